From an optimization exercise on the open Yosys and OpenROAD flow, aimed at small area and a short achievable clock period; shortcuts taken in it are not production practice. At most, simulation tests tie the RTL to the original design; equivalence was not proved. Order is by start time. A run may have started before the one above it ended, and the first run may already hold edits. Not every run is shown, and edits may drop behaviour that the tests do not exercise. Only the layout flow was run in runs 2, 3, 5, 15 and 16; the RTL was not checked for function there. Power is estimated from default activity; no workload was simulated.

File: config.mk
export PLATFORM = sky130hd
export DESIGN_NAME = naive_dot
export DESIGN_NICKNAME = naive_dot
export VERILOG_FILES = /design/flow/design.v
export SDC_FILE = /design/flow/constraint.sdc
export NUM_CORES = 4
export LEC_CHECK = 0
export CAP_MARGIN = 20
export CORE_MARGIN = 2
export CORE_UTILIZATION = 40
export SETUP_SLACK_MARGIN = 0.05
export SLEW_MARGIN = 20
File: constraint.sdc
create_clock -name core_clock -period 4.5 [get_ports {clk}]
set_input_delay 0.9000 -clock core_clock [delete_from_list [all_inputs] [get_ports {clk}]]
set_output_delay 0.9000 -clock core_clock [all_outputs]
set_load 0.01 [all_outputs]
File: design.v
`timescale 1ns / 1ps
module naive_dot #(
    parameter N = 128,
    parameter WEIGHT_WIDTH = 4,
    parameter ACT_WIDTH = 4
)(
    input                        clk,
    input                        rst,
    input                        start,
    input [N*WEIGHT_WIDTH-1 : 0] i_weights_flat, 
    input [N*ACT_WIDTH-1 : 0]    i_acts_flat,
    output reg                   done,
    output reg [15:0]            result
);
    wire signed [WEIGHT_WIDTH-1:0] w_wire [0:N-1];
    wire signed [ACT_WIDTH-1:0]    a_wire [0:N-1];
    wire signed [7:0]             mul_wire [0:N-1];
    genvar i;
    generate
        for (i=0; i<N; i=i+1) begin : GEN_INPUT_MUL
            assign w_wire[i] = i_weights_flat[i*WEIGHT_WIDTH +: WEIGHT_WIDTH];
            assign a_wire[i] = i_acts_flat[i*ACT_WIDTH +: ACT_WIDTH];
            assign mul_wire[i] = $signed(w_wire[i]) * $signed(a_wire[i]);
        end
    endgenerate
    reg signed [8:0]  pipe1 [0:63];   
    reg signed [10:0] pipe2 [0:15];   
    reg signed [12:0] pipe3 [0:3];    
    reg signed [14:0] pipe4;          
    reg [3:0] valid_pipe;   
    integer k;
    always @(posedge clk) begin
        if (rst) begin
            for (k=0; k<64; k=k+1) pipe1[k] <= 0;
            for (k=0; k<16; k=k+1) pipe2[k] <= 0;
            for (k=0; k<4; k=k+1)  pipe3[k] <= 0;
            pipe4 <= 0;
            valid_pipe <= 4'b0000;
            done <= 0;
            result <= 0;
        end else begin
            for (k=0; k<64; k=k+1) begin
                pipe1[k] <= mul_wire[2*k] + mul_wire[2*k+1];
            end
            valid_pipe[0] <= start;   
            for (k=0; k<16; k=k+1) begin
                pipe2[k] <= (pipe1[4*k] + pipe1[4*k+1]) + (pipe1[4*k+2] + pipe1[4*k+3]);
            end
            valid_pipe[1] <= valid_pipe[0];   
            for (k=0; k<4; k=k+1) begin
                pipe3[k] <= (pipe2[4*k] + pipe2[4*k+1]) + (pipe2[4*k+2] + pipe2[4*k+3]);
            end
            valid_pipe[2] <= valid_pipe[1];
            pipe4 <= ((pipe3[0] + pipe3[1]) + (pipe3[2] + pipe3[3]));
            valid_pipe[3] <= valid_pipe[2];
            if (valid_pipe[3]) begin   
                done <= 1'b1;
                result <= {pipe4[14], pipe4};   
            end else begin
                done <= 1'b0;
            end
        end
    end
endmodule
File: run.sh
#!/bin/bash
# synth_recipe.tcl (not shown) runs the flow's synth.tcl, then flattens the netlist and writes it again
# the make line also repeats each setting of config.mk as NAME=value (left out here)
make -C /OpenROAD-flow-scripts/flow DESIGN_CONFIG=/design/flow/config.mk WORK_HOME=/design/flow/orfs CLKGATE_MAP_FILE= SYNTH_SCRIPT=/design/flow/synth_recipe.tcl finish
==> summary.md, run 1 <==
| Metric | Value |
|---|---|
| Hold Fails Final Rpt | 0 |
| Vias | 103000 |
| Post-DP HPWL | between 300000 and 400000 µm |
| RD Place Congestion | between 0.8 and 0.9 |
| Clock Tree Buf Depth | 3 |
| Most numerous cell on the critical path | fa_1 |
| Drt first pass iters | 5 |
| # nets final | about 22000 |
| Endpoint class of the critical path | register |
| Slew headroom | between 30% and 40% |
| Psw | about 53 mW |
| Synth-to-Final Area Change | 24.7% |
| Die H | approximately 590 µm |
| Tot GR Track Use | between 20% and 30% |
| R2R setup slack | between 1000 and 1500 ps |
| Core area | ~340000 µm² |
| I/O pin cnt | between 1000 and 1500 |
| Share of layout cells above drive strength 1 | 13.9% |
| Worst Tran Pin Value | ~920 ps |
| Sequential-to-total area share from yosys stat | between 10% and 20% |
| Post-synth ARST share | 0% |
| Worst r2r src | pipe2[13][1]$_SDFF_PP0_ |
| Clock root buffer master | clkbuf_16 |
| Worst Path Buf+Inv | 6 |
| #FFs+latches synth | between 800 and 900 |
| Setup crit start kind | primary input |
| Slew Viols, Final | 0 |
| Sw Ratio | 46.8% |
| Skew final | between 40 and 50 ps |
| Clk pin slew, worst setup/hold paths | 60 ps |
| Grt ovf | 0 |
| Starting DRC count in detailed routing | ~4500 |
| Unrepaired setup endpoints after global routing | true |
| Fillers | between 30000 and 40000 |
| Die W | ~590 µm |
| Critical Path Max Stage Delay | 580 ps |
| # hold bufs at CTS | 0 |
| Hold_ws | ~440 ps |
| Leak Pwr | 84.7 nW |
| CTS tree | done |
| Vias in the first global route | between 100k and 150k |
| Starting Density | between 40% and 50% |
| FMAX | roughly 0.23 GHz |
| Cell area power density | between 600 and 700 nW/µm² |
| Top_reg_cell synth | dfxtp_1 |
| H-tree Lvls | 3 |
| Status | complete, no violations |
| Required time of the worst setup path | 5110 ps |
| Clock latency on the worst-skew pair | 740 ps |
| Period minus WS final | 4400 ps |
| P_int | approximately 60 mW |
| Gate power share | ~80% |
| Final setup vio count | 0 |
| Ordered list of cells on the worst path | clkdlybuf4s50_1, buf_4, nand2_1, fa_1, inv_1, fa_1, fa_1, inv_1, fa_1, inv_1, ha_1, a21o_1, o211ai_1, and3_1, nor3_1, buf_4 |
| CP endpoint | pipe1[39][8]$_SDFF_PP0_ |
| WL final | 359000 µm |
| Max Cap Viol | 0 |
| CP Max Fanout | 3 |
| Clock Sinks | between 800 and 900 |
| Synth Instances | between 10000 and 15000 |
| IO buf count | around 1000 |
| Critical path class | primary input to register |
| Share of power burned in registers | about an eighth |
| Vias per cell | 4.69 |
| Largest net degree at the start of global routing | between 150 and 200 |
| HP Class | register to register |
| Crit. Startpoint | i_weights_flat[314] |
| Synth warnings | 4 |
| # rows | around 220 |
| Overall power | around 110 mW |
| Delay-heaviest family, CP | adder cells |
| Cell Area, Synth | 138000 µm² |
| Hold depth | 1 |
| Total negative slack | 0 ps |
| Slowest cell on the critical path | fa_1 |
| Synth cell types | between 50 and 60 |
| Syn Area/Cell | approximately 9.5 µm² |
| DRC errors left | 0 |
| Depth of the worst register-to-register path | 10 |
| DIE AREA | approximately 350000 µm² |
| First-pass GRT wire length | around 600000 µm |
| CP Depth | 16 |
| CTS Buf Count | ~100 |
| Crit path DAT | 5010 ps |
| Post-synth EDFFs | 0 |
| Initial antenna violation count | between 50 and 60 |
| Routed length per instance | approximately 16 µm |
| Crit share post-route | a little over nine tenths |
| IR drop worst, VDD | 0.418 mV |
| FF-to-FF End | pipe3[3][9]$_SDFF_PP0_ |
| Clk pwr share | under 10% |
| Routed Antenna Nets | 0 |
==> power groups by stage <==
stage / Sequential [mW] / Clock (mW) / Combinational (mW)
final: 13.8 / 8.79 / 91.0
after global routing: 14.1 / 9.34 / 104
after CTS: 13.9 / 9.08 / 91.9
after detailed placement: 14.0 / 0 / 90.8
after global placement: 14.1 / 0 / 90.0
after floorplan: 12.5 / 0 / 61.3
==> cells by family after synthesis <==
logic type                 after synthesis  share of synthesized area, %
buffers and inverters                 3147                          8.66
and+or+nand+nor                       3985                          15.6
xor gates and xnor gates               728                          4.63
DFF                                    839                          12.2
muxes                                  181                          1.46
adders and majority gates             4094                          50.4
AOI/OAI and AO/OA                     1497                          7.09
==> cell usage in the layout, fill, tap and decap left out, drive strengths merged, types with 17 or more instances in the layout <==
| cell | count |
|---|---|
| a211o | 17 |
| a211oi | 100 |
| a21boi | 59 |
| a21o | 114 |
| a21oi | 435 |
| a31oi | 27 |
| and2 | 1132 |
| and3 | 69 |
| buf | 1895 |
| clkbuf | 131 |
| clkdlybuf4s50 | 1007 |
| clkinv | 30 |
| dfxtp | 839 |
| diode | 39 |
| dlymetal6s2s | 35 |
| fa | 2408 |
| ha | 1686 |
| inv | 3017 |
| mux2 | 158 |
| mux2i | 23 |
| nand2 | 681 |
| nand2b | 256 |
| nand3 | 60 |
| nand4 | 36 |
| nand4b | 47 |
| nor2 | 761 |
| nor2b | 357 |
| nor3 | 280 |
| nor3b | 104 |
| nor4b | 25 |
| nor4bb | 27 |
| o211ai | 255 |
| o21a | 96 |
| o21ai | 242 |
| o31a | 68 |
| o41ai | 17 |
| or2 | 72 |
| or4b | 28 |
| xnor2 | 484 |
| xor2 | 244 |
==> metrics by stage <==
step | worst slack [ps] | area, µm² | utilization [%] | cells
floorplan | -15.2 | 138000 | - | 14500
global placement | -708 | 168000 | 48.9 | 21800
detailed placement | -708 | 168000 | 48.9 | 21800
CTS | 131 | 171000 | 49.9 | 22000
global route | 20.5 | 172000 | 50.1 | 22000
finish | 97.7 | 172000 | 50.1 | 22100
==> sequential cells by signal, summed over array words and instances, names as in the netlist <==
name,count
done,1
pipe3,52
result,15
pipe4,15
valid_pipe,4
pipe1,576
pipe2,176
==> worst reg2reg max path: stages, from the launching register on <==
cell,delay (ps)
dfxtp_1,510
fa_1,530
fa_1,470
ha_1,230
inv_1,80
fa_1,180
nor2b_1,70
o31a_1,270
o21a_1,210
o41ai_1,360
mux2_2,430
==> layout make-up <==
cell class,instances,area (µm²),share of cell area [%]
Multi-Input combinational cell,10500,109000,63.7
Timing Repair Buffer,2937,24900,14.5
Sequential cell,839,16800,9.79
Inverter,3008,11300,6.58
Tap cell,4557,5700,3.32
Clock buffer,131,2850,1.66
Clock inverter,56,681,0.397
Antenna cell,39,97.6,0.0569
==> worst min-delay path by stage <==
stage / from / end / slack [ps]
after floorplan: valid_pipe[0]$_SDFF_PP0_ / valid_pipe[1]$_SDFF_PP0_ / 410
after global placement: valid_pipe[2]$_SDFF_PP0_ / valid_pipe[3]$_SDFF_PP0_ / 420
after detailed placement: valid_pipe[0]$_SDFF_PP0_ / valid_pipe[1]$_SDFF_PP0_ / 430
after CTS: valid_pipe[2]$_SDFF_PP0_ / valid_pipe[3]$_SDFF_PP0_ / 440
after global routing: valid_pipe[0]$_SDFF_PP0_ / valid_pipe[1]$_SDFF_PP0_ / 450
final: valid_pipe[0]$_SDFF_PP0_ / valid_pipe[1]$_SDFF_PP0_ / 440
==> Yosys cell counts (all sizes together), types with 97 or more instances <==
cell    count  area [µm²]
a21oi     435        2190
inv      3008       11300
a211oi    100         751
and2     1132        7080
o211ai    255        1910
nand2     681        2560
xor2      244        2140
nor3      280        1400
nor2      761        2860
dfxtp     839       16800
fa       2408       48200
buf        97         473
ha       1686       21100
xnor2     484        4240
o21ai     242        1210
nand2b    256        1600
nor3b     104         781
mux2      158        1780
a21o      114         856
nor2b     357        2230
==> routing by layer <==
metal,wire (µm),track usage [%]
met5,181,0
met4,9390,5.22
met3,14800,2.77
met2,170000,35.4
met1,164000,28.6
==> timing repair <==
item | in CTS | in global routing
resized for setup | 0 | 111
buffers inserted | 0 | 2
endpoints found under the setup margin | 0 | 61
hold endpoints to repair | 0 | 0
--- run 2: outline of the changes from run 1 ---
design.v: 64 -> 11819 lines; modules unchanged: 0
  naive_dot: edited, 63 -> 11814 lines, shown in part
  fa: new, 4 lines
==> module naive_dot as of run 2, first 150 of 11814 lines <==
module naive_dot #(
    parameter N = 128,
    parameter WEIGHT_WIDTH = 4,
    parameter ACT_WIDTH = 4
)(
    input                        clk,
    input                        rst,
    input                        start,
    input [N*WEIGHT_WIDTH-1 : 0] i_weights_flat,
    input [N*ACT_WIDTH-1 : 0]    i_acts_flat,
    output reg                   done,
    output reg [15:0]            result
);
wire p1;
wire p2;
wire p3;
wire p4;
wire p5;
wire p6;
wire p7;
wire p8;
wire p9;
wire p10;
wire p11;
wire p12;
wire p13;
wire p14;
wire p15;
wire p16;
wire p17;
wire p18;
wire p19;
wire p20;
wire p21;
wire p22;
wire p23;
wire p24;
wire p25;
wire p26;
wire p27;
wire p28;
wire p29;
wire p30;
wire p31;
wire p32;
wire p33;
wire p34;
wire p35;
wire p36;
wire p37;
wire p38;
wire p39;
wire p40;
wire p41;
wire p42;
wire p43;
wire p44;
wire p45;
wire p46;
wire p47;
wire p48;
wire p49;
wire p50;
wire p51;
wire p52;
wire p53;
wire p54;
wire p55;
wire p56;
wire p57;
wire p58;
wire p59;
wire p60;
wire p61;
wire p62;
wire p63;
wire p64;
wire p65;
wire p66;
wire p67;
wire p68;
wire p69;
wire p70;
wire p71;
wire p72;
wire p73;
wire p74;
wire p75;
wire p76;
wire p77;
wire p78;
wire p79;
wire p80;
wire p81;
wire p82;
wire p83;
wire p84;
wire p85;
wire p86;
wire p87;
wire p88;
wire p89;
wire p90;
wire p91;
wire p92;
wire p93;
wire p94;
wire p95;
wire p96;
wire p97;
wire p98;
wire p99;
wire p100;
wire p101;
wire p102;
wire p103;
wire p104;
wire p105;
wire p106;
wire p107;
wire p108;
wire p109;
wire p110;
wire p111;
wire p112;
wire p113;
wire p114;
wire p115;
wire p116;
wire p117;
wire p118;
wire p119;
wire p120;
wire p121;
wire p122;
wire p123;
wire p124;
wire p125;
wire p126;
wire p127;
wire p128;
wire p129;
wire p130;
wire p131;
wire p132;
wire p133;
wire p134;
wire p135;
wire p136;
wire p137;
==> module fa as of run 2 <==
module fa(input a, input b, input ci, output s, output co);
    assign s = a ^ b ^ ci;
    assign co = (a & b) | (ci & (a ^ b));
endmodule
--- a/config.mk
+++ b/config.mk
@@ -9,4 +9,6 @@
 export CORE_MARGIN = 2
-export CORE_UTILIZATION = 40
+export CORE_UTILIZATION = 55
 export SETUP_SLACK_MARGIN = 0.05
 export SLEW_MARGIN = 20
+export SYNTH_HIERARCHICAL = 1
+export SYNTH_MINIMUM_KEEP_SIZE = 0
==> run 2 against run 1 <==
Against the previous run: sequential cell count is 19 lower; first-iteration DRC count is 11% higher; synthesized cell count is 66% lower; combinational power is 52% lower; routed wire length is 24% lower; synthesized area is 50% lower; setup slack better by 1100 ps; final area is 51% lower; global-route usage is 24 points higher.
==> summary.md, run 2 <==
| Metric | Value |
|---|---|
| Status | complete, no violations |
| Clock Sinks | between 800 and 900 |
| Core area | about 120000 µm² |
| FMAX | ~0.30 GHz |
| Crit path DAT | approximately 3800 ps |
| Clk pin slew, worst setup/hold paths | about 60 ps |
| Post-synth ARST share | 0% |
| Slowest cell on the critical path | clkdlybuf4s50_1 |
| IO buf count | 1043 |
| # rows | about 130 |
| Post-CTS sizing | 0 |
| HP Class | register to register |
| Most common cell after layout, fill and taps aside | fa_1 |
| Delay-heaviest family, CP | adder cells |
| Synth area leader | fa_1 |
| Unrepaired setup endpoints after global routing | false |
| Total negative slack | 0 ps |
| Setup WS post-layout | between 1000 and 1500 ps |
| R2R setup slack | about 1500 ps |
| Vias | approximately 45000 |
| Endpoint class of the critical path | register |
| Post-DP HPWL | approximately 250000 µm |
| Cell Area, Synth | between 60000 and 70000 µm² |
| Largest net degree at the start of global routing | 16 |
| Starting DRC count in detailed routing | 4929 |
| Synth-to-Final Area Change | 22.4% |
| Critical Path Max Stage Delay | ~900 ps |
| Worst r2r src | r1_c4548$_DFF_P_ |
| # hold bufs at CTS | 0 |
| Syn Area/Cell | 13.8 µm² |
| Top post-synthesis cells by count | fa_1 (2029), and2_1 (1281), dfxtp_1 (820), nand2_1 (771), xnor2_1 (10) |
| CTS tree | done |
| Grt ovf | 0 |
| Final setup vio count | 0 |
| Leak Pwr | around 33 nW |
| Vias per cell | 5.78 |
| Post-synth EDFFs | 0 |
| Hold Fails Final Rpt | 0 |
| Worst Hold End | r3_r2_s4949$_DFF_P_ |
| First-pass GRT wire length | around 380000 µm |
| Skew final | 22.1 ps |
| Worst Path Buf+Inv | 1 |
| Required time of the worst setup path | between 5000 and 6000 ps |
| Sequential-to-total area share from yosys stat | between 20% and 30% |
| Synth top area cells | fa_1 (59%), dfxtp_1 (24%), and2_1 (12%), nand2_1 (4.2%), ha_1 (0.13%) |
| Worst Hold Launch | r2_s4949$_DFF_P_ |
| Drt first pass iters | 5 |
| Biggest regs | result (16), vld (4) |
| Tot GR Track Use | between 40 and 50% |
| Setup crit start kind | primary input |
| Top_reg_cell synth | dfxtp_1 |
| Vias in the first global route | approximately 52000 |
| CP Max Fanout | 4 |
| Depth of the worst register-to-register path | 4 |
| Routed Antenna Nets | 0 |
| Critical path class | primary input to register |
| Most frequent cells in the layout | fa_1 (2029), and2_1 (1281), clkdlybuf4s50_1 (1043), dfxtp_1 (820), nand2_1 (771) |
| RD Place Congestion | approximately 1.1 |
| Ordered list of cells on the worst path | clkdlybuf4s50_1, nand2_1, fa_1, fa_1, fa_1 |
| Routed length per instance | between 30 and 40 µm |
| Initial antenna violation count | 15 |
| Die W | about 360 µm |
| Clock root buffer master | clkbuf_16 |
| Worst Tran Pin Value | about 750 ps |
| Crit share post-route | around 73% |
| Post-DP Area | between 80000 and 90000 µm² |
| Top reg by flops | result |
| I/O pin cnt | ~1000 |
| Post-CTS setup buffers | 0 |
| Post-synth top area share | approximately 59% |
| Most numerous cell on the critical path | fa_1 |
| WL final | 274000 µm |
| Slew Viols, Final | 0 |
| IR drop worst, VDD | about 0.88 mV |
| Clock Tree Buf Depth | 3 |
| FF-to-FF End | r2_s5667$_DFF_P_ |
| Synth cell types | 22 |
| Most frequent cell after synthesis | fa_1 |
| Period minus WS final | roughly 3300 ps |
| Die H | around 360 µm |
| Hold depth | 0 |
| Synth Instances | a little under 5000 |
| Clock latency on the worst-skew pair | ~660 ps |
| Finished layout cell area | 83700 µm² |
| # nets final | slightly above 9000 |
| Starting Density | around 55% |
| Max reg flops | 16 |
| #FFs+latches synth | around 800 |
| Cell area power density | around 800 nW/µm² |
| DIE AREA | approximately 130000 µm² |
| Slew headroom | 49.9% |
| Max Cap Viol | 0 |
| H-tree Lvls | 3 |
| DRC errors left | 0 |
| Synth warnings | 7 |
| CTS Buf Count | between 80 and 90 |
| Share of layout cells above drive strength 1 | 2.51% |
| Placement Setup Slack | ~630 ps |
==> run 2: cell count changes after synthesis, sizes merged, moves of 280 or more <==
cell	change
ha	-1679
nor3	-280
fa	-379
inv	-3004
nor2	-761
nor2b	-352
a21oi	-434
xnor2	-474
==> run 2: cell families (layout without fill, tap and decap cells) <==
| family | after synthesis | after routing | share of synthesized area, % |
|---|---|---|---|
| XOR/XNOR | 12 | 12 | 0.154 |
| AO/OA/AOI/OAI | 7 | 7 | 0.156 |
| adder cells (fa/ha/maj) | 2036 | 2036 | 59.5 |
| AND/OR/NAND/NOR | 2066 | 2066 | 16.1 |
| buffers and inverters | 4 | 1201 | 0.0220 |
| other | 0 | 3 | 0 |
| flip-flops | 820 | 820 | 24.0 |
==> run 2: where the power goes <==
group          switching (mW)  internal (mW)  leakage (nW)
Clock                    3.21           3.99          1.38
Sequential               2.96           11.8          6.89
Combinational            24.5           19.3          24.9
==> run 2: modules after synthesis, one instance, submodules excluded <==
module	cells inside	copies in the design
fa	1	2029
naive_dot	2916	1
==> run 2: stage by stage <==
stage | power (mW) | utilization [%] | std cells | hold slack (ps)
2_1_floorplan | 36.3 | - | 4945 | 310
3_3_place_gp | 55.6 | 65.5 | 7625 | 312
3_5_place_dp | 56.8 | 65.5 | 7625 | 312
4_1_cts | 64.4 | 67.8 | 7779 | 305
5_1_grt | 69.2 | 67.8 | 7780 | 323
6_report | 65.7 | 67.8 | 7782 | 321
==> run 2: how the worst max path moves through the flow <==
stage / cells after the start / slack, ps / endpoint / from
floorplan: 4 / 1840 / r1_s3553$_DFF_P_ / i_weights_flat[270]
global placement: 5 / 700 / r1_s4153$_DFF_P_ / i_acts_flat[1]
detailed placement: 5 / 630 / r1_s3575$_DFF_P_ / i_acts_flat[3]
CTS: 5 / 1320 / r1_s3575$_DFF_P_ / i_acts_flat[3]
global route: 5 / 1270 / r1_s4153$_DFF_P_ / i_acts_flat[1]
finish: 5 / 1210 / r1_s4153$_DFF_P_ / i_acts_flat[1]
==> run 2: layout make-up <==
type	count	area (µm²)
inverter	4	15.0
tap	1637	2050
clock buffer	107	2310
multi-input combinational	4121	51900
clock inverter	47	508
timing repair buffer	1043	10400
antenna	3	7.51
sequential	820	16400
fill	9025	39800
==> run 2: routing by layer <==
| metal | global-route usage [%] | up-vias | routed length [µm] |
|---|---|---|---|
| met1 | 58.5 | 24000 | 99800 |
| met2 | 70.3 | 2951 | 129000 |
| li1 | - | 17300 | - |
| met3 | 10.8 | 723 | 28000 |
| met5 | 0 | - | 109 |
| met4 | 22.5 | 18 | 17400 |
## Run 3: large edit since run 2, in outline
design.v: 11819 -> 12769 lines; modules unchanged: 1
  naive_dot: edited, 11814 -> 12760 lines, shown in part
  ha: new, 4 lines
==> module naive_dot, changes in run 3, first 123 of 11858 lines <==
@@ -6121,245 +6121,590 @@
 wire c6108;
+wire s6109;
+wire c6110;
+wire s6111;
+wire c6112;
+wire s6113;
+wire c6114;
+wire s6115;
+wire c6116;
+wire s6117;
+wire c6118;
+wire s6119;
+wire c6120;
+wire s6121;
+wire c6122;
+wire s6123;
+wire c6124;
+wire s6125;
+wire c6126;
+wire s6127;
+wire c6128;
+wire s6129;
+wire c6130;
+wire s6131;
+wire c6132;
+wire s6133;
+wire c6134;
+wire s6135;
+wire c6136;
+wire s6137;
+wire s6138;
+reg r1_s2133;
+reg r1_s2135;
+reg r1_s2137;
+reg r1_s2139;
+reg r1_s2141;
+reg r1_s2143;
+reg r1_s2145;
+reg r1_s2147;
+reg r1_s2149;
+reg r1_s2151;
+reg r1_s2153;
+reg r1_s2155;
+reg r1_s2157;
 reg r1_s2159;
 reg r1_s2161;
-reg r1_s2163;
-reg r1_s2165;
-reg r1_s2167;
-reg r1_s2169;
-reg r1_s2423;
+reg r1_c2138;
+reg r1_c2140;
+reg r1_c2142;
+reg r1_c2144;
+reg r1_c2146;
+reg r1_c2148;
+reg r1_c2150;
+reg r1_c2152;
+reg r1_c2154;
+reg r1_c2156;
+reg r1_c2158;
+reg r1_c2160;
 reg r1_c2162;
-reg r1_c2164;
-reg r1_c2166;
-reg r1_c2168;
-reg r1_c2170;
-reg r1_s2425;
-reg r1_s2427;
-reg r1_s2429;
-reg r1_s2431;
-reg r1_s2433;
-reg r1_s2435;
-reg r1_s2437;
-reg r1_s2439;
-reg r1_s2441;
-reg r1_s2443;
-reg r1_s2445;
-reg r1_s2447;
-reg r1_s2449;
-reg r1_s2451;
-reg r1_s2453;
-reg r1_s2455;
-reg r1_s2457;
-reg r1_s2459;
-reg r1_s2461;
-reg r1_s2857;
-reg r1_s2859;
-reg r1_c2426;
-reg r1_c2428;
-reg r1_c2430;
-reg r1_c2432;
-reg r1_c2434;
-reg r1_c2436;
-reg r1_c2438;
-reg r1_c2440;
-reg r1_c2442;
-reg r1_c2444;
-reg r1_c2446;
-reg r1_c2448;
-reg r1_c2450;
-reg r1_c2452;
-reg r1_c2454;
-reg r1_c2456;
-reg r1_c2458;
-reg r1_c2460;
-reg r1_c2462;
-reg r1_s2861;
-reg r1_s2863;
-reg r1_s2865;
-reg r1_s2867;
-reg r1_s2869;
-reg r1_s2871;
-reg r1_s2873;
-reg r1_s2875;
-reg r1_s2877;
-reg r1_s2879;
-reg r1_s2881;
-reg r1_s2883;
-reg r1_s2885;
-reg r1_s2887;
==> module ha as of run 3 <==
module ha(input a, input b, output s, output co);
    assign s = a ^ b;
    assign co = a & b;
endmodule
removed: run.sh
==> flow/run.sh (new file) <==
#!/bin/bash
cp standard.sh standard_sh.txt
bash standard.sh BUFFER_PORTS_ARGS="-buffer_cell sky130_fd_sc_hd__buf_1" REMOVE_ABC_BUFFERS=1 finish > standard.log 2>&1
==> standard.sh (new file) <==
#!/bin/bash
# synth_recipe.tcl (not shown) runs the flow's synth.tcl, then flattens the netlist and writes it again
# the make line also repeats each setting of config.mk as NAME=value (left out here)
make -C /OpenROAD-flow-scripts/flow DESIGN_CONFIG=/design/flow/config.mk WORK_HOME=/design/flow/orfs CLKGATE_MAP_FILE= SYNTH_SCRIPT=/design/flow/synth_recipe.tcl "${@:-finish}"
--- a/config.mk
+++ b/config.mk
@@ -10,3 +10,3 @@
 export CORE_UTILIZATION = 55
-export SETUP_SLACK_MARGIN = 0.05
+export SETUP_SLACK_MARGIN = 2.3
 export SLEW_MARGIN = 20
==> run 3 against run 2 <==
Against the previous run: still clean on timing, DRC and antenna; sequential cell count grew 447; final area is 3.9% higher; largest cell class unchanged; setup slack improved by 1000 ps; final cell count increased by 9.2%; largest power group unchanged; count of clock-buffer cells in the layout up 79.
==> summary.md, run 3 <==
| Metric | Value |
|---|---|
| Fillers | 10900 |
| Post-DP Area | approximately 80000 µm² |
| Most frequent cell after synthesis | fa_1 |
| Finished layout cell area | 86900 µm² |
| CTS tree | done |
| HP Class | register to register |
| Max reg flops | 15 |
| H-tree Lvls | 4 |
| Multiplexer share of the synthesized area | 0% |
| Top_reg_cell synth | dfxtp_1 |
| Status | complete, no violations |
| # nets final | 9651 |
| Max Cap Viol | 0 |
| DRC errors left | 0 |
| Post-DP HPWL | 254000 µm |
| IO buf count | about 1000 |
| Top post-synthesis cells by count | fa_1 (2033), nand2_1 (1274), dfxtp_1 (1267), and2_1 (774), inv_1 (38) |
| Slowest cell on the critical path | fa_2 |
| Required time of the worst setup path | 5100 ps |
| Placement Setup Slack | 1430 ps |
| Grt ovf | 0 |
| Adder-Cell Fraction of Synth Area | between 50 and 60% |
| Most frequent cells in the layout | fa_1 (1926), nand2_1 (1274), dfxtp_1 (1239), buf_1 (1021), and2_1 (774) |
| Largest family of logic cells by synthesized area | adder cells |
| Synth area leader | fa_1 |
| Unrepaired setup endpoints after global routing | true |
| DIE AREA | about 140000 µm² |
| Clock root buffer master | clkbuf_16 |
| Initial antenna violation count | 37 |
| Clock latency on the worst-skew pair | roughly 760 ps |
| Biggest regs | result (15), vld (6) |
| Hold Fails Final Rpt | 0 |
| Die W | 376 µm |
| Endpoint class of the critical path | register |
| Cell area power density | between 700 and 800 nW/µm² |
| Synth warnings | 7 |
| # hold bufs at CTS | 0 |
| WL final | roughly 280000 µm |
| Skew final | approximately 28 ps |
| Starting DRC count in detailed routing | 4331 |
| Most numerous cell on the critical path | fa_2 |
| Die H | 376 µm |
| Synth cell types | 8 |
| CP Max Fanout | 1 |
| Post-synth top area share | around 54% |
| Share of layout cells above drive strength 1 | around 5.4% |
| Post-synth EDFFs | 0 |
| Post-CTS setup buffers | 0 |
| Setup crit start kind | register |
| CTS Buf Count | around 130 |
| Final setup vio count | 0 |
| Synth top area cells | fa_1 (54%), dfxtp_1 (33%), and2_1 (6.4%), nand2_1 (6.3%), inv_1 (0.19%) |
| Routed Antenna Nets | 0 |
| Synth Instances | 5405 |
| IR drop worst, VDD | 0.621 mV |
| Slew headroom | 69.3% |
| Most common cell after layout, fill and taps aside | fa_1 |
| Compound-cell area share of the yosys netlist | 0% |
| FMAX | about 0.44 GHz |
| Core area | approximately 140000 µm² |
| Top reg by flops | result |
| # rows | approximately 140 |
| Simple-gate share of the synthesized area | between 10% and 20% |
| Cell Area, Synth | around 76000 µm² |
| First-pass GRT wire length | approximately 390000 µm |
| Vias per cell | ~5.5 |
| Starting Density | around 55% |
| Vias | about 46000 |
| Clock Tree Buf Depth | 3 |
| Crit share post-route | a little over 50% |
| Sequential-to-total area share from yosys stat | 33.4% |
| Critical path class | register to register |
| Syn Area/Cell | roughly 14 µm² |
| Period minus WS final | 2290 ps |
| Ordered list of cells on the worst path | fa_2, fa_2, fa_1 |
| Critical Path Max Stage Delay | between 600 and 700 ps |
| Hold_ws | approximately 330 ps |
| Total negative slack | 0 ps |
| Xor and xnor fraction of the mapped netlist area | 0% |
| Slew Viols, Final | 0 |
| Vias in the first global route | ~53000 |
| Leak Pwr | about 33 nW |
| Worst Tran Pin Value | ~460 ps |
| RD Place Congestion | between 1 and 1.5 |
| Synth-to-Final Area Change | 14.3% |
| Tot GR Track Use | a little over 40% |
| Clock Sinks | approximately 1300 |
| Clk pin slew, worst setup/hold paths | about 60 ps |
| Setup WS post-layout | approximately 2200 ps |
| I/O pin cnt | between 1000 and 1500 |
| Crit path DAT | 2900 ps |
| Drt first pass iters | 6 |
| #FFs+latches synth | about 1300 |
| Largest net degree at the start of global routing | 17 |
| Routed length per instance | roughly 33 µm |
| Post-synth ARST share | 0% |
==> run 3: cell count changes after synthesis, sizes merged, moves of 3 or more <==
cell / previous run / this run
inv: 4 / 38
nand4: 3 / 0
nand2: 771 / 1274
ha: 7 / 11
xnor2: 10 / 0
fa: 2029 / 2033
and2: 1281 / 774
dfxtp: 820 / 1267
==> run 3: worst paths after layout <==
path | cells after the start | slack, ps | startpoint | endpoint
worst max-delay path | 3 | 2210 | r1_c4200$_DFF_P_ | r2_s5493$_DFF_P_
worst min-delay path | 0 | 330 | r5_s6105$_DFF_P_ | r6_r5_s6105$_DFF_P_
worst max register to register | 3 | 2210 | r1_c4200$_DFF_P_ | r2_s5493$_DFF_P_
worst min register to register | 0 | 330 | r5_s6105$_DFF_P_ | r6_r5_s6105$_DFF_P_
==> run 3: modules after synthesis, one instance, submodules excluded <==
module     flops+latches  cells  area (µm²)  times used
ha                     0      1        12.5           1
naive_dot           1267   3371       35300           1
fa                     0      1        20.0        2033
==> run 3: report_power, final <==
part / switching (mW) / internal (mW) / total [mW]
registers: 2.88 / 16.5 / 19.4
logic: 22.4 / 15.8 / 38.2
clock network: 4.70 / 6.41 / 11.1
total: 29.9 / 38.7 / 68.7
==> run 3: cells by family (layout without fill, tap and decap cells) <==
family,count (synthesis),after routing
flip-flops,1267,1267
adder cells (fa/ha/maj),2044,2044
other,0,27
buffers and inverters,39,1313
AND/OR/NAND/NOR,2055,2055
==> run 3: critical path: cells and delay by family, from the launching register on <==
kind	cells	cell delay, ps
adders and majority gates	3	1730
DFF	1	390
==> run 3: repair_timing <==
| item | 4_1_cts | 5_1_grt |
|---|---|---|
| pin swaps | 15 | 13 |
| gates cloned | 0 | 0 |
| endpoints found under the setup margin | 88 | 45 |
| resized for setup | 109 | 48 |
==> run 3: per-stage QoR <==
| step | power [mW] | util [%] | instances |
|---|---|---|---|
| after floorplan | 36.0 | - | 5404 |
| after global placement | 54.9 | 59.8 | 8241 |
| after detailed placement | 55.9 | 59.8 | 8241 |
| after CTS | 67.8 | 63.2 | 8473 |
| after global routing | 71.7 | 63.3 | 8497 |
| final | 68.7 | 63.3 | 8500 |
==> run 3: area by class of cell <==
class / instances / area [µm²] / area share, %
clock inverters: 46 / 571 / 0.656
diodes: 27 / 67.6 / 0.0777
well taps: 1794 / 2240 / 2.58
clock buffers: 186 / 3780 / 4.35
repair buffers: 1043 / 3940 / 4.54
flip-flops and latches: 1267 / 25400 / 29.2
inverters: 38 / 143 / 0.164
multi-input cells: 4099 / 50800 / 58.4
==> run 3: layer usage <==
layer	track usage [%]	share of wire, %
met5	0	0.032
met4	20.4	5.9
met3	8.88	8.6
met2	65.6	48
met1	54.1	38
--- run 4: outline of the changes from run 3 ---
design.v: 12769 -> 12355 lines; modules unchanged: 2
  naive_dot: edited, 12760 -> 12346 lines, shown in part
==> module naive_dot, changes in run 4, first 117 of 7365 lines <==
@@ -6166,29 +6166,2 @@
 reg r1_s2161;
-reg r1_c2138;
-reg r1_c2140;
-reg r1_c2142;
-reg r1_c2144;
-reg r1_c2146;
-reg r1_c2148;
-reg r1_c2150;
-reg r1_c2152;
-reg r1_c2154;
-reg r1_c2156;
-reg r1_c2158;
-reg r1_c2160;
-reg r1_c2162;
-reg r1_s2335;
-reg r1_s2337;
-reg r1_s2339;
-reg r1_s2341;
-reg r1_s2343;
-reg r1_s2345;
-reg r1_s2347;
-reg r1_s2349;
-reg r1_s2351;
-reg r1_s2353;
-reg r1_s2355;
-reg r1_s2357;
-reg r1_s2359;
-reg r1_s2361;
 reg r1_s2363;
@@ -6222,69 +6195,12 @@
 reg r1_s2419;
-reg r1_c2362;
-reg r1_c2364;
-reg r1_c2366;
-reg r1_c2368;
-reg r1_c2370;
-reg r1_c2372;
-reg r1_c2374;
-reg r1_c2376;
-reg r1_c2378;
-reg r1_c2380;
-reg r1_c2382;
-reg r1_c2384;
-reg r1_c2386;
-reg r1_c2388;
-reg r1_c2390;
-reg r1_c2392;
-reg r1_c2394;
-reg r1_c2396;
-reg r1_c2398;
-reg r1_c2400;
-reg r1_c2402;
-reg r1_c2404;
-reg r1_c2406;
-reg r1_c2408;
-reg r1_c2410;
-reg r1_c2412;
-reg r1_c2414;
-reg r1_c2416;
+reg r1_s2421;
+reg r1_s2423;
+reg r1_s2425;
+reg r1_s2427;
+reg r1_s2429;
+reg r1_s2431;
+reg r1_s2433;
+reg r1_s2435;
+reg r1_s2437;
 reg r1_c2418;
-reg r1_s2677;
-reg r1_s2679;
-reg r1_s2681;
-reg r1_s2683;
-reg r1_s2685;
-reg r1_s2687;
-reg r1_s2689;
-reg r1_s2691;
-reg r1_s2693;
-reg r1_s2695;
-reg r1_s2697;
-reg r1_s2699;
-reg r1_s2701;
-reg r1_s2703;
-reg r1_s2705;
-reg r1_s2707;
-reg r1_s2709;
-reg r1_s2711;
-reg r1_s2713;
-reg r1_s2715;
-reg r1_s2717;
-reg r1_s2719;
-reg r1_s2721;
-reg r1_s2723;
-reg r1_s2725;
-reg r1_s2727;
-reg r1_s2729;
-reg r1_s2731;
-reg r1_s2733;
-reg r1_s2735;
-reg r1_s2737;
-reg r1_s2739;
-reg r1_s2741;
-reg r1_s2743;
-reg r1_s2745;
-reg r1_s2747;
-reg r1_s2749;
-reg r1_s2751;
 reg r1_s2753;
@@ -6322,3 +6238,2 @@
 reg r1_s2817;
-reg r1_c2420;
 reg r1_s2819;
@@ -6328,117 +6243,40 @@
 reg r1_s2827;
-reg r1_c2734;
-reg r1_c2736;
==> run 4 against run 3 <==
Against the previous run: still clean on timing, DRC and antenna; final cell count fell by 3.7%; register-to-register slack improved by 40 ps; hold slack got worse by 5.1 ps.
==> summary.md, run 4 <==
| Metric | Value |
|---|---|
| Routed Antenna Nets | 0 |
| Synth top area cells | fa_1 (57%), dfxtp_1 (30%), and2_1 (6.7%), nand2_1 (6.7%), inv_1 (0.20%) |
| GR Layer Usage met3 | 9.00% |
| Clock Tree Buf Depth | 3 |
| Worst Hold Launch | r4_s6025$_DFF_P_ |
| DRC errors left | 0 |
| CP Max Fanout | 1 |
| I/O pin cnt | 1044 |
| Slew headroom | approximately two thirds |
| FMAX | between 0.4 and 0.5 GHz |
| Clock Sinks | between 1000 and 1500 |
| R2R setup slack | roughly 2200 ps |
| Synth-to-Final Area Change | 15.2% |
| Simple-gate share of the synthesized area | a little over an eighth |
| Post-synth EDFFs | 0 |
| Grt ovf | 0 |
| Clock latency on the worst-skew pair | about 740 ps |
| Drt first pass iters | 6 |
| Top_reg_cell synth | dfxtp_1 |
| # hold bufs at CTS | 0 |
| Vias | about 45000 |
| Depth of the worst register-to-register path | 3 |
| P_int | 35.7 mW |
| Clock root buffer master | clkbuf_16 |
| Required time of the worst setup path | about 5100 ps |
| Period minus WS final | ~2300 ps |
| Tot GR Track Use | 41.5% |
| First-pass GRT wire length | 372000 µm |
| Cell Area, Synth | just over 70000 µm² |
| Busiest grt layer | met2 |
| Hold_ws | around 320 ps |
| Total negative slack | 0 ps |
| Post-synth ARST share | 0% |
| IR drop worst, VDD | roughly 0.53 mV |
| Final setup vio count | 0 |
| Worst r2r src | r1_s2769$_DFF_P_ |
| Xor and xnor fraction of the mapped netlist area | 0% |
| Share of layout cells above drive strength 1 | between 10% and 20% |
| Syn Area/Cell | 13.8 µm² |
| Psw | between 20 and 30 mW |
| Crit path DAT | ~2800 ps |
| Core area | 130000 µm² |
| Max Cap Viol | 0 |
| Synth Instances | a little over 5000 |
| Biggest regs | result (15), vld (6) |
| Starting DRC count in detailed routing | between 4000 and 5000 |
| Gate power share | 58.1% |
| CTS tree | done |
| Share of power burned in registers | 27.5% |
| # nets final | 9419 |
| Slew Viols, Final | 0 |
| Post-DP HPWL | roughly 240000 µm |
| WL final | roughly 270000 µm |
| Skew final | 45.6 ps |
| Unrepaired setup endpoints after global routing | true |
| Critical path class | register to register |
| Adder-Cell Fraction of Synth Area | 56.8% |
| Hold depth | 0 |
| IO buf count | about 1000 |
| Initial antenna violation count | 20 |
| Sw Ratio | between 40% and 50% |
| Top reg by flops | result |
| Fillers | 10200 |
| Setup crit start kind | register |
| Cell area power density | between 700 and 800 nW/µm² |
| Endpoint class of the critical path | register |
| Die H | 366 µm |
| Synth cell types | 8 |
| Crit share post-route | between 50% and 60% |
| Leak Pwr | around 31 nW |
| Starting Density | a little under three fifths |
| Worst Tran Pin Value | 517 ps |
| Vias per cell | ~5.5 |
| Post-CTS setup buffers | 0 |
| Top post-synthesis cells by count | fa_1 (2033), nand2_1 (1274), dfxtp_1 (1060), and2_1 (774), inv_1 (38) |
| Vias in the first global route | between 50000 and 60000 |
| Synth warnings | 7 |
| Sequential-to-total area share from yosys stat | 29.5% |
| # rows | ~130 |
| Most common cell after layout, fill and taps aside | fa_1 |
| Die W | between 300 and 400 µm |
| CTS Buf Count | 106 |
| #FFs+latches synth | 1060 |
| Multiplexer share of the synthesized area | 0% |
| Hold Fails Final Rpt | 0 |
| Footprint of the multi-input gates | roughly 50000 µm² |
| Most frequent cells in the layout | fa_1 (1745), nand2_1 (1269), dfxtp_1 (1022), buf_1 (797), and2_1 (765) |
| Routed length per instance | around 33 µm |
| RD Place Congestion | between 1 and 1.5 |
| H-tree Lvls | 3 |
| Flip-flop and latch area | 21300 µm² |
| DIE AREA | 134000 µm² |
| FF-to-FF End | r2_s4921$_DFF_P_ |
| Worst Hold End | r5_r4_s6025$_DFF_P_ |
| Met2 Resource Use GR | about two thirds |
| Max reg flops | 15 |
| Largest family of logic cells by synthesized area | adder cells |
| Status | complete, no violations |
| Grt met1 use | a little under three fifths |
| Clk pin slew, worst setup/hold paths | ~60 ps |
| HP Class | register to register |
| Largest net degree at the start of global routing | 17 |
| Synth area leader | fa_1 |
| Post-synth top area share | between 50% and 60% |
| Compound-cell area share of the yosys netlist | 0% |
| Clk pwr share | between 10 and 15% |
| Most frequent cell after synthesis | fa_1 |
==> run 4: changes by cell type in the layout (fill, tap and decap cells not counted), moves of 14 or more <==
cell and change:
clkbuf_16 -29, diode_2 -15, dfxtp_1 -217, clkbuf_2 +193, buf_2 +31, clkbuf_1 -14
buf_1 -224, fa_1 -181, fa_2 +181
==> run 4: worst max-delay path by stage <==
stage                       start                to  cells after the start
2_1_floorplan      i_acts_flat[0]  r1_s3501$_DFF_P_                      4
3_3_place_gp     i_acts_flat[287]  r1_s4781$_DFF_P_                      5
3_5_place_dp     i_acts_flat[287]  r1_s4781$_DFF_P_                      5
4_1_cts          r1_s2769$_DFF_P_  r2_s4921$_DFF_P_                      3
5_1_grt        i_weights_flat[42]  r1_s3991$_DFF_P_                      5
6_report         r1_s2769$_DFF_P_  r2_s4921$_DFF_P_                      3
==> run 4: cells by family (layout without fill, tap and decap cells) <==
family                   after synthesis  count (layout)
adder cells (fa/ha/maj)             2044            2044
buffers and inverters                 39            1276
flip-flops                          1060            1060
other                                  0              12
AND/OR/NAND/NOR                     2055            2055
==> run 4: final cells by class <==
type,instances,area share [%]
Multi-Input combinational cell,4099,61.9
Clock buffer,141,3.59
Clock inverter,54,0.833
Sequential cell,1060,25.7
Antenna cell,12,0.0363
Inverter,38,0.172
Timing Repair Buffer,1043,5.10
Tap cell,1742,2.63
==> run 4: what timing repair did <==
action / 4_1_cts / 5_1_grt
hold endpoints to repair: 0 / 0
gates resized for setup: 227 / 361
setup endpoints to repair: 165 / 192
gates cloned: 0 / 0
pin swaps: 52 / 111
==> run 4: routing by layer <==
metal	vias up	wire, µm
met5	-	64
met4	10	14600
met3	551	24300
met2	2443	128000
met1	24100	101000
li1	18000	-
==> run 4: power by group through the flow <==
stage	sequential [mW]	clock (mW)	combinational, mW
after floorplan	16.6	0	17.7
after global placement	17.9	0	35.2
after detailed placement	17.9	0	35.8
after CTS	17.8	9.31	36.7
after global routing	18.2	9.67	40.1
final	17.9	9.29	37.7
==> run 4: per-stage QoR <==
stage | power [mW] | setup slack (ps) | utilization (%) | std cells | instance area [µm²]
after global routing | 67.9 | 2240 | 63.8 | 8184 | 82800
final | 64.8 | 2250 | 63.8 | 8189 | 82800
after CTS | 63.9 | 2270 | 63.3 | 8177 | 82100
after floorplan | 34.3 | 1890 | - | 5197 | 71900
after global placement | 53.1 | 1320 | 60.1 | 7982 | 78000
after detailed placement | 53.8 | 1340 | 60.1 | 7982 | 78000
==> run 4: modules after synthesis, one instance, submodules excluded <==
module / cell area [µm²] / times used
naive_dot: 31200 / 1
fa: 20.0 / 2033
ha: 12.5 / 1
==> run 4: worst max-delay path, cell delays in order, from the launching register on <==
cell     delay (ps)
dfxtp_1         320
fa_2            690
fa_2            570
fa_1            500
## Run 5: large edit since run 4, in outline
design.v: 12355 -> 12145 lines; modules unchanged: 2
  naive_dot: edited, 12346 -> 12136 lines, shown in part
==> module naive_dot, changes in run 5, first 118 of 7651 lines <==
@@ -6151,51 +6151,14 @@
 wire s6138;
-reg r1_s2133;
-reg r1_s2135;
-reg r1_s2137;
-reg r1_s2139;
-reg r1_s2141;
-reg r1_s2143;
-reg r1_s2145;
-reg r1_s2147;
-reg r1_s2149;
-reg r1_s2151;
-reg r1_s2153;
-reg r1_s2155;
-reg r1_s2157;
-reg r1_s2159;
-reg r1_s2161;
-reg r1_s2363;
-reg r1_s2365;
-reg r1_s2367;
-reg r1_s2369;
-reg r1_s2371;
-reg r1_s2373;
-reg r1_s2375;
-reg r1_s2377;
-reg r1_s2379;
-reg r1_s2381;
-reg r1_s2383;
-reg r1_s2385;
-reg r1_s2387;
-reg r1_s2389;
-reg r1_s2391;
-reg r1_s2393;
-reg r1_s2395;
-reg r1_s2397;
-reg r1_s2399;
-reg r1_s2401;
-reg r1_s2403;
-reg r1_s2405;
-reg r1_s2407;
-reg r1_s2409;
-reg r1_s2411;
-reg r1_s2413;
-reg r1_s2415;
-reg r1_s2417;
-reg r1_s2419;
-reg r1_s2421;
-reg r1_s2423;
-reg r1_s2425;
+reg r1_s2163;
+reg r1_s2165;
+reg r1_s2167;
+reg r1_s2169;
+reg r1_s2171;
 reg r1_s2427;
 reg r1_s2429;
+reg r1_c2164;
+reg r1_c2166;
+reg r1_c2168;
+reg r1_c2170;
+reg r1_c2172;
 reg r1_s2431;
@@ -6204,56 +6167,19 @@
 reg r1_s2437;
-reg r1_c2418;
-reg r1_s2753;
-reg r1_s2755;
-reg r1_s2757;
-reg r1_s2759;
-reg r1_s2761;
-reg r1_s2763;
-reg r1_s2765;
-reg r1_s2767;
-reg r1_s2769;
-reg r1_s2771;
-reg r1_s2773;
-reg r1_s2775;
-reg r1_s2777;
-reg r1_s2779;
-reg r1_s2781;
-reg r1_s2783;
-reg r1_s2785;
-reg r1_s2787;
-reg r1_s2789;
-reg r1_s2791;
-reg r1_s2793;
-reg r1_s2795;
-reg r1_s2797;
-reg r1_s2799;
-reg r1_s2801;
-reg r1_s2803;
-reg r1_s2805;
-reg r1_s2807;
-reg r1_s2809;
-reg r1_s2811;
-reg r1_s2813;
-reg r1_s2815;
-reg r1_s2817;
-reg r1_s2819;
-reg r1_s2821;
-reg r1_s2823;
-reg r1_s2825;
-reg r1_s2827;
-reg r1_s2829;
-reg r1_s2831;
-reg r1_s2833;
-reg r1_s2835;
-reg r1_c2420;
-reg r1_s2837;
-reg r1_c2422;
-reg r1_c2424;
-reg r1_c2426;
-reg r1_c2428;
-reg r1_s2839;
-reg r1_s2841;
-reg r1_s2843;
-reg r1_s2845;
+reg r1_s2439;
==> run 5 against run 4 <==
Against the previous run: via count shrank 0.88%; final area grew 0.96%; setup slack lost 67 ps; still clean.
==> summary.md, run 5 <==
| Metric | Value |
|---|---|
| Gate power share | a little under 60% |
| Share of layout cells above drive strength 1 | between 20% and 30% |
| Top reg by flops | result |
| H-tree Lvls | 3 |
| Max reg flops | 15 |
| Multiplexer share of the synthesized area | 0% |
| Share of power burned in registers | approximately 28% |
| Status | complete, no violations |
| IR drop worst, VDD | between 0.5 and 0.6 mV |
| CTS Buf Count | just under 100 |
| Overall power | 60.3 mW |
| Routed length per instance | 33.6 µm |
| Synth Instances | between 5000 and 6000 |
| Synth top area cells | fa_1 (58%), dfxtp_1 (27%), and2_1 (6.9%), nand2_1 (6.9%), inv_1 (0.20%) |
| Fillers | 9631 |
| Biggest regs | result (15), vld (6) |
| Cell Area, Synth | between 60000 and 70000 µm² |
| Critical path class | primary input to register |
| Vias | 44800 |
| First-pass GRT wire length | between 300000 and 400000 µm |
| CP Max Fanout | 4 |
| Starting Density | a little under three fifths |
| CTS tree | done |
| Vias in the first global route | slightly above 50000 |
| Adder-Cell Fraction of Synth Area | 58.5% |
| Largest net degree at the start of global routing | 15 |
| Clock Tree Buf Depth | 3 |
| Required time of the worst setup path | ~5000 ps |
| Leak Pwr | ~33 nW |
| Setup WS post-layout | about 2200 ps |
| Syn Area/Cell | roughly 14 µm² |
| Grt ovf | 0 |
| Worst Tran Pin Value | about 670 ps |
| Largest family of logic cells by synthesized area | adder cells |
| Die H | ~360 µm |
| Clk pin slew, worst setup/hold paths | 70 ps |
| FMAX | approximately 0.43 GHz |
| Clock root buffer master | clkbuf_16 |
| # nets final | just over 9000 |
| WL final | approximately 270000 µm |
| DRC errors left | 0 |
| Depth of the worst register-to-register path | 3 |
| Top post-synthesis cells by count | fa_1 (2033), nand2_1 (1274), dfxtp_1 (955), and2_1 (774), inv_1 (38) |
| Sequential-to-total area share from yosys stat | a little over a quarter |
| Compound-cell area share of the yosys netlist | 0% |
| Post-layout util | between 60% and 70% |
| RD Place Congestion | 1.05 |
| Setup crit start kind | primary input |
| Tot GR Track Use | approximately 43% |
| Worst r2r src | r1_c4908$_DFF_P_ |
| Starting DRC count in detailed routing | 4073 |
| DIE AREA | roughly 130000 µm² |
| Most frequent cells in the layout | fa_1 (1729), nand2_1 (1176), dfxtp_1 (938), and2_1 (449), buf_2 (364) |
| # rows | 130 |
| Synth-to-Final Area Change | 19.8% |
| Post-synth EDFFs | 0 |
| Slew headroom | roughly 55% |
| Crit. Startpoint | i_acts_flat[410] |
| Crit share post-route | about half |
| R2R setup slack | between 2000 and 2500 ps |
| Period minus WS final | 2320 ps |
| Total negative slack | 0 ps |
| Post-DP HPWL | roughly 240000 µm |
| Most common cell after layout, fill and taps aside | fa_1 |
| I/O pin cnt | approximately 1000 |
| Clk pwr share | between 10% and 20% |
| Simple-gate share of the synthesized area | about 14% |
| Skew final | 25.6 ps |
| Drt first pass iters | 7 |
| Initial antenna violation count | 13 |
| Sw Ratio | between 40% and 50% |
| Hold_ws | 314 ps |
| # hold bufs at CTS | 0 |
| Flip-flop and latch area | about 19000 µm² |
| Vias per cell | ~5.6 |
| Placement Setup Slack | 1300 ps |
| Endpoint class of the critical path | register |
| Core area | around 130000 µm² |
| Post-synth top area share | 58.3% |
| Max Cap Viol | 0 |
| Die W | 360 µm |
| Xor and xnor fraction of the mapped netlist area | 0% |
| IO buf count | ~1000 |
| Clock latency on the worst-skew pair | between 600 and 700 ps |
| Hold Fails Final Rpt | 0 |
| Top_reg_cell synth | dfxtp_1 |
| Synth cell types | 8 |
| Footprint of the multi-input gates | ~52000 µm² |
| FF-to-FF End | r2_s5775$_DFF_P_ |
| #FFs+latches synth | 955 |
| Post-synth ARST share | 0% |
| Synth warnings | 7 |
| CP endpoint | r1_s4607$_DFF_P_ |
| P_int | 33.5 mW |
| Clock Sinks | about 960 |
| Slew Viols, Final | 0 |
| Final setup vio count | 0 |
| HP Class | register to register |
| Most frequent cell after synthesis | fa_1 |
| Synth area leader | fa_1 |
| Crit path DAT | roughly 2900 ps |
| Routed Antenna Nets | 0 |
| Cell area power density | approximately 720 nW/µm² |
| Unrepaired setup endpoints after global routing | true |
| Psw | approximately 27 mW |
-- run 5: kinds of logic after synthesis --
kind of cell  Yosys count
simple gates         2055
fa+ha+maj            2044
flops                 955
buf+inv                39
-- run 5: timing repair --
item	4_1_cts	5_1_grt
setup buffers	0	2
resized for setup	989	1224
setup endpoints to repair	334	283
pin swaps	347	576
-- run 5: per-module statistics from Yosys, one instance, submodules excluded --
module / area [µm²] / copies in the design / flops+latches / cells inside
ha: 12.5 / 1 / 0 / 1
fa: 20.0 / 2033 / 0 / 1
naive_dot: 29100 / 1 / 955 / 3059
-- run 5: critical path, stage by stage --
cell,delay (ps)
buf_2,140
and2_4,170
fa_2,580
fa_2,480
fa_2,640
-- run 5: per-layer routing --
layer	wire (µm)	global-route usage, %	vias up	part of all wire, %
li1	-	-	17700	-
met1	101000	56.5	24000	38
met2	129000	68.9	2514	48
met3	23100	8.83	567	8.6
met4	14700	17.7	6	5.5
met5	35	0	-	0.013
-- run 5: metrics by stage --
step                      std cells  instance area, µm²
final                          7981               83600
after floorplan                5092               69800
after global routing           7978               83600
after CTS                      7972               81000
after detailed placement       7785               75700
after global placement         7785               75700
-- run 5: worst min-delay path by stage --
stage	start	end	slack, ps	cells after the start
finish	r5_r4_r3_r2_s4933$_DFF_P_	r6_r5_r4_r3_r2_s4933$_DFF_P_	310	0
global route	r4_c6110$_DFF_P_	r5_r4_c6110$_DFF_P_	320	0
CTS	r5_r4_r3_r2_s4933$_DFF_P_	r6_r5_r4_r3_r2_s4933$_DFF_P_	310	0
detailed placement	r5_s6113$_DFF_P_	r6_r5_s6113$_DFF_P_	310	0
global placement	r5_s6111$_DFF_P_	r6_r5_s6111$_DFF_P_	310	0
floorplan	r2_s4933$_DFF_P_	r3_r2_s4933$_DFF_P_	310	0
-- run 5: power by group through the flow --
stage               registers, mW  logic (mW)  clock network (mW)
finish                       16.6        35.0                8.70
CTS                          16.5        33.8                8.72
floorplan                    15.1        17.1                   0
global route                 16.8        37.3                9.03
detailed placement           16.6        32.9                   0
global placement             16.6        32.1                   0
-- run 5: cell type report --
class	instances	area share, %
Timing Repair Buffer	1045	7.62
Sequential cell	955	22.9
Inverter	38	0.171
Multi-Input combinational cell	4099	62.7
Clock buffer	142	3.54
Tap cell	1650	2.47
Antenna cell	7	0.0210
Clock inverter	45	0.612
==> inputs of run 6 (changes only) <==
==> design.v: back to that of run 4 <==
==> flow/run.sh (replaced) <==
#!/bin/bash
cp standard.sh standard_sh.txt
bash standard.sh BUFFER_PORTS_ARGS="-buffer_cell sky130_fd_sc_hd__buf_1" REMOVE_ABC_BUFFERS=1 RECOVER_POWER=100 finish > standard.log 2>&1
==> run 6 against run 5 <==
Against the previous run: count of clock-buffer cells in the layout fell by 1; die area increased by 3.0%; routed wire length about the same; largest cell class unchanged; largest power group unchanged.
==> summary.md, run 6 <==
| Metric | Value |
|---|---|
| Status | complete, no violations |
| IR drop worst, VDD | around 0.53 mV |
| Post-layout util | a little under two thirds |
| Finished layout cell area | slightly above 80000 µm² |
| Clock root buffer master | clkbuf_16 |
| Grt met1 use | between 50% and 60% |
| Synth-to-Final Area Change | 14.6% |
| Post-synth ARST share | 0% |
| Hold_ws | 321 ps |
| Top post-synthesis cells by count | fa_1 (2033), nand2_1 (1274), dfxtp_1 (1060), and2_1 (774), inv_1 (38) |
| Clock Sinks | roughly 1100 |
| Worst r2r src | r1_s2763$_DFF_P_ |
| Routed length per instance | approximately 33 µm |
| Setup crit start kind | register |
| # rows | 132 |
| Critical path class | register to register |
| Synth area leader | fa_1 |
| Met2 Resource Use GR | approximately 67% |
| Grt ovf | 0 |
| Setup WS post-layout | 2070 ps |
| Biggest regs | result (15), vld (6) |
| Synth warnings | 7 |
| RD Place Congestion | a little over 1 |
| FF-to-FF End | r2_s4921$_DFF_P_ |
| Cell area power density | a little under 800 nW/µm² |
| Starting DRC count in detailed routing | roughly 4200 |
| Cell Area, Synth | a little over 70000 µm² |
| Vias per cell | approximately 5.5 |
| Crit. Startpoint | r1_s2763$_DFF_P_ |
| Post-DP Area | around 80000 µm² |
| Top_reg_cell synth | dfxtp_1 |
| Largest net degree at the start of global routing | 17 |
| Post-synth EDFFs | 0 |
| HP Class | register to register |
| Leak Pwr | between 30 and 40 nW |
| Most frequent cell after synthesis | fa_1 |
| Die H | about 370 µm |
| Tot GR Track Use | 41.5% |
| Initial antenna violation count | 20 |
| Top reg by flops | result |
| Share of layout cells above drive strength 1 | about a tenth |
| CP endpoint | r2_s4921$_DFF_P_ |
| Syn Area/Cell | ~14 µm² |
| Die W | 366 µm |
| Vias | between 40000 and 50000 |
| Post-synth top area share | between 50 and 60% |
| Period minus WS final | approximately 2400 ps |
| Depth of the worst register-to-register path | 3 |
| CTS Buf Count | ~110 |
| IO buf count | 1043 |
| H-tree Lvls | 3 |
| Max reg flops | 15 |
| Skew final | between 40 and 50 ps |
| Vias in the first global route | ~50000 |
| Sequential-to-total area share from yosys stat | about 30% |
| Fillers | just over 10000 |
| First-pass GRT wire length | around 370000 µm |
| Crit path DAT | about 3000 ps |
| Total negative slack | 0 ps |
| Unrepaired setup endpoints after global routing | true |
| Required time of the worst setup path | a little over 5000 ps |
| WL final | about 270000 µm |
| Drt first pass iters | 5 |
| Synth top area cells | fa_1 (57%), dfxtp_1 (30%), and2_1 (6.7%), nand2_1 (6.7%), inv_1 (0.20%) |
| Crit share post-route | 54.0% |
| Synth cell types | 8 |
| #FFs+latches synth | about 1100 |
| Routed Antenna Nets | 0 |
| Post-DP HPWL | about 240000 µm |
| DIE AREA | 134000 µm² |
| Synth Instances | slightly above 5000 |
| Hold Fails Final Rpt | 0 |
| Core area | ~130000 µm² |
| Max Cap Viol | 0 |
| Endpoint class of the critical path | register |
| Most common cell after layout, fill and taps aside | fa_1 |
| # nets final | between 9000 and 10000 |
| GR Layer Usage met3 | a little under a tenth |
| CTS tree | done |
| Slew headroom | 60.7% |
| I/O pin cnt | 1044 |
| Starting Density | 55.4% |
| Final setup vio count | 0 |
| Busiest grt layer | met2 |
| Post-CTS setup buffers | 0 |
| CP Max Fanout | 1 |
| FMAX | 0.411 GHz |
| Clk pin slew, worst setup/hold paths | 70 ps |
| Slew Viols, Final | 0 |
| DRC errors left | 0 |
| Most frequent cells in the layout | fa_1 (1877), nand2_1 (1269), dfxtp_1 (1036), buf_1 (791), and2_1 (638) |
| Clock Tree Buf Depth | 3 |
| Placement Setup Slack | approximately 1300 ps |
| R2R setup slack | 2070 ps |
| Clock latency on the worst-skew pair | 740 ps |
| Worst Tran Pin Value | about 590 ps |
run 6: cell types whose count changed after synthesis:
cell | previous run | this run
dfxtp_1 | 955 | 1060
run 6: worst min path at each step:
stage          cells after the start                           end                       from  slack (ps)
2_1_floorplan                      0           r3_r2_s4797$_DFF_P_           r2_s4797$_DFF_P_         310
3_3_place_gp                       0           r5_r4_s6025$_DFF_P_           r4_s6025$_DFF_P_         310
3_5_place_dp                       0           r6_r5_s6107$_DFF_P_           r5_s6107$_DFF_P_         310
4_1_cts                            0           r5_r4_s6025$_DFF_P_           r4_s6025$_DFF_P_         320
5_1_grt                            0  r6_r5_r4_r3_r2_s4797$_DFF_P_  r5_r4_r3_r2_s4797$_DFF_P_         330
6_report                           0  r6_r5_r4_r3_r2_s4797$_DFF_P_  r5_r4_r3_r2_s4797$_DFF_P_         320
run 6: power breakdown:
group          total [mW]  leakage, nW  internal, mW  switching, mW
Sequential           17.8         8.91          14.7           3.17
Clock                9.29         1.78          5.23           4.06
Combinational        37.3         20.6          15.5           21.8
Total                64.4         31.3          35.4           29.0
run 6: per-layer routing:
metal,vias to the layer above,share of wire (%)
li1,18000,-
met1,24100,38
met2,2426,48
met3,552,9.0
met4,10,5.4
met5,-,0.024
run 6: through the flow:
step                      power, mW  std cells
after detailed placement       53.8       7982
after floorplan                34.3       5197
after global routing           67.5       8184
after CTS                      63.9       8177
final                          64.4       8189
after global placement         53.1       7982
run 6: final cells by class:
class	count	area (µm²)	share of cell area [%]
tap	1742	2180	2.65
clock inverter	54	689	0.837
clock buffer	141	2970	3.61
timing repair buffer	1043	4200	5.10
antenna	12	30.0	0.0364
sequential	1060	21300	25.8
inverter	38	143	0.173
multi-input combinational	4099	50900	61.8
run 6: repair_timing:
action	in CTS	in global routing
hold buffers	0	0
pin swaps	52	111
gates resized for setup	227	361
setup endpoints to repair	165	192
hold endpoints to repair	0	0
run 6: kinds of logic after synthesis:
logic type,Yosys count,synth area share (%)
adders and majority gates,2044,56.8
buffers and inverters,39,0.209
DFF,1060,29.5
and+or+nand+nor,2055,13.5
run 6: Yosys stat by module, one instance, submodules excluded:
module | cell area, µm² | flip-flops and latches
fa | 20.0 | 0
naive_dot | 31200 | 1060
ha | 12.5 | 0
run 6: worst max-delay path, stage by stage, from the launching register on:
cell     delay [ps]
dfxtp_1         330
fa_1            590
fa_1            830
fa_1            520
==> inputs of run 7 (changes only) <==
==> flow/run.sh (replaced) <==
#!/bin/bash
cp standard.sh standard_sh.txt
bash standard.sh BUFFER_PORTS_ARGS="-buffer_cell sky130_fd_sc_hd__buf_1" REMOVE_ABC_BUFFERS=1 finish > standard.log 2>&1
--- a/config.mk
+++ b/config.mk
@@ -10,2 +10,4 @@
 export CORE_UTILIZATION = 55
+export CTS_CLUSTER_DIAMETER = 50
+export CTS_CLUSTER_SIZE = 20
 export SETUP_SLACK_MARGIN = 2.3
==> run 7 against run 6 <==
Against the previous run: register-to-register slack improved by 200 ps; synthesized area stayed put; setup slack improved by 200 ps; count of clock-buffer cells in the layout fell by 33; sequential share of layout area is 0.12 points lower; hold slack improved by 9.6 ps; sequential cell count is the same; via count shrank 0.13%; non-clock buffer count stayed put; combinational power about the same; global-route usage fell by 0.16 points; sequential power is essentially flat.
==> summary.md, run 7 <==
| Metric | Value |
|---|---|
| Status | complete, no violations |
| Post-placement cell count | around 8000 |
| Vias | 45000 |
| Top_reg_cell synth | dfxtp_1 |
| Clk pwr share | 14.3% |
| Simple-gate share of the synthesized area | a little over an eighth |
| Hold Fails Final Rpt | 0 |
| Share of layout cells above drive strength 1 | 13.1% |
| Cell area power density | 780 nW/µm² |
| WL final | 267000 µm |
| Met3 WL post-DR | 22800 µm |
| Post-synth top area share | around 57% |
| Post-synth ARST share | 0% |
| Compound-cell area share of the yosys netlist | 0% |
| Max Used Layer | met5 |
| Most numerous cell on the critical path | fa_2 |
| Clock root buffer master | clkbuf_16 |
| #FFs+latches synth | ~1100 |
| Clk pin slew, worst setup/hold paths | approximately 80 ps |
| IO buf count | between 1000 and 1500 |
| Skew final | roughly 36 ps |
| CP Max Fanout | 4 |
| CTS tree | done |
| Synth-to-Final Area Change | 15.3% |
| Wire length on met2 | 128000 µm |
| Core area | approximately 130000 µm² |
| Routed Antenna Nets | 0 |
| DRC errors left | 0 |
| Synth top area cells | fa_1 (57%), dfxtp_1 (30%), and2_1 (6.7%), nand2_1 (6.7%), inv_1 (0.20%) |
| Drt first pass iters | 5 |
| Gate power share | about three fifths |
| Synth Instances | between 5000 and 6000 |
| Critical path class | primary input to register |
| Worst Path Buf+Inv | 1 |
| Overall power | about 65 mW |
| Die W | 366 µm |
| Worst Tran Pin Value | 553 ps |
| Post-layout util | between 60% and 70% |
| Most frequent cells in the layout | fa_1 (1720), nand2_1 (1269), dfxtp_1 (1021), buf_1 (761), and2_1 (747) |
| Total negative slack | 0 ps |
| HP Class | register to register |
| Slew headroom | between 60% and 70% |
| Die H | around 370 µm |
| DIE AREA | between 100000 and 150000 µm² |
| Top post-synthesis cells by count | fa_1 (2033), nand2_1 (1274), dfxtp_1 (1060), and2_1 (774), inv_1 (38) |
| M1 WL | between 100000 and 150000 µm |
| Synth area leader | fa_1 |
| Post-synth EDFFs | 0 |
| First-pass GRT wire length | roughly 370000 µm |
| Max reg flops | 15 |
| Critical Path Max Stage Delay | approximately 730 ps |
| Xor and xnor fraction of the mapped netlist area | 0% |
| Unrepaired setup endpoints after global routing | true |
| Vias in the first global route | 50500 |
| H-tree Lvls | 3 |
| Most frequent cell after synthesis | fa_1 |
| Clock Tree Buf Depth | 3 |
| CTS Buf Count | between 90 and 100 |
| IR drop worst, VDD | between 0.4 and 0.5 mV |
| Post-DP HPWL | ~240000 µm |
| Synth cell types | 8 |
| Routed length per instance | approximately 33 µm |
| # rows | 132 |
| Period minus WS final | 2230 ps |
| Ordered list of cells on the worst path | buf_1, nand2_1, fa_2, fa_2, fa_2 |
| Hold_ws | ~330 ps |
| Psw | around 30 mW |
| Clock latency on the worst-skew pair | 730 ps |
| Crit path DAT | roughly 2800 ps |
| P_int | 35.3 mW |
| Tot GR Track Use | approximately 41% |
| Initial antenna violation count | 24 |
| FMAX | roughly 0.45 GHz |
| Starting Density | 55.4% |
| Syn Area/Cell | between 10 and 15 µm² |
| Delay-heaviest family, CP | adder cells |
| Vias per cell | roughly 5.5 |
| Most common cell after layout, fill and taps aside | fa_1 |
| I/O pin cnt | between 1000 and 1500 |
| RD Place Congestion | 1.02 |
| Grt ovf | 0 |
| Clock Sinks | between 1000 and 1500 |
| Max Cap Viol | 0 |
| Synth warnings | 7 |
| Multiplexer share of the synthesized area | 0% |
| Required time of the worst setup path | 5080 ps |
| Adder-Cell Fraction of Synth Area | between 50% and 60% |
| Crit share post-route | around half |
| Share of power burned in registers | between 20% and 30% |
| Post-CTS setup buffers | 0 |
| Top reg by flops | result |
| Biggest regs | result (15), vld (6) |
| Largest net degree at the start of global routing | 21 |
| Layout Cells excl Fill | 8177 |
| Cell Area, Synth | 71900 µm² |
| Sw Ratio | between 40 and 50% |
| # nets final | approximately 9400 |
| Final setup vio count | 0 |
| Slew Viols, Final | 0 |
| Leak Pwr | ~31 nW |
| Starting DRC count in detailed routing | roughly 4400 |
| Sequential-to-total area share from yosys stat | between 20% and 30% |
| Largest family of logic cells by synthesized area | adder cells |
| Setup crit start kind | primary input |
| Endpoint class of the critical path | register |
| Slowest cell on the critical path | fa_2 |
==> run 7: power groups by stage <==
stage	Combinational (mW)	Sequential (mW)	Clock [mW]
2_1_floorplan	17.7	16.6	0
3_3_place_gp	35.2	17.9	0
3_5_place_dp	35.8	17.9	0
4_1_cts	36.6	17.8	9.26
5_1_grt	40.1	18.1	9.64
6_report	37.6	17.8	9.25
==> run 7: layer usage <==
layer / up-vias / track usage (%)
li1: 18000 / -
met1: 24100 / 55.1
met2: 2360 / 66.4
met3: 523 / 8.78
met4: 10 / 17.7
met5: - / 0
==> run 7: logic make-up after synthesis <==
| family | Yosys count |
|---|---|
| adders and majority gates | 2044 |
| buffers and inverters | 39 |
| DFF | 1060 |
| and+or+nand+nor | 2055 |
==> run 7: worst register-to-register path, delay by kind of cell (launching register included) <==
kind | cells | cell delay [ps]
adders and majority gates | 3 | 1770
DFF | 1 | 320
==> run 7: layout make-up <==
class	instances	area (µm²)
multi-input cells	4099	51400
fillers	10100	46800
flip-flops and latches	1060	21300
repair buffers	1043	4270
clock buffers	108	2560
well taps	1742	2180
clock inverters	72	1030
inverters	38	143
diodes	15	37.5
==> run 7: path summary, 6_finish.rpt <==
path                       start                   to  slack (ps)  cells after the start
min reg2reg     r5_s6107$_DFF_P_  r6_r5_s6107$_DFF_P_         330                      0
max reg2reg     r1_s2773$_DFF_P_     r2_s4921$_DFF_P_        2270                      3
max          i_weights_flat[367]     r1_s4763$_DFF_P_        2270                      5
min             r5_s6107$_DFF_P_  r6_r5_s6107$_DFF_P_         330                      0
==> run 7: metrics by stage <==
| stage | instance area [µm²] | worst slack (ps) |
|---|---|---|
| detailed placement | 78000 | 1340 |
| finish | 82900 | 2270 |
| CTS | 82000 | 2210 |
| global placement | 78000 | 1320 |
| global route | 82900 | 2270 |
| floorplan | 71900 | 1890 |
==> run 7: timing repair <==
item,CTS,global route
resized for setup,221,450
pin swaps,47,134
endpoints found under the setup margin,157,216
hold buffers,0,0
==> run 7: modules after synthesis, one instance, submodules excluded <==
module     flops+latches  cells inside  copies in the design  area (µm²)
fa                     0             1                  2033        20.0
naive_dot           1060          3164                     1       31200
ha                     0             1                     1        12.5
==> inputs of run 8 (changes only) <==
--- a/config.mk
+++ b/config.mk
@@ -10,5 +10,3 @@
 export CORE_UTILIZATION = 55
-export CTS_CLUSTER_DIAMETER = 50
-export CTS_CLUSTER_SIZE = 20
-export SETUP_SLACK_MARGIN = 2.3
+export SETUP_SLACK_MARGIN = 2.1
 export SLEW_MARGIN = 20
==> run 8 against run 7 <==
Against the previous run: still clean; setup slack got worse by 180 ps; critical path depth fell by 2; synthesized cell count did not move; first-iteration DRC count fell by 1.2%; sequential share of layout area rose by 0.30 points; clock power rose by 0.6%; sequential cell count did not move; final cell count rose by 0.23%; power fell by 0.84%; largest cell class unchanged; highest routed layer unchanged.
==> summary.md, run 8 <==
| Metric | Value |
|---|---|
| Cell area power density | ~780 nW/µm² |
| Biggest regs | result (15), vld (6) |
| Fillers | about 10000 |
| Share of layout cells above drive strength 1 | under 10% |
| Unrepaired setup endpoints after global routing | false |
| Clock root buffer master | clkbuf_16 |
| Ordered list of cells on the worst path | fa_1, fa_1, fa_1 |
| Critical path class | register to register |
| Vias per cell | 5.49 |
| DIE AREA | approximately 130000 µm² |
| H-tree Lvls | 3 |
| RD Place Congestion | slightly above 1 |
| Starting DRC count in detailed routing | ~4300 |
| Clk pin slew, worst setup/hold paths | 60 ps |
| IR drop worst, VDD | between 0.5 and 0.6 mV |
| Core area | about 130000 µm² |
| Skew final | 42.5 ps |
| Cell Area, Synth | between 70000 and 80000 µm² |
| Top reg by flops | result |
| Hold_ws | 322 ps |
| Most common cell after layout, fill and taps aside | fa_1 |
| Total negative slack | 0 ps |
| Post-synth ARST share | 0% |
| Finished layout cell area | roughly 80000 µm² |
| Sequential-to-total area share from yosys stat | between 20% and 30% |
| Post-DP Area | between 70000 and 80000 µm² |
| Endpoint class of the critical path | register |
| Vias in the first global route | just over 50000 |
| Setup crit start kind | register |
| Most frequent cells in the layout | fa_1 (2023), nand2_1 (1274), dfxtp_1 (1059), buf_1 (1043), and2_1 (774) |
| Synth-to-Final Area Change | 13.7% |
| I/O pin cnt | 1044 |
| Required time of the worst setup path | 5070 ps |
| Max Cap Viol | 0 |
| Crit share post-route | 53.7% |
| Leak Pwr | just over 30 nW |
| Routed Antenna Nets | 0 |
| Crit path DAT | around 3000 ps |
| Most numerous cell on the critical path | fa_1 |
| # nets final | about 9400 |
| Synth warnings | 7 |
| Top_reg_cell synth | dfxtp_1 |
| Synth cell types | 8 |
| First-pass GRT wire length | about 370000 µm |
| Vias | 45000 |
| Slew headroom | between 50% and 60% |
| Period minus WS final | 2420 ps |
| Max reg flops | 15 |
| IO buf count | 1043 |
| Footprint of the multi-input gates | around 51000 µm² |
| Tot GR Track Use | roughly two fifths |
| DRC errors left | 0 |
| Initial antenna violation count | 25 |
| Worst Path Buf+Inv | 0 |
| Status | complete, no violations |
| Hold Fails Final Rpt | 0 |
| FMAX | 0.414 GHz |
| Starting Density | a little under three fifths |
| Synth Instances | 5198 |
| Die W | between 300 and 400 µm |
| CTS tree | done |
| Synth top area cells | fa_1 (57%), dfxtp_1 (30%), and2_1 (6.7%), nand2_1 (6.7%), inv_1 (0.20%) |
| Largest net degree at the start of global routing | 17 |
| # rows | approximately 130 |
| Post-CTS setup buffers | 0 |
| Final setup vio count | 0 |
| Flip-flop and latch area | about 21000 µm² |
| Grt ovf | 0 |
| HP Class | register to register |
| Post-synth EDFFs | 0 |
| WL final | between 200000 and 300000 µm |
| Overall power | around 64 mW |
| Post-synth top area share | 56.6% |
| Drt first pass iters | 6 |
| Syn Area/Cell | ~14 µm² |
| Slowest cell on the critical path | fa_1 |
| #FFs+latches synth | roughly 1100 |
| Clock Tree Buf Depth | 3 |
| Top post-synthesis cells by count | fa_1 (2033), nand2_1 (1274), dfxtp_1 (1060), and2_1 (774), inv_1 (38) |
| CP Max Fanout | 1 |
| Slew Viols, Final | 0 |
| Clock Sinks | roughly 1100 |
| Most frequent cell after synthesis | fa_1 |
| Routed length per instance | approximately 33 µm |
| Delay-heaviest family, CP | adder cells |
| Clock latency on the worst-skew pair | about 740 ps |
| Worst Tran Pin Value | 660 ps |
| Post-DP HPWL | approximately 240000 µm |
| Critical Path Max Stage Delay | around 790 ps |
| CTS Buf Count | 106 |
| Die H | 366 µm |
| Synth area leader | fa_1 |
run 8: cell types whose count changed in the layout (fill, tap and decap cells not counted), sizes merged, moves of 4 or more:
cell	delta
clkbuf	-204
diode	+4
inv	-34
clkinvlp	+5
buf	+237
clkinv	+8
run 8: report_power, final:
part	leakage, nW	total, mW	switching, mW	internal, mW
clock	1.78	9.31	4.07	5.23
combinational	20.1	37.0	21.8	15.2
sequential	8.91	17.8	3.16	14.6
total	30.8	64.1	29.0	35.1
run 8: Yosys stat by module (local to each module, per instance):
| module | times used | cells inside |
|---|---|---|
| ha | 1 | 1 |
| fa | 2033 | 1 |
| naive_dot | 1 | 3164 |
run 8: per-stage QoR:
step	instances	utilization, %	setup slack [ps]
detailed placement	7982	60.1	1340
global route	8189	63.0	2100
finish	8196	63.0	2080
floorplan	5197	-	1890
CTS	8177	63.0	2110
global placement	7982	60.1	1320
run 8: cells by family (layout without fill, tap and decap cells):
| group | Yosys count | after routing | synth area share, % |
|---|---|---|---|
| AND/OR/NAND/NOR | 2055 | 2055 | 13.5 |
| other | 0 | 19 | 0 |
| adder cells (fa/ha/maj) | 2044 | 2044 | 56.8 |
| buffers and inverters | 39 | 1276 | 0.209 |
| flip-flops | 1060 | 1060 | 29.5 |
run 8: layout make-up:
type,instances,area share [%]
flip-flops and latches,1060,26.0
well taps,1742,2.67
diodes,19,0.0582
clock inverters,54,0.844
multi-input cells,4099,61.8
clock buffers,141,3.64
inverters,38,0.175
repair buffers,1043,4.79
run 8: path summary, 6_finish.rpt:
path | start | endpoint | cells after the start | slack, ps
max reg2reg | r1_s2769$_DFF_P_ | r2_s4921$_DFF_P_ | 3 | 2080
max | r1_s2769$_DFF_P_ | r2_s4921$_DFF_P_ | 3 | 2080
min reg2reg | r5_r4_r3_r2_s4797$_DFF_P_ | r6_r5_r4_r3_r2_s4797$_DFF_P_ | 0 | 320
min | r5_r4_r3_r2_s4797$_DFF_P_ | r6_r5_r4_r3_r2_s4797$_DFF_P_ | 0 | 320
run 8: metal layers:
layer,GRT usage [%],vias up,part of all wire [%]
met5,0,-,0.021
met4,17.4,8,5.0
met3,9.30,516,9.1
met2,66.9,2361,48
met1,54.8,24100,38
li1,-,18000,-
run 8: timing repair:
item / in CTS / in global routing
setup endpoints to repair: 5 / 6
gates resized for setup: 5 / 6
pin swaps: 0 / 0
hold buffers: 0 / 0
cloned: 0 / 0
hold endpoints to repair: 0 / 0
==> inputs of run 9 (changes only) <==
--- a/config.mk
+++ b/config.mk
@@ -9,4 +9,4 @@
 export CORE_MARGIN = 2
-export CORE_UTILIZATION = 55
-export SETUP_SLACK_MARGIN = 2.1
+export CORE_UTILIZATION = 45
+export SETUP_SLACK_MARGIN = 2.3
 export SLEW_MARGIN = 20
==> run 9 against run 8 <==
Against the previous run: still clean on timing, DRC and antenna; global-route usage down 4.6 points; sequential cell count stayed put; first-iteration DRC count is 9.1% lower; synthesized cell count is the same; die area up 22%; critical endpoint is now r1_s4763$_DFF_P_; highest routed layer unchanged.
==> summary.md, run 9 <==
| Metric | Value |
|---|---|
| RD Place Congestion | roughly 1.0 |
| Syn Area/Cell | approximately 14 µm² |
| Clock Sinks | 1060 |
| IR drop worst, VDD | 0.570 mV |
| Required time of the worst setup path | 5120 ps |
| Synth warnings | 7 |
| Critical path class | primary input to register |
| # nets final | between 9000 and 10000 |
| Final setup vio count | 0 |
| Die H | between 400 and 500 µm |
| CTS tree | done |
| Routed length per instance | 34.3 µm |
| Slew headroom | about 66% |
| Tot GR Track Use | between 30% and 40% |
| Finished layout cell area | ~84000 µm² |
| Worst Hold End | r6_r5_r4_r3_r2_s4797$_DFF_P_ |
| Fillers | 13900 |
| Post-synth top area share | a little under three fifths |
| Top reg by flops | result |
| Share of layout cells above drive strength 1 | between 10% and 20% |
| CTS Buf Count | 110 |
| Vias per cell | approximately 5.3 |
| Hold_ws | roughly 330 ps |
| Largest net degree at the start of global routing | 16 |
| Sequential-to-total area share from yosys stat | between 20% and 30% |
| Worst r2r src | r1_s4745$_DFF_P_ |
| Clock latency on the worst-skew pair | roughly 740 ps |
| Post-DP HPWL | 267000 µm |
| Setup WS post-layout | 2160 ps |
| Max Cap Viol | 0 |
| Endpoint class of the critical path | register |
| Post-DP Area | 78400 µm² |
| Placement Setup Slack | approximately 1300 ps |
| IO buf count | ~1000 |
| HP Class | register to register |
| Biggest regs | result (15), vld (6) |
| Period minus WS final | roughly 2300 ps |
| # hold bufs at CTS | 0 |
| FMAX | 0.427 GHz |
| #FFs+latches synth | around 1100 |
| Hold Fails Final Rpt | 0 |
| Synth Instances | slightly above 5000 |
| Unrepaired setup endpoints after global routing | true |
| R2R setup slack | around 2300 ps |
| CP Max Fanout | 4 |
| Drt first pass iters | 5 |
| Starting DRC count in detailed routing | 3915 |
| Clock Tree Buf Depth | 3 |
| Post-layout util | between 50 and 60% |
| Most frequent cell after synthesis | fa_1 |
| Synth-to-Final Area Change | 16.2% |
| Most frequent cells in the layout | fa_1 (1731), nand2_1 (1273), dfxtp_1 (1028), and2_1 (761), buf_1 (739) |
| Worst Hold Launch | r5_r4_r3_r2_s4797$_DFF_P_ |
| First-pass GRT wire length | 405000 µm |
| # rows | ~150 |
| Vias | approximately 45000 |
| Crit path DAT | 2960 ps |
| Skew final | between 30 and 40 ps |
| Grt ovf | 0 |
| Vias in the first global route | around 52000 |
| Routed Antenna Nets | 0 |
| Hold depth | 0 |
| Die W | between 400 and 500 µm |
| Synth cell types | 8 |
| DIE AREA | ~160000 µm² |
| Top_reg_cell synth | dfxtp_1 |
| Cell area power density | 791 nW/µm² |
| Clock root buffer master | clkbuf_16 |
| Cell Area, Synth | ~72000 µm² |
| Crit share post-route | about 52% |
| Core area | between 150000 and 200000 µm² |
| Starting Density | between 40% and 50% |
| Max reg flops | 15 |
| Total negative slack | 0 ps |
| Setup crit start kind | primary input |
| Post-CTS setup buffers | 0 |
| Synth area leader | fa_1 |
| Post-synth EDFFs | 0 |
| WL final | between 200000 and 300000 µm |
| H-tree Lvls | 3 |
| Post-synth ARST share | 0% |
| Most common cell after layout, fill and taps aside | fa_1 |
| Top post-synthesis cells by count | fa_1 (2033), nand2_1 (1274), dfxtp_1 (1060), and2_1 (774), inv_1 (38) |
| Clk pin slew, worst setup/hold paths | approximately 60 ps |
| Initial antenna violation count | 40 |
| DRC errors left | 0 |
| Slew Viols, Final | 0 |
| Leak Pwr | 31.6 nW |
| I/O pin cnt | between 1000 and 1500 |
| Synth top area cells | fa_1 (57%), dfxtp_1 (30%), and2_1 (6.7%), nand2_1 (6.7%), inv_1 (0.20%) |
| FF-to-FF End | r2_s5669$_DFF_P_ |
| Depth of the worst register-to-register path | 3 |
| Status | complete, no violations |
| Worst Tran Pin Value | between 500 and 600 ps |
run 9: cell count changes in the layout (fill, tap and decap cells not counted), moves of 6 or more:
| cell | previous run | this run |
|---|---|---|
| buf_1 | 1043 | 739 |
| fa_1 | 2023 | 1731 |
| fa_2 | 10 | 302 |
| clkbuf_2 | 0 | 230 |
| buf_2 | 0 | 74 |
| dfxtp_1 | 1059 | 1028 |
| dfxtp_2 | 1 | 31 |
| diode_2 | 19 | 33 |
| and2_1 | 774 | 761 |
| and2_4 | 0 | 13 |
| bufinv_16 | 9 | 15 |
run 9: cell type report:
class / count / area, µm² / share of cell area [%]
Antenna cell: 33 / 82.6 / 0.0988
Clock buffer: 142 / 3030 / 3.63
Clock inverter: 64 / 842 / 1.01
Inverter: 38 / 143 / 0.171
Multi-Input combinational cell: 4099 / 51300 / 61.4
Sequential cell: 1060 / 21300 / 25.5
Tap cell: 2072 / 2590 / 3.10
Timing Repair Buffer: 1043 / 4300 / 5.14
run 9: where the power goes:
| group | internal (mW) | total (mW) | switching (mW) |
|---|---|---|---|
| clock network | 5.68 | 9.83 | 4.15 |
| registers | 14.7 | 17.9 | 3.25 |
| logic | 16.0 | 38.3 | 22.3 |
run 9: worst max-delay path, cell delays in order:
cell	delay [ps]
buf_1	190
nand2_1	110
fa_1	510
fa_1	530
fa_2	710
run 9: per-module statistics from Yosys, one instance, submodules excluded:
module / flops+latches / cells inside / times used / cell area [µm²]
ha: 0 / 1 / 1 / 12.5
fa: 0 / 1 / 2033 / 20.0
naive_dot: 1060 / 3164 / 1 / 31200
run 9: timing repair:
| action | in CTS | in global routing |
|---|---|---|
| cloned | 0 | 0 |
| pin swaps | 32 | 76 |
| setup endpoints to repair | 173 | 221 |
| resized for setup | 243 | 410 |
run 9: layer usage:
metal	GRT usage, %	vias up	wire length [µm]	part of all wire [%]
li1	-	18100	-	-
met1	48.0	24200	113000	39
met2	60.7	2266	142000	49
met3	7.00	498	22100	7.5
met4	15.5	14	14900	5.1
met5	0	-	93	0.032
run 9: how the worst max path moves through the flow:
stage | slack [ps] | to | startpoint
2_1_floorplan | 1890 | r1_s3501$_DFF_P_ | i_acts_flat[0]
3_3_place_gp | 1310 | r1_s4763$_DFF_P_ | i_acts_flat[359]
3_5_place_dp | 1300 | r1_s4763$_DFF_P_ | i_acts_flat[359]
4_1_cts | 2130 | r1_s4763$_DFF_P_ | i_acts_flat[359]
5_1_grt | 2180 | r1_s4763$_DFF_P_ | i_acts_flat[359]
6_report | 2160 | r1_s4763$_DFF_P_ | i_acts_flat[455]
run 9: cells by family (layout without fill, tap and decap cells):
logic type    Yosys count  count (layout)  share of synthesized area, %
buf+inv                39            1287                         0.209
other cells             0              33                             0
fa+ha+maj            2044            2044                          56.8
flops                1060            1060                          29.5
simple gates         2055            2055                          13.5
run 9: stage by stage:
stage | power (mW) | std cells
3_3_place_gp | 54.1 | 8312
5_1_grt | 69.5 | 8547
4_1_cts | 65.4 | 8518
2_1_floorplan | 34.3 | 5197
3_5_place_dp | 54.7 | 8312
6_report | 66.1 | 8551
==> inputs of run 10 (changes only) <==
--- a/config.mk
+++ b/config.mk
@@ -9,4 +9,4 @@
 export CORE_MARGIN = 2
-export CORE_UTILIZATION = 45
-export SETUP_SLACK_MARGIN = 2.3
+export CORE_UTILIZATION = 55
+export SETUP_SLACK_MARGIN = 2.5
 export SLEW_MARGIN = 20
==> run 10 against run 9 <==
Against the previous run: still clean on timing, DRC and antenna; non-clock buffer count increased by 2; combinational power rose by 5%; global-route usage rose by 5.1 points; critical path depth down 2; highest routed layer unchanged.
==> summary.md, run 10 <==
| Metric | Value |
|---|---|
| Leak Pwr | between 30 and 40 nW |
| Synth-to-Final Area Change | 28.2% |
| Most frequent cells in the layout | fa_2 (1215), nand2_1 (954), dfxtp_1 (912), fa_1 (818), and2_4 (540) |
| FMAX | 0.444 GHz |
| Worst Tran Pin Value | between 500 and 600 ps |
| Synth area leader | fa_1 |
| Endpoint class of the critical path | register |
| Clock root buffer master | clkbuf_16 |
| Worst Path Buf+Inv | 0 |
| Post-DP HPWL | 243000 µm |
| Initial antenna violation count | 19 |
| Setup crit start kind | register |
| Critical Path Max Stage Delay | slightly above 700 ps |
| Vias in the first global route | between 50000 and 60000 |
| Most numerous cell on the critical path | fa_2 |
| Share of layout cells above drive strength 1 | 53.4% |
| Starting Density | between 50% and 60% |
| Post-layout util | between 70% and 80% |
| Largest net degree at the start of global routing | 17 |
| Post-synth EDFFs | 0 |
| IO buf count | approximately 1000 |
| Tot GR Track Use | 42.0% |
| Critical path class | register to register |
| Core area | between 100000 and 150000 µm² |
| IR drop worst, VDD | roughly 0.56 mV |
| Die W | approximately 370 µm |
| Status | complete, no violations |
| Ordered list of cells on the worst path | fa_2, fa_2, fa_2 |
| Overall power | a little under 70 mW |
| H-tree Lvls | 3 |
| WL final | between 200000 and 300000 µm |
| Starting DRC count in detailed routing | around 4200 |
| Most frequent cell after synthesis | fa_1 |
| Total negative slack | 0 ps |
| Hold Fails Final Rpt | 0 |
| Fillers | 8983 |
| Sequential-to-total area share from yosys stat | between 20 and 30% |
| Skew final | approximately 45 ps |
| CP Max Fanout | 1 |
| Top_reg_cell synth | dfxtp_1 |
| Slowest cell on the critical path | fa_2 |
| Post-synth ARST share | 0% |
| Hold_ws | 322 ps |
| Clock Sinks | approximately 1100 |
| DIE AREA | approximately 130000 µm² |
| Cell area power density | approximately 730 nW/µm² |
| #FFs+latches synth | around 1100 |
| Crit path DAT | about 2800 ps |
| I/O pin cnt | around 1000 |
| Die H | between 300 and 400 µm |
| Syn Area/Cell | between 10 and 15 µm² |
| Synth top area cells | fa_1 (57%), dfxtp_1 (30%), and2_1 (6.7%), nand2_1 (6.7%), inv_1 (0.20%) |
| # rows | 132 |
| Max Cap Viol | 0 |
| Period minus WS final | 2250 ps |
| CTS tree | done |
| Slew Viols, Final | 0 |
| RD Place Congestion | roughly 1 |
| Clk pin slew, worst setup/hold paths | ~60 ps |
| Biggest regs | result (15), vld (6) |
| Grt ovf | 0 |
| CTS Buf Count | 106 |
| Routed length per instance | 33.4 µm |
| Delay-heaviest family, CP | adder cells |
| Vias per cell | around 5.6 |
| Finished layout cell area | ~90000 µm² |
| DRC errors left | 0 |
| Cell Area, Synth | approximately 72000 µm² |
| Final setup vio count | 0 |
| Unrepaired setup endpoints after global routing | true |
| Synth cell types | 8 |
| Vias | roughly 46000 |
| Crit share post-route | between 50% and 60% |
| # nets final | between 9000 and 10000 |
| Max reg flops | 15 |
| Top reg by flops | result |
| Post-synth top area share | between 50 and 60% |
| Clock Tree Buf Depth | 3 |
| First-pass GRT wire length | ~380000 µm |
| Most common cell after layout, fill and taps aside | fa_2 |
| Post-DP Area | 78000 µm² |
| Required time of the worst setup path | 5080 ps |
| Routed Antenna Nets | 0 |
| Synth Instances | 5198 |
| HP Class | register to register |
| Synth warnings | 7 |
| Slew headroom | 64.2% |
| Top post-synthesis cells by count | fa_1 (2033), nand2_1 (1274), dfxtp_1 (1060), and2_1 (774), inv_1 (38) |
| Drt first pass iters | 7 |
| Clock latency on the worst-skew pair | ~730 ps |
## run 10: area by class of cell
class,count,area [µm²],area share [%]
antenna,16,40.0,0.0435
clock inverter,54,689,0.748
clock buffer,141,2970,3.23
tap,1742,2180,2.37
sequential,1060,21500,23.3
inverter,38,143,0.155
multi-input combinational,4099,56000,60.7
timing repair buffer,1045,8660,9.39
## run 10: worst paths after layout
| path | to | slack, ps | cells after the start | startpoint |
|---|---|---|---|---|
| worst min register to register | r6_r5_r4_r3_r2_s4797$_DFF_P_ | 320 | 0 | r5_r4_r3_r2_s4797$_DFF_P_ |
| worst min-delay path | r6_r5_r4_r3_r2_s4797$_DFF_P_ | 320 | 0 | r5_r4_r3_r2_s4797$_DFF_P_ |
| worst max register to register | r2_s4921$_DFF_P_ | 2250 | 3 | r1_s2769$_DFF_P_ |
| worst max-delay path | r2_s4921$_DFF_P_ | 2250 | 3 | r1_s2769$_DFF_P_ |
## run 10: kinds of logic after synthesis
| logic type | Yosys count | synth area share, % |
|---|---|---|
| flip-flops | 1060 | 29.5 |
| AND/OR/NAND/NOR | 2055 | 13.5 |
| buffers and inverters | 39 | 0.209 |
| adder cells (fa/ha/maj) | 2044 | 56.8 |
## run 10: modules after synthesis (local to each module, per instance)
module	area (µm²)	flops+latches	cells	times used
ha	12.5	0	1	1
naive_dot	31200	1060	3164	1
fa	20.0	0	1	2033
## run 10: per-stage QoR
stage | setup WS [ps] | instances
detailed placement | 1340 | 7982
floorplan | 1890 | 5197
finish | 2250 | 8195
global route | 2240 | 8189
CTS | 2280 | 8177
global placement | 1320 | 7982
## run 10: timing repair
action / 4_1_cts / 5_1_grt
endpoints found under the setup margin: 638 / 333
pin swaps: 989 / 824
gates resized for setup: 3251 / 1237
buffers inserted: 0 / 2
endpoints found under the hold margin: 0 / 0
hold buffers: 0 / 0
## run 10: routing by layer
metal  vias to the layer above  global-route usage (%)  part of all wire (%)  wire length, µm
met5                         -                       0                 0.023               64
met4                        10                    19.4                   6.1            16600
met3                       679                    9.03                   8.7            23700
met2                      2505                    67.8                    48           131000
met1                     24500                    55.0                    37           102000
li1                      18000                       -                     -                -
## run 10: power by group
group          switching (mW)  internal (mW)  total (mW)
registers                3.29           14.8        18.1
clock network            4.08           5.23        9.31
logic                    22.3           17.9        40.1
==> inputs of run 11 (changes only) <==
--- a/config.mk
+++ b/config.mk
@@ -10,3 +10,4 @@
 export CORE_UTILIZATION = 55
-export SETUP_SLACK_MARGIN = 2.5
+export PLACE_DENSITY = 0.75
+export SETUP_SLACK_MARGIN = 2.3
 export SLEW_MARGIN = 20
==> run 11 against run 10 <==
Against the previous run: clock skew fell by 3.4 ps; first-iteration DRC count rose by 17%; global-route usage rose by 1.6 points; power fell by 3.0%; synthesized area did not move; count of clock-buffer cells in the layout fell by 2; sequential share of layout area rose by 2.2 points; synthesized cell count did not move; register-to-register slack barely moved; utilization fell by 6.8 points; final cell count rose by 0.34%.
==> summary.md, run 11 <==
| Metric | Value |
|---|---|
| Initial antenna violation count | 64 |
| Hold depth | 0 |
| Psw | slightly below 30 mW |
| Post-layout util | roughly 64% |
| Sequential-to-total area share from yosys stat | about 30% |
| Required time of the worst setup path | 5030 ps |
| Leak Pwr | between 30 and 40 nW |
| Slew Viols, Final | 0 |
| Clk pin slew, worst setup/hold paths | 60 ps |
| Starting Density | between 50% and 60% |
| IO buf count | roughly 1000 |
| Synth-to-Final Area Change | 15.9% |
| Clock latency on the worst-skew pair | approximately 710 ps |
| Critical path class | primary input to register |
| Max reg flops | 15 |
| CTS tree | done |
| Endpoint class of the critical path | register |
| Worst Hold Launch | r4_s6025$_DFF_P_ |
| Drt first pass iters | 5 |
| Grt ovf | 0 |
| Post-CTS setup buffers | 0 |
| Post-synth ARST share | 0% |
| Sw Ratio | between 40% and 50% |
| Die W | 366 µm |
| Vias | roughly 47000 |
| Synth warnings | 7 |
| Fillers | 9983 |
| Worst Tran Pin Value | roughly 630 ps |
| Clk pwr share | between 10% and 20% |
| IR drop worst, VDD | 0.567 mV |
| Gate power share | between 50% and 60% |
| Synth cell types | 8 |
| Most frequent cell after synthesis | fa_1 |
| Clock root buffer master | clkbuf_16 |
| H-tree Lvls | 3 |
| First-pass GRT wire length | just under 400000 µm |
| Top_reg_cell synth | dfxtp_1 |
| Share of layout cells above drive strength 1 | 16.6% |
| Post-synth EDFFs | 0 |
| DIE AREA | around 130000 µm² |
| HP Class | register to register |
| DRC errors left | 0 |
| Starting DRC count in detailed routing | just under 5000 |
| #FFs+latches synth | roughly 1100 |
| Share of power burned in registers | a little over a quarter |
| Largest net degree at the start of global routing | 16 |
| Top post-synthesis cells by count | fa_1 (2033), nand2_1 (1274), dfxtp_1 (1060), and2_1 (774), inv_1 (38) |
| Die H | 366 µm |
| Crit share post-route | 51.8% |
| P_int | between 30 and 40 mW |
| Crit path DAT | between 2000 and 3000 ps |
| CTS Buf Count | approximately 100 |
| Top reg by flops | result |
| Routed Antenna Nets | 0 |
| Synth area leader | fa_1 |
| Max Cap Viol | 0 |
| Period minus WS final | ~2300 ps |
| Skew final | between 40 and 50 ps |
| Biggest regs | result (15), vld (6) |
| Slew headroom | between 50% and 60% |
| Final setup vio count | 0 |
| Cell area power density | slightly below 800 nW/µm² |
| Worst r2r src | r1_s2363$_DFF_P_ |
| Clock Tree Buf Depth | 3 |
| I/O pin cnt | 1044 |
| Worst Hold End | r5_r4_s6025$_DFF_P_ |
| Post-DP HPWL | around 250000 µm |
| FMAX | between 0.4 and 0.5 GHz |
| Synth Instances | 5198 |
| Most common cell after layout, fill and taps aside | fa_1 |
| RD Place Congestion | 1.06 |
| Setup crit start kind | primary input |
| Hold Fails Final Rpt | 0 |
| Vias in the first global route | about 52000 |
| CP Max Fanout | 4 |
| Tot GR Track Use | between 40 and 50% |
| Status | complete, no violations |
| Total negative slack | 0 ps |
| Clock Sinks | 1060 |
| Overall power | around 66 mW |
| Core area | ~130000 µm² |
| # rows | roughly 130 |
| Synth top area cells | fa_1 (57%), dfxtp_1 (30%), and2_1 (6.7%), nand2_1 (6.7%), inv_1 (0.20%) |
| Routed length per instance | 34.4 µm |
| FF-to-FF End | r2_s4837$_DFF_P_ |
| Most frequent cells in the layout | fa_1 (1658), nand2_1 (1271), dfxtp_1 (1040), and2_1 (745), buf_1 (581) |
| Cell Area, Synth | roughly 70000 µm² |
| Syn Area/Cell | approximately 14 µm² |
| R2R setup slack | about 2300 ps |
| Unrepaired setup endpoints after global routing | true |
| Post-synth top area share | ~57% |
| Vias per cell | between 5 and 6 |
| WL final | between 200000 and 300000 µm |
| Depth of the worst register-to-register path | 3 |
| # nets final | ~9400 |
run 11: cell counts after synthesis:
No cell type changed its count.
run 11: how the worst max path moves through the flow:
| stage | slack [ps] | cells past startpoint | startpoint | to |
|---|---|---|---|---|
| after floorplan | 1890 | 4 | i_acts_flat[0] | r1_s3501$_DFF_P_ |
| after global placement | 1260 | 5 | i_acts_flat[359] | r1_s4763$_DFF_P_ |
| after detailed placement | 1240 | 5 | i_acts_flat[359] | r1_s4763$_DFF_P_ |
| after CTS | 2190 | 5 | i_acts_flat[359] | r1_s4763$_DFF_P_ |
| after global routing | 2200 | 5 | i_weights_flat[451] | r1_s4763$_DFF_P_ |
| final | 2170 | 5 | i_weights_flat[451] | r1_s4763$_DFF_P_ |
run 11: worst max-delay path: stages:
cell and delay [ps]:
buf_1 190, nand2_1 130, fa_1 420, fa_2 640, fa_2 580
run 11: routing by layer:
| metal | GRT usage (%) | part of all wire [%] | vias to the layer above |
|---|---|---|---|
| met1 | 57.5 | 37 | 24900 |
| met3 | 9.55 | 9.7 | 718 |
| met4 | 22.6 | 6.5 | 14 |
| met2 | 68.8 | 47 | 3023 |
| met5 | 0 | 0.032 | - |
| li1 | - | - | 18100 |
run 11: final cells by class:
| class | instances | area (µm²) | share of cell area, % |
|---|---|---|---|
| diodes | 48 | 120 | 0.144 |
| clock buffers | 139 | 2940 | 3.53 |
| clock inverters | 54 | 642 | 0.771 |
| inverters | 38 | 143 | 0.171 |
| multi-input cells | 4099 | 51500 | 61.9 |
| flip-flops and latches | 1060 | 21200 | 25.5 |
| well taps | 1742 | 2180 | 2.62 |
| repair buffers | 1043 | 4500 | 5.40 |
run 11: kinds of logic after synthesis:
| group | share of synthesized area [%] |
|---|---|
| adders and majority gates | 56.8 |
| DFF | 29.5 |
| and+or+nand+nor | 13.5 |
| buffers and inverters | 0.209 |
run 11: through the flow:
stage                     hold slack [ps]  std cells  setup WS [ps]  instance area, µm²
after global placement                311       7982           1260               78000
final                                 328       8223           2170               83300
after CTS                             327       8175           2190               82300
after detailed placement              312       7982           1240               78000
after global routing                  334       8222           2200               83300
after floorplan                       310       5197           1890               71900
run 11: power groups by stage:
stage / Combinational [mW] / Clock, mW / Sequential (mW)
global placement: 34.7 / 0 / 17.9
CTS: 37.1 / 9.12 / 17.9
finish: 38.5 / 9.11 / 18.0
global route: 40.3 / 9.48 / 18.3
floorplan: 17.7 / 0 / 16.6
detailed placement: 35.9 / 0 / 18.0
run 11: timing repair:
item,CTS,global route
setup endpoints to repair,226,234
hold buffers,0,0
gates cloned,0,0
pin swaps,55,105
gates resized for setup,383,508
run 11: Yosys stat by module, one instance, submodules excluded:
module / area [µm²] / cells
naive_dot: 31200 / 3164
fa: 20.0 / 1
ha: 12.5 / 1
==> inputs of run 12 (changes only) <==
--- a/config.mk
+++ b/config.mk
@@ -9,4 +9,3 @@
 export CORE_MARGIN = 2
-export CORE_UTILIZATION = 55
-export PLACE_DENSITY = 0.75
+export CORE_UTILIZATION = 60
 export SETUP_SLACK_MARGIN = 2.3
==> run 12 against run 11 <==
Against the previous run: non-clock buffer count unchanged; register-to-register slack hardly changed; utilization grew 5.8 points; sequential power hardly changed; routed wire length down 7.1%; die area fell by 8.2%; still clean; power shrank 0.45%; via count is 2.3% lower; global-route usage grew 0.66 points; first-iteration DRC count is 5.4% lower; final cell count shrank 1.9%; final area shrank 0.40%.
==> summary.md, run 12 <==
| Metric | Value |
|---|---|
| Status | complete, no violations |
| Vias in the first global route | a little over 50000 |
| Drt first pass iters | 5 |
| Crit share post-route | between 50 and 60% |
| Worst r2r src | r1_s2769$_DFF_P_ |
| FMAX | 0.439 GHz |
| Finished layout cell area | roughly 83000 µm² |
| Depth of the worst register-to-register path | 3 |
| Die W | about 350 µm |
| Synth top area cells | fa_1 (57%), dfxtp_1 (30%), and2_1 (6.7%), nand2_1 (6.7%), inv_1 (0.20%) |
| Synth cell types | 8 |
| Layout Cells excl Fill | 8063 |
| CP Max Fanout | 4 |
| Crit. Startpoint | i_acts_flat[248] |
| Synth warnings | 7 |
| Critical path class | primary input to register |
| CTS Buf Count | around 100 |
| DRC errors left | 0 |
| H-tree Lvls | 3 |
| Synth Instances | between 5000 and 6000 |
| Post-synth EDFFs | 0 |
| Most frequent cell after synthesis | fa_1 |
| Biggest regs | result (15), vld (6) |
| FF-to-FF End | r2_s4921$_DFF_P_ |
| Ordered list of cells on the worst path | buf_1, nand2_1, fa_1, fa_2, fa_2 |
| Routed Antenna Nets | 0 |
| IO buf count | ~1000 |
| Delay-heaviest family, CP | adder cells |
| DIE AREA | around 120000 µm² |
| Clock Sinks | 1060 |
| Period minus WS final | roughly 2300 ps |
| Hold_ws | 325 ps |
| Most frequent cells in the layout | fa_1 (1671), nand2_1 (1266), dfxtp_1 (1031), and2_1 (745), buf_1 (639) |
| #FFs+latches synth | ~1100 |
| RD Place Congestion | 1.04 |
| WL final | between 200000 and 300000 µm |
| First-pass GRT wire length | ~370000 µm |
| HP Class | register to register |
| Fillers | ~8600 |
| Top reg by flops | result |
| Slew headroom | between 50% and 60% |
| Starting DRC count in detailed routing | roughly 4700 |
| Post-DP HPWL | about 240000 µm |
| Footprint of the multi-input gates | around 50000 µm² |
| Final setup vio count | 0 |
| Flip-flop and latch area | roughly 21000 µm² |
| Post-layout util | between 70% and 80% |
| IR drop worst, VDD | 0.603 mV |
| Post-synth ARST share | 0% |
| Most common cell after layout, fill and taps aside | fa_1 |
| Hold Fails Final Rpt | 0 |
| Skew final | 41.3 ps |
| Crit path DAT | around 2900 ps |
| Largest net degree at the start of global routing | 16 |
| Starting Density | 60.7% |
| Max reg flops | 15 |
| Routed length per instance | between 30 and 40 µm |
| Slowest cell on the critical path | fa_2 |
| Required time of the worst setup path | 5100 ps |
| I/O pin cnt | 1044 |
| Clock root buffer master | clkbuf_16 |
| Core area | around 120000 µm² |
| Clock latency on the worst-skew pair | ~720 ps |
| Synth-to-Final Area Change | 15.4% |
| Tot GR Track Use | approximately 44% |
| Worst Path Buf+Inv | 1 |
| # hold bufs at CTS | 0 |
| Slew Viols, Final | 0 |
| Die H | around 350 µm |
| Leak Pwr | about 32 nW |
| Vias per cell | around 5.7 |
| Clk pin slew, worst setup/hold paths | around 60 ps |
| Most numerous cell on the critical path | fa_2 |
| Sequential-to-total area share from yosys stat | between 20 and 30% |
| R2R setup slack | between 2000 and 2500 ps |
| Setup WS post-layout | 2220 ps |
| Grt ovf | 0 |
| Post-synth top area share | 56.6% |
| Initial antenna violation count | 45 |
| Unrepaired setup endpoints after global routing | true |
| Max Cap Viol | 0 |
| Worst Tran Pin Value | 614 ps |
| Worst Hold End | result[11]$_DFF_P_ |
| CTS tree | done |
| Syn Area/Cell | 13.8 µm² |
| Cell area power density | a little under 800 nW/µm² |
| Vias | 45700 |
| Critical Path Max Stage Delay | between 600 and 700 ps |
| # nets final | roughly 9400 |
| Endpoint class of the critical path | register |
| Overall power | 65.2 mW |
| Clock Tree Buf Depth | 3 |
| Share of layout cells above drive strength 1 | about 16% |
| Synth area leader | fa_1 |
| Top post-synthesis cells by count | fa_1 (2033), nand2_1 (1274), dfxtp_1 (1060), and2_1 (774), inv_1 (38) |
| Worst Hold Launch | r6_s6131$_DFF_P_ |
| Setup crit start kind | primary input |
| Top_reg_cell synth | dfxtp_1 |
| # rows | about 130 |
| Post-placement cell count | just under 8000 |
| Placement Setup Slack | 1200 ps |
| Hold depth | 1 |
| Cell Area, Synth | 71900 µm² |
| Post-DP Area | 77800 µm² |
| Total negative slack | 0 ps |
[run 12: how the worst max path moves through the flow]
stage                       endpoint  cells after the start  slack, ps
floorplan           r1_s3501$_DFF_P_                      4       1890
global placement    r1_s2433$_DFF_P_                      5       1150
detailed placement  r1_s2433$_DFF_P_                      5       1200
CTS                 r1_s2433$_DFF_P_                      5       2150
global route        r1_s2433$_DFF_P_                      5       2220
finish              r1_s2433$_DFF_P_                      5       2220
[run 12: cell families after synthesis]
| kind of cell | Yosys count | share of synthesized area [%] |
|---|---|---|
| simple gates | 2055 | 13.5 |
| buf+inv | 39 | 0.209 |
| flops | 1060 | 29.5 |
| fa+ha+maj | 2044 | 56.8 |
[run 12: cell type report]
cell class | count | area share [%]
inverters | 38 | 0.172
diodes | 37 | 0.112
clock buffers | 136 | 3.52
well taps | 1600 | 2.41
clock inverters | 50 | 0.741
multi-input cells | 4099 | 62.1
flip-flops and latches | 1060 | 25.6
repair buffers | 1043 | 5.33
[run 12: repair_timing]
action                                 4_1_cts  5_1_grt
resized for setup                          228      605
pin swaps                                   65      156
setup buffers                                0        0
endpoints found under the hold margin        0        0
setup endpoints to repair                  150      235
[run 12: Yosys stat by module (local to each module, per instance)]
module     area (µm²)  flops+latches  cells
naive_dot       31200           1060   3164
fa               20.0              0      1
ha               12.5              0      1
[run 12: report_power, final]
group          switching, mW  internal (mW)
combinational           22.1           16.1
clock                   3.97           5.13
sequential              3.22           14.7
[run 12: layer usage]
| metal | track usage [%] | routed length (µm) | vias to the layer above |
|---|---|---|---|
| li1 | - | - | 18000 |
| met2 | 69.3 | 123000 | 2826 |
| met1 | 57.7 | 94400 | 24200 |
| met5 | 0 | 55 | - |
| met4 | 23.6 | 17100 | 8 |
| met3 | 11.3 | 28100 | 635 |
==> inputs of run 13 (changes only) <==
--- a/config.mk
+++ b/config.mk
@@ -9,3 +9,4 @@
 export CORE_MARGIN = 2
-export CORE_UTILIZATION = 60
+export CORE_UTILIZATION = 55
+export CTS_BUF_LIST = sky130_fd_sc_hd__clkbuf_4 sky130_fd_sc_hd__clkbuf_8 sky130_fd_sc_hd__clkbuf_16
 export SETUP_SLACK_MARGIN = 2.3
==> run 13 against run 12 <==
Against the previous run: still clean on timing, DRC and antenna; utilization down 6.2 points; non-clock buffer count unchanged; via count down 1.1%; sequential power about the same; maximum frequency up 0.45%; global-route usage down 2.8 points; final cell count up 1.6%; sequential cell count unchanged; synthesized area unchanged; power down 0.53%; setup slack better by 10 ps; final area down 0.12%; critical path type is now register to register.
==> summary.md, run 13 <==
| Metric | Value |
|---|---|
| H-tree Lvls | 3 |
| Slew Viols, Final | 0 |
| Endpoint class of the critical path | register |
| Most frequent cell after synthesis | fa_1 |
| HP Class | register to register |
| CTS tree | done |
| Final setup vio count | 0 |
| RD Place Congestion | between 1 and 1.5 |
| Clock latency on the worst-skew pair | about 740 ps |
| IO buf count | between 1000 and 1500 |
| CTS Buf Count | approximately 110 |
| Share of layout cells above drive strength 1 | between 10 and 15% |
| Sequential-to-total area share from yosys stat | between 20% and 30% |
| Die W | approximately 370 µm |
| Worst r2r src | r1_s2769$_DFF_P_ |
| Synth area leader | fa_1 |
| Worst Tran Pin Value | roughly 560 ps |
| Most frequent cells in the layout | fa_1 (1741), nand2_1 (1270), dfxtp_1 (1018), buf_1 (789), and2_1 (765) |
| Crit. Startpoint | r1_s2769$_DFF_P_ |
| Unrepaired setup endpoints after global routing | true |
| Synth warnings | 7 |
| Post-DP HPWL | roughly 240000 µm |
| Required time of the worst setup path | ~5000 ps |
| Met3 WL post-DR | 24500 µm |
| Fillers | around 10000 |
| Post-synth ARST share | 0% |
| Tot GR Track Use | between 40% and 50% |
| Top post-synthesis cells by count | fa_1 (2033), nand2_1 (1274), dfxtp_1 (1060), and2_1 (774), inv_1 (38) |
| Starting Density | a little under three fifths |
| Initial antenna violation count | 22 |
| Post-synth EDFFs | 0 |
| Clock Sinks | 1060 |
| Cell Area, Synth | a little over 70000 µm² |
| Largest net degree at the start of global routing | 17 |
| Status | complete, no violations |
| Setup crit start kind | register |
| WL final | about 270000 µm |
| Hold depth | 0 |
| CP Max Fanout | 1 |
| # nets final | about 9400 |
| Post-synth top area share | 56.6% |
| IR drop worst, VDD | between 0.5 and 0.6 mV |
| Synth top area cells | fa_1 (57%), dfxtp_1 (30%), and2_1 (6.7%), nand2_1 (6.7%), inv_1 (0.20%) |
| Synth-to-Final Area Change | 15.3% |
| Max Used Layer | met5 |
| Total negative slack | 0 ps |
| Overall power | approximately 65 mW |
| DIE AREA | around 130000 µm² |
| Post-layout util | a little under two thirds |
| FF-to-FF End | r2_s4921$_DFF_P_ |
| Cell area power density | 783 nW/µm² |
| First-pass GRT wire length | 372000 µm |
| Max Cap Viol | 0 |
| Crit path DAT | between 2000 and 3000 ps |
| Vias | approximately 45000 |
| DRC errors left | 0 |
| Clk pin slew, worst setup/hold paths | roughly 60 ps |
| I/O pin cnt | 1044 |
| Hold Fails Final Rpt | 0 |
| Max reg flops | 15 |
| Most common cell after layout, fill and taps aside | fa_1 |
| Skew final | approximately 46 ps |
| Leak Pwr | 31.4 nW |
| Routed Antenna Nets | 0 |
| Vias in the first global route | ~51000 |
| FMAX | about 0.44 GHz |
| Core area | between 100000 and 150000 µm² |
| Starting DRC count in detailed routing | ~4100 |
| Period minus WS final | between 2000 and 2500 ps |
| Wire length on met2 | around 130000 µm |
| Clock Tree Buf Depth | 3 |
| Slew headroom | between 60% and 70% |
| Top reg by flops | result |
| Biggest regs | result (15), vld (6) |
| M1 WL | around 100000 µm |
| Worst Hold End | r5_r4_s6025$_DFF_P_ |
| Top_reg_cell synth | dfxtp_1 |
| R2R setup slack | ~2200 ps |
| Vias per cell | around 5.5 |
| Syn Area/Cell | between 10 and 15 µm² |
| Drt first pass iters | 6 |
| Grt ovf | 0 |
| #FFs+latches synth | 1060 |
| Synth Instances | between 5000 and 6000 |
| Routed length per instance | between 30 and 40 µm |
| Critical path class | register to register |
| Crit share post-route | between 50% and 60% |
| Die H | 366 µm |
| Worst Hold Launch | r4_s6025$_DFF_P_ |
| Synth cell types | 8 |
| # rows | between 100 and 150 |
| Depth of the worst register-to-register path | 3 |
| Clock root buffer master | clkbuf_16 |
run 13: per-layer routing:
layer / up-vias / global-route usage (%)
li1: 18000 / -
met1: 24200 / 54.6
met2: 2424 / 66.5
met3: 577 / 9.70
met4: 10 / 18.5
met5: - / 0
run 13: kinds of logic (layout without fill, tap and decap cells):
| logic type | count (synthesis) | after routing | share of synthesized area [%] |
|---|---|---|---|
| other | 0 | 13 | 0 |
| flip-flops | 1060 | 1060 | 29.5 |
| AND/OR/NAND/NOR | 2055 | 2055 | 13.5 |
| adder cells (fa/ha/maj) | 2044 | 2044 | 56.8 |
| buffers and inverters | 39 | 1276 | 0.209 |
run 13: worst max path at each step:
stage	endpoint	depth (start not counted)	slack, ps
after floorplan	r1_s3501$_DFF_P_	4	1890
after global placement	r1_s4781$_DFF_P_	5	1320
after detailed placement	r1_s4781$_DFF_P_	5	1340
after CTS	r2_s4921$_DFF_P_	3	2270
after global routing	r1_s3991$_DFF_P_	5	2250
final	r2_s4921$_DFF_P_	3	2230
run 13: cell type report:
class / instances / area [µm²] / share of cell area, %
Antenna cell: 13 / 32.5 / 0.0393
Clock buffer: 141 / 3030 / 3.66
Clock inverter: 54 / 689 / 0.832
Inverter: 38 / 143 / 0.172
Multi-Input combinational cell: 4099 / 51300 / 61.9
Sequential cell: 1060 / 21300 / 25.7
Tap cell: 1742 / 2180 / 2.63
Timing Repair Buffer: 1043 / 4230 / 5.11
run 13: power by group:
group | switching (mW) | internal (mW) | leakage (nW) | total [mW]
logic | 21.8 | 15.8 | 20.7 | 37.7
registers | 3.18 | 14.7 | 8.91 | 17.9
clock network | 4.05 | 5.33 | 1.83 | 9.38
total | 29.1 | 35.8 | 31.4 | 64.9
run 13: per-module statistics from Yosys (local to each module, per instance):
module,times used,cell area (µm²),flip-flops and latches,cells
naive_dot,1,31200,1060,3164
fa,2033,20.0,0,1
ha,1,12.5,0,1
run 13: stage by stage:
step	instance area, µm²	instances	hold WS [ps]	setup WS, ps
floorplan	71900	5197	310	1890
global placement	78000	7982	310	1320
detailed placement	78000	7982	312	1340
CTS	82200	8177	322	2270
global route	82800	8185	330	2250
finish	82900	8190	320	2230
run 13: what timing repair did:
item | CTS | global route
gates resized for setup | 226 | 377
cloned | 0 | 0
endpoints found under the setup margin | 165 | 195
hold buffers | 0 | 0
setup buffers | 0 | 0
pin swaps | 53 | 114
run 13: critical path: stages (launching register included):
cell     delay [ps]
dfxtp_1         320
fa_2            690
fa_2            580
fa_1            500
==> inputs of run 14 (changes only) <==
--- a/config.mk
+++ b/config.mk
@@ -10,3 +10,3 @@
 export CORE_UTILIZATION = 55
-export CTS_BUF_LIST = sky130_fd_sc_hd__clkbuf_4 sky130_fd_sc_hd__clkbuf_8 sky130_fd_sc_hd__clkbuf_16
+export CTS_BUF_LIST = sky130_fd_sc_hd__clkbuf_4
 export SETUP_SLACK_MARGIN = 2.3
==> run 14 against run 13 <==
Against the previous run: final cell count increased by 3.4%; sequential power hardly changed; global-route usage grew 0.21 points; utilization fell by 0.80 points; first-iteration DRC count increased by 4.8%; combinational power hardly changed; hold slack worse by 94 ps; largest power group unchanged; highest routed layer unchanged.
==> summary.md, run 14 <==
| Metric | Value |
|---|---|
| Status | complete, no violations |
| Synth warnings | 7 |
| CTS Buf Count | about 300 |
| Xor and xnor fraction of the mapped netlist area | 0% |
| Post-synth top area share | a little under three fifths |
| Most frequent cells in the layout | fa_1 (1965), nand2_1 (1274), buf_1 (1026), dfxtp_1 (1005), and2_1 (774) |
| Setup WS post-layout | between 1500 and 2000 ps |
| Crit share post-route | between 50 and 60% |
| Worst Tran Pin Value | 667 ps |
| Required time of the worst setup path | approximately 3600 ps |
| Post-CTS setup buffers | 0 |
| CP Max Fanout | 1 |
| Clock root buffer master | clkbuf_4 |
| Max reg flops | 15 |
| Synth cell types | 8 |
| Synth top area cells | fa_1 (57%), dfxtp_1 (30%), and2_1 (6.7%), nand2_1 (6.7%), inv_1 (0.20%) |
| First-pass GRT wire length | 374000 µm |
| Period minus WS final | 2590 ps |
| Post-DP HPWL | ~240000 µm |
| Biggest regs | result (15), vld (6) |
| Top_reg_cell synth | dfxtp_1 |
| Sequential-to-total area share from yosys stat | between 20 and 30% |
| Ordered list of cells on the worst path | buf_6 |
| Layout Cells excl Fill | ~8500 |
| # nets final | between 9000 and 10000 |
| Largest net degree at the start of global routing | 17 |
| Vias in the first global route | about 52000 |
| FMAX | about 0.39 GHz |
| Largest family of logic cells by synthesized area | adder cells |
| Post-synth EDFFs | 0 |
| Drt first pass iters | 6 |
| CP Depth | 1 |
| Core area | between 100000 and 150000 µm² |
| Slew Viols, Final | 0 |
| Simple-gate share of the synthesized area | between 10% and 20% |
| Vias | approximately 46000 |
| H-tree Lvls | 5 |
| Fillers | approximately 10000 |
| Hold_ws | 226 ps |
| Share of layout cells above drive strength 1 | between 8 and 9% |
| Critical path class | register to primary output |
| RD Place Congestion | 1.02 |
| Synth area leader | fa_1 |
| Multiplexer share of the synthesized area | 0% |
| Vias per cell | about 5.5 |
| IR drop worst, VDD | between 0.5 and 0.6 mV |
| Overall power | 63.7 mW |
| Post-placement cell count | between 7000 and 8000 |
| Final setup vio count | 0 |
| Skew final | 109 ps |
| Top reg by flops | result |
| Post-synth ARST share | 0% |
| Leak Pwr | 31.1 nW |
| Synth Instances | around 5200 |
| Cell Area, Synth | 71900 µm² |
| Starting DRC count in detailed routing | about 4300 |
| Hold Fails Final Rpt | 0 |
| Routed Antenna Nets | 0 |
| Hold depth | 3 |
| DRC errors left | 0 |
| Delay-heaviest family, CP | flip-flops |
| Max Cap Viol | 0 |
| Depth of the worst register-to-register path | 3 |
| # rows | between 100 and 150 |
| Clk pin slew, worst setup/hold paths | around 60 ps |
| Endpoint class of the critical path | primary output |
| Clock latency on the worst-skew pair | about 1200 ps |
| Slowest cell on the critical path | dfxtp_4 |
| Adder-Cell Fraction of Synth Area | 56.8% |
| Die H | between 300 and 400 µm |
| Clock Sinks | ~1100 |
| Top post-synthesis cells by count | fa_1 (2033), nand2_1 (1274), dfxtp_1 (1060), and2_1 (774), inv_1 (38) |
| Compound-cell area share of the yosys netlist | 0% |
| I/O pin cnt | approximately 1000 |
| CTS tree | done |
| Crit path DAT | ~1700 ps |
| Starting Density | a little under three fifths |
| Tot GR Track Use | 41.7% |
| Worst Path Buf+Inv | 1 |
| Placement Setup Slack | 1340 ps |
| Critical Path Max Stage Delay | ~370 ps |
| DIE AREA | between 100000 and 150000 µm² |
| Slew headroom | between 50% and 60% |
| Setup crit start kind | register |
| Most common cell after layout, fill and taps aside | fa_1 |
| #FFs+latches synth | roughly 1100 |
| Unrepaired setup endpoints after global routing | true |
| Grt ovf | 0 |
| Initial antenna violation count | 27 |
| Clock Tree Buf Depth | 4 |
| Routed length per instance | around 32 µm |
| Cell area power density | approximately 780 nW/µm² |
| Synth-to-Final Area Change | 13.8% |
| WL final | approximately 270000 µm |
| Syn Area/Cell | ~14 µm² |
| Most frequent cell after synthesis | fa_1 |
| IO buf count | 1043 |
| Die W | 366 µm |
| Total negative slack | 0 ps |
| HP Class | primary input to register |
-- run 14: cell types whose count changed in the layout (fill, tap and decap cells not counted), moves of 35 or more --
cell,change
buf_1,+237
buf_2,-45
clkbuf_16,-106
clkbuf_2,-208
clkbuf_4,+383
clkinv_1,+35
fa_1,+224
fa_2,-224
-- run 14: per-module statistics from Yosys (local to each module, per instance) --
| module | flops+latches | copies in the design |
|---|---|---|
| fa | 0 | 2033 |
| ha | 0 | 1 |
| naive_dot | 1060 | 1 |
-- run 14: timing repair --
action,CTS,global route
gates resized for setup,127,39
hold buffers,3,0
hold endpoints to repair,7,0
pin swaps,14,16
setup endpoints to repair,66,46
-- run 14: where the power goes --
group          internal, mW  total (mW)  switching, mW
clock                  4.35        8.32           3.97
combinational          15.7        37.5           21.8
sequential             14.7        17.9           3.19
total                  34.8        63.7           28.9
-- run 14: area by class of cell --
type / count / area, µm² / area share [%]
tap: 1742 / 2180 / 2.66
timing repair buffer: 1046 / 4070 / 4.97
antenna: 25 / 62.6 / 0.0765
clock inverter: 59 / 378 / 0.462
sequential: 1060 / 21300 / 26.1
clock buffer: 399 / 3000 / 3.66
inverter: 38 / 143 / 0.174
multi-input combinational: 4099 / 50700 / 61.9
-- run 14: cells by family after synthesis --
| group | after synthesis |
|---|---|
| buffers and inverters | 39 |
| adder cells (fa/ha/maj) | 2044 |
| AND/OR/NAND/NOR | 2055 |
| flip-flops | 1060 |
-- run 14: worst register-to-register path: stages (launching register included) --
cell and delay, ps:
dfxtp_1 320, fa_2 700, fa_2 590, fa_1 490
-- run 14: path summary, 6_finish.rpt --
kind                             end                start  slack (ps)
hold reg to reg   result[11]$_DFF_P_     r6_s6131$_DFF_P_         290
setup / recovery          result[10]   result[10]$_DFF_P_        1910
setup reg to reg    r2_s4921$_DFF_P_     r1_s2773$_DFF_P_        2270
hold / removal      r1_s2133$_DFF_P_  i_weights_flat[508]         230
-- run 14: metal layers --
layer  track usage (%)  up-vias  wire [µm]
li1                  -    18500          -
met1              54.5    24600     101000
met2              66.8     2535     130000
met3              10.6      503      24600
met4              18.4       10      12900
met5                 0        -         68
-- run 14: per-stage QoR --
stage	cell area (µm²)	utilization [%]
after floorplan	71900	-
after global placement	78000	60.1
after detailed placement	78000	60.1
after CTS	81700	63.0
after global routing	81800	63.1
final	81800	63.1
==> run 15: too many edits to list; what changed since run 14 <==
design.v: 12355 -> 12355 lines; modules unchanged: 2
  naive_dot: edited, 12346 -> 12346 lines, shown in part
==> module naive_dot, changes in run 15, first 113 of 1635 lines <==
@@ -6204,3 +6204,3 @@
 reg r1_s2437;
-reg r1_c2418;
+reg r1_s2751;
 reg r1_s2753;
@@ -6253,6 +6253,2 @@
 reg r1_c2428;
-reg r1_s2839;
-reg r1_s2841;
-reg r1_s2843;
-reg r1_s2845;
 reg r1_c2430;
@@ -6262,2 +6258,6 @@
 reg r1_c2438;
+reg r1_s2839;
+reg r1_s2841;
+reg r1_s2843;
+reg r1_s2845;
 reg r1_s2847;
@@ -6336,3 +6336,2 @@
 reg r1_s3423;
-reg r1_s3425;
 reg r1_c2838;
@@ -6342,2 +6341,3 @@
 reg r1_c2846;
+reg r1_s3425;
 reg r1_c2848;
@@ -6352,11 +6352,2 @@
 reg r1_c2866;
-reg r1_s3427;
-reg r1_s3429;
-reg r1_s3431;
-reg r1_s3433;
-reg r1_s3435;
-reg r1_s3437;
-reg r1_s3439;
-reg r1_s3441;
-reg r1_s3443;
 reg r1_c2868;
@@ -6370,2 +6361,11 @@
 reg r1_c2884;
+reg r1_s3427;
+reg r1_s3429;
+reg r1_s3431;
+reg r1_s3433;
+reg r1_s3435;
+reg r1_s3437;
+reg r1_s3439;
+reg r1_s3441;
+reg r1_s3443;
 reg r1_s3445;
@@ -6467,2 +6467,15 @@
 reg r1_c3474;
+reg r1_c3476;
+reg r1_c3478;
+reg r1_c3480;
+reg r1_c3482;
+reg r1_c3484;
+reg r1_c3486;
+reg r1_c3488;
+reg r1_c3490;
+reg r1_c3492;
+reg r1_c3494;
+reg r1_c3496;
+reg r1_c3498;
+reg r1_c3500;
 reg r1_s3959;
@@ -6481,15 +6494,2 @@
 reg r1_s3985;
-reg r1_c3476;
-reg r1_c3478;
-reg r1_c3480;
-reg r1_c3482;
-reg r1_c3484;
-reg r1_c3486;
-reg r1_c3488;
-reg r1_c3490;
-reg r1_c3492;
-reg r1_c3494;
-reg r1_c3496;
-reg r1_c3498;
-reg r1_c3500;
 reg r1_c3502;
@@ -6533,3 +6533,3 @@
 reg r1_s4061;
-reg r1_c3958;
+reg r1_s4317;
 reg r1_s4319;
@@ -6562,3 +6562,2 @@
 reg r1_s4373;
-reg r1_s4375;
 reg r1_c3960;
@@ -6577,2 +6576,3 @@
 reg r1_c3986;
+reg r1_s4375;
 reg r1_c3988;
@@ -6596,21 +6596,2 @@
 reg r1_c4024;
-reg r1_s4377;
-reg r1_s4379;
-reg r1_s4381;
-reg r1_s4383;
-reg r1_s4385;
-reg r1_s4387;
-reg r1_s4389;
-reg r1_s4391;
-reg r1_s4393;
-reg r1_s4395;
-reg r1_s4397;
-reg r1_s4399;
-reg r1_s4401;
-reg r1_s4403;
-reg r1_s4405;
--- a/config.mk
+++ b/config.mk
@@ -10,3 +10,2 @@
 export CORE_UTILIZATION = 55
-export CTS_BUF_LIST = sky130_fd_sc_hd__clkbuf_4
 export SETUP_SLACK_MARGIN = 2.3
==> run 15 against run 14 <==
Against the previous run: hold slack improved by 92 ps; largest cell class unchanged; utilization rose by 0.91 points; critical path depth rose by 4; first-iteration DRC count rose by 5.7%; power rose by 1.1%; count of clock-buffer cells in the layout fell by 257; critical endpoint is now r1_s4769$_DFF_P_; routed wire length barely moved; critical path type is now primary input to register.
==> summary.md, run 15 <==
| Metric | Value |
|---|---|
| Status | complete, no violations |
| Clock Tree Buf Depth | 3 |
| Ordered list of cells on the worst path | buf_1, nand2_1, fa_1, fa_2, fa_2 |
| Die H | 366 µm |
| Setup crit start kind | primary input |
| Leak Pwr | ~32 nW |
| Starting Density | 55.4% |
| CTS tree | done |
| Skew final | between 30 and 40 ps |
| Met3 WL post-DR | around 23000 µm |
| Most common cell after layout, fill and taps aside | fa_1 |
| Total negative slack | 0 ps |
| Top post-synthesis cells by count | fa_1 (2033), nand2_1 (1274), dfxtp_1 (1060), and2_1 (774), inv_1 (38) |
| #FFs+latches synth | 1060 |
| Drt first pass iters | 6 |
| Slowest cell on the critical path | fa_2 |
| Post-DP HPWL | between 200000 and 250000 µm |
| IR drop worst, VDD | around 0.59 mV |
| Routed length per instance | 32.8 µm |
| Cell area power density | 776 nW/µm² |
| # nets final | 9420 |
| FMAX | about 0.44 GHz |
| Critical Path Max Stage Delay | about 650 ps |
| Core area | 130000 µm² |
| Endpoint class of the critical path | register |
| H-tree Lvls | 3 |
| Cell Area, Synth | about 72000 µm² |
| Synth-to-Final Area Change | 15.5% |
| DRC errors left | 0 |
| Worst Tran Pin Value | just under 500 ps |
| Post-synth top area share | 56.6% |
| Starting DRC count in detailed routing | 4520 |
| WL final | about 270000 µm |
| Vias | 45100 |
| Max Used Layer | met5 |
| Most frequent cells in the layout | fa_1 (1699), nand2_1 (1265), dfxtp_1 (1045), and2_1 (758), buf_1 (679) |
| Tot GR Track Use | about 42% |
| Top_reg_cell synth | dfxtp_1 |
| Unrepaired setup endpoints after global routing | true |
| Slew headroom | between 60% and 70% |
| Synth warnings | 7 |
| Clk pin slew, worst setup/hold paths | 60 ps |
| Post-layout util | 64.0% |
| Synth Instances | approximately 5200 |
| Crit share post-route | between 50% and 60% |
| Critical path class | primary input to register |
| Hold Fails Final Rpt | 0 |
| Wire length on met2 | about 130000 µm |
| I/O pin cnt | about 1000 |
| Final setup vio count | 0 |
| Synth area leader | fa_1 |
| Vias in the first global route | 51000 |
| Max Cap Viol | 0 |
| Vias per cell | between 5 and 6 |
| Initial antenna violation count | 40 |
| Largest net degree at the start of global routing | 16 |
| # rows | 132 |
| Die W | approximately 370 µm |
| CP Max Fanout | 4 |
| Period minus WS final | around 2300 ps |
| Layout Cells excl Fill | 8204 |
| Syn Area/Cell | approximately 14 µm² |
| M1 WL | ~100000 µm |
| Slew Viols, Final | 0 |
| DIE AREA | 134000 µm² |
| Post-placement cell count | roughly 8000 |
| Synth top area cells | fa_1 (57%), dfxtp_1 (30%), and2_1 (6.7%), nand2_1 (6.7%), inv_1 (0.20%) |
| Required time of the worst setup path | about 5000 ps |
| Max reg flops | 15 |
| Clock root buffer master | clkbuf_16 |
| # hold bufs at CTS | 0 |
| Routed Antenna Nets | 0 |
| Top reg by flops | result |
| Crit path DAT | between 2000 and 3000 ps |
| Biggest regs | result (15), vld (6) |
| Post-synth EDFFs | 0 |
| Sequential-to-total area share from yosys stat | between 20% and 30% |
| HP Class | register to register |
| CTS Buf Count | 107 |
| Clock Sinks | roughly 1100 |
| Most frequent cell after synthesis | fa_1 |
| First-pass GRT wire length | 373000 µm |
| RD Place Congestion | 1.02 |
| Most numerous cell on the critical path | fa_2 |
| Synth cell types | 8 |
| Clock latency on the worst-skew pair | around 710 ps |
| IO buf count | roughly 1000 |
| Share of layout cells above drive strength 1 | between 10 and 15% |
| Post-synth ARST share | 0% |
| Grt ovf | 0 |
run 15: cell counts after synthesis:
No cell type changed its count.
run 15: timing repair:
action | in CTS | in global routing
endpoints found under the setup margin | 158 | 209
setup buffers | 0 | 0
gates resized for setup | 267 | 471
pin swaps | 55 | 130
run 15: metal layers:
| metal | GRT usage [%] | up-vias |
|---|---|---|
| li1 | - | 18000 |
| met5 | 0 | - |
| met4 | 19.0 | 10 |
| met3 | 7.51 | 511 |
| met2 | 66.2 | 2451 |
| met1 | 56.4 | 24100 |
run 15: final timing paths:
check / cells past startpoint / from / to / slack, ps
hold / removal: 0 / r5_r4_s6025$_DFF_P_ / r6_r5_r4_s6025$_DFF_P_ / 320
setup / recovery: 5 / i_weights_flat[259] / r1_s4769$_DFF_P_ / 2240
setup reg to reg: 3 / r1_s3429$_DFF_P_ / r2_s5067$_DFF_P_ / 2270
hold reg to reg: 0 / r5_r4_s6025$_DFF_P_ / r6_r5_r4_s6025$_DFF_P_ / 320
run 15: cell families (layout without fill, tap and decap cells):
logic type / after synthesis / count (layout) / share of synthesized area [%]
simple gates: 2055 / 2055 / 13.5
fa+ha+maj: 2044 / 2044 / 56.8
flops: 1060 / 1060 / 29.5
buf+inv: 39 / 1275 / 0.209
other cells: 0 / 28 / 0
run 15: critical path, delay by kind of cell:
family        cells  cell delay (ps)
simple gates      1              130
fa+ha+maj         3             1610
buf+inv           1              170
run 15: power by group:
part,switching [mW],internal (mW)
Sequential,3.16,14.7
Combinational,21.6,15.7
Clock,4.01,5.22
Total,28.8,35.6
run 15: cell type report:
type                       instances  area (µm²)
tap                             1742        2180
clock inverter                    52         652
fill                           10300       46700
multi-input combinational       4099       51400
clock buffer                     142        2940
timing repair buffer            1043        4370
inverter                          38         143
sequential                      1060       21200
antenna                           28        70.1
run 15: stage by stage:
step / instance area [µm²] / power (mW) / setup slack, ps / hold slack (ps)
floorplan: 71900 / 34.4 / 1890 / 310
global placement: 78000 / 52.9 / 1310 / 311
detailed placement: 78000 / 53.6 / 1290 / 312
CTS: 82100 / 63.4 / 2210 / 325
global route: 83000 / 67.4 / 2230 / 327
finish: 83000 / 64.4 / 2240 / 318
run 15: modules after synthesis (local to each module, per instance):
module | copies in the design | cells | cell area [µm²] | flip-flops and latches
ha | 1 | 1 | 12.5 | 0
fa | 2033 | 1 | 20.0 | 0
naive_dot | 1 | 3164 | 31200 | 1060
==> run 16: too many edits to list; what changed since run 15 <==
design.v: 12355 -> 11453 lines; modules unchanged: 2
  naive_dot: edited, 12346 -> 11444 lines, shown in part
==> module naive_dot as of run 16, first 150 of 11444 lines <==
module naive_dot #(
    parameter N = 128,
    parameter WEIGHT_WIDTH = 4,
    parameter ACT_WIDTH = 4
)(
    input                        clk,
    input                        rst,
    input                        start,
    input [N*WEIGHT_WIDTH-1 : 0] i_weights_flat,
    input [N*ACT_WIDTH-1 : 0]    i_acts_flat,
    output reg                   done,
    output reg [15:0]            result
);
wire p1;
wire p2;
wire p3;
wire p4;
wire p5;
wire p6;
wire p7;
wire p8;
wire p9;
wire p10;
wire p11;
wire p12;
wire p13;
wire p14;
wire p15;
wire p16;
wire p17;
wire p18;
wire p19;
wire p20;
wire p21;
wire p22;
wire p23;
wire p24;
wire p25;
wire p26;
wire p27;
wire p28;
wire p29;
wire p30;
wire p31;
wire p32;
wire p33;
wire p34;
wire p35;
wire p36;
wire p37;
wire p38;
wire p39;
wire p40;
wire p41;
wire p42;
wire p43;
wire p44;
wire p45;
wire p46;
wire p47;
wire p48;
wire p49;
wire p50;
wire p51;
wire p52;
wire p53;
wire p54;
wire p55;
wire p56;
wire p57;
wire p58;
wire p59;
wire p60;
wire p61;
wire p62;
wire p63;
wire p64;
wire p65;
wire p66;
wire p67;
wire p68;
wire p69;
wire p70;
wire p71;
wire p72;
wire p73;
wire p74;
wire p75;
wire p76;
wire p77;
wire p78;
wire p79;
wire p80;
wire p81;
wire p82;
wire p83;
wire p84;
wire p85;
wire p86;
wire p87;
wire p88;
wire p89;
wire p90;
wire p91;
wire p92;
wire p93;
wire p94;
wire p95;
wire p96;
wire p97;
wire p98;
wire p99;
wire p100;
wire p101;
wire p102;
wire p103;
wire p104;
wire p105;
wire p106;
wire p107;
wire p108;
wire p109;
wire p110;
wire p111;
wire p112;
wire p113;
wire p114;
wire p115;
wire p116;
wire p117;
wire p118;
wire p119;
wire p120;
wire p121;
wire p122;
wire p123;
wire p124;
wire p125;
wire p126;
wire p127;
wire p128;
wire p129;
wire p130;
wire p131;
wire p132;
wire p133;
wire p134;
wire p135;
wire p136;
wire p137;
--- a/config.mk
+++ b/config.mk
@@ -10,3 +10,3 @@
 export CORE_UTILIZATION = 55
-export SETUP_SLACK_MARGIN = 2.3
+export SETUP_SLACK_MARGIN = 1.8
 export SLEW_MARGIN = 20
==> run 16 against run 15 <==
Against the previous run: final cell count decreased by 9.4%; utilization is 3.8 points higher; die area fell by 12%; sequential cell count fell by 453; sequential power down 32%; maximum frequency is 21% lower.
==> summary.md, run 16 <==
| Metric | Value |
|---|---|
| Max reg flops | 15 |
| Most common cell after layout, fill and taps aside | nand2_1 |
| Clock latency on the worst-skew pair | roughly 630 ps |
| Crit path DAT | roughly 3400 ps |
| Synth cell types | 9 |
| CTS Buf Count | 67 |
| Clk pwr share | approximately 10% |
| Critical path class | primary input to register |
| Period minus WS final | 2850 ps |
| Die W | 343 µm |
| # nets final | 8925 |
| IO buf count | between 1000 and 1500 |
| First-pass GRT wire length | about 350000 µm |
| I/O pin cnt | between 1000 and 1500 |
| Largest net degree at the start of global routing | 16 |
| Worst Tran Pin Value | 453 ps |
| Most frequent cell after synthesis | fa_1 |
| Crit share post-route | a little over three fifths |
| Total negative slack | 0 ps |
| Initial antenna violation count | 23 |
| Footprint of the multi-input gates | 54400 µm² |
| Drt first pass iters | 6 |
| IR drop worst, VDD | ~0.9 mV |
| CTS tree | done |
| DIE AREA | 118000 µm² |
| Critical Path Max Stage Delay | just over 800 ps |
| WL final | approximately 250000 µm |
| Cell area power density | 734 nW/µm² |
| Top post-synthesis cells by count | fa_1 (2033), nand2_1 (1274), dfxtp_1 (607), and2_1 (393), and2_2 (381) |
| Clk pin slew, worst setup/hold paths | 60 ps |
| Status | complete, no violations |
| H-tree Lvls | 3 |
| Routed Antenna Nets | 0 |
| Synth warnings | 7 |
| Slew headroom | about 70% |
| Post-placement cell count | between 7000 and 8000 |
| #FFs+latches synth | slightly above 600 |
| Die H | between 300 and 400 µm |
| Post-DP HPWL | about 230000 µm |
| Sequential-to-total area share from yosys stat | between 10% and 20% |
| Flip-flop and latch area | about 12000 µm² |
| RD Place Congestion | between 1 and 1.5 |
| Tot GR Track Use | around 45% |
| Leak Pwr | between 20 and 30 nW |
| Post-synth top area share | between 60 and 70% |
| Gate power share | roughly two thirds |
| Routed length per instance | around 34 µm |
| Post-synth EDFFs | 0 |
| Fillers | 8565 |
| Syn Area/Cell | roughly 13 µm² |
| Vias in the first global route | about 48000 |
| Max Cap Viol | 0 |
| Synth top area cells | fa_1 (64%), dfxtp_1 (19%), nand2_1 (7.6%), and2_2 (4.5%), and2_1 (3.9%) |
| Ordered list of cells on the worst path | buf_4, nand2_2, fa_2, fa_2, fa_2, fa_1 |
| Sw Ratio | 46.7% |
| Post-synth ARST share | 0% |
| Layout Cells excl Fill | 7435 |
| Required time of the worst setup path | around 5000 ps |
| Endpoint class of the critical path | register |
| Post-CTS setup buffers | 0 |
| Setup crit start kind | primary input |
| Synth-to-Final Area Change | 22.5% |
| Grt ovf | 0 |
| Skew final | 28.9 ps |
| HP Class | register to register |
| Share of power burned in registers | between 20% and 30% |
| Top reg by flops | result |
| CP Max Fanout | 4 |
| Cell Area, Synth | between 60000 and 70000 µm² |
| Hold Fails Final Rpt | 0 |
| Slowest cell on the critical path | fa_2 |
| Clock Sinks | 607 |
| Unrepaired setup endpoints after global routing | true |
| Synth area leader | fa_1 |
| Core area | roughly 110000 µm² |
| Most numerous cell on the critical path | fa_2 |
| FMAX | between 0.3 and 0.4 GHz |
| Clock root buffer master | clkbuf_16 |
| Psw | around 27 mW |
| Most frequent cells in the layout | nand2_1 (1140), fa_1 (1095), fa_2 (938), dfxtp_1 (600), buf_2 (474) |
| # rows | ~120 |
| Slew Viols, Final | 0 |
| P_int | between 30 and 40 mW |
| Starting Density | between 50% and 60% |
| Share of layout cells above drive strength 1 | between 40% and 50% |
| Biggest regs | result (15), vld (4) |
| Vias | 42700 |
| Vias per cell | 5.74 |
| Starting DRC count in detailed routing | roughly 3800 |
| DRC errors left | 0 |
| Top_reg_cell synth | dfxtp_1 |
| Synth Instances | approximately 4700 |
| Final setup vio count | 0 |
| Clock Tree Buf Depth | 3 |
## run 16: cell count changes after synthesis, sizes merged
cell / change
nor2b: -2
dfxtp: -453
## run 16: final timing paths
kind	start	endpoint	slack, ps	depth (start not counted)
setup reg to reg	r1_s3659$_DFF_P_	r2_s5521$_DFF_P_	1770	4
hold / removal	r3_r2_s5303$_DFF_P_	r4_r3_r2_s5303$_DFF_P_	320	0
hold reg to reg	r3_r2_s5303$_DFF_P_	r4_r3_r2_s5303$_DFF_P_	320	0
setup / recovery	i_acts_flat[124]	r1_s2475$_DFF_P_	1650	6
## run 16: cell families after synthesis
kind of cell / share of synthesized area (%)
buffers and inverters: 0.237
adders and majority gates: 64.5
and+or+nand+nor: 16.0
DFF: 19.2
## run 16: metrics by stage
| stage | hold WS [ps] | area, µm² | total power [mW] | utilization (%) | worst slack, ps |
|---|---|---|---|---|---|
| after floorplan | 310 | 63300 | 31.0 | - | 1360 |
| after global placement | 310 | 69100 | 47.4 | 60.5 | 526 |
| after detailed placement | 312 | 69100 | 48.1 | 60.5 | 517 |
| after CTS | 319 | 75100 | 55.6 | 65.7 | 1700 |
| after global routing | 317 | 77500 | 60.3 | 67.8 | 1660 |
| final | 319 | 77500 | 56.9 | 67.9 | 1650 |
## run 16: per-module statistics from Yosys (local to each module, per instance)
| module | times used | cells | flops+latches | cell area [µm²] |
|---|---|---|---|---|
| fa | 2033 | 1 | 0 | 20.0 |
| ha | 1 | 1 | 0 | 12.5 |
| naive_dot | 1 | 2709 | 607 | 22600 |
## run 16: power groups by stage
stage               clock [mW]  combinational (mW)  sequential, mW
floorplan                    0                20.5            10.5
global placement             0                35.4            12.1
detailed placement           0                36.0            12.0
CTS                       5.82                37.8            12.0
global route              6.04                42.1            12.2
finish                    5.82                39.0            12.1
## run 16: critical path: cells and delay by family
| kind | cells | cell delay [ps] |
|---|---|---|
| adders and majority gates | 4 | 2250 |
| buffers and inverters | 1 | 120 |
| and+or+nand+nor | 1 | 70 |
## run 16: area by class of cell
class | count | area share [%]
multi-input combinational | 4097 | 70.2
clock buffer | 84 | 2.40
timing repair buffer | 1043 | 8.43
tap | 1512 | 2.44
antenna | 17 | 0.0549
sequential | 607 | 15.7
clock inverter | 37 | 0.593
inverter | 38 | 0.184
## run 16: timing repair
| action | in CTS | in global routing |
|---|---|---|
| hold buffers | 0 | 0 |
| endpoints found under the setup margin | 332 | 168 |
| gates resized for setup | 1855 | 1120 |
| pin swaps | 655 | 668 |
## run 16: metal layers
metal	up-vias	GRT usage [%]	part of all wire [%]
met4	18	20.9	6.2
met3	625	10.2	10
met5	-	0	0.045
met2	2692	70.2	47
li1	16500	-	-
met1	22800	59.5	37

[separate check: timing with driven ports]
No port has a modelled driver above. Below, the same layouts with a new extraction and two added sets of constraints. Step 1, drivers: a clkbuf_16 drives clk and a buf_2 each remaining input, both assumed. Step 2 moves the port delays by t, midway between the first and last clock arrival at a register: inputs arrive t later, outputs are due t later. That takes back most of the time a late clock gives input paths. a / b / c = ideal / step 1 / step 2; a / b = the first two.
| run | t, ns | setup WS [ns] | worst setup path after step 2 | slew at the worst register clock pin (ns) |
|---|---|---|---|---|
| run 1 | 0.827 | 0.098 / 0.027 / -0.800 | input to register | 0.07 / 0.07 |
| run 2 | 0.728 | 1.210 / 1.259 / 0.532 | input to register | 0.07 / 0.07 |
| run 3 | 0.839 | 2.208 / 2.208 / 1.496 | input to register | 0.07 / 0.07 |
| run 4 | 0.807 | 2.250 / 2.242 / 1.514 | input to register | 0.07 / 0.07 |
| run 5 | 0.759 | 2.182 / 2.227 / 1.468 | input to register | 0.07 / 0.07 |
| run 6 | 0.806 | 2.069 / 2.069 / 1.341 | input to register | 0.07 / 0.07 |
| run 7 | 0.800 | 2.267 / 2.245 / 1.514 | input to register | 0.08 / 0.08 |
| run 8 | 0.814 | 2.083 / 2.083 / 1.353 | input to register | 0.07 / 0.07 |
| run 9 | 0.806 | 2.160 / 2.133 / 1.327 | input to register | 0.07 / 0.07 |
| run 10 | 0.808 | 2.246 / 2.246 / 1.579 | input to register | 0.08 / 0.08 |
| run 11 | 0.772 | 2.168 / 2.137 / 1.365 | input to register | 0.07 / 0.07 |
| run 12 | 0.786 | 2.225 / 2.218 / 1.432 | input to register | 0.07 / 0.07 |
| run 13 | 0.807 | 2.235 / 2.235 / 1.507 | input to register | 0.07 / 0.07 |
| run 14 | 1.232 | 1.910 / 1.824 / 1.253 | input to register | 0.08 / 0.08 |
| run 15 | 0.755 | 2.242 / 2.207 / 1.452 | input to register | 0.07 / 0.07 |
| run 16 | 0.686 | 1.652 / 1.690 / 1.003 | input to register | 0.08 / 0.08 |
Met with ideal ports but missed after step 2: setup timing in run 1. The setup slack of run 1, which loses most, moves by -0.071 ns with the drivers and by -0.898 ns with both steps.
